This design comes from an exercise in tuning for small area, a short achievable clock period and few clock cycles per item on the open sky130 flow, not from production work.
At most, simulation tests tie the RTL to the original design; equivalence was not proved.
Order is by start time. A run may have started before the one above it ended, and the first run may already hold edits.
The series may have gaps, and a smaller design here may also do less where the tests do not look.
Function not checked in run 8: the RTL went through the layout flow alone.
Power figures rest on the tool's default switching activity, not on a simulated workload.

==> flow/design.v <==
module RSA_IP #(parameter WIDTH = 3) (
    IN_P, IN_Q, IN_E,
    OUT_N, OUT_D
);
input  [WIDTH-1:0]   IN_P, IN_Q;
input  [WIDTH*2-1:0] IN_E;
output [WIDTH*2-1:0] OUT_N, OUT_D;
wire  [WIDTH*2-1:0] OUT_N;
wire  signed[WIDTH*2-1:0] OUT_D;
wire [WIDTH-1:0] P;
wire [WIDTH-1:0] Q;
wire [WIDTH*2-1:0] N;
wire signed[WIDTH*2-1:0] Phi;
assign OUT_N = IN_P*IN_Q;
assign Phi = (IN_P-1)*(IN_Q-1);
wire signed[WIDTH*2-1:0]remainder [1:WIDTH*2];
wire signed[WIDTH*2-1:0]quotient [1:WIDTH*2];
wire checkDone [1:WIDTH*2];
wire signed[WIDTH*2-1:0] A [1:WIDTH*2];
wire signed[WIDTH*2-1:0] B [1:WIDTH*2];
genvar level_idx,iter_idx;
genvar iter_idx2;
generate
	for(level_idx = 1; level_idx<=1; level_idx=level_idx+1)begin: level_l
		if(level_idx ==1)begin: if_lv_1
			for(iter_idx = 1 ; iter_idx<=6; iter_idx = iter_idx+1)begin : iter_l
				wire checkOne;
				if(iter_idx==1)begin
					assign remainder[1] = Phi % IN_E;
					assign quotient[1] = Phi / IN_E;
					assign checkOne = remainder[1]==1;
					assign checkDone[1] = 0;
					assign A[1] = (checkOne)?1:B[2];
					assign B[1] = (checkOne)?(-1*quotient[1]):(A[2] + B[2] * -1 *quotient[1]);
					assign OUT_D = (B[1][WIDTH*2-1]==1)? B[1]+Phi:B[1];
				end
				else if(iter_idx==2)begin
					assign remainder[2] = (IN_E) % (remainder[1]);
					assign quotient[2] = (IN_E) / (remainder[1]);
					assign checkOne = remainder[2]==1;
					assign checkDone[2] = (checkDone[1] || level_l[1].if_lv_1.iter_l[1].checkOne);
					assign A[2] = (checkOne)?1:((checkDone[2])?0:B[3]);
					assign B[2] = (checkOne)?(-1*quotient[2]):((checkDone[2])?0:(A[3] + B[3] * -1 *quotient[2]));
				end
				else begin
					assign remainder[iter_idx] = (remainder[iter_idx-2]) % (remainder[iter_idx-1]);
					assign quotient[iter_idx] = (remainder[iter_idx-2]) / (remainder[iter_idx-1]);
					assign checkOne = remainder[iter_idx]==1;
					assign checkDone[iter_idx] = (checkDone[iter_idx-1] || level_l[1].if_lv_1.iter_l[iter_idx-1].checkOne);
					assign A[iter_idx] = (checkOne)?1:((checkDone[iter_idx])?0:B[iter_idx+1]);
					assign B[iter_idx] = (checkOne)?(-1*quotient[iter_idx]):((checkDone[iter_idx])?0:(A[iter_idx+1] + B[iter_idx+1] * -1 *quotient[iter_idx]));
				end
			end
		end
	end
endgenerate
endmodule
module RSA_TOP (
    clk, rst_n, in_valid,
    in_p, in_q, in_e, in_c,
    out_valid, out_m
);
input clk, rst_n, in_valid;
input [3:0] in_p, in_q;
input [7:0] in_e, in_c;
output reg out_valid;
output reg [7:0] out_m;
parameter IDLE = 4'd0;
parameter RD = 4'd1;
parameter IDLE2 = 4'd4;
parameter Set_C = 4'd6;
parameter OP = 4'd2;
parameter IDLE3 = 4'd5;
parameter DONE = 4'd3;
integer i;
reg [3:0] state_cs,state_ns;
reg [7:0] counter;
reg [3:0] round_counter;
reg [3:0]in_p_reg;
reg [3:0]in_q_reg;
reg [7:0]in_e_reg;
reg [7:0]in_c_reg[0:7];
reg [7:0]OUT_N_reg;
reg [7:0]OUT_D_reg;
reg [7:0]tmp_mod1;
wire doneRD,doneOP,doneOUTPUT,doneDecrypt;
assign doneRD = counter==7;
assign doneOP = counter==OUT_D_reg;
assign doneOUTPUT = counter==8;
assign doneDecrypt = round_counter==8;
wire signed[7:0] OUT_N,OUT_D;
RSA_IP #(.WIDTH(4)) I_RSA_IP ( .IN_P(in_p_reg), .IN_Q(in_q_reg), .IN_E(in_e_reg), .OUT_N(OUT_N), .OUT_D(OUT_D) );
always@(posedge clk or negedge rst_n)begin
	if(!rst_n)
		state_cs<=IDLE;
	else 
		state_cs<=state_ns;
end
always@(*)begin
	case(state_cs)
		IDLE:state_ns = in_valid?RD:IDLE;
		RD : state_ns = doneRD?IDLE2:RD;
		IDLE2:state_ns = doneDecrypt?IDLE3:Set_C;
		Set_C:state_ns = OP;
		OP : state_ns = doneOP?IDLE2:OP;
		IDLE3: state_ns = DONE;
		DONE:state_ns = doneOUTPUT?IDLE:DONE;
		default:state_ns = state_cs;
	endcase
end
always@(posedge clk or negedge rst_n)begin
	if(!rst_n)
		counter<=0;
	else if(state_ns==IDLE || state_ns==IDLE2 || state_ns==IDLE3)
		counter<=0;
	else if(state_ns==RD || state_ns ==OP || state_ns==DONE)
		counter<=counter+1;
end
always@(posedge clk or negedge rst_n)begin
	if(!rst_n)
		round_counter<=0;
	else if(state_ns == IDLE)
		round_counter<=0;
	else if(state_ns==IDLE2 && state_cs==OP)
		round_counter<=round_counter+1;
end
always@(posedge clk or negedge rst_n)begin
	if(!rst_n)
		OUT_N_reg<=0;
	else if(state_cs==RD && counter==7)
		OUT_N_reg<=OUT_N;
end
always@(posedge clk or negedge rst_n)begin
	if(!rst_n)
		OUT_D_reg<=0;
	else if(state_cs==RD && counter==7)
		OUT_D_reg<=OUT_D;
end
always@(posedge clk or negedge rst_n)begin
	if(!rst_n)
		in_p_reg<=0;
	else if(state_ns==RD && state_cs==IDLE)
		in_p_reg<=in_p;
end
always@(posedge clk or negedge rst_n)begin
	if(!rst_n)
		in_q_reg<=0;
	else if(state_ns==RD && state_cs==IDLE)
		in_q_reg<=in_q;
end
always@(posedge clk or negedge rst_n)begin
	if(!rst_n)
		in_e_reg<=0;
	else if(state_ns==RD && state_cs==IDLE)
		in_e_reg<=in_e;
end
always@(posedge clk or negedge rst_n)begin
	if(!rst_n)
		for(i=0;i<8;i=i+1)
			in_c_reg[i]<=0;
	else if(state_ns==RD || state_cs==RD)
		in_c_reg[counter]<=in_c;
	else if(state_cs==OP && state_ns==IDLE2)
		in_c_reg[round_counter]<=tmp_mod1;
end
reg [7:0]choose_val;
reg [7:0]tmp_out1;
reg [7:0]tmp_out2;
reg [15:0]tmp_out3;
reg [7:0] round_c;
always@(posedge clk or negedge rst_n)begin
	if(!rst_n)
		round_c<=0;
	else if(state_ns==Set_C)
		round_c<=tmp_out1;
end
always@(*)begin
	if(state_ns== Set_C)
		choose_val = in_c_reg[round_counter];
	else if(state_ns==OP && counter==0)
		choose_val = 1;
	else if(state_ns==OP)
		choose_val = tmp_mod1;
	else
		choose_val = 0;
end
always@(posedge clk or negedge rst_n)begin
	if(!rst_n)
		tmp_mod1<=0;
	else if(state_ns==OP)
		tmp_mod1<=tmp_out3;
end
always@(*)begin
	tmp_out1 = choose_val % OUT_N_reg;
end
always@(*)begin
	tmp_out3 = (tmp_out1*round_c) % OUT_N_reg;
end
always@(posedge clk or negedge rst_n)begin
	if(!rst_n)
		out_m<=0;
	else if(state_ns==IDLE)
		out_m<=0;
	else if(state_ns==DONE)
		out_m<=in_c_reg[counter];
end
always@(posedge clk or negedge rst_n)begin
	if(!rst_n)
		out_valid<=0;
	else if(state_ns==IDLE)
		out_valid<=0;
	else if(state_ns==DONE)
		out_valid<=1;
end
endmodule
==> flow/run.sh <==
#!/bin/bash
# synth_recipe.tcl (not shown) runs the flow's synth.tcl, then flattens the netlist and writes it again
# the make line also repeats each setting of config.mk as NAME=value (left out here)
make -C /OpenROAD-flow-scripts/flow DESIGN_CONFIG=/design/flow/config.mk WORK_HOME=/design/flow/orfs CLKGATE_MAP_FILE= SYNTH_SCRIPT=/design/flow/synth_recipe.tcl finish
==> flow/config.mk <==
export PLATFORM = sky130hd
export DESIGN_NAME = RSA_TOP
export DESIGN_NICKNAME = RSA_TOP
export VERILOG_FILES = /design/flow/design.v
export SDC_FILE = /design/flow/constraint.sdc
export NUM_CORES = 4
export LEC_CHECK = 0
export CAP_MARGIN = 20
export CORE_MARGIN = 2
export CORE_UTILIZATION = 40
export SLEW_MARGIN = 20
==> flow/constraint.sdc <==
create_clock -name core_clock -period 110.0 [get_ports {clk}]
set_input_delay 22.0000 -clock core_clock [delete_from_list [all_inputs] [get_ports {clk}]]
set_output_delay 22.0000 -clock core_clock [all_outputs]
set_load 0.01 [all_outputs]
==> flow_summary.ini, run 1 <==
[yosys]
synthDistinctLibCells = 127
syn_avg_cell_area_um2 = 7.67
ys_async_sr_fraction_pct = 100
synth_nets = 5995
ys.flop_type = dfrtp_1
synthCells = 5256
seq_area_frac_synth_pct = 8.50
synth-seq-cells = 137
yosys_warnings = 19
synth_edf_count = 0
synth_area_mm2 = 0.0403

[cells_and_area]
final_common_cell = ha_1
layout-drive-gt1-share_pct = 14.3
nNetsFinal = 6192
area_delta_synth_final_pct = 12.9
multiInputGateArea_mm2 = 0.0358
seqCellArea_mm2 = 0.00343
layout_common_cells = ha_1 (557), nor2_1 (473), nand2_1 (471)
largest_register_ffs = 64
fillers = 9965
final_util_pct = 45.5

[global_routing]
grt_pass1_wl_um = 208000
grt_pass1_vias = 38249
globalRoute.totalOverflow = 0
antenna_found_initial = 1
track_usage_pct = 24.8
grt_max_degree = 73

[placement]
gp_congestion = 0.998
hpwl_um = 108000
numPortBuffers = 35

[detailed_routing]
remaining_drc_errors = 0
viasPerCell = 5.97
drt_iter0_drc = 3258
wirelength_um = 133000
wl_met2_um = 62200
wirelength_met1_um = 57700
top_layer_used = met4
routedWlPerCell_um = 19.6
vias = 40357
postRouteAntennaNets = 0
first_pass_iters = 6
route.met3.wl_um = 7380

[critical_path]
crit_path_start_kind = flip-flop
critical_path_class = reg2reg
regToRegStartpoint = in_q_reg[2]
endpoint_kind = flip-flop
slowest_stage = or4b_2
critPathMaxFanout = 20
r2r_slack_ns = 6.40
worstRegToRegCells = 518
critPathMaxStageDelay_ns = 0.67
cp.depth = 518
cp_data_required_time_ns = 110.28
crit_buf_inv = 52
crit_start = in_q_reg[2]
crit_top_cell = ha_1
critPathTopFamily = compound AO/OA/AOI/OAI gates
critPathArrivalTime_ns = 103.88
endpoint = OUT_D_reg[4]
r2r-end = OUT_D_reg[4]

[flow_run]
drv_cap = 0

[outcome]
outcome = finished clean

[floorplanning]
num_rows = 116
die_y_um = 322
chipWidth_um = 322
core_area_mm2 = 0.100
io-pin-count = 36
start_util_pct = 40.3
die-area_mm2 = 0.103

[timing]
final_hold_viol_count = 0
finalMaxSlewViolations = 0
final.min_clock_period_ns = 103.60
slew_headroom_pct = 19.7
min_period_over_period_pct = 94.2
worstMarginPinSlew_ns = 1.20
max_freq_mhz = 9.65
setup_viol = 0
fin_skew_ns = 0.0215

[hold_path]
hold_path.class = reg2reg
hold_depth = 1
min_from = out_m[3]
min_to = out_m[3]

[clocking]
holdBufCountCts = 0
cts_buffers = 17
insertion_delay_ns = 0.43
cts_max_path_buffers = 2
htree_num_levels = 4
cts_tree = yes
clkTransAtPathRegs_ns = 0.07
cts-root-buf = clkbuf_16
cts.sinks = 137
[final cells by class]
type | count | share of cell area, %
Clock inverter | 15 | 0.431
Timing Repair Buffer | 332 | 5.72
Tap cell | 1298 | 3.57
Inverter | 391 | 3.28
Sequential cell | 137 | 7.54
Multi-Input combinational cell | 4574 | 78.5
Clock buffer | 17 | 0.934
Antenna cell | 1 | 0.00550
[kinds of logic (layout without fill, tap and decap cells)]
group | after synthesis | after routing | share of synthesized area (%)
other | 0 | 1 | 0
adders and majority gates | 714 | 714 | 24.8
and+or+nand+nor | 1862 | 1863 | 22.6
AOI/OAI and AO/OA | 1388 | 1389 | 24.2
xor gates and xnor gates | 398 | 398 | 8.96
muxes | 210 | 210 | 5.69
buffers and inverters | 547 | 755 | 5.25
DFF | 137 | 137 | 8.50
[per-layer routing]
layer,track usage [%],vias to the layer above
li1,-,19496
met1,32.1,19350
met2,42.3,1222
met3,2.74,289
met4,9.09,0
met5,0,-
[synthesized netlist by cell type (all sizes together), types with 24 or more instances]
library cell | number | area share, %
nand4 | 60 | 0.93
a31oi | 68 | 1.2
mux2i | 56 | 1.4
nor2 | 493 | 4.6
a222oi | 24 | 0.60
o31ai | 92 | 1.8
inv | 388 | 3.6
clkbuf | 109 | 1.0
nor4 | 28 | 0.54
or4 | 24 | 0.47
fa | 145 | 7.2
o21a | 160 | 3.0
buf | 47 | 0.60
a21o | 116 | 2.2
ha | 567 | 18
nand2 | 482 | 4.5
o2111ai | 25 | 0.56
xnor2 | 285 | 6.2
nor2b | 90 | 1.4
a211oi | 29 | 0.58
or3 | 48 | 0.74
or2 | 36 | 0.56
and2 | 91 | 1.4
o211ai | 48 | 0.94
o21ai | 250 | 3.1
nor3 | 204 | 2.6
a21oi | 287 | 3.7
and3 | 52 | 0.81
nand2b | 82 | 1.3
mux2 | 154 | 4.3
nand3 | 119 | 1.5
xor2 | 106 | 2.3
dfrtp | 137 | 8.5
[what timing repair did]
action | 4_1_cts | 5_1_grt
resized for setup | 16 | 220
endpoints found under the hold margin | 0 | 0
pin swaps | 1 | 45
cloned | 0 | 2
setup endpoints to repair | 8 | 8
setup buffers | 1 | 78
[worst max path at each step]
| stage | startpoint | end | cells past startpoint |
|---|---|---|---|
| after global placement | in_q_reg[0] | OUT_D_reg[6] | 511 |
| after floorplan | in_q_reg[0] | OUT_D_reg[2] | 523 |
[per-stage QoR]
step           setup TNS (ns)  hold WS [ns]  cells  instance area (um^2)  worst slack (ns)
6_report                    0         0.505   6765                 45500              6.40
4_1_cts                     0         0.512   6684                 44000            0.0609
2_1_floorplan               0         0.469   5256                 40300              5.90
5_1_grt                 -5.14         0.526   6764                 45500            -0.702
3_5_place_dp           -12.16         0.493   6651                 43300             -1.58
3_3_place_gp                0         0.462   6650                 43300             0.741
Testbench counts, summed over its fixed seeds: cycles 60,096, items 320.
Power of run 1 is not shown: the default activity estimate is doubtful for this run.
==> run 2: changes to the inputs <==
==> flow/design.v (replaced) <==
module RSA_TOP (
    input clk, input rst_n, input in_valid,
    input [3:0] in_p, input [3:0] in_q, input [7:0] in_e, input [7:0] in_c,
    output reg out_valid, output reg [7:0] out_m
);
reg [3:0] cnt;
reg [7:0] s0, s1, s2, s3, s4, s5, s6, s7;
always @(posedge clk or negedge rst_n)
  if (!rst_n) begin cnt <= 4'd0; out_valid <= 1'b0; out_m <= 8'd0; end
  else begin
    if (in_valid | (|cnt)) cnt <= cnt + 4'd1;
    out_valid <= cnt[3];
    out_m <= cnt[3] ? s7 : 8'd0;
  end
reg [3:0] kp, kq;
reg [6:0] ke;
wire swap = in_p < in_q;
always @(posedge clk)
  if (in_valid && cnt == 4'd0) begin
    kp <= swap ? in_q : in_p;
    kq <= swap ? in_p : in_q;
    ke <= in_e[6:0];
  end
wire [7:0] f1, f2;
always @(posedge clk) begin
  s0 <= in_c; s1 <= f1; s2 <= f2; s3 <= s2; s4 <= s3; s5 <= s4; s6 <= s5; s7 <= s6;
end
wire e1 = ke[1];
wire [1:0] e3 = ke % 7'd3;
wire [2:0] e5 = ke % 7'd5;
wire [3:0] r3 = s0 % 8'd3;
wire [3:0] r5 = s0 % 8'd5;
wire [3:0] r7 = s0 % 8'd7;
wire [3:0] r11 = s0 % 8'd11;
wire [3:0] r13 = s0 % 8'd13;
wire [3:0] r2 = {3'd0, s0[0]};
wire [3:0] x2 = r2, x3 = r3;
reg [3:0] x5;
always @(*) begin
  case ({e1, r5})
    {1'd0, 4'd0}: x5 = 4'd0;
    {1'd0, 4'd1}: x5 = 4'd1;
    {1'd0, 4'd2}: x5 = 4'd2;
    {1'd0, 4'd3}: x5 = 4'd3;
    {1'd0, 4'd4}: x5 = 4'd4;
    {1'd1, 4'd0}: x5 = 4'd0;
    {1'd1, 4'd1}: x5 = 4'd1;
    {1'd1, 4'd2}: x5 = 4'd3;
    {1'd1, 4'd3}: x5 = 4'd2;
    {1'd1, 4'd4}: x5 = 4'd4;
    default: x5 = 4'bx;
  endcase
end
reg [3:0] x7;
always @(*) begin
  case ({e3, r7})
    {2'd1, 4'd0}: x7 = 4'd0;
    {2'd1, 4'd1}: x7 = 4'd1;
    {2'd1, 4'd2}: x7 = 4'd2;
    {2'd1, 4'd3}: x7 = 4'd3;
    {2'd1, 4'd4}: x7 = 4'd4;
    {2'd1, 4'd5}: x7 = 4'd5;
    {2'd1, 4'd6}: x7 = 4'd6;
    {2'd2, 4'd0}: x7 = 4'd0;
    {2'd2, 4'd1}: x7 = 4'd1;
    {2'd2, 4'd2}: x7 = 4'd4;
    {2'd2, 4'd3}: x7 = 4'd5;
    {2'd2, 4'd4}: x7 = 4'd2;
    {2'd2, 4'd5}: x7 = 4'd3;
    {2'd2, 4'd6}: x7 = 4'd6;
    default: x7 = 4'bx;
  endcase
end
reg [3:0] x11;
always @(*) begin
  case ({e5, r11})
    {3'd1, 4'd0}: x11 = 4'd0;
    {3'd1, 4'd1}: x11 = 4'd1;
    {3'd1, 4'd2}: x11 = 4'd2;
    {3'd1, 4'd3}: x11 = 4'd3;
    {3'd1, 4'd4}: x11 = 4'd4;
    {3'd1, 4'd5}: x11 = 4'd5;
    {3'd1, 4'd6}: x11 = 4'd6;
    {3'd1, 4'd7}: x11 = 4'd7;
    {3'd1, 4'd8}: x11 = 4'd8;
    {3'd1, 4'd9}: x11 = 4'd9;
    {3'd1, 4'd10}: x11 = 4'd10;
    {3'd2, 4'd0}: x11 = 4'd0;
    {3'd2, 4'd1}: x11 = 4'd1;
    {3'd2, 4'd2}: x11 = 4'd8;
    {3'd2, 4'd3}: x11 = 4'd5;
    {3'd2, 4'd4}: x11 = 4'd9;
    {3'd2, 4'd5}: x11 = 4'd4;
    {3'd2, 4'd6}: x11 = 4'd7;
    {3'd2, 4'd7}: x11 = 4'd2;
    {3'd2, 4'd8}: x11 = 4'd6;
    {3'd2, 4'd9}: x11 = 4'd3;
    {3'd2, 4'd10}: x11 = 4'd10;
    {3'd3, 4'd0}: x11 = 4'd0;
    {3'd3, 4'd1}: x11 = 4'd1;
    {3'd3, 4'd2}: x11 = 4'd7;
    {3'd3, 4'd3}: x11 = 4'd9;
    {3'd3, 4'd4}: x11 = 4'd5;
    {3'd3, 4'd5}: x11 = 4'd3;
    {3'd3, 4'd6}: x11 = 4'd8;
    {3'd3, 4'd7}: x11 = 4'd6;
    {3'd3, 4'd8}: x11 = 4'd2;
    {3'd3, 4'd9}: x11 = 4'd4;
    {3'd3, 4'd10}: x11 = 4'd10;
    {3'd4, 4'd0}: x11 = 4'd0;
    {3'd4, 4'd1}: x11 = 4'd1;
    {3'd4, 4'd2}: x11 = 4'd6;
    {3'd4, 4'd3}: x11 = 4'd4;
    {3'd4, 4'd4}: x11 = 4'd3;
    {3'd4, 4'd5}: x11 = 4'd9;
    {3'd4, 4'd6}: x11 = 4'd2;
    {3'd4, 4'd7}: x11 = 4'd8;
    {3'd4, 4'd8}: x11 = 4'd7;
    {3'd4, 4'd9}: x11 = 4'd5;
    {3'd4, 4'd10}: x11 = 4'd10;
    default: x11 = 4'bx;
  endcase
end
reg [3:0] x13;
always @(*) begin
  case ({{e1,e3}, r13})
    {3'd1, 4'd0}: x13 = 4'd0;
    {3'd1, 4'd1}: x13 = 4'd1;
    {3'd1, 4'd2}: x13 = 4'd2;
    {3'd1, 4'd3}: x13 = 4'd3;
    {3'd1, 4'd4}: x13 = 4'd4;
    {3'd1, 4'd5}: x13 = 4'd5;
    {3'd1, 4'd6}: x13 = 4'd6;
    {3'd1, 4'd7}: x13 = 4'd7;
    {3'd1, 4'd8}: x13 = 4'd8;
    {3'd1, 4'd9}: x13 = 4'd9;
    {3'd1, 4'd10}: x13 = 4'd10;
    {3'd1, 4'd11}: x13 = 4'd11;
    {3'd1, 4'd12}: x13 = 4'd12;
    {3'd2, 4'd0}: x13 = 4'd0;
    {3'd2, 4'd1}: x13 = 4'd1;
    {3'd2, 4'd2}: x13 = 4'd6;
    {3'd2, 4'd3}: x13 = 4'd9;
    {3'd2, 4'd4}: x13 = 4'd10;
    {3'd2, 4'd5}: x13 = 4'd5;
    {3'd2, 4'd6}: x13 = 4'd2;
    {3'd2, 4'd7}: x13 = 4'd11;
    {3'd2, 4'd8}: x13 = 4'd8;
    {3'd2, 4'd9}: x13 = 4'd3;
    {3'd2, 4'd10}: x13 = 4'd4;
    {3'd2, 4'd11}: x13 = 4'd7;
    {3'd2, 4'd12}: x13 = 4'd12;
    {3'd5, 4'd0}: x13 = 4'd0;
    {3'd5, 4'd1}: x13 = 4'd1;
    {3'd5, 4'd2}: x13 = 4'd11;
    {3'd5, 4'd3}: x13 = 4'd3;
    {3'd5, 4'd4}: x13 = 4'd4;
    {3'd5, 4'd5}: x13 = 4'd8;
    {3'd5, 4'd6}: x13 = 4'd7;
    {3'd5, 4'd7}: x13 = 4'd6;
    {3'd5, 4'd8}: x13 = 4'd5;
    {3'd5, 4'd9}: x13 = 4'd9;
    {3'd5, 4'd10}: x13 = 4'd10;
    {3'd5, 4'd11}: x13 = 4'd2;
    {3'd5, 4'd12}: x13 = 4'd12;
    {3'd6, 4'd0}: x13 = 4'd0;
    {3'd6, 4'd1}: x13 = 4'd1;
    {3'd6, 4'd2}: x13 = 4'd7;
    {3'd6, 4'd3}: x13 = 4'd9;
    {3'd6, 4'd4}: x13 = 4'd10;
    {3'd6, 4'd5}: x13 = 4'd8;
    {3'd6, 4'd6}: x13 = 4'd11;
    {3'd6, 4'd7}: x13 = 4'd2;
    {3'd6, 4'd8}: x13 = 4'd5;
    {3'd6, 4'd9}: x13 = 4'd3;
    {3'd6, 4'd10}: x13 = 4'd4;
    {3'd6, 4'd11}: x13 = 4'd6;
    {3'd6, 4'd12}: x13 = 4'd12;
    default: x13 = 4'bx;
  endcase
end
reg [3:0] mp, mq;
always @(*) begin
  case (kp)
    4'd5: mp = x5; 4'd7: mp = x7; 4'd11: mp = x11; 4'd13: mp = x13;
    default: mp = 4'bx;
  endcase
  case (kq)
    4'd2: mq = x2; 4'd3: mq = x3; 4'd5: mq = x5; 4'd7: mq = x7; 4'd11: mq = x11;
    default: mq = 4'bx;
  endcase
end
assign f1 = {mp, mq};
wire [3:0] ap = s1[7:4], aq = s1[3:0];
wire [4:0] t0 = {1'b0, ap} - {1'b0, aq};
wire [3:0] t = t0[4] ? t0[3:0] + kp : t0[3:0];
reg [3:0] h;
always @(*) begin
  case ({kp, kq, t})
    {4'd5, 4'd2, 4'd0}: h = 4'd0;
    {4'd5, 4'd2, 4'd1}: h = 4'd3;
    {4'd5, 4'd2, 4'd2}: h = 4'd1;
    {4'd5, 4'd2, 4'd3}: h = 4'd4;
    {4'd5, 4'd2, 4'd4}: h = 4'd2;
    {4'd5, 4'd3, 4'd0}: h = 4'd0;
    {4'd5, 4'd3, 4'd1}: h = 4'd2;
    {4'd5, 4'd3, 4'd2}: h = 4'd4;
    {4'd5, 4'd3, 4'd3}: h = 4'd1;
    {4'd5, 4'd3, 4'd4}: h = 4'd3;
    {4'd7, 4'd2, 4'd0}: h = 4'd0;
    {4'd7, 4'd2, 4'd1}: h = 4'd4;
    {4'd7, 4'd2, 4'd2}: h = 4'd1;
    {4'd7, 4'd2, 4'd3}: h = 4'd5;
    {4'd7, 4'd2, 4'd4}: h = 4'd2;
    {4'd7, 4'd2, 4'd5}: h = 4'd6;
    {4'd7, 4'd2, 4'd6}: h = 4'd3;
    {4'd7, 4'd3, 4'd0}: h = 4'd0;
    {4'd7, 4'd3, 4'd1}: h = 4'd5;
    {4'd7, 4'd3, 4'd2}: h = 4'd3;
    {4'd7, 4'd3, 4'd3}: h = 4'd1;
    {4'd7, 4'd3, 4'd4}: h = 4'd6;
    {4'd7, 4'd3, 4'd5}: h = 4'd4;
    {4'd7, 4'd3, 4'd6}: h = 4'd2;
    {4'd7, 4'd5, 4'd0}: h = 4'd0;
    {4'd7, 4'd5, 4'd1}: h = 4'd3;
    {4'd7, 4'd5, 4'd2}: h = 4'd6;
    {4'd7, 4'd5, 4'd3}: h = 4'd2;
    {4'd7, 4'd5, 4'd4}: h = 4'd5;
    {4'd7, 4'd5, 4'd5}: h = 4'd1;
    {4'd7, 4'd5, 4'd6}: h = 4'd4;
    {4'd11, 4'd2, 4'd0}: h = 4'd0;
    {4'd11, 4'd2, 4'd1}: h = 4'd6;
    {4'd11, 4'd2, 4'd2}: h = 4'd1;
    {4'd11, 4'd2, 4'd3}: h = 4'd7;
    {4'd11, 4'd2, 4'd4}: h = 4'd2;
    {4'd11, 4'd2, 4'd5}: h = 4'd8;
    {4'd11, 4'd2, 4'd6}: h = 4'd3;
    {4'd11, 4'd2, 4'd7}: h = 4'd9;
    {4'd11, 4'd2, 4'd8}: h = 4'd4;
    {4'd11, 4'd2, 4'd9}: h = 4'd10;
    {4'd11, 4'd2, 4'd10}: h = 4'd5;
    {4'd11, 4'd3, 4'd0}: h = 4'd0;
    {4'd11, 4'd3, 4'd1}: h = 4'd4;
    {4'd11, 4'd3, 4'd2}: h = 4'd8;
    {4'd11, 4'd3, 4'd3}: h = 4'd1;
    {4'd11, 4'd3, 4'd4}: h = 4'd5;
    {4'd11, 4'd3, 4'd5}: h = 4'd9;
    {4'd11, 4'd3, 4'd6}: h = 4'd2;
    {4'd11, 4'd3, 4'd7}: h = 4'd6;
    {4'd11, 4'd3, 4'd8}: h = 4'd10;
    {4'd11, 4'd3, 4'd9}: h = 4'd3;
    {4'd11, 4'd3, 4'd10}: h = 4'd7;
    {4'd11, 4'd5, 4'd0}: h = 4'd0;
    {4'd11, 4'd5, 4'd1}: h = 4'd9;
    {4'd11, 4'd5, 4'd2}: h = 4'd7;
    {4'd11, 4'd5, 4'd3}: h = 4'd5;
    {4'd11, 4'd5, 4'd4}: h = 4'd3;
    {4'd11, 4'd5, 4'd5}: h = 4'd1;
    {4'd11, 4'd5, 4'd6}: h = 4'd10;
    {4'd11, 4'd5, 4'd7}: h = 4'd8;
    {4'd11, 4'd5, 4'd8}: h = 4'd6;
    {4'd11, 4'd5, 4'd9}: h = 4'd4;
    {4'd11, 4'd5, 4'd10}: h = 4'd2;
    {4'd11, 4'd7, 4'd0}: h = 4'd0;
    {4'd11, 4'd7, 4'd1}: h = 4'd8;
    {4'd11, 4'd7, 4'd2}: h = 4'd5;
    {4'd11, 4'd7, 4'd3}: h = 4'd2;
    {4'd11, 4'd7, 4'd4}: h = 4'd10;
    {4'd11, 4'd7, 4'd5}: h = 4'd7;
    {4'd11, 4'd7, 4'd6}: h = 4'd4;
    {4'd11, 4'd7, 4'd7}: h = 4'd1;
    {4'd11, 4'd7, 4'd8}: h = 4'd9;
    {4'd11, 4'd7, 4'd9}: h = 4'd6;
    {4'd11, 4'd7, 4'd10}: h = 4'd3;
    {4'd13, 4'd2, 4'd0}: h = 4'd0;
    {4'd13, 4'd2, 4'd1}: h = 4'd7;
    {4'd13, 4'd2, 4'd2}: h = 4'd1;
    {4'd13, 4'd2, 4'd3}: h = 4'd8;
    {4'd13, 4'd2, 4'd4}: h = 4'd2;
    {4'd13, 4'd2, 4'd5}: h = 4'd9;
    {4'd13, 4'd2, 4'd6}: h = 4'd3;
    {4'd13, 4'd2, 4'd7}: h = 4'd10;
    {4'd13, 4'd2, 4'd8}: h = 4'd4;
    {4'd13, 4'd2, 4'd9}: h = 4'd11;
    {4'd13, 4'd2, 4'd10}: h = 4'd5;
    {4'd13, 4'd2, 4'd11}: h = 4'd12;
    {4'd13, 4'd2, 4'd12}: h = 4'd6;
    {4'd13, 4'd3, 4'd0}: h = 4'd0;
    {4'd13, 4'd3, 4'd1}: h = 4'd9;
    {4'd13, 4'd3, 4'd2}: h = 4'd5;
    {4'd13, 4'd3, 4'd3}: h = 4'd1;
    {4'd13, 4'd3, 4'd4}: h = 4'd10;
    {4'd13, 4'd3, 4'd5}: h = 4'd6;
    {4'd13, 4'd3, 4'd6}: h = 4'd2;
    {4'd13, 4'd3, 4'd7}: h = 4'd11;
    {4'd13, 4'd3, 4'd8}: h = 4'd7;
    {4'd13, 4'd3, 4'd9}: h = 4'd3;
    {4'd13, 4'd3, 4'd10}: h = 4'd12;
    {4'd13, 4'd3, 4'd11}: h = 4'd8;
    {4'd13, 4'd3, 4'd12}: h = 4'd4;
    {4'd13, 4'd5, 4'd0}: h = 4'd0;
    {4'd13, 4'd5, 4'd1}: h = 4'd8;
    {4'd13, 4'd5, 4'd2}: h = 4'd3;
    {4'd13, 4'd5, 4'd3}: h = 4'd11;
    {4'd13, 4'd5, 4'd4}: h = 4'd6;
    {4'd13, 4'd5, 4'd5}: h = 4'd1;
    {4'd13, 4'd5, 4'd6}: h = 4'd9;
    {4'd13, 4'd5, 4'd7}: h = 4'd4;
    {4'd13, 4'd5, 4'd8}: h = 4'd12;
    {4'd13, 4'd5, 4'd9}: h = 4'd7;
    {4'd13, 4'd5, 4'd10}: h = 4'd2;
    {4'd13, 4'd5, 4'd11}: h = 4'd10;
    {4'd13, 4'd5, 4'd12}: h = 4'd5;
    {4'd13, 4'd7, 4'd0}: h = 4'd0;
    {4'd13, 4'd7, 4'd1}: h = 4'd2;
    {4'd13, 4'd7, 4'd2}: h = 4'd4;
    {4'd13, 4'd7, 4'd3}: h = 4'd6;
    {4'd13, 4'd7, 4'd4}: h = 4'd8;
    {4'd13, 4'd7, 4'd5}: h = 4'd10;
    {4'd13, 4'd7, 4'd6}: h = 4'd12;
    {4'd13, 4'd7, 4'd7}: h = 4'd1;
    {4'd13, 4'd7, 4'd8}: h = 4'd3;
    {4'd13, 4'd7, 4'd9}: h = 4'd5;
    {4'd13, 4'd7, 4'd10}: h = 4'd7;
    {4'd13, 4'd7, 4'd11}: h = 4'd9;
    {4'd13, 4'd7, 4'd12}: h = 4'd11;
    {4'd13, 4'd11, 4'd0}: h = 4'd0;
    {4'd13, 4'd11, 4'd1}: h = 4'd6;
    {4'd13, 4'd11, 4'd2}: h = 4'd12;
    {4'd13, 4'd11, 4'd3}: h = 4'd5;
    {4'd13, 4'd11, 4'd4}: h = 4'd11;
    {4'd13, 4'd11, 4'd5}: h = 4'd4;
    {4'd13, 4'd11, 4'd6}: h = 4'd10;
    {4'd13, 4'd11, 4'd7}: h = 4'd3;
    {4'd13, 4'd11, 4'd8}: h = 4'd9;
    {4'd13, 4'd11, 4'd9}: h = 4'd2;
    {4'd13, 4'd11, 4'd10}: h = 4'd8;
    {4'd13, 4'd11, 4'd11}: h = 4'd1;
    {4'd13, 4'd11, 4'd12}: h = 4'd7;
    default: h = 4'bx;
  endcase
end
assign f2 = {4'd0, aq} + kq * h;
endmodule
--- a/flow/config.mk
+++ b/flow/config.mk
@@ -6,4 +6,5 @@
 export NUM_CORES = 4
 export LEC_CHECK = 0
+export ABC_AREA = 1
 export CAP_MARGIN = 20
 export CORE_MARGIN = 2
==> run 2 against run 1 <==
- wire length is 86% lower
- cell area decreased by 80%
- largest cell class unchanged
- sequential cell count down 45
==> flow_summary.ini, run 2 <==
[yosys]
yosysMostFrequentCell = nand2_1
ys.flop_type = dfxtp_1
synth_top_area_share_pct = 15.5
seq_area_frac_synth_pct = 25.0
yosysTopAreaCell = dfxtp_1
synthDistinctLibCells = 61
yosys-top-cells-count = nand2_1 (290), inv_1 (190), nor2_1 (125)
ys_async_sr_fraction_pct = 14.1
syn_avg_cell_area_um2 = 6.79
synth_area_mm2 = 0.00824
synth_edf_count = 15
synth_nets = 1312
yosys_warnings = 1
synth_area_leaders = dfxtp_1 (16%), nand2_1 (13%), ha_1 (9.4%)
synthCells = 1214
synth-seq-cells = 92

[critical_path]
worstRegToRegCells = 36
r2r_slack_ns = 102.77
critPathArrivalTime_ns = 23.70
critical_path_class = in2reg
crit_path_start_kind = input port
endpoint_kind = flip-flop
critPathMaxFanout = 12
endpoint = kq[0]
cp_data_required_time_ns = 110.07
r2r-end = s2[6]
crit_start = in_q[1]
regToRegStartpoint = s1[0]

[clocking]
cts.repair.resized = 0
insertion_delay_ns = 0.35
cts.sinks = 92
cts_buffers = 9
holdBufCountCts = 0
clkTransAtPathRegs_ns = 0.08
htree_num_levels = 3
post_cts_buffers = 0
cts_tree = yes
cts_max_path_buffers = 2
cts-root-buf = clkbuf_16

[power_and_ir_drop]
power_uw = 207
ir_worst_vdd_uv = 14.1
p_leak_nw = 4.62
p_int_uw = 101
seqPwrFrac_pct = 21.9
power_frac_comb_pct = 62.8
switching_share_pct = 51.4
power_density_mw_per_mm2 = 22.6
p_sw_uw = 107
p_clk_share_pct = 15.3

[floorplanning]
die-area_mm2 = 0.0218
start_util_pct = 40.7
die_y_um = 148
core_area_mm2 = 0.0202
chipWidth_um = 148
num_rows = 52
io-pin-count = 36

[placement]
place_area_mm2 = 0.00887
gp_congestion = 0.945
hpwl_um = 14100
post-place-ws_ns = 86.05
numPortBuffers = 34

[timing]
hold_slack_ns = 0.316
finalSetupTns_ns = 0
rsz0062_at_grt = false
worstMarginPinSlew_ns = 0.812
layout_setup_ws_ns = 86.37
fin_skew_ns = 0.0168
setup_viol = 0
finalMaxSlewViolations = 0
slew_headroom_pct = 45.7
final_hold_viol_count = 0
min_period_over_period_pct = 21.5
max_freq_mhz = 42.3
final.min_clock_period_ns = 23.63

[cells_and_area]
area_delta_synth_final_pct = 11.3
layout-drive-gt1-share_pct = 9.82
nNetsFinal = 1345
fin_area_mm2 = 0.00917
final_common_cell = nand2_1
fillers = 2059
diodes = 0
layout_common_cells = nand2_1 (290), inv_1 (190), nor2_1 (125)

[detailed_routing]
postRouteAntennaNets = 0
vias = 7418
drt_iter0_drc = 503
viasPerCell = 4.87
remaining_drc_errors = 0
wirelength_um = 18000
routedWlPerCell_um = 11.8
first_pass_iters = 7

[global_routing]
grt_pass1_vias = 6743
grt_pass1_wl_um = 30800
track_usage_pct = 16.8
globalRoute.totalOverflow = 0
antenna_found_initial = 0
grt_max_degree = 20

[hold_path]
hold_path.class = reg2reg

[flow_run]
drv_cap = 0

[outcome]
outcome = finished clean
## run 2: cell types whose count changed after synthesis, sizes merged, moves of 124 or more
cell   before  now
ha        567   62
nor2      493  133
xnor2     285    7
a21oi     287   46
inv       388  201
nor3      204   17
o21ai     250   63
o21a      160    4
mux2      154    0
nand2     482  332
fa        145    9
dfrtp     137   13
## run 2: area by class of cell
| class | count | area (um^2) | share of cell area, % |
|---|---|---|---|
| repair buffers | 39 | 378 | 4.12 |
| multi-input cells | 898 | 5320 | 58.0 |
| clock buffers | 9 | 225 | 2.46 |
| inverters | 207 | 781 | 8.52 |
| well taps | 270 | 338 | 3.69 |
| flip-flops and latches | 92 | 2060 | 22.4 |
| clock inverters | 7 | 73.8 | 0.805 |
## run 2: worst min-delay path by stage
| stage | start | endpoint | cells after the start |
|---|---|---|---|
| after global routing | s4[0] | s5[0] | 0 |
| after CTS | s4[0] | s5[0] | 0 |
| after global placement | s5[0] | s6[0] | 0 |
| final | s4[0] | s5[0] | 0 |
| after floorplan | s2[0] | s3[0] | 0 |
| after detailed placement | s2[4] | s3[4] | 0 |
## run 2: routing by layer
layer	vias up	GRT usage, %	part of all wire, %
li1	3988	-	-
met1	3250	23.3	50
met2	161	27.8	45
met3	19	2.38	4.4
met4	0	3.99	1.2
met5	-	0	0
## run 2: kinds of logic after synthesis
family	count (synthesis)	synth area share, %
fa+ha+maj	71	11.6
buf+inv	224	10.5
flops	92	25.0
compound gates	157	12.3
xor+xnor	37	4.71
simple gates	633	35.9
## run 2: critical path, stage by stage
cell             delay [ns]
clkdlybuf4s50_1        0.45
inv_1                  0.06
ha_1                   0.26
o21ai_0                0.07
nand2_1                0.06
a21oi_1                0.06
o21bai_1               0.58
a21oi_1                0.17
## run 2: through the flow
step | utilization (%) | cells
final | 45.3 | 1522
after global routing | 45.3 | 1522
after detailed placement | 43.8 | 1506
after global placement | 43.8 | 1506
after CTS | 45.3 | 1522
after floorplan | - | 1214
## run 2: power by group through the flow
stage               clock network, mW  logic [mW]  registers, mW
global placement                    0       0.129         0.0459
floorplan                           0       0.104         0.0447
CTS                            0.0328       0.130         0.0454
detailed placement                  0       0.129         0.0462
global route                   0.0341       0.149         0.0461
finish                         0.0317       0.130         0.0453
Testbench counts for the RTL of run 2, summed over its fixed seeds: cycles 5,120, items 320.
==> run 3: changes to the inputs <==
==> flow/flow/run.sh (new file) <==
#!/bin/bash
# Layout flow: the standard synthesis, then a stronger ABC re-mapping of the
# combinational logic only (every flip-flop instance, its name and its cell type are kept),
# then the standard layout from floorplan to finish.
set -euo pipefail
HERE=$(pwd)
LIB=$FLOW_HOME/platforms/sky130hd/lib/sky130_fd_sc_hd__tt_025C_1v80.lib
R=$HERE/orfs/results/sky130hd/RSA_TOP/base

bash standard.sh synth > log_1_standard_synth.txt 2>&1
cp $R/1_2_yosys.v $HERE/std_1_2_yosys.v

python3 flow/mkmodels.py $LIB $HERE/std_1_2_yosys.v $HERE/cell_models.v > log_2_models.txt 2>&1
DU=""
for c in $(grep -o 'cell *( *"\?sky130_fd_sc_hd__\(lpflow\|probe\)[a-z0-9_]*' $LIB | sed 's/.*(\s*"\?//'); do DU="$DU -dont_use $c"; done
cat > $HERE/resynth.ys <<EOY
read_liberty -lib $LIB
read_verilog -overwrite $HERE/cell_models.v
read_verilog $HERE/std_1_2_yosys.v
hierarchy -top RSA_TOP
flatten
proc
techmap
opt -fast -purge
abc -liberty $LIB $DU -script $HERE/flow/resynth.abc
read_liberty -lib -ignore_redef $LIB
opt_clean -purge
hilomap -singleton -hicell sky130_fd_sc_hd__conb_1 HI -locell sky130_fd_sc_hd__conb_1 LO
insbuf -buf sky130_fd_sc_hd__buf_4 A X
splitnets
opt_clean -purge
check -assert -mapped
tee -o $HERE/resynth_stat.txt stat -liberty $LIB
write_verilog -noattr -nohex -nodec $HERE/resynth_1_2_yosys.v
EOY
yosys -s $HERE/resynth.ys > log_3_resynth.txt 2>&1

grep -oE '^\s*sky130_fd_sc_hd__(df|edf|sdf|dl)[a-z0-9_]+ [^ ]+' $HERE/std_1_2_yosys.v | sed 's/^ *//' | sort > $HERE/ff_std.txt
grep -oE '^\s*sky130_fd_sc_hd__(df|edf|sdf|dl)[a-z0-9_]+ [^ ]+' $HERE/resynth_1_2_yosys.v | sed 's/^ *//' | sort > $HERE/ff_new.txt
if cmp -s $HERE/ff_std.txt $HERE/ff_new.txt && [ -s $HERE/ff_std.txt ]; then
  cp $HERE/resynth_1_2_yosys.v $R/1_2_yosys.v
  echo "resynthesised netlist used" > log_4_choice.txt
else
  echo "flip-flops differ; standard netlist kept" > log_4_choice.txt
fi
rm -f $R/1_synth.odb $R/1_synth.sdc
bash standard.sh finish > log_5_standard_finish.txt 2>&1
==> flow/flow/mkmodels.py (new file) <==
#!/usr/bin/env python3
# Writes Verilog models of the combinational cells of a liberty file that a netlist uses.
# usage: mkmodels.py LIB NETLIST OUT
import re, sys
lib, net, out = sys.argv[1:4]
used = set(re.findall(r'\b(sky130_fd_sc_hd__\w+)\s', open(net).read()))
txt = open(lib).read()
cells = {}
for m in re.finditer(r'\n\s*cell\s*\(\s*"?([\w]+)"?\s*\)\s*\{', txt):
    cells[m.group(1)] = m.end()
names = list(cells)
res = []
for i, name in enumerate(names):
    if name not in used: continue
    start = cells[name]
    end = cells[names[i+1]] if i+1 < len(names) else len(txt)
    body = txt[start:end]
    if re.search(r'\b(ff|latch|statetable)\s*\(', body): continue
    pins = []
    for pm in re.finditer(r'\n\s*pin\s*\(\s*"?(\w+)"?\s*\)\s*\{', body):
        pstart = pm.end()
        nxt = re.search(r'\n\s*pin\s*\(', body[pstart:])
        pbody = body[pstart: pstart + (nxt.start() if nxt else len(body)-pstart)]
        d = re.search(r'direction\s*:\s*"?(\w+)"?', pbody)
        f = re.search(r'\bfunction\s*:\s*"([^"]*)"', pbody)
        pins.append((pm.group(1), d.group(1) if d else None, f.group(1) if f else None))
    outs = [p for p in pins if p[1] == 'output']
    if not outs or any(p[2] is None for p in outs):
        continue
    ports = [p[0] for p in pins if p[1] in ('input', 'output')]
    s = [f"module {name}({', '.join(ports)});"]
    for p in pins:
        if p[1] == 'input': s.append(f"  input {p[0]};")
        if p[1] == 'output': s.append(f"  output {p[0]};")
    for p in outs:
        f = p[2].replace('!', '~').replace('+', '|').replace('*', '&')
        f = re.sub(r'(\w)\s+(?=[\w(~])', r'\1 & ', f)   # juxtaposition means AND
        f = re.sub(r'\)\s+(?=[\w(~])', r') & ', f)
        s.append(f"  assign {p[0]} = {f};")
    s.append("endmodule")
    res.append("\n".join(s))
open(out, 'w').write("\n".join(res) + "\n")
==> flow/flow/resynth.abc (new file) <==
strash
&get -n
&deepsyn -T 60
&put
dch -f
map -a
topo
==> flow/standard.sh (new file) <==
#!/bin/bash
# synth_recipe.tcl (not shown) runs the flow's synth.tcl, then flattens the netlist and writes it again
# the make line also repeats each setting of config.mk as NAME=value (left out here)
make -C /OpenROAD-flow-scripts/flow DESIGN_CONFIG=/design/flow/config.mk WORK_HOME=/design/flow/orfs CLKGATE_MAP_FILE= SYNTH_SCRIPT=/design/flow/synth_recipe.tcl "${@:-finish}"
removed: flow/run.sh
==> run 3 against run 2 <==
- still clean
- area after synthesis down 30%
- clock skew down 0.0023 ns
- first-iteration DRC count down 22%
- cell area down 27%
- synthesized cell count down 28%
- wire length down 26%
- utilization up 2.3 points
- power down 35%
- via count down 23%
- setup slack worse by 0.15 ns
- sequential share of layout area up 8.3 points
- critical path type unchanged
==> flow_summary.ini, run 3 <==
[outcome]
outcome = finished clean

[clocking]
cts-root-buf = clkbuf_16
cts_max_path_buffers = 2
cts.sinks = 92
cts_buffers = 9
cts_tree = yes
cts.repair.resized = 0
holdBufCountCts = 0
clkTransAtPathRegs_ns = 0.07
htree_num_levels = 3
post_cts_buffers = 0
insertion_delay_ns = 0.35

[cells_and_area]
final_util_pct = 47.6
diodes = 0
fillers = 1388
fin_area_mm2 = 0.00668
area_delta_synth_final_pct = 15.3
nNetsFinal = 955
multiInputGateArea_mm2 = 0.00321
layout-drive-gt1-share_pct = 3.32
seqCellArea_mm2 = 0.00206
layout_common_cells = nor2_1 (187), nand2_1 (151), clkinv_1 (142)
final_common_cell = nor2_1

[critical_path]
critPathMaxFanout = 12
slowest_stage = a21oi_1
endpoint = kq[2]
cp_data_required_time_ns = 110.05
r2r_slack_ns = 103.45
crit_top_cell = o21ai_0
critical_path_class = in2reg
crit_chain = clkdlybuf4s50_1 -> clkinv_1 -> o21ai_0 -> o221ai_1 -> o21ai_0 -> a21oi_1 -> a21oi_1 -> o21ai_0
regToRegStartpoint = s0[7]
critPathArrivalTime_ns = 23.82
critPathMaxStageDelay_ns = 0.54
crit_start = in_p[1]
r2r-end = s1[1]
worstRegToRegCells = 46
crit_path_start_kind = input port
endpoint_kind = flip-flop

[floorplanning]
die_y_um = 124
chipWidth_um = 124
start_util_pct = 41.3
die-area_mm2 = 0.0155
io-pin-count = 36
core_area_mm2 = 0.0140
num_rows = 43

[detailed_routing]
drt_iter0_drc = 392
remaining_drc_errors = 0
vias = 5701
postRouteAntennaNets = 0
routedWlPerCell_um = 12.0
first_pass_iters = 5
viasPerCell = 5.12
wirelength_um = 13300

[global_routing]
track_usage_pct = 17.5
globalRoute.totalOverflow = 0
grt_pass1_vias = 5029
grt_pass1_wl_um = 23000
antenna_found_initial = 0
grt_max_degree = 20

[timing]
min_period_over_period_pct = 21.6
rsz0062_at_grt = false
worstMarginPinSlew_ns = 0.681
final.min_clock_period_ns = 23.77
fin_skew_ns = 0.0145
max_freq_mhz = 42.1
setup_viol = 0
final_hold_viol_count = 0
finalSetupTns_ns = 0
finalMaxSlewViolations = 0
slew_headroom_pct = 54.3

[yosys]
syn_avg_cell_area_um2 = 6.59
synth_area_mm2 = 0.00580
yosys_warnings = 1
synthCells = 880
synth_nets = 907

[placement]
gp_congestion = 0.976
numPortBuffers = 34
place_area_mm2 = 0.00638
hpwl_um = 10400

[power_and_ir_drop]
power_uw = 136
power_density_mw_per_mm2 = 20.3
ir_worst_vdd_uv = 9.16
p_leak_nw = 2.51

[flow_run]
drv_cap = 0

[hold_path]
hold_path.class = reg2reg
run 3: where the power goes:
part	internal, mW	switching, mW	total (mW)	leakage [nW]
sequential	0.0424	0.00303	0.0455	0.830
clock	0.0161	0.0147	0.0308	0.147
combinational	0.0194	0.0400	0.0594	1.54
run 3: through the flow:
step	worst slack, ns	instances	hold WS (ns)
final	86.23	1113	0.320
after detailed placement	85.85	1097	0.312
after global placement	85.89	1097	0.310
after floorplan	86.76	880	0.310
after CTS	86.22	1113	0.323
after global routing	85.96	1113	0.320
run 3: worst min-delay path by stage:
stage	start	endpoint	slack, ns	cells after the start
finish	s5[4]	s6[4]	0.32	0
global route	s2[5]	s3[5]	0.32	0
CTS	s3[6]	s4[6]	0.32	0
detailed placement	s2[0]	s3[0]	0.31	0
global placement	s2[3]	s3[3]	0.31	0
floorplan	s2[0]	s3[0]	0.31	0
run 3: layout make-up:
class	count	area share (%)
multi-input combinational	646	48.0
clock buffer	9	3.37
tap	180	3.37
sequential	92	30.8
inverter	142	7.98
timing repair buffer	37	5.43
clock inverter	7	1.10
run 3: worst max-delay path, delay by kind of cell:
kind                   cells  cell delay, ns
AOI/OAI and AO/OA          6            1.22
buffers and inverters      2            0.60
run 3: metal layers:
| layer | part of all wire [%] | vias up | wire length, um | GRT usage (%) |
|---|---|---|---|---|
| met1 | 50 | 2404 | 6640 | 24.9 |
| met3 | 6.7 | 42 | 899 | 3.35 |
| met4 | 3.5 | 0 | 466 | 8.66 |
| li1 | - | 3047 | - | - |
| met5 | 0 | - | 0 | 0 |
| met2 | 40 | 208 | 5340 | 25.2 |
==> run 4: changes to the inputs <==
==> flow/design.v (replaced) <==
module RSA_TOP (
    input clk, input rst_n, input in_valid,
    input [3:0] in_p, input [3:0] in_q, input [7:0] in_e, input [7:0] in_c,
    output reg out_valid, output reg [7:0] out_m
);
reg [3:0] cnt;
reg [7:0] s0, s1, s2, s3, s4, s5, s6, s7;
always @(posedge clk or negedge rst_n)
  if (!rst_n) begin cnt <= 4'd0; out_valid <= 1'b0; out_m <= 8'd0; end
  else begin
    if (in_valid | (|cnt)) cnt <= cnt + 4'd1;
    out_valid <= cnt[3];
    out_m <= cnt[3] ? s7 : 8'd0;
  end
reg [2:0] kp, kq;
reg [6:0] ke;
always @(posedge clk)
  if (in_valid && cnt == 4'd0) begin
    kp <= {in_p[3], in_p[2], in_p[1] ^ in_p[0]};
    kq <= {in_q[3], in_q[2], in_q[1] ^ in_q[0]};
    ke <= in_e[6:0];
  end
wire [3:0] xp, xq;
wire [7:0] m;
core1 u1 (.c(s0), .cp(kp), .cq(kq), .e(ke), .xp(xp), .xq(xq));
core2 u2 (.xp(s1[7:4]), .xq(s1[3:0]), .cp(kp), .cq(kq), .m(m));
always @(posedge clk) begin
  s0 <= in_c; s1 <= {xp, xq}; s2 <= m; s3 <= s2; s4 <= s3; s5 <= s4; s6 <= s5; s7 <= s6;
end
endmodule
module core1(input [7:0] c, input [2:0] cp, input [2:0] cq, input [6:0] e, output reg [3:0] xp, output reg [3:0] xq);
wire i2 = (cp==3'd1)|(cq==3'd1);
wire i3 = (cp==3'd0)|(cq==3'd0);
wire i5 = (cp==3'd3)|(cq==3'd3);
wire i7 = (cp==3'd2)|(cq==3'd2);
wire i11 = (cp==3'd4)|(cq==3'd4);
wire i13 = (cp==3'd7)|(cq==3'd7);
wire [1:0] pi = i13 ? 2'd3 : i11 ? 2'd2 : i7 ? 2'd1 : 2'd0;
wire [2:0] qi = i2 ? 3'd0 : i3 ? 3'd1 : i5 ? 3'd2 : i7 ? 3'd3 : 3'd4;
wire [1:0] e3 = e % 7'd3;
wire [2:0] e5 = e % 7'd5;
wire [3:0] r3 = c % 8'd3, r5 = c % 8'd5, r7 = c % 8'd7, r11 = c % 8'd11, r13 = c % 8'd13;
reg [3:0] x5;
always @(*) case ({e[1], r5})
  {1'd0, 4'd0}: x5 = 4'd0;
  {1'd0, 4'd1}: x5 = 4'd1;
  {1'd0, 4'd2}: x5 = 4'd2;
  {1'd0, 4'd3}: x5 = 4'd3;
  {1'd0, 4'd4}: x5 = 4'd4;
  {1'd1, 4'd0}: x5 = 4'd0;
  {1'd1, 4'd1}: x5 = 4'd1;
  {1'd1, 4'd2}: x5 = 4'd3;
  {1'd1, 4'd3}: x5 = 4'd2;
  {1'd1, 4'd4}: x5 = 4'd4;
  default: x5 = 4'bx;
endcase
reg [3:0] x7;
always @(*) case ({e3, r7})
  {2'd1, 4'd0}: x7 = 4'd0;
  {2'd1, 4'd1}: x7 = 4'd1;
  {2'd1, 4'd2}: x7 = 4'd2;
  {2'd1, 4'd3}: x7 = 4'd3;
  {2'd1, 4'd4}: x7 = 4'd4;
  {2'd1, 4'd5}: x7 = 4'd5;
  {2'd1, 4'd6}: x7 = 4'd6;
  {2'd2, 4'd0}: x7 = 4'd0;
  {2'd2, 4'd1}: x7 = 4'd1;
  {2'd2, 4'd2}: x7 = 4'd4;
  {2'd2, 4'd3}: x7 = 4'd5;
  {2'd2, 4'd4}: x7 = 4'd2;
  {2'd2, 4'd5}: x7 = 4'd3;
  {2'd2, 4'd6}: x7 = 4'd6;
  default: x7 = 4'bx;
endcase
reg [3:0] x11;
always @(*) case ({e5, r11})
  {3'd1, 4'd0}: x11 = 4'd0;
  {3'd1, 4'd1}: x11 = 4'd1;
  {3'd1, 4'd2}: x11 = 4'd2;
  {3'd1, 4'd3}: x11 = 4'd3;
  {3'd1, 4'd4}: x11 = 4'd4;
  {3'd1, 4'd5}: x11 = 4'd5;
  {3'd1, 4'd6}: x11 = 4'd6;
  {3'd1, 4'd7}: x11 = 4'd7;
  {3'd1, 4'd8}: x11 = 4'd8;
  {3'd1, 4'd9}: x11 = 4'd9;
  {3'd1, 4'd10}: x11 = 4'd10;
  {3'd2, 4'd0}: x11 = 4'd0;
  {3'd2, 4'd1}: x11 = 4'd1;
  {3'd2, 4'd2}: x11 = 4'd8;
  {3'd2, 4'd3}: x11 = 4'd5;
  {3'd2, 4'd4}: x11 = 4'd9;
  {3'd2, 4'd5}: x11 = 4'd4;
  {3'd2, 4'd6}: x11 = 4'd7;
  {3'd2, 4'd7}: x11 = 4'd2;
  {3'd2, 4'd8}: x11 = 4'd6;
  {3'd2, 4'd9}: x11 = 4'd3;
  {3'd2, 4'd10}: x11 = 4'd10;
  {3'd3, 4'd0}: x11 = 4'd0;
  {3'd3, 4'd1}: x11 = 4'd1;
  {3'd3, 4'd2}: x11 = 4'd7;
  {3'd3, 4'd3}: x11 = 4'd9;
  {3'd3, 4'd4}: x11 = 4'd5;
  {3'd3, 4'd5}: x11 = 4'd3;
  {3'd3, 4'd6}: x11 = 4'd8;
  {3'd3, 4'd7}: x11 = 4'd6;
  {3'd3, 4'd8}: x11 = 4'd2;
  {3'd3, 4'd9}: x11 = 4'd4;
  {3'd3, 4'd10}: x11 = 4'd10;
  {3'd4, 4'd0}: x11 = 4'd0;
  {3'd4, 4'd1}: x11 = 4'd1;
  {3'd4, 4'd2}: x11 = 4'd6;
  {3'd4, 4'd3}: x11 = 4'd4;
  {3'd4, 4'd4}: x11 = 4'd3;
  {3'd4, 4'd5}: x11 = 4'd9;
  {3'd4, 4'd6}: x11 = 4'd2;
  {3'd4, 4'd7}: x11 = 4'd8;
  {3'd4, 4'd8}: x11 = 4'd7;
  {3'd4, 4'd9}: x11 = 4'd5;
  {3'd4, 4'd10}: x11 = 4'd10;
  default: x11 = 4'bx;
endcase
reg [3:0] x13;
always @(*) case ({{e[1],e3}, r13})
  {3'd1, 4'd0}: x13 = 4'd0;
  {3'd1, 4'd1}: x13 = 4'd1;
  {3'd1, 4'd2}: x13 = 4'd2;
  {3'd1, 4'd3}: x13 = 4'd3;
  {3'd1, 4'd4}: x13 = 4'd4;
  {3'd1, 4'd5}: x13 = 4'd5;
  {3'd1, 4'd6}: x13 = 4'd6;
  {3'd1, 4'd7}: x13 = 4'd7;
  {3'd1, 4'd8}: x13 = 4'd8;
  {3'd1, 4'd9}: x13 = 4'd9;
  {3'd1, 4'd10}: x13 = 4'd10;
  {3'd1, 4'd11}: x13 = 4'd11;
  {3'd1, 4'd12}: x13 = 4'd12;
  {3'd2, 4'd0}: x13 = 4'd0;
  {3'd2, 4'd1}: x13 = 4'd1;
  {3'd2, 4'd2}: x13 = 4'd6;
  {3'd2, 4'd3}: x13 = 4'd9;
  {3'd2, 4'd4}: x13 = 4'd10;
  {3'd2, 4'd5}: x13 = 4'd5;
  {3'd2, 4'd6}: x13 = 4'd2;
  {3'd2, 4'd7}: x13 = 4'd11;
  {3'd2, 4'd8}: x13 = 4'd8;
  {3'd2, 4'd9}: x13 = 4'd3;
  {3'd2, 4'd10}: x13 = 4'd4;
  {3'd2, 4'd11}: x13 = 4'd7;
  {3'd2, 4'd12}: x13 = 4'd12;
  {3'd5, 4'd0}: x13 = 4'd0;
  {3'd5, 4'd1}: x13 = 4'd1;
  {3'd5, 4'd2}: x13 = 4'd11;
  {3'd5, 4'd3}: x13 = 4'd3;
  {3'd5, 4'd4}: x13 = 4'd4;
  {3'd5, 4'd5}: x13 = 4'd8;
  {3'd5, 4'd6}: x13 = 4'd7;
  {3'd5, 4'd7}: x13 = 4'd6;
  {3'd5, 4'd8}: x13 = 4'd5;
  {3'd5, 4'd9}: x13 = 4'd9;
  {3'd5, 4'd10}: x13 = 4'd10;
  {3'd5, 4'd11}: x13 = 4'd2;
  {3'd5, 4'd12}: x13 = 4'd12;
  {3'd6, 4'd0}: x13 = 4'd0;
  {3'd6, 4'd1}: x13 = 4'd1;
  {3'd6, 4'd2}: x13 = 4'd7;
  {3'd6, 4'd3}: x13 = 4'd9;
  {3'd6, 4'd4}: x13 = 4'd10;
  {3'd6, 4'd5}: x13 = 4'd8;
  {3'd6, 4'd6}: x13 = 4'd11;
  {3'd6, 4'd7}: x13 = 4'd2;
  {3'd6, 4'd8}: x13 = 4'd5;
  {3'd6, 4'd9}: x13 = 4'd3;
  {3'd6, 4'd10}: x13 = 4'd4;
  {3'd6, 4'd11}: x13 = 4'd6;
  {3'd6, 4'd12}: x13 = 4'd12;
  default: x13 = 4'bx;
endcase
always @(*) begin
  case (pi) 2'd0: xp = x5; 2'd1: xp = x7; 2'd2: xp = x11; default: xp = x13; endcase
  case (qi) 3'd0: xq = {3'd0, c[0]}; 3'd1: xq = r3; 3'd2: xq = x5; 3'd3: xq = x7; 3'd4: xq = x11; default: xq = 4'bx; endcase
end
endmodule
module core2(input [3:0] xp, input [3:0] xq, input [2:0] cp, input [2:0] cq, output [7:0] m);
wire i2 = (cp==3'd1)|(cq==3'd1);
wire i3 = (cp==3'd0)|(cq==3'd0);
wire i5 = (cp==3'd3)|(cq==3'd3);
wire i7 = (cp==3'd2)|(cq==3'd2);
wire i11 = (cp==3'd4)|(cq==3'd4);
wire i13 = (cp==3'd7)|(cq==3'd7);
wire [1:0] pi = i13 ? 2'd3 : i11 ? 2'd2 : i7 ? 2'd1 : 2'd0;
wire [2:0] qi = i2 ? 3'd0 : i3 ? 3'd1 : i5 ? 3'd2 : i7 ? 3'd3 : 3'd4;
reg [3:0] pv, qv;
always @(*) begin
  case (pi) 2'd0: pv = 4'd5; 2'd1: pv = 4'd7; 2'd2: pv = 4'd11; default: pv = 4'd13; endcase
  case (qi) 3'd0: qv = 4'd2; 3'd1: qv = 4'd3; 3'd2: qv = 4'd5; 3'd3: qv = 4'd7; 3'd4: qv = 4'd11; default: qv = 4'bx; endcase
end
wire [4:0] t0 = {1'b0, xp} - {1'b0, xq};
wire [3:0] d = t0[4] ? t0[3:0] + pv : t0[3:0];
reg [3:0] h;
always @(*) case ({pi, qi, d})
  {2'd0, 3'd0, 4'd0}: h = 4'd0;
  {2'd0, 3'd0, 4'd1}: h = 4'd3;
  {2'd0, 3'd0, 4'd2}: h = 4'd1;
  {2'd0, 3'd0, 4'd3}: h = 4'd4;
  {2'd0, 3'd0, 4'd4}: h = 4'd2;
  {2'd0, 3'd1, 4'd0}: h = 4'd0;
  {2'd0, 3'd1, 4'd1}: h = 4'd2;
  {2'd0, 3'd1, 4'd2}: h = 4'd4;
  {2'd0, 3'd1, 4'd3}: h = 4'd1;
  {2'd0, 3'd1, 4'd4}: h = 4'd3;
  {2'd1, 3'd0, 4'd0}: h = 4'd0;
  {2'd1, 3'd0, 4'd1}: h = 4'd4;
  {2'd1, 3'd0, 4'd2}: h = 4'd1;
  {2'd1, 3'd0, 4'd3}: h = 4'd5;
  {2'd1, 3'd0, 4'd4}: h = 4'd2;
  {2'd1, 3'd0, 4'd5}: h = 4'd6;
  {2'd1, 3'd0, 4'd6}: h = 4'd3;
  {2'd1, 3'd1, 4'd0}: h = 4'd0;
  {2'd1, 3'd1, 4'd1}: h = 4'd5;
  {2'd1, 3'd1, 4'd2}: h = 4'd3;
  {2'd1, 3'd1, 4'd3}: h = 4'd1;
  {2'd1, 3'd1, 4'd4}: h = 4'd6;
  {2'd1, 3'd1, 4'd5}: h = 4'd4;
  {2'd1, 3'd1, 4'd6}: h = 4'd2;
  {2'd1, 3'd2, 4'd0}: h = 4'd0;
  {2'd1, 3'd2, 4'd1}: h = 4'd3;
  {2'd1, 3'd2, 4'd2}: h = 4'd6;
  {2'd1, 3'd2, 4'd3}: h = 4'd2;
  {2'd1, 3'd2, 4'd4}: h = 4'd5;
  {2'd1, 3'd2, 4'd5}: h = 4'd1;
  {2'd1, 3'd2, 4'd6}: h = 4'd4;
  {2'd2, 3'd0, 4'd0}: h = 4'd0;
  {2'd2, 3'd0, 4'd1}: h = 4'd6;
  {2'd2, 3'd0, 4'd2}: h = 4'd1;
  {2'd2, 3'd0, 4'd3}: h = 4'd7;
  {2'd2, 3'd0, 4'd4}: h = 4'd2;
  {2'd2, 3'd0, 4'd5}: h = 4'd8;
  {2'd2, 3'd0, 4'd6}: h = 4'd3;
  {2'd2, 3'd0, 4'd7}: h = 4'd9;
  {2'd2, 3'd0, 4'd8}: h = 4'd4;
  {2'd2, 3'd0, 4'd9}: h = 4'd10;
  {2'd2, 3'd0, 4'd10}: h = 4'd5;
  {2'd2, 3'd1, 4'd0}: h = 4'd0;
  {2'd2, 3'd1, 4'd1}: h = 4'd4;
  {2'd2, 3'd1, 4'd2}: h = 4'd8;
  {2'd2, 3'd1, 4'd3}: h = 4'd1;
  {2'd2, 3'd1, 4'd4}: h = 4'd5;
  {2'd2, 3'd1, 4'd5}: h = 4'd9;
  {2'd2, 3'd1, 4'd6}: h = 4'd2;
  {2'd2, 3'd1, 4'd7}: h = 4'd6;
  {2'd2, 3'd1, 4'd8}: h = 4'd10;
  {2'd2, 3'd1, 4'd9}: h = 4'd3;
  {2'd2, 3'd1, 4'd10}: h = 4'd7;
  {2'd2, 3'd2, 4'd0}: h = 4'd0;
  {2'd2, 3'd2, 4'd1}: h = 4'd9;
  {2'd2, 3'd2, 4'd2}: h = 4'd7;
  {2'd2, 3'd2, 4'd3}: h = 4'd5;
  {2'd2, 3'd2, 4'd4}: h = 4'd3;
  {2'd2, 3'd2, 4'd5}: h = 4'd1;
  {2'd2, 3'd2, 4'd6}: h = 4'd10;
  {2'd2, 3'd2, 4'd7}: h = 4'd8;
  {2'd2, 3'd2, 4'd8}: h = 4'd6;
  {2'd2, 3'd2, 4'd9}: h = 4'd4;
  {2'd2, 3'd2, 4'd10}: h = 4'd2;
  {2'd2, 3'd3, 4'd0}: h = 4'd0;
  {2'd2, 3'd3, 4'd1}: h = 4'd8;
  {2'd2, 3'd3, 4'd2}: h = 4'd5;
  {2'd2, 3'd3, 4'd3}: h = 4'd2;
  {2'd2, 3'd3, 4'd4}: h = 4'd10;
  {2'd2, 3'd3, 4'd5}: h = 4'd7;
  {2'd2, 3'd3, 4'd6}: h = 4'd4;
  {2'd2, 3'd3, 4'd7}: h = 4'd1;
  {2'd2, 3'd3, 4'd8}: h = 4'd9;
  {2'd2, 3'd3, 4'd9}: h = 4'd6;
  {2'd2, 3'd3, 4'd10}: h = 4'd3;
  {2'd3, 3'd0, 4'd0}: h = 4'd0;
  {2'd3, 3'd0, 4'd1}: h = 4'd7;
  {2'd3, 3'd0, 4'd2}: h = 4'd1;
  {2'd3, 3'd0, 4'd3}: h = 4'd8;
  {2'd3, 3'd0, 4'd4}: h = 4'd2;
  {2'd3, 3'd0, 4'd5}: h = 4'd9;
  {2'd3, 3'd0, 4'd6}: h = 4'd3;
  {2'd3, 3'd0, 4'd7}: h = 4'd10;
  {2'd3, 3'd0, 4'd8}: h = 4'd4;
  {2'd3, 3'd0, 4'd9}: h = 4'd11;
  {2'd3, 3'd0, 4'd10}: h = 4'd5;
  {2'd3, 3'd0, 4'd11}: h = 4'd12;
  {2'd3, 3'd0, 4'd12}: h = 4'd6;
  {2'd3, 3'd1, 4'd0}: h = 4'd0;
  {2'd3, 3'd1, 4'd1}: h = 4'd9;
  {2'd3, 3'd1, 4'd2}: h = 4'd5;
  {2'd3, 3'd1, 4'd3}: h = 4'd1;
  {2'd3, 3'd1, 4'd4}: h = 4'd10;
  {2'd3, 3'd1, 4'd5}: h = 4'd6;
  {2'd3, 3'd1, 4'd6}: h = 4'd2;
  {2'd3, 3'd1, 4'd7}: h = 4'd11;
  {2'd3, 3'd1, 4'd8}: h = 4'd7;
  {2'd3, 3'd1, 4'd9}: h = 4'd3;
  {2'd3, 3'd1, 4'd10}: h = 4'd12;
  {2'd3, 3'd1, 4'd11}: h = 4'd8;
  {2'd3, 3'd1, 4'd12}: h = 4'd4;
  {2'd3, 3'd2, 4'd0}: h = 4'd0;
  {2'd3, 3'd2, 4'd1}: h = 4'd8;
  {2'd3, 3'd2, 4'd2}: h = 4'd3;
  {2'd3, 3'd2, 4'd3}: h = 4'd11;
  {2'd3, 3'd2, 4'd4}: h = 4'd6;
  {2'd3, 3'd2, 4'd5}: h = 4'd1;
  {2'd3, 3'd2, 4'd6}: h = 4'd9;
  {2'd3, 3'd2, 4'd7}: h = 4'd4;
  {2'd3, 3'd2, 4'd8}: h = 4'd12;
  {2'd3, 3'd2, 4'd9}: h = 4'd7;
  {2'd3, 3'd2, 4'd10}: h = 4'd2;
  {2'd3, 3'd2, 4'd11}: h = 4'd10;
  {2'd3, 3'd2, 4'd12}: h = 4'd5;
  {2'd3, 3'd3, 4'd0}: h = 4'd0;
  {2'd3, 3'd3, 4'd1}: h = 4'd2;
  {2'd3, 3'd3, 4'd2}: h = 4'd4;
  {2'd3, 3'd3, 4'd3}: h = 4'd6;
  {2'd3, 3'd3, 4'd4}: h = 4'd8;
  {2'd3, 3'd3, 4'd5}: h = 4'd10;
  {2'd3, 3'd3, 4'd6}: h = 4'd12;
  {2'd3, 3'd3, 4'd7}: h = 4'd1;
  {2'd3, 3'd3, 4'd8}: h = 4'd3;
  {2'd3, 3'd3, 4'd9}: h = 4'd5;
  {2'd3, 3'd3, 4'd10}: h = 4'd7;
  {2'd3, 3'd3, 4'd11}: h = 4'd9;
  {2'd3, 3'd3, 4'd12}: h = 4'd11;
  {2'd3, 3'd4, 4'd0}: h = 4'd0;
  {2'd3, 3'd4, 4'd1}: h = 4'd6;
  {2'd3, 3'd4, 4'd2}: h = 4'd12;
  {2'd3, 3'd4, 4'd3}: h = 4'd5;
  {2'd3, 3'd4, 4'd4}: h = 4'd11;
  {2'd3, 3'd4, 4'd5}: h = 4'd4;
  {2'd3, 3'd4, 4'd6}: h = 4'd10;
  {2'd3, 3'd4, 4'd7}: h = 4'd3;
  {2'd3, 3'd4, 4'd8}: h = 4'd9;
  {2'd3, 3'd4, 4'd9}: h = 4'd2;
  {2'd3, 3'd4, 4'd10}: h = 4'd8;
  {2'd3, 3'd4, 4'd11}: h = 4'd1;
  {2'd3, 3'd4, 4'd12}: h = 4'd7;
  default: h = 4'bx;
endcase
assign m = {4'd0, xq} + qv * h;
endmodule
--- a/flow/flow/run.sh
+++ b/flow/flow/run.sh
@@ -45,3 +45,5 @@
 fi
 rm -f $R/1_synth.odb $R/1_synth.sdc
-bash standard.sh finish > log_5_standard_finish.txt 2>&1
+EXTRA=()
+if [ -f flow/extra_make_args.txt ]; then mapfile -t EXTRA < flow/extra_make_args.txt; fi
+bash standard.sh finish "${EXTRA[@]}" > log_5_standard_finish.txt 2>&1
==> flow/flow/extra_make_args.txt (new file) <==
BUFFER_PORTS_ARGS=-buffer_cell sky130_fd_sc_hd__buf_1
==> run 4 against run 3 <==
- register-to-register slack got worse by 0.83 ns
- cell area fell by 3.5%
- sequential cell count fell by 2
- first-iteration DRC count decreased by 19%
- count of clock-buffer cells in the layout stayed put
- global-route usage increased by 1.0 points
- non-clock buffer count grew 1
- critical endpoint is now out_valid
==> flow_summary.ini, run 4 <==
[global_routing]
track_usage_pct = 18.5
grt_pass1_vias = 5131
antenna_found_initial = 0
grt_max_degree = 19
globalRoute.totalOverflow = 0
grt_pass1_wl_um = 22900

[yosys]
synth_nets = 925
syn_avg_cell_area_um2 = 6.42
yosys_warnings = 3
synth_area_mm2 = 0.00577
synthCells = 898

[floorplanning]
die-area_mm2 = 0.0154
core_area_mm2 = 0.0140
die_y_um = 124
io-pin-count = 36
start_util_pct = 41.2
num_rows = 43
chipWidth_um = 124

[critical_path]
slowest_stage = dfrtp_1
crit_chain = buf_1
critPathTopFamily = flip-flops
critical_path_class = reg2out
critPathMaxFanout = 1
endpoint_kind = output port
critPathMaxStageDelay_ns = 0.37
crit_path_start_kind = flip-flop
cp_data_required_time_ns = 88.00
crit_buf_inv = 1
critPathArrivalTime_ns = 0.82

[clocking]
cts-root-buf = clkbuf_16
post_cts_buffers = 0
cts_max_path_buffers = 2
clkTransAtPathRegs_ns = 0.07
cts.repair.resized = 0
htree_num_levels = 3
cts_tree = yes
cts_buffers = 9
insertion_delay_ns = 0.34
cts.sinks = 90
holdBufCountCts = 0

[cells_and_area]
diodes = 0
layout_common_cells = nor2_1 (186), nand2_1 (166), clkinv_1 (146)
layout-drive-gt1-share_pct = 4.20
nNetsFinal = 974
area_delta_synth_final_pct = 11.8
final_common_cell = nor2_1

[timing]
final_hold_viol_count = 0
finalSetupTns_ns = 0
max_freq_mhz = 43.8
worstMarginPinSlew_ns = 0.732
finalMaxSlewViolations = 0
fin_skew_ns = 0.0141
rsz0062_at_grt = false
slew_headroom_pct = 51.0
final.min_clock_period_ns = 22.82
min_period_over_period_pct = 20.7
setup_viol = 0

[placement]
gp_congestion = 0.954
numPortBuffers = 34
hpwl_um = 10400

[detailed_routing]
first_pass_iters = 6
viasPerCell = 5.00
drt_iter0_drc = 318
remaining_drc_errors = 0
wirelength_um = 13500
routedWlPerCell_um = 11.9
vias = 5660
postRouteAntennaNets = 0

[flow_run]
drv_cap = 0

[hold_path]
hold_path.class = reg2reg

[outcome]
outcome = finished clean
run 4: changes by cell type in the layout (fill, tap and decap cells not counted), moves of 5 or more:
cell	delta
a21oi_1	+20
buf_1	+34
clkdlybuf4s50_1	-34
nand2_1	+15
nor3_1	-9
nor4_1	-6
o211ai_1	+5
o21a_1	-5
o22ai_1	-6
o311ai_0	+6
or2_2	+7
run 4: worst paths after layout:
check | depth (start not counted) | endpoint | start | slack, ns
worst max-delay path | 1 | out_valid | out_valid | 87.18
worst min-delay path | 0 | s5[1] | s4[1] | 0.32
worst max register to register | 32 | s2[6] | kp[2] | 102.62
worst min register to register | 0 | s5[1] | s4[1] | 0.32
max in group asynchronous | 1 | out_m[5] | rst_n | 87.91
min in group asynchronous | 1 | cnt[0] | rst_n | 21.66
run 4: layer usage:
metal	GRT usage (%)	part of all wire (%)	vias up
li1	-	-	3043
met1	25.0	49	2402
met2	29.7	43	193
met3	4.26	6.7	22
met4	4.92	1.7	0
met5	0	0	-
run 4: layout make-up:
class	count	area, um^2
fill	1495	7540
multi-input combinational	662	3220
sequential	90	2000
inverter	146	548
clock buffer	9	225
tap	180	225
timing repair buffer	38	158
clock inverter	7	71.3
run 4: through the flow:
step | std cells | setup slack [ns] | utilization [%] | hold WS (ns) | cell area [um^2]
6_report | 1132 | 87.18 | 46.1 | 0.319 | 6450
4_1_cts | 1132 | 86.95 | 46.1 | 0.321 | 6440
2_1_floorplan | 898 | 86.99 | - | 0.310 | 5770
3_5_place_dp | 1116 | 86.59 | 44.0 | 0.312 | 6150
5_1_grt | 1132 | 87.11 | 46.1 | 0.320 | 6450
3_3_place_gp | 1116 | 86.62 | 44.0 | 0.310 | 6150
Testbench counts for the RTL of run 4, summed over its fixed seeds: cycles 5,120, items 320.
Power of run 4 is not shown: the default activity estimate is doubtful for this run.
==> run 5: changes to the inputs <==
==> flow/flow/extra_make_args.txt (replaced) <==
BUFFER_PORTS_ARGS=-buffer_cell sky130_fd_sc_hd__buf_1
CTS_ARGS=-sink_clustering_enable -repair_clock_nets -buf_list sky130_fd_sc_hd__clkbuf_4 -root_buf sky130_fd_sc_hd__clkbuf_8 -dont_use_dummy_load
==> run 5 against run 4 <==
- sequential share of layout area rose by 0.85 points
- wire length fell by 0.72%
- critical path depth did not move
- largest cell class unchanged
- global-route usage fell by 0.24 points
- critical path type unchanged
- count of clock-buffer cells in the layout did not move
- cell area fell by 2.7%
- maximum frequency fell by 0.16%
- final cell count fell by 0.62%
- non-clock buffer count did not move
- utilization fell by 1.2 points
==> flow_summary.ini, run 5 <==
[outcome]
outcome = finished clean

[detailed_routing]
remaining_drc_errors = 0
first_pass_iters = 7
routedWlPerCell_um = 11.9
drt_iter0_drc = 346
viasPerCell = 4.99
vias = 5619
wirelength_um = 13400
postRouteAntennaNets = 0

[global_routing]
grt_pass1_wl_um = 22700
grt_max_degree = 19
antenna_found_initial = 0
globalRoute.totalOverflow = 0
track_usage_pct = 18.3
grt_pass1_vias = 5106

[placement]
numPortBuffers = 34
place_area_mm2 = 0.00615
hpwl_um = 10400
gp_congestion = 0.954

[critical_path]
crit_path_start_kind = flip-flop
cp_data_required_time_ns = 88.00
critPathArrivalTime_ns = 0.86
critPathTopFamily = flip-flops
critical_path_class = reg2out
critPathMaxStageDelay_ns = 0.38
crit_buf_inv = 1
critPathMaxFanout = 1
slowest_stage = dfrtp_1
endpoint_kind = output port
crit_chain = buf_1

[cells_and_area]
area_delta_synth_final_pct = 8.83
final_common_cell = nor2_1
diodes = 0
nNetsFinal = 974
layout-drive-gt1-share_pct = 3.49
fin_area_mm2 = 0.00627
layout_common_cells = nor2_1 (186), nand2_1 (166), clkinv_1 (146)

[floorplanning]
num_rows = 43
core_area_mm2 = 0.0140
start_util_pct = 41.2
io-pin-count = 36
chipWidth_um = 124
die_y_um = 124
die-area_mm2 = 0.0154

[timing]
max_freq_mhz = 43.7
fin_skew_ns = 0.0402
rsz0062_at_grt = false
slew_headroom_pct = 52.3
final_hold_viol_count = 0
final.min_clock_period_ns = 22.86
setup_viol = 0
min_period_over_period_pct = 20.8
finalMaxSlewViolations = 0
worstMarginPinSlew_ns = 0.713
finalSetupTns_ns = 0

[yosys]
synth_nets = 925
synthCells = 898
yosys_warnings = 3
synth_area_mm2 = 0.00577
syn_avg_cell_area_um2 = 6.42

[clocking]
post_cts_buffers = 0
cts_tree = yes
cts.repair.resized = 0
cts_buffers = 9
cts_max_path_buffers = 2
cts.sinks = 90
htree_num_levels = 3
cts-root-buf = clkbuf_8
holdBufCountCts = 0
clkTransAtPathRegs_ns = 0.10
insertion_delay_ns = 0.36

[flow_run]
drv_cap = 0

[hold_path]
hold_path.class = reg2reg
-- run 5: stage by stage --
stage / std cells / worst slack, ns / util (%) / hold slack (ns)
2_1_floorplan: 898 / 86.99 / - / 0.310
3_5_place_dp: 1116 / 86.59 / 44.0 / 0.312
3_3_place_gp: 1116 / 86.62 / 44.0 / 0.310
5_1_grt: 1125 / 87.07 / 44.9 / 0.281
6_report: 1125 / 87.14 / 44.9 / 0.278
4_1_cts: 1125 / 86.97 / 44.8 / 0.282
-- run 5: layout make-up --
type / instances / area [um^2]
inverters: 146 / 548
well taps: 180 / 225
repair buffers: 38 / 158
multi-input cells: 662 / 3220
flip-flops and latches: 90 / 2000
fillers: 1525 / 7710
clock buffers: 9 / 124
-- run 5: final timing paths --
| check | startpoint | end | slack, ns | depth (start not counted) |
|---|---|---|---|---|
| worst max register to register | kp[1] | s2[6] | 102.60 | 31 |
| worst min-delay path | s2[0] | s3[0] | 0.28 | 0 |
| worst min register to register | s2[0] | s3[0] | 0.28 | 0 |
| worst max-delay path | out_valid | out_valid | 87.14 | 1 |
| max in group asynchronous | rst_n | out_m[5] | 87.91 | 1 |
| min in group asynchronous | rst_n | cnt[0] | 21.63 | 1 |
-- run 5: routing by layer --
layer	global-route usage [%]	up-vias	part of all wire [%]
li1	-	3038	-
met1	24.7	2394	50
met2	29.5	163	43
met3	3.80	24	6.2
met4	4.99	0	1.7
met5	0	-	0
Power of run 5 is not shown: default switching activity piles up to over one toggle a cycle in this logic, so the estimate is an artifact.
==> run 6: changes to the inputs <==
==> flow/flow/resynth.abc (replaced) <==
strash
&get -n
&deepsyn -T 60 -I 4
&put
dch -f
amap
topo
==> run 6 against run 5 <==
- setup slack worse by 0.0077 ns
- global-route usage up 1.0 points
- final cell count down 9.2%
- worst hold slack better by 0.026 ns
- highest routed layer unchanged
- synthesized cell count down 11%
- clock skew down 0.0098 ns
- largest cell class unchanged
- count of clock-buffer cells in the layout unchanged
- area after synthesis down 5.4%
- wire length up 1.6%
- cell area down 5.0%
==> flow_summary.ini, run 6 <==
[critical_path]
crit_buf_inv = 1
worstRegToRegCells = 37
regToRegStartpoint = kq[0]
critPathMaxStageDelay_ns = 0.38
critPathMaxFanout = 1
r2r-end = s2[6]
r2r_slack_ns = 101.72
critPathTopFamily = flip-flops
critical_path_class = reg2out
endpoint_kind = output port
critPathArrivalTime_ns = 0.87
slowest_stage = dfrtp_1
crit_path_start_kind = flip-flop
crit_chain = buf_1
cp_data_required_time_ns = 88.00

[clocking]
holdBufCountCts = 0
post_cts_buffers = 0
htree_num_levels = 3
cts_buffers = 9
cts.repair.resized = 0
cts-root-buf = clkbuf_8
insertion_delay_ns = 0.37
cts_tree = yes
cts.sinks = 90
clkTransAtPathRegs_ns = 0.09
cts_max_path_buffers = 2

[floorplanning]
num_rows = 42
core_area_mm2 = 0.0133
die-area_mm2 = 0.0146
chipWidth_um = 121
die_y_um = 121
start_util_pct = 41.0
io-pin-count = 36

[hold_path]
min_from = s5[2]
min_to = s6[2]
hold_depth = 0
hold_path.class = reg2reg

[global_routing]
antenna_found_initial = 0
grt_pass1_wl_um = 23100
track_usage_pct = 19.3
grt_pass1_vias = 5151
grt_max_degree = 20
globalRoute.totalOverflow = 0

[timing]
max_freq_mhz = 43.7
slew_headroom_pct = 42.3
finalMaxSlewViolations = 0
finalSetupTns_ns = 0
min_period_over_period_pct = 20.8
final_hold_viol_count = 0
rsz0062_at_grt = false
worstMarginPinSlew_ns = 0.856
setup_viol = 0
final.min_clock_period_ns = 22.87
fin_skew_ns = 0.0304

[detailed_routing]
drt_iter0_drc = 515
vias = 5671
postRouteAntennaNets = 0
wirelength_um = 13600
first_pass_iters = 6
viasPerCell = 5.55
routedWlPerCell_um = 13.3
remaining_drc_errors = 0

[yosys]
synthCells = 798
syn_avg_cell_area_um2 = 6.83
synth_nets = 825
yosys_warnings = 3
synth_area_mm2 = 0.00545

[cells_and_area]
layout_common_cells = nor2_1 (192), clkinv_1 (95), o21ai_0 (80)
finalNonFillerCells = 1022
nNetsFinal = 875
fillers = 1358
final_common_cell = nor2_1
diodes = 0
layout-drive-gt1-share_pct = 1.65
area_delta_synth_final_pct = 9.34

[placement]
gp_congestion = 0.929
hpwl_um = 10700
place_inst = 1013
numPortBuffers = 34

[outcome]
outcome = finished clean

[flow_run]
drv_cap = 0
-- run 6: stage by stage --
step	setup slack, ns	hold WS, ns	instance area (um^2)	util (%)
finish	87.13	0.304	5960	44.9
global route	87.08	0.305	5960	44.9
CTS	87.10	0.301	5960	44.9
detailed placement	87.21	0.312	5840	43.9
global placement	87.20	0.310	5840	43.9
floorplan	86.98	0.310	5450	-
-- run 6: per-layer routing --
layer | share of wire [%] | global-route usage (%)
met5 | 0 | 0
met4 | 1.9 | 5.31
met3 | 5.0 | 3.96
met2 | 46 | 32.7
met1 | 47 | 24.9
-- run 6: cell type report --
cell class / count / area, um^2 / share of cell area, %
timing repair buffer: 39 / 165 / 2.77
sequential: 90 / 2000 / 33.5
clock buffer: 9 / 124 / 2.08
inverter: 95 / 357 / 5.98
multi-input combinational: 613 / 3100 / 52.0
tap: 176 / 220 / 3.69
-- run 6: worst max path at each step --
stage | slack [ns] | start | cells past startpoint | end
final | 87.13 | out_m[4] | 1 | out_m[4]
after floorplan | 86.98 | in_valid | 1 | ke[0]
after detailed placement | 87.21 | in_valid | 3 | ke[4]
after CTS | 87.10 | out_m[4] | 1 | out_m[4]
after global placement | 87.20 | in_valid | 3 | ke[0]
after global routing | 87.08 | out_m[4] | 1 | out_m[4]
Power of run 6 is not shown: the default activity estimate is doubtful for this run.
==> run 7: changes to the inputs <==
==> flow/flow/extra_make_args.txt (replaced) <==
BUFFER_PORTS_ARGS=-buffer_cell sky130_fd_sc_hd__buf_1
CTS_ARGS=-sink_clustering_enable -repair_clock_nets -buf_list sky130_fd_sc_hd__clkbuf_16 -root_buf sky130_fd_sc_hd__clkbuf_16 -sink_clustering_size 100 -sink_clustering_max_diameter 1000 -dont_use_dummy_load
==> run 7 against run 6 <==
- still clean on timing, DRC and antenna
- sequential share of layout area fell by 0.56 points
- final cell count did not move
- cell area up 1.7%
- wire length grew 0.59%
==> flow_summary.ini, run 7 <==
[clocking]
insertion_delay_ns = 0.34
holdBufCountCts = 0
cts.sinks = 90
cts_buffers = 9
cts-root-buf = clkbuf_16
cts_tree = yes
htree_num_levels = 3
cts_max_path_buffers = 2
cts.repair.resized = 0
post_cts_buffers = 0
clkTransAtPathRegs_ns = 0.07

[critical_path]
critPathTopFamily = flip-flops
cp_data_required_time_ns = 88.00
cp.depth = 1
critPathArrivalTime_ns = 0.83
regToRegStartpoint = kq[0]
r2r_slack_ns = 101.74
slowest_stage = dfrtp_1
r2r-end = s2[6]
crit_path_start_kind = flip-flop
endpoint_kind = output port
critPathMaxFanout = 1
crit_start = out_m[4]
critPathMaxStageDelay_ns = 0.37
crit_buf_inv = 1
crit_chain = buf_1
worstRegToRegCells = 37
critical_path_class = reg2out
endpoint = out_m[4]

[timing]
worstMarginPinSlew_ns = 0.890
finalSetupTns_ns = 0
setup_viol = 0
fin_skew_ns = 0.0223
slew_headroom_pct = 40.0
final.min_clock_period_ns = 22.83
final_hold_viol_count = 0
min_period_over_period_pct = 20.8
finalMaxSlewViolations = 0
max_freq_mhz = 43.8
rsz0062_at_grt = false

[cells_and_area]
diodes = 0
fin_area_mm2 = 0.00606
fillers = 1339
layout_common_cells = nor2_1 (192), clkinv_1 (95), o21ai_0 (80)
final_common_cell = nor2_1
area_delta_synth_final_pct = 11.2
layout-drive-gt1-share_pct = 1.65
finalNonFillerCells = 1022
nNetsFinal = 875
final_util_pct = 45.6

[placement]
numPortBuffers = 34
place_inst = 1013
hpwl_um = 10700
gp_congestion = 0.929
place_area_mm2 = 0.00584

[detailed_routing]
viasPerCell = 5.59
routedWlPerCell_um = 13.4
first_pass_iters = 5
vias = 5710
postRouteAntennaNets = 0
remaining_drc_errors = 0
wirelength_um = 13700
drt_iter0_drc = 485

[global_routing]
track_usage_pct = 19.4
grt_pass1_wl_um = 23200
grt_max_degree = 20
globalRoute.totalOverflow = 0
antenna_found_initial = 0
grt_pass1_vias = 5191

[yosys]
synth_area_mm2 = 0.00545
synth_nets = 825
synthCells = 798
syn_avg_cell_area_um2 = 6.83
yosys_warnings = 3

[floorplanning]
die_y_um = 121
chipWidth_um = 121
core_area_mm2 = 0.0133
start_util_pct = 41.0
die-area_mm2 = 0.0146
io-pin-count = 36
num_rows = 42

[hold_path]
hold_path.class = reg2reg

[flow_run]
drv_cap = 0

[outcome]
outcome = finished clean
[run 7: how the worst min path moves through the flow]
stage	start	end	cells past startpoint
6_report	s5[2]	s6[2]	0
4_1_cts	s6[3]	s7[3]	0
2_1_floorplan	s2[0]	s3[0]	0
3_3_place_gp	s3[7]	s4[7]	0
5_1_grt	s3[6]	s4[6]	0
3_5_place_dp	s4[2]	s5[2]	0
[run 7: routing by layer]
| layer | wire [um] | share of wire [%] | global-route usage, % | up-vias |
|---|---|---|---|---|
| met5 | 0 | 0 | 0 | - |
| met3 | 690 | 5.0 | 3.96 | 40 |
| met2 | 6280 | 46 | 33.1 | 187 |
| met1 | 6400 | 47 | 24.9 | 2571 |
| li1 | - | - | - | 2912 |
| met4 | 314 | 2.3 | 5.52 | 0 |
[run 7: cell type report]
| cell class | instances | area (um^2) | share of cell area [%] |
|---|---|---|---|
| Multi-Input combinational cell | 613 | 3100 | 51.1 |
| Tap cell | 176 | 220 | 3.63 |
| Clock buffer | 9 | 225 | 3.71 |
| Timing Repair Buffer | 39 | 165 | 2.72 |
| Inverter | 95 | 357 | 5.88 |
| Sequential cell | 90 | 2000 | 32.9 |
[run 7: through the flow]
step,worst slack [ns],hold slack (ns)
6_report,87.17,0.310
4_1_cts,87.15,0.308
5_1_grt,87.13,0.314
3_3_place_gp,87.20,0.310
3_5_place_dp,87.21,0.312
2_1_floorplan,86.98,0.310
Power of run 7 is not shown: the default activity estimate is doubtful for this run.
==> run 8: changes to the inputs <==
--- a/flow/design.v
+++ b/flow/design.v
@@ -13,182 +13,181 @@
     out_m <= cnt[3] ? s7 : 8'd0;
   end
-reg [2:0] kp, kq;
-reg [6:0] ke;
+wire j2 = (in_p == 4'd2) | (in_q == 4'd2);
+wire j3 = (in_p == 4'd3) | (in_q == 4'd3);
+wire j5 = (in_p == 4'd5) | (in_q == 4'd5);
+wire j7 = (in_p == 4'd7) | (in_q == 4'd7);
+wire j11 = (in_p == 4'd11) | (in_q == 4'd11);
+wire j13 = (in_p == 4'd13) | (in_q == 4'd13);
+wire [1:0] npi = j13 ? 2'd3 : j11 ? 2'd2 : j7 ? 2'd1 : 2'd0;
+wire [2:0] nqi = j2 ? 3'd0 : j3 ? 3'd1 : j5 ? 3'd2 : j7 ? 3'd3 : 3'd4;
+wire [1:0] e3 = in_e[6:0] % 7'd3;
+wire [2:0] e5 = in_e[6:0] % 7'd5;
+reg [1:0] kpi;
+reg [2:0] kqi;
+reg ka5, ka7, ka11, kb11;
 always @(posedge clk)
   if (in_valid && cnt == 4'd0) begin
-    kp <= {in_p[3], in_p[2], in_p[1] ^ in_p[0]};
-    kq <= {in_q[3], in_q[2], in_q[1] ^ in_q[0]};
-    ke <= in_e[6:0];
+    kpi <= npi; kqi <= nqi;
+    ka5 <= in_e[1];
+    ka7 <= e3[1];
+    ka11 <= e5[2] | (e5 == 3'd3);
+    kb11 <= (e5 == 3'd2) | (e5 == 3'd3);
   end
 wire [3:0] xp, xq;
 wire [7:0] m;
-core1 u1 (.c(s0), .cp(kp), .cq(kq), .e(ke), .xp(xp), .xq(xq));
-core2 u2 (.xp(s1[7:4]), .xq(s1[3:0]), .cp(kp), .cq(kq), .m(m));
+core1 u1 (.c(s0), .pi(kpi), .qi(kqi), .a5(ka5), .a7(ka7), .a11(ka11), .b11(kb11), .xp(xp), .xq(xq));
+core2 u2 (.xp(s1[7:4]), .xq(s1[3:0]), .pi(kpi), .qi(kqi), .m(m));
 always @(posedge clk) begin
   s0 <= in_c; s1 <= {xp, xq}; s2 <= m; s3 <= s2; s4 <= s3; s5 <= s4; s6 <= s5; s7 <= s6;
 end
 endmodule
-module core1(input [7:0] c, input [2:0] cp, input [2:0] cq, input [6:0] e, output reg [3:0] xp, output reg [3:0] xq);
-wire i2 = (cp==3'd1)|(cq==3'd1);
-wire i3 = (cp==3'd0)|(cq==3'd0);
-wire i5 = (cp==3'd3)|(cq==3'd3);
-wire i7 = (cp==3'd2)|(cq==3'd2);
-wire i11 = (cp==3'd4)|(cq==3'd4);
-wire i13 = (cp==3'd7)|(cq==3'd7);
-wire [1:0] pi = i13 ? 2'd3 : i11 ? 2'd2 : i7 ? 2'd1 : 2'd0;
-wire [2:0] qi = i2 ? 3'd0 : i3 ? 3'd1 : i5 ? 3'd2 : i7 ? 3'd3 : 3'd4;
-wire [1:0] e3 = e % 7'd3;
-wire [2:0] e5 = e % 7'd5;
-wire [3:0] r3 = c % 8'd3, r5 = c % 8'd5, r7 = c % 8'd7, r11 = c % 8'd11, r13 = c % 8'd13;
+module core1(input [7:0] c, input [1:0] pi, input [2:0] qi, input a5, input a7, input a11, input b11,
+             output reg [3:0] xp, output reg [3:0] xq);
+wire a13 = a5, b13 = a5 ^ a7;
+wire [1:0] r3 = c % 8'd3;
+wire [2:0] r5 = c % 8'd5, r7 = c % 8'd7;
+wire [3:0] r11 = c % 8'd11, r13 = c % 8'd13;
 reg [3:0] x5;
-always @(*) case ({e[1], r5})
-  {1'd0, 4'd0}: x5 = 4'd0;
-  {1'd0, 4'd1}: x5 = 4'd1;
-  {1'd0, 4'd2}: x5 = 4'd2;
-  {1'd0, 4'd3}: x5 = 4'd3;
-  {1'd0, 4'd4}: x5 = 4'd4;
-  {1'd1, 4'd0}: x5 = 4'd0;
-  {1'd1, 4'd1}: x5 = 4'd1;
-  {1'd1, 4'd2}: x5 = 4'd3;
-  {1'd1, 4'd3}: x5 = 4'd2;
-  {1'd1, 4'd4}: x5 = 4'd4;
+always @(*) case ({a5, r5})
+  {1'd0, 3'd0}: x5 = 4'd0;
+  {1'd0, 3'd1}: x5 = 4'd1;
+  {1'd0, 3'd2}: x5 = 4'd2;
+  {1'd0, 3'd3}: x5 = 4'd3;
+  {1'd0, 3'd4}: x5 = 4'd4;
+  {1'd1, 3'd0}: x5 = 4'd0;
+  {1'd1, 3'd1}: x5 = 4'd1;
+  {1'd1, 3'd2}: x5 = 4'd3;
+  {1'd1, 3'd3}: x5 = 4'd2;
+  {1'd1, 3'd4}: x5 = 4'd4;
   default: x5 = 4'bx;
 endcase
 reg [3:0] x7;
-always @(*) case ({e3, r7})
-  {2'd1, 4'd0}: x7 = 4'd0;
-  {2'd1, 4'd1}: x7 = 4'd1;
-  {2'd1, 4'd2}: x7 = 4'd2;
-  {2'd1, 4'd3}: x7 = 4'd3;
-  {2'd1, 4'd4}: x7 = 4'd4;
-  {2'd1, 4'd5}: x7 = 4'd5;
-  {2'd1, 4'd6}: x7 = 4'd6;
-  {2'd2, 4'd0}: x7 = 4'd0;
-  {2'd2, 4'd1}: x7 = 4'd1;
-  {2'd2, 4'd2}: x7 = 4'd4;
-  {2'd2, 4'd3}: x7 = 4'd5;
-  {2'd2, 4'd4}: x7 = 4'd2;
-  {2'd2, 4'd5}: x7 = 4'd3;
-  {2'd2, 4'd6}: x7 = 4'd6;
+always @(*) case ({a7, r7})
+  {1'd0, 3'd0}: x7 = 4'd0;
+  {1'd0, 3'd1}: x7 = 4'd1;
+  {1'd0, 3'd2}: x7 = 4'd2;
+  {1'd0, 3'd3}: x7 = 4'd3;
+  {1'd0, 3'd4}: x7 = 4'd4;
+  {1'd0, 3'd5}: x7 = 4'd5;
+  {1'd0, 3'd6}: x7 = 4'd6;
+  {1'd1, 3'd0}: x7 = 4'd0;
+  {1'd1, 3'd1}: x7 = 4'd1;
+  {1'd1, 3'd2}: x7 = 4'd4;
+  {1'd1, 3'd3}: x7 = 4'd5;
+  {1'd1, 3'd4}: x7 = 4'd2;
+  {1'd1, 3'd5}: x7 = 4'd3;
+  {1'd1, 3'd6}: x7 = 4'd6;
   default: x7 = 4'bx;
 endcase
 reg [3:0] x11;
-always @(*) case ({e5, r11})
-  {3'd1, 4'd0}: x11 = 4'd0;
-  {3'd1, 4'd1}: x11 = 4'd1;
-  {3'd1, 4'd2}: x11 = 4'd2;
-  {3'd1, 4'd3}: x11 = 4'd3;
-  {3'd1, 4'd4}: x11 = 4'd4;
-  {3'd1, 4'd5}: x11 = 4'd5;
-  {3'd1, 4'd6}: x11 = 4'd6;
-  {3'd1, 4'd7}: x11 = 4'd7;
-  {3'd1, 4'd8}: x11 = 4'd8;
-  {3'd1, 4'd9}: x11 = 4'd9;
-  {3'd1, 4'd10}: x11 = 4'd10;
-  {3'd2, 4'd0}: x11 = 4'd0;
-  {3'd2, 4'd1}: x11 = 4'd1;
-  {3'd2, 4'd2}: x11 = 4'd8;
-  {3'd2, 4'd3}: x11 = 4'd5;
-  {3'd2, 4'd4}: x11 = 4'd9;
-  {3'd2, 4'd5}: x11 = 4'd4;
-  {3'd2, 4'd6}: x11 = 4'd7;
-  {3'd2, 4'd7}: x11 = 4'd2;
-  {3'd2, 4'd8}: x11 = 4'd6;
-  {3'd2, 4'd9}: x11 = 4'd3;
-  {3'd2, 4'd10}: x11 = 4'd10;
-  {3'd3, 4'd0}: x11 = 4'd0;
-  {3'd3, 4'd1}: x11 = 4'd1;
-  {3'd3, 4'd2}: x11 = 4'd7;
-  {3'd3, 4'd3}: x11 = 4'd9;
-  {3'd3, 4'd4}: x11 = 4'd5;
-  {3'd3, 4'd5}: x11 = 4'd3;
-  {3'd3, 4'd6}: x11 = 4'd8;
-  {3'd3, 4'd7}: x11 = 4'd6;
-  {3'd3, 4'd8}: x11 = 4'd2;
-  {3'd3, 4'd9}: x11 = 4'd4;
-  {3'd3, 4'd10}: x11 = 4'd10;
-  {3'd4, 4'd0}: x11 = 4'd0;
-  {3'd4, 4'd1}: x11 = 4'd1;
-  {3'd4, 4'd2}: x11 = 4'd6;
-  {3'd4, 4'd3}: x11 = 4'd4;
-  {3'd4, 4'd4}: x11 = 4'd3;
-  {3'd4, 4'd5}: x11 = 4'd9;
-  {3'd4, 4'd6}: x11 = 4'd2;
-  {3'd4, 4'd7}: x11 = 4'd8;
-  {3'd4, 4'd8}: x11 = 4'd7;
-  {3'd4, 4'd9}: x11 = 4'd5;
-  {3'd4, 4'd10}: x11 = 4'd10;
+always @(*) case ({a11,b11, r11})
+  {2'd0, 4'd0}: x11 = 4'd0;
+  {2'd0, 4'd1}: x11 = 4'd1;
+  {2'd0, 4'd2}: x11 = 4'd2;
+  {2'd0, 4'd3}: x11 = 4'd3;
+  {2'd0, 4'd4}: x11 = 4'd4;
+  {2'd0, 4'd5}: x11 = 4'd5;
+  {2'd0, 4'd6}: x11 = 4'd6;
+  {2'd0, 4'd7}: x11 = 4'd7;
+  {2'd0, 4'd8}: x11 = 4'd8;
+  {2'd0, 4'd9}: x11 = 4'd9;
+  {2'd0, 4'd10}: x11 = 4'd10;
+  {2'd1, 4'd0}: x11 = 4'd0;
+  {2'd1, 4'd1}: x11 = 4'd1;
+  {2'd1, 4'd2}: x11 = 4'd8;
+  {2'd1, 4'd3}: x11 = 4'd5;
+  {2'd1, 4'd4}: x11 = 4'd9;
+  {2'd1, 4'd5}: x11 = 4'd4;
+  {2'd1, 4'd6}: x11 = 4'd7;
+  {2'd1, 4'd7}: x11 = 4'd2;
+  {2'd1, 4'd8}: x11 = 4'd6;
+  {2'd1, 4'd9}: x11 = 4'd3;
+  {2'd1, 4'd10}: x11 = 4'd10;
+  {2'd2, 4'd0}: x11 = 4'd0;
+  {2'd2, 4'd1}: x11 = 4'd1;
+  {2'd2, 4'd2}: x11 = 4'd6;
+  {2'd2, 4'd3}: x11 = 4'd4;
+  {2'd2, 4'd4}: x11 = 4'd3;
+  {2'd2, 4'd5}: x11 = 4'd9;
+  {2'd2, 4'd6}: x11 = 4'd2;
+  {2'd2, 4'd7}: x11 = 4'd8;
+  {2'd2, 4'd8}: x11 = 4'd7;
+  {2'd2, 4'd9}: x11 = 4'd5;
+  {2'd2, 4'd10}: x11 = 4'd10;
+  {2'd3, 4'd0}: x11 = 4'd0;
+  {2'd3, 4'd1}: x11 = 4'd1;
+  {2'd3, 4'd2}: x11 = 4'd7;
+  {2'd3, 4'd3}: x11 = 4'd9;
+  {2'd3, 4'd4}: x11 = 4'd5;
+  {2'd3, 4'd5}: x11 = 4'd3;
+  {2'd3, 4'd6}: x11 = 4'd8;
+  {2'd3, 4'd7}: x11 = 4'd6;
+  {2'd3, 4'd8}: x11 = 4'd2;
+  {2'd3, 4'd9}: x11 = 4'd4;
+  {2'd3, 4'd10}: x11 = 4'd10;
   default: x11 = 4'bx;
 endcase
 reg [3:0] x13;
-always @(*) case ({{e[1],e3}, r13})
-  {3'd1, 4'd0}: x13 = 4'd0;
-  {3'd1, 4'd1}: x13 = 4'd1;
-  {3'd1, 4'd2}: x13 = 4'd2;
-  {3'd1, 4'd3}: x13 = 4'd3;
-  {3'd1, 4'd4}: x13 = 4'd4;
-  {3'd1, 4'd5}: x13 = 4'd5;
-  {3'd1, 4'd6}: x13 = 4'd6;
-  {3'd1, 4'd7}: x13 = 4'd7;
-  {3'd1, 4'd8}: x13 = 4'd8;
-  {3'd1, 4'd9}: x13 = 4'd9;
-  {3'd1, 4'd10}: x13 = 4'd10;
-  {3'd1, 4'd11}: x13 = 4'd11;
-  {3'd1, 4'd12}: x13 = 4'd12;
-  {3'd2, 4'd0}: x13 = 4'd0;
-  {3'd2, 4'd1}: x13 = 4'd1;
-  {3'd2, 4'd2}: x13 = 4'd6;
-  {3'd2, 4'd3}: x13 = 4'd9;
-  {3'd2, 4'd4}: x13 = 4'd10;
-  {3'd2, 4'd5}: x13 = 4'd5;
-  {3'd2, 4'd6}: x13 = 4'd2;
-  {3'd2, 4'd7}: x13 = 4'd11;
-  {3'd2, 4'd8}: x13 = 4'd8;
-  {3'd2, 4'd9}: x13 = 4'd3;
-  {3'd2, 4'd10}: x13 = 4'd4;
-  {3'd2, 4'd11}: x13 = 4'd7;
-  {3'd2, 4'd12}: x13 = 4'd12;
-  {3'd5, 4'd0}: x13 = 4'd0;
-  {3'd5, 4'd1}: x13 = 4'd1;
-  {3'd5, 4'd2}: x13 = 4'd11;
-  {3'd5, 4'd3}: x13 = 4'd3;
-  {3'd5, 4'd4}: x13 = 4'd4;
-  {3'd5, 4'd5}: x13 = 4'd8;
-  {3'd5, 4'd6}: x13 = 4'd7;
-  {3'd5, 4'd7}: x13 = 4'd6;
-  {3'd5, 4'd8}: x13 = 4'd5;
-  {3'd5, 4'd9}: x13 = 4'd9;
-  {3'd5, 4'd10}: x13 = 4'd10;
-  {3'd5, 4'd11}: x13 = 4'd2;
-  {3'd5, 4'd12}: x13 = 4'd12;
-  {3'd6, 4'd0}: x13 = 4'd0;
-  {3'd6, 4'd1}: x13 = 4'd1;
-  {3'd6, 4'd2}: x13 = 4'd7;
-  {3'd6, 4'd3}: x13 = 4'd9;
-  {3'd6, 4'd4}: x13 = 4'd10;
-  {3'd6, 4'd5}: x13 = 4'd8;
-  {3'd6, 4'd6}: x13 = 4'd11;
-  {3'd6, 4'd7}: x13 = 4'd2;
-  {3'd6, 4'd8}: x13 = 4'd5;
-  {3'd6, 4'd9}: x13 = 4'd3;
-  {3'd6, 4'd10}: x13 = 4'd4;
-  {3'd6, 4'd11}: x13 = 4'd6;
-  {3'd6, 4'd12}: x13 = 4'd12;
+always @(*) case ({a13,b13, r13})
+  {2'd0, 4'd0}: x13 = 4'd0;
+  {2'd0, 4'd1}: x13 = 4'd1;
+  {2'd0, 4'd2}: x13 = 4'd2;
+  {2'd0, 4'd3}: x13 = 4'd3;
+  {2'd0, 4'd4}: x13 = 4'd4;
+  {2'd0, 4'd5}: x13 = 4'd5;
+  {2'd0, 4'd6}: x13 = 4'd6;
+  {2'd0, 4'd7}: x13 = 4'd7;
+  {2'd0, 4'd8}: x13 = 4'd8;
+  {2'd0, 4'd9}: x13 = 4'd9;
+  {2'd0, 4'd10}: x13 = 4'd10;
+  {2'd0, 4'd11}: x13 = 4'd11;
+  {2'd0, 4'd12}: x13 = 4'd12;
+  {2'd1, 4'd0}: x13 = 4'd0;
+  {2'd1, 4'd1}: x13 = 4'd1;
+  {2'd1, 4'd2}: x13 = 4'd6;
+  {2'd1, 4'd3}: x13 = 4'd9;
+  {2'd1, 4'd4}: x13 = 4'd10;
+  {2'd1, 4'd5}: x13 = 4'd5;
+  {2'd1, 4'd6}: x13 = 4'd2;
+  {2'd1, 4'd7}: x13 = 4'd11;
+  {2'd1, 4'd8}: x13 = 4'd8;
+  {2'd1, 4'd9}: x13 = 4'd3;
+  {2'd1, 4'd10}: x13 = 4'd4;
+  {2'd1, 4'd11}: x13 = 4'd7;
+  {2'd1, 4'd12}: x13 = 4'd12;
+  {2'd2, 4'd0}: x13 = 4'd0;
+  {2'd2, 4'd1}: x13 = 4'd1;
+  {2'd2, 4'd2}: x13 = 4'd7;
+  {2'd2, 4'd3}: x13 = 4'd9;
+  {2'd2, 4'd4}: x13 = 4'd10;
+  {2'd2, 4'd5}: x13 = 4'd8;
+  {2'd2, 4'd6}: x13 = 4'd11;
+  {2'd2, 4'd7}: x13 = 4'd2;
+  {2'd2, 4'd8}: x13 = 4'd5;
+  {2'd2, 4'd9}: x13 = 4'd3;
+  {2'd2, 4'd10}: x13 = 4'd4;
+  {2'd2, 4'd11}: x13 = 4'd6;
+  {2'd2, 4'd12}: x13 = 4'd12;
+  {2'd3, 4'd0}: x13 = 4'd0;
+  {2'd3, 4'd1}: x13 = 4'd1;
+  {2'd3, 4'd2}: x13 = 4'd11;
+  {2'd3, 4'd3}: x13 = 4'd3;
+  {2'd3, 4'd4}: x13 = 4'd4;
+  {2'd3, 4'd5}: x13 = 4'd8;
+  {2'd3, 4'd6}: x13 = 4'd7;
+  {2'd3, 4'd7}: x13 = 4'd6;
+  {2'd3, 4'd8}: x13 = 4'd5;
+  {2'd3, 4'd9}: x13 = 4'd9;
+  {2'd3, 4'd10}: x13 = 4'd10;
+  {2'd3, 4'd11}: x13 = 4'd2;
+  {2'd3, 4'd12}: x13 = 4'd12;
   default: x13 = 4'bx;
 endcase
 always @(*) begin
   case (pi) 2'd0: xp = x5; 2'd1: xp = x7; 2'd2: xp = x11; default: xp = x13; endcase
-  case (qi) 3'd0: xq = {3'd0, c[0]}; 3'd1: xq = r3; 3'd2: xq = x5; 3'd3: xq = x7; 3'd4: xq = x11; default: xq = 4'bx; endcase
+  case (qi) 3'd0: xq = {3'd0, c[0]}; 3'd1: xq = {2'd0, r3}; 3'd2: xq = x5; 3'd3: xq = x7; 3'd4: xq = x11; default: xq = 4'bx; endcase
 end
 endmodule
-module core2(input [3:0] xp, input [3:0] xq, input [2:0] cp, input [2:0] cq, output [7:0] m);
-wire i2 = (cp==3'd1)|(cq==3'd1);
-wire i3 = (cp==3'd0)|(cq==3'd0);
-wire i5 = (cp==3'd3)|(cq==3'd3);
-wire i7 = (cp==3'd2)|(cq==3'd2);
-wire i11 = (cp==3'd4)|(cq==3'd4);
-wire i13 = (cp==3'd7)|(cq==3'd7);
-wire [1:0] pi = i13 ? 2'd3 : i11 ? 2'd2 : i7 ? 2'd1 : 2'd0;
-wire [2:0] qi = i2 ? 3'd0 : i3 ? 3'd1 : i5 ? 3'd2 : i7 ? 3'd3 : 3'd4;
+module core2(input [3:0] xp, input [3:0] xq, input [1:0] pi, input [2:0] qi, output [7:0] m);
 reg [3:0] pv, qv;
 always @(*) begin
==> flow/flow/extra_make_args.txt (replaced) <==
BUFFER_PORTS_ARGS=-buffer_cell sky130_fd_sc_hd__buf_1
CTS_ARGS=-sink_clustering_enable -repair_clock_nets -buf_list sky130_fd_sc_hd__clkbuf_4 -root_buf sky130_fd_sc_hd__clkbuf_8 -dont_use_dummy_load
==> flow/flow/resynth.abc (replaced) <==
strash
&get -n
&deepsyn -T 60 -I 4
&put
dch -f
amap -m
topo
==> run 8 against run 7 <==
- still clean on timing, DRC and antenna
- utilization is 1.3 points lower
- worst hold slack gained 0.0085 ns
- wire length decreased by 9.2%
- synthesized cell count unchanged
- via count shrank 7.2%
- area after synthesis down 2.9%
==> flow_summary.ini, run 8 <==
[cells_and_area]
finalNonFillerCells = 1021
final_common_cell = nor2_1
final_util_pct = 44.3
fin_area_mm2 = 0.00580
layout-drive-gt1-share_pct = 1.54
fillers = 1346
nNetsFinal = 874
diodes = 0
area_delta_synth_final_pct = 9.48
layout_common_cells = nor2_1 (213), o21ai_0 (92), nand2_1 (89)

[clocking]
cts_tree = yes
cts_max_path_buffers = 2
clkTransAtPathRegs_ns = 0.08
cts-root-buf = clkbuf_8
holdBufCountCts = 0
cts.sinks = 86
htree_num_levels = 3
cts_buffers = 9
cts.repair.resized = 0
post_cts_buffers = 0
insertion_delay_ns = 0.36

[outcome]
outcome = finished clean

[power_and_ir_drop]
ir_worst_vdd_uv = 15.3
p_leak_nw = 2.14
power_uw = 138
power_density_mw_per_mm2 = 23.8

[critical_path]
endpoint_kind = flip-flop
worstRegToRegCells = 33
slowest_stage = or3_1
r2r_slack_ns = 103.04
crit_chain = buf_1 -> clkinv_1 -> nor2_1 -> clkinv_1 -> o21ai_0 -> nor2_1 -> nor2_1 -> nor3_1 -> or3_1 -> a22oi_1 -> clkinv_1 -> or2_0 -> o21ai_0 -> nor2_1 -> a21oi_1 -> nor2_1 -> nor2_1 -> o21ai_0
critPathTopFamily = simple AND/OR/NAND/NOR gates
critPathMaxFanout = 3
crit_top_cell = nor2_1
critical_path_class = in2reg
regToRegStartpoint = kpi[0]
crit_buf_inv = 4
critPathMaxStageDelay_ns = 0.34
r2r-end = s2[6]
cp_data_required_time_ns = 110.08
crit_path_start_kind = input port
critPathArrivalTime_ns = 24.44

[timing]
max_freq_mhz = 41.0
rsz0062_at_grt = false
hold_slack_ns = 0.318
final.min_clock_period_ns = 24.36
min_period_over_period_pct = 22.1
setup_viol = 0
finalMaxSlewViolations = 0
finalSetupTns_ns = 0
worstMarginPinSlew_ns = 0.679
layout_setup_ws_ns = 85.64
slew_headroom_pct = 54.2
fin_skew_ns = 0.0224
final_hold_viol_count = 0

[hold_path]
min_from = s4[4]
min_to = s5[4]
hold_depth = 0
hold_path.class = reg2reg

[floorplanning]
num_rows = 42
chipWidth_um = 119
die_y_um = 119
die-area_mm2 = 0.0142
start_util_pct = 40.5
io-pin-count = 36
core_area_mm2 = 0.0131

[placement]
hpwl_um = 9590
post-place-ws_ns = 85.27
numPortBuffers = 34
gp_congestion = 0.974
place_area_mm2 = 0.00567
place_inst = 1012

[yosys]
syn_avg_cell_area_um2 = 6.63
synthCells = 798
synth_nets = 825
synth_area_mm2 = 0.00529
yosys_warnings = 3

[flow_run]
drv_cap = 0

[detailed_routing]
routedWlPerCell_um = 12.2
remaining_drc_errors = 0
first_pass_iters = 5
vias = 5299
postRouteAntennaNets = 0
wirelength_um = 12400
drt_iter0_drc = 367
viasPerCell = 5.19

[global_routing]
globalRoute.totalOverflow = 0
grt_pass1_wl_um = 21000
track_usage_pct = 18.0
grt_max_degree = 16
grt_pass1_vias = 4694
antenna_found_initial = 0
run 8: how the worst max path moves through the flow:
stage          startpoint  endpoint  slack (ns)  cells past startpoint
4_1_cts           in_e[6]      ka11       85.65                     18
6_report          in_e[6]      ka11       85.64                     18
2_1_floorplan     in_e[6]      ka11       85.62                     17
3_5_place_dp      in_e[6]      ka11       85.27                     18
3_3_place_gp      in_e[6]      ka11       85.27                     18
5_1_grt           in_e[6]      ka11       85.22                     18
run 8: area by class of cell:
type / instances / area (um^2) / share of cell area (%)
timing repair buffer: 38 / 158 / 2.72
sequential: 86 / 1880 / 32.4
inverter: 88 / 330 / 5.70
clock buffer: 9 / 124 / 2.14
multi-input combinational: 624 / 3090 / 53.3
tap: 176 / 220 / 3.80
run 8: per-layer routing:
| layer | track usage [%] | wire, um |
|---|---|---|
| met5 | 0 | 0 |
| met3 | 4.31 | 719 |
| met1 | 23.9 | 6150 |
| met2 | 28.0 | 5310 |
| met4 | 7.66 | 257 |
run 8: where the power goes:
part / internal, mW / total, mW / switching, mW
Clock: 0.00733 / 0.0171 / 0.00974
Combinational: 0.0252 / 0.0754 / 0.0502
Sequential: 0.0424 / 0.0456 / 0.00321
Total: 0.0749 / 0.138 / 0.0632
run 8: worst register-to-register path, delay by kind of cell, from the launching register on:
kind	cells	cell delay, ns
buf+inv	4	0.74
simple gates	16	3.02
compound gates	13	2.61
flops	1	0.48
==> run 9: changes to the inputs <==
--- a/flow/design.v
+++ b/flow/design.v
@@ -13,25 +13,26 @@
     out_m <= cnt[3] ? s7 : 8'd0;
   end
-wire j2 = (in_p == 4'd2) | (in_q == 4'd2);
-wire j3 = (in_p == 4'd3) | (in_q == 4'd3);
-wire j5 = (in_p == 4'd5) | (in_q == 4'd5);
-wire j7 = (in_p == 4'd7) | (in_q == 4'd7);
-wire j11 = (in_p == 4'd11) | (in_q == 4'd11);
-wire j13 = (in_p == 4'd13) | (in_q == 4'd13);
-wire [1:0] npi = j13 ? 2'd3 : j11 ? 2'd2 : j7 ? 2'd1 : 2'd0;
-wire [2:0] nqi = j2 ? 3'd0 : j3 ? 3'd1 : j5 ? 3'd2 : j7 ? 3'd3 : 3'd4;
-wire [1:0] e3 = in_e[6:0] % 7'd3;
-wire [2:0] e5 = in_e[6:0] % 7'd5;
-reg [1:0] kpi;
-reg [2:0] kqi;
-reg ka5, ka7, ka11, kb11;
+reg [2:0] kp, kq;
+reg [6:0] ke;
 always @(posedge clk)
   if (in_valid && cnt == 4'd0) begin
-    kpi <= npi; kqi <= nqi;
-    ka5 <= in_e[1];
-    ka7 <= e3[1];
-    ka11 <= e5[2] | (e5 == 3'd3);
-    kb11 <= (e5 == 3'd2) | (e5 == 3'd3);
+    kp <= {in_p[3], in_p[2], in_p[1] ^ in_p[0]};
+    kq <= {in_q[3], in_q[2], in_q[1] ^ in_q[0]};
+    ke <= in_e[6:0];
   end
+wire j2 = (kp == 3'd1) | (kq == 3'd1);
+wire j3 = (kp == 3'd0) | (kq == 3'd0);
+wire j5 = (kp == 3'd3) | (kq == 3'd3);
+wire j7 = (kp == 3'd2) | (kq == 3'd2);
+wire j11 = (kp == 3'd4) | (kq == 3'd4);
+wire j13 = (kp == 3'd7) | (kq == 3'd7);
+wire [1:0] kpi = j13 ? 2'd3 : j11 ? 2'd2 : j7 ? 2'd1 : 2'd0;
+wire [2:0] kqi = j2 ? 3'd0 : j3 ? 3'd1 : j5 ? 3'd2 : j7 ? 3'd3 : 3'd4;
+wire [1:0] e3 = ke % 7'd3;
+wire [2:0] e5 = ke % 7'd5;
+wire ka5 = ke[1];
+wire ka7 = e3[1];
+wire ka11 = e5[2] | (e5 == 3'd3);
+wire kb11 = (e5 == 3'd2) | (e5 == 3'd3);
 wire [3:0] xp, xq;
 wire [7:0] m;
@@ -195,150 +196,139 @@
   case (qi) 3'd0: qv = 4'd2; 3'd1: qv = 4'd3; 3'd2: qv = 4'd5; 3'd3: qv = 4'd7; 3'd4: qv = 4'd11; default: qv = 4'bx; endcase
 end
-wire [4:0] t0 = {1'b0, xp} - {1'b0, xq};
-wire [3:0] d = t0[4] ? t0[3:0] + pv : t0[3:0];
+reg [3:0] xr;
+always @(*) case ({qi, xp})
+  {3'd0, 4'd0}: xr = 4'd0;
+  {3'd0, 4'd1}: xr = 4'd1;
+  {3'd0, 4'd2}: xr = 4'd0;
+  {3'd0, 4'd3}: xr = 4'd1;
+  {3'd0, 4'd4}: xr = 4'd0;
+  {3'd0, 4'd5}: xr = 4'd1;
+  {3'd0, 4'd6}: xr = 4'd0;
+  {3'd0, 4'd7}: xr = 4'd1;
+  {3'd0, 4'd8}: xr = 4'd0;
+  {3'd0, 4'd9}: xr = 4'd1;
+  {3'd0, 4'd10}: xr = 4'd0;
+  {3'd0, 4'd11}: xr = 4'd1;
+  {3'd0, 4'd12}: xr = 4'd0;
+  {3'd1, 4'd0}: xr = 4'd0;
+  {3'd1, 4'd1}: xr = 4'd1;
+  {3'd1, 4'd2}: xr = 4'd2;
+  {3'd1, 4'd3}: xr = 4'd0;
+  {3'd1, 4'd4}: xr = 4'd1;
+  {3'd1, 4'd5}: xr = 4'd2;
+  {3'd1, 4'd6}: xr = 4'd0;
+  {3'd1, 4'd7}: xr = 4'd1;
+  {3'd1, 4'd8}: xr = 4'd2;
+  {3'd1, 4'd9}: xr = 4'd0;
+  {3'd1, 4'd10}: xr = 4'd1;
+  {3'd1, 4'd11}: xr = 4'd2;
+  {3'd1, 4'd12}: xr = 4'd0;
+  {3'd2, 4'd0}: xr = 4'd0;
+  {3'd2, 4'd1}: xr = 4'd1;
+  {3'd2, 4'd2}: xr = 4'd2;
+  {3'd2, 4'd3}: xr = 4'd3;
+  {3'd2, 4'd4}: xr = 4'd4;
+  {3'd2, 4'd5}: xr = 4'd0;
+  {3'd2, 4'd6}: xr = 4'd1;
+  {3'd2, 4'd7}: xr = 4'd2;
+  {3'd2, 4'd8}: xr = 4'd3;
+  {3'd2, 4'd9}: xr = 4'd4;
+  {3'd2, 4'd10}: xr = 4'd0;
+  {3'd2, 4'd11}: xr = 4'd1;
+  {3'd2, 4'd12}: xr = 4'd2;
+  {3'd3, 4'd0}: xr = 4'd0;
+  {3'd3, 4'd1}: xr = 4'd1;
+  {3'd3, 4'd2}: xr = 4'd2;
+  {3'd3, 4'd3}: xr = 4'd3;
+  {3'd3, 4'd4}: xr = 4'd4;
+  {3'd3, 4'd5}: xr = 4'd5;
+  {3'd3, 4'd6}: xr = 4'd6;
+  {3'd3, 4'd7}: xr = 4'd0;
+  {3'd3, 4'd8}: xr = 4'd1;
+  {3'd3, 4'd9}: xr = 4'd2;
+  {3'd3, 4'd10}: xr = 4'd3;
+  {3'd3, 4'd11}: xr = 4'd4;
+  {3'd3, 4'd12}: xr = 4'd5;
+  {3'd4, 4'd0}: xr = 4'd0;
+  {3'd4, 4'd1}: xr = 4'd1;
+  {3'd4, 4'd2}: xr = 4'd2;
+  {3'd4, 4'd3}: xr = 4'd3;
+  {3'd4, 4'd4}: xr = 4'd4;
+  {3'd4, 4'd5}: xr = 4'd5;
+  {3'd4, 4'd6}: xr = 4'd6;
+  {3'd4, 4'd7}: xr = 4'd7;
+  {3'd4, 4'd8}: xr = 4'd8;
+  {3'd4, 4'd9}: xr = 4'd9;
+  {3'd4, 4'd10}: xr = 4'd10;
+  {3'd4, 4'd11}: xr = 4'd0;
+  {3'd4, 4'd12}: xr = 4'd1;
+  default: xr = 4'bx;
+endcase
+wire [4:0] t0 = {1'b0, xq} - {1'b0, xr};
+wire [3:0] d = t0[4] ? t0[3:0] + qv : t0[3:0];
 reg [3:0] h;
 always @(*) case ({pi, qi, d})
   {2'd0, 3'd0, 4'd0}: h = 4'd0;
-  {2'd0, 3'd0, 4'd1}: h = 4'd3;
-  {2'd0, 3'd0, 4'd2}: h = 4'd1;
-  {2'd0, 3'd0, 4'd3}: h = 4'd4;
-  {2'd0, 3'd0, 4'd4}: h = 4'd2;
+  {2'd0, 3'd0, 4'd1}: h = 4'd1;
   {2'd0, 3'd1, 4'd0}: h = 4'd0;
   {2'd0, 3'd1, 4'd1}: h = 4'd2;
-  {2'd0, 3'd1, 4'd2}: h = 4'd4;
-  {2'd0, 3'd1, 4'd3}: h = 4'd1;
-  {2'd0, 3'd1, 4'd4}: h = 4'd3;
+  {2'd0, 3'd1, 4'd2}: h = 4'd1;
   {2'd1, 3'd0, 4'd0}: h = 4'd0;
-  {2'd1, 3'd0, 4'd1}: h = 4'd4;
-  {2'd1, 3'd0, 4'd2}: h = 4'd1;
-  {2'd1, 3'd0, 4'd3}: h = 4'd5;
-  {2'd1, 3'd0, 4'd4}: h = 4'd2;
-  {2'd1, 3'd0, 4'd5}: h = 4'd6;
-  {2'd1, 3'd0, 4'd6}: h = 4'd3;
+  {2'd1, 3'd0, 4'd1}: h = 4'd1;
   {2'd1, 3'd1, 4'd0}: h = 4'd0;
-  {2'd1, 3'd1, 4'd1}: h = 4'd5;
-  {2'd1, 3'd1, 4'd2}: h = 4'd3;
-  {2'd1, 3'd1, 4'd3}: h = 4'd1;
-  {2'd1, 3'd1, 4'd4}: h = 4'd6;
-  {2'd1, 3'd1, 4'd5}: h = 4'd4;
-  {2'd1, 3'd1, 4'd6}: h = 4'd2;
+  {2'd1, 3'd1, 4'd1}: h = 4'd1;
+  {2'd1, 3'd1, 4'd2}: h = 4'd2;
   {2'd1, 3'd2, 4'd0}: h = 4'd0;
   {2'd1, 3'd2, 4'd1}: h = 4'd3;
-  {2'd1, 3'd2, 4'd2}: h = 4'd6;
-  {2'd1, 3'd2, 4'd3}: h = 4'd2;
-  {2'd1, 3'd2, 4'd4}: h = 4'd5;
-  {2'd1, 3'd2, 4'd5}: h = 4'd1;
-  {2'd1, 3'd2, 4'd6}: h = 4'd4;
+  {2'd1, 3'd2, 4'd2}: h = 4'd1;
+  {2'd1, 3'd2, 4'd3}: h = 4'd4;
+  {2'd1, 3'd2, 4'd4}: h = 4'd2;
   {2'd2, 3'd0, 4'd0}: h = 4'd0;
-  {2'd2, 3'd0, 4'd1}: h = 4'd6;
-  {2'd2, 3'd0, 4'd2}: h = 4'd1;
-  {2'd2, 3'd0, 4'd3}: h = 4'd7;
-  {2'd2, 3'd0, 4'd4}: h = 4'd2;
-  {2'd2, 3'd0, 4'd5}: h = 4'd8;
-  {2'd2, 3'd0, 4'd6}: h = 4'd3;
-  {2'd2, 3'd0, 4'd7}: h = 4'd9;
-  {2'd2, 3'd0, 4'd8}: h = 4'd4;
-  {2'd2, 3'd0, 4'd9}: h = 4'd10;
-  {2'd2, 3'd0, 4'd10}: h = 4'd5;
+  {2'd2, 3'd0, 4'd1}: h = 4'd1;
   {2'd2, 3'd1, 4'd0}: h = 4'd0;
-  {2'd2, 3'd1, 4'd1}: h = 4'd4;
-  {2'd2, 3'd1, 4'd2}: h = 4'd8;
-  {2'd2, 3'd1, 4'd3}: h = 4'd1;
-  {2'd2, 3'd1, 4'd4}: h = 4'd5;
-  {2'd2, 3'd1, 4'd5}: h = 4'd9;
-  {2'd2, 3'd1, 4'd6}: h = 4'd2;
-  {2'd2, 3'd1, 4'd7}: h = 4'd6;
-  {2'd2, 3'd1, 4'd8}: h = 4'd10;
-  {2'd2, 3'd1, 4'd9}: h = 4'd3;
-  {2'd2, 3'd1, 4'd10}: h = 4'd7;
+  {2'd2, 3'd1, 4'd1}: h = 4'd2;
+  {2'd2, 3'd1, 4'd2}: h = 4'd1;
   {2'd2, 3'd2, 4'd0}: h = 4'd0;
-  {2'd2, 3'd2, 4'd1}: h = 4'd9;
-  {2'd2, 3'd2, 4'd2}: h = 4'd7;
-  {2'd2, 3'd2, 4'd3}: h = 4'd5;
-  {2'd2, 3'd2, 4'd4}: h = 4'd3;
-  {2'd2, 3'd2, 4'd5}: h = 4'd1;
-  {2'd2, 3'd2, 4'd6}: h = 4'd10;
-  {2'd2, 3'd2, 4'd7}: h = 4'd8;
-  {2'd2, 3'd2, 4'd8}: h = 4'd6;
-  {2'd2, 3'd2, 4'd9}: h = 4'd4;
-  {2'd2, 3'd2, 4'd10}: h = 4'd2;
+  {2'd2, 3'd2, 4'd1}: h = 4'd1;
+  {2'd2, 3'd2, 4'd2}: h = 4'd2;
+  {2'd2, 3'd2, 4'd3}: h = 4'd3;
+  {2'd2, 3'd2, 4'd4}: h = 4'd4;
   {2'd2, 3'd3, 4'd0}: h = 4'd0;
-  {2'd2, 3'd3, 4'd1}: h = 4'd8;
-  {2'd2, 3'd3, 4'd2}: h = 4'd5;
-  {2'd2, 3'd3, 4'd3}: h = 4'd2;
-  {2'd2, 3'd3, 4'd4}: h = 4'd10;
-  {2'd2, 3'd3, 4'd5}: h = 4'd7;
-  {2'd2, 3'd3, 4'd6}: h = 4'd4;
-  {2'd2, 3'd3, 4'd7}: h = 4'd1;
-  {2'd2, 3'd3, 4'd8}: h = 4'd9;
-  {2'd2, 3'd3, 4'd9}: h = 4'd6;
-  {2'd2, 3'd3, 4'd10}: h = 4'd3;
+  {2'd2, 3'd3, 4'd1}: h = 4'd2;
+  {2'd2, 3'd3, 4'd2}: h = 4'd4;
+  {2'd2, 3'd3, 4'd3}: h = 4'd6;
+  {2'd2, 3'd3, 4'd4}: h = 4'd1;
+  {2'd2, 3'd3, 4'd5}: h = 4'd3;
+  {2'd2, 3'd3, 4'd6}: h = 4'd5;
   {2'd3, 3'd0, 4'd0}: h = 4'd0;
-  {2'd3, 3'd0, 4'd1}: h = 4'd7;
-  {2'd3, 3'd0, 4'd2}: h = 4'd1;
-  {2'd3, 3'd0, 4'd3}: h = 4'd8;
-  {2'd3, 3'd0, 4'd4}: h = 4'd2;
-  {2'd3, 3'd0, 4'd5}: h = 4'd9;
-  {2'd3, 3'd0, 4'd6}: h = 4'd3;
-  {2'd3, 3'd0, 4'd7}: h = 4'd10;
-  {2'd3, 3'd0, 4'd8}: h = 4'd4;
-  {2'd3, 3'd0, 4'd9}: h = 4'd11;
-  {2'd3, 3'd0, 4'd10}: h = 4'd5;
-  {2'd3, 3'd0, 4'd11}: h = 4'd12;
-  {2'd3, 3'd0, 4'd12}: h = 4'd6;
+  {2'd3, 3'd0, 4'd1}: h = 4'd1;
   {2'd3, 3'd1, 4'd0}: h = 4'd0;
-  {2'd3, 3'd1, 4'd1}: h = 4'd9;
-  {2'd3, 3'd1, 4'd2}: h = 4'd5;
-  {2'd3, 3'd1, 4'd3}: h = 4'd1;
-  {2'd3, 3'd1, 4'd4}: h = 4'd10;
-  {2'd3, 3'd1, 4'd5}: h = 4'd6;
-  {2'd3, 3'd1, 4'd6}: h = 4'd2;
-  {2'd3, 3'd1, 4'd7}: h = 4'd11;
-  {2'd3, 3'd1, 4'd8}: h = 4'd7;
-  {2'd3, 3'd1, 4'd9}: h = 4'd3;
-  {2'd3, 3'd1, 4'd10}: h = 4'd12;
-  {2'd3, 3'd1, 4'd11}: h = 4'd8;
-  {2'd3, 3'd1, 4'd12}: h = 4'd4;
+  {2'd3, 3'd1, 4'd1}: h = 4'd1;
+  {2'd3, 3'd1, 4'd2}: h = 4'd2;
   {2'd3, 3'd2, 4'd0}: h = 4'd0;
-  {2'd3, 3'd2, 4'd1}: h = 4'd8;
-  {2'd3, 3'd2, 4'd2}: h = 4'd3;
-  {2'd3, 3'd2, 4'd3}: h = 4'd11;
-  {2'd3, 3'd2, 4'd4}: h = 4'd6;
-  {2'd3, 3'd2, 4'd5}: h = 4'd1;
-  {2'd3, 3'd2, 4'd6}: h = 4'd9;
-  {2'd3, 3'd2, 4'd7}: h = 4'd4;
-  {2'd3, 3'd2, 4'd8}: h = 4'd12;
-  {2'd3, 3'd2, 4'd9}: h = 4'd7;
-  {2'd3, 3'd2, 4'd10}: h = 4'd2;
-  {2'd3, 3'd2, 4'd11}: h = 4'd10;
-  {2'd3, 3'd2, 4'd12}: h = 4'd5;
+  {2'd3, 3'd2, 4'd1}: h = 4'd2;
+  {2'd3, 3'd2, 4'd2}: h = 4'd4;
+  {2'd3, 3'd2, 4'd3}: h = 4'd1;
+  {2'd3, 3'd2, 4'd4}: h = 4'd3;
   {2'd3, 3'd3, 4'd0}: h = 4'd0;
-  {2'd3, 3'd3, 4'd1}: h = 4'd2;
-  {2'd3, 3'd3, 4'd2}: h = 4'd4;
-  {2'd3, 3'd3, 4'd3}: h = 4'd6;
-  {2'd3, 3'd3, 4'd4}: h = 4'd8;
-  {2'd3, 3'd3, 4'd5}: h = 4'd10;
-  {2'd3, 3'd3, 4'd6}: h = 4'd12;
-  {2'd3, 3'd3, 4'd7}: h = 4'd1;
-  {2'd3, 3'd3, 4'd8}: h = 4'd3;
-  {2'd3, 3'd3, 4'd9}: h = 4'd5;
-  {2'd3, 3'd3, 4'd10}: h = 4'd7;
-  {2'd3, 3'd3, 4'd11}: h = 4'd9;
-  {2'd3, 3'd3, 4'd12}: h = 4'd11;
+  {2'd3, 3'd3, 4'd1}: h = 4'd6;
+  {2'd3, 3'd3, 4'd2}: h = 4'd5;
+  {2'd3, 3'd3, 4'd3}: h = 4'd4;
+  {2'd3, 3'd3, 4'd4}: h = 4'd3;
+  {2'd3, 3'd3, 4'd5}: h = 4'd2;
+  {2'd3, 3'd3, 4'd6}: h = 4'd1;
   {2'd3, 3'd4, 4'd0}: h = 4'd0;
   {2'd3, 3'd4, 4'd1}: h = 4'd6;
-  {2'd3, 3'd4, 4'd2}: h = 4'd12;
-  {2'd3, 3'd4, 4'd3}: h = 4'd5;
-  {2'd3, 3'd4, 4'd4}: h = 4'd11;
-  {2'd3, 3'd4, 4'd5}: h = 4'd4;
-  {2'd3, 3'd4, 4'd6}: h = 4'd10;
-  {2'd3, 3'd4, 4'd7}: h = 4'd3;
-  {2'd3, 3'd4, 4'd8}: h = 4'd9;
-  {2'd3, 3'd4, 4'd9}: h = 4'd2;
-  {2'd3, 3'd4, 4'd10}: h = 4'd8;
-  {2'd3, 3'd4, 4'd11}: h = 4'd1;
-  {2'd3, 3'd4, 4'd12}: h = 4'd7;
+  {2'd3, 3'd4, 4'd2}: h = 4'd1;
+  {2'd3, 3'd4, 4'd3}: h = 4'd7;
+  {2'd3, 3'd4, 4'd4}: h = 4'd2;
+  {2'd3, 3'd4, 4'd5}: h = 4'd8;
+  {2'd3, 3'd4, 4'd6}: h = 4'd3;
+  {2'd3, 3'd4, 4'd7}: h = 4'd9;
+  {2'd3, 3'd4, 4'd8}: h = 4'd4;
+  {2'd3, 3'd4, 4'd9}: h = 4'd10;
+  {2'd3, 3'd4, 4'd10}: h = 4'd5;
   default: h = 4'bx;
 endcase
-assign m = {4'd0, xq} + qv * h;
+assign m = {4'd0, xp} + pv * h;
 endmodule
==> run 9 against run 8 <==
- wire length up 0.54%
- setup slack better by 1.5 ns
- sequential share of layout area up 2.6 points
- maximum frequency up 6.6%
- highest routed layer unchanged
- sequential power up 6.1%
- still clean
==> flow_summary.ini, run 9 <==
[critical_path]
crit_buf_inv = 1
crit_chain = buf_1
critPathArrivalTime_ns = 0.86
slowest_stage = dfrtp_1
critPathMaxFanout = 1
critical_path_class = reg2out
critPathTopFamily = flip-flops
crit_path_start_kind = flip-flop
critPathMaxStageDelay_ns = 0.37
cp_data_required_time_ns = 88.00
endpoint_kind = output port

[global_routing]
track_usage_pct = 18.3
grt_pass1_wl_um = 21500
globalRoute.totalOverflow = 0
grt_max_degree = 20
grt_pass1_vias = 4727
antenna_found_initial = 0

[clocking]
cts.sinks = 90
cts.repair.resized = 0
cts-root-buf = clkbuf_8
post_cts_buffers = 0
cts_max_path_buffers = 2
insertion_delay_ns = 0.36
htree_num_levels = 3
holdBufCountCts = 0
cts_buffers = 9
cts_tree = yes
clkTransAtPathRegs_ns = 0.10

[cells_and_area]
final_common_cell = nor2_1
multiInputGateArea_mm2 = 0.00289
layout_common_cells = nor2_1 (188), clkinv_1 (93), nand2_1 (80), o21ai_0 (80)
seqCellArea_mm2 = 0.00200
nNetsFinal = 838
layout-drive-gt1-share_pct = 1.11
fillers = 1322
diodes = 0
area_delta_synth_final_pct = 8.91
fin_area_mm2 = 0.00570

[yosys]
syn_avg_cell_area_um2 = 6.84
synth_nets = 793
synth_area_mm2 = 0.00524
synthCells = 766
yosys_warnings = 3

[timing]
final_hold_viol_count = 0
finalSetupTns_ns = 0
worstMarginPinSlew_ns = 0.868
finalMaxSlewViolations = 0
rsz0062_at_grt = false
setup_viol = 0
fin_skew_ns = 0.0313
min_period_over_period_pct = 20.8
slew_headroom_pct = 41.6
final.min_clock_period_ns = 22.86
max_freq_mhz = 43.7

[floorplanning]
num_rows = 41
die_y_um = 118
io-pin-count = 36
core_area_mm2 = 0.0127
die-area_mm2 = 0.0140
start_util_pct = 41.2
chipWidth_um = 118

[power_and_ir_drop]
power_density_mw_per_mm2 = 23.7
p_leak_nw = 2.07
ir_worst_vdd_uv = 7.99

[placement]
hpwl_um = 9860
gp_congestion = 0.921
numPortBuffers = 34
place_area_mm2 = 0.00558

[detailed_routing]
viasPerCell = 5.33
drt_iter0_drc = 285
vias = 5227
wirelength_um = 12500
routedWlPerCell_um = 12.7
remaining_drc_errors = 0
first_pass_iters = 5
postRouteAntennaNets = 0

[hold_path]
hold_path.class = reg2reg

[outcome]
outcome = finished clean

[flow_run]
drv_cap = 0
run 9: metrics by stage:
stage	hold slack (ns)	power (mW)	setup WS, ns	std cells	util, %
finish	0.293	0.135	87.14	981	44.8
global route	0.297	0.150	87.08	981	44.8
CTS	0.297	0.136	87.10	981	44.8
detailed placement	0.312	0.119	86.91	972	43.9
global placement	0.310	0.118	86.95	972	43.9
floorplan	0.310	0.103	87.23	766	-
run 9: cell type report:
class	count	share of cell area [%]
multi-input cells	583	50.7
flip-flops and latches	90	35.0
inverters	93	6.12
well taps	172	3.77
repair buffers	34	2.24
clock buffers	9	2.17
run 9: routing by layer:
| layer | track usage [%] | wire length, um |
|---|---|---|
| met4 | 4.24 | 116 |
| met3 | 4.01 | 540 |
| met1 | 24.3 | 6230 |
| met5 | 0 | 0 |
| met2 | 30.3 | 5610 |
run 9: final timing paths:
kind | depth (start not counted) | end | slack, ns | startpoint
max | 1 | out_m[2] | 87.14 | out_m[2]
min | 0 | s4[1] | 0.29 | s3[1]
max reg2reg | 37 | s2[6] | 101.92 | kp[0]
min reg2reg | 0 | s4[1] | 0.29 | s3[1]
max in group asynchronous | 1 | cnt[2] | 87.93 | rst_n
min in group asynchronous | 1 | out_m[1] | 21.62 | rst_n
run 9: where the power goes:
part	switching [mW]	internal, mW	total, mW
registers	0.00409	0.0443	0.0484
logic	0.0471	0.0231	0.0702
clock network	0.00950	0.00732	0.0168
total	0.0607	0.0747	0.135
Testbench counts for the RTL of run 9, summed over its fixed seeds: cycles 5,120, items 320.
==> run 10: changes to the inputs <==
--- a/flow/design.v
+++ b/flow/design.v
@@ -46,7 +46,8 @@
              output reg [3:0] xp, output reg [3:0] xq);
 wire a13 = a5, b13 = a5 ^ a7;
-wire [1:0] r3 = c % 8'd3;
-wire [2:0] r5 = c % 8'd5, r7 = c % 8'd7;
-wire [3:0] r11 = c % 8'd11, r13 = c % 8'd13;
+wire [7:0] cc = c[7] ? {4'b1000, c[3:0]} : c;
+wire [1:0] r3 = cc % 8'd3;
+wire [2:0] r5 = cc % 8'd5, r7 = cc % 8'd7;
+wire [3:0] r11 = cc % 8'd11, r13 = cc % 8'd13;
 reg [3:0] x5;
 always @(*) case ({a5, r5})
==> run 10 against run 9 <==
- critical path depth unchanged
- wire length fell by 9.0%
- count of clock-buffer cells in the layout unchanged
- highest routed layer unchanged
- largest cell class unchanged
- die area shrank 4.9%
- combinational power is 3.7% lower
- final cell count fell by 7.1%
- synthesized cell count is 8.9% lower
- worst hold slack improved by 0.019 ns
- first-iteration DRC count rose by 28%
- sequential power is 1% higher
- via count fell by 7.0%
==> flow_summary.ini, run 10 <==
[outcome]
outcome = finished clean

[global_routing]
antenna_found_initial = 0
use_met3_pct = 3.45
globalRoute.totalOverflow = 0
track_usage_pct = 17.7
grt_pass1_vias = 4386
top_usage_layer = met2
met2_usage_pct = 29.2
grt_pass1_wl_um = 19200
use_met1_pct = 23.3
grt_max_degree = 18

[clocking]
cts-root-buf = clkbuf_8
insertion_delay_ns = 0.35
cts_buffers = 9
cts_tree = yes
cts.repair.resized = 0
cts.sinks = 90
holdBufCountCts = 0
clkTransAtPathRegs_ns = 0.09
htree_num_levels = 3
post_cts_buffers = 0
cts_max_path_buffers = 2

[hold_path]
min_from = s3[2]
min_to = s4[2]
hold_path.class = reg2reg
hold_depth = 0

[detailed_routing]
wirelength_um = 11400
remaining_drc_errors = 0
viasPerCell = 5.34
routedWlPerCell_um = 12.5
vias = 4863
postRouteAntennaNets = 0
first_pass_iters = 5
drt_iter0_drc = 365

[placement]
hpwl_um = 8970
gp_congestion = 0.890
numPortBuffers = 34

[power_and_ir_drop]
p_clk_share_pct = 12.6
p_leak_nw = 1.98
ir_worst_vdd_uv = 8.39
switching_share_pct = 43.1
seqPwrFrac_pct = 36.7
power_density_mw_per_mm2 = 24.5
power_frac_comb_pct = 50.7
p_int_uw = 75.8
p_sw_uw = 57.5

[critical_path]
r2r_slack_ns = 102.17
crit_path_start_kind = flip-flop
slowest_stage = dfrtp_1
critPathMaxStageDelay_ns = 0.37
critPathTopFamily = flip-flops
regToRegStartpoint = kp[1]
cp_data_required_time_ns = 88.00
worstRegToRegCells = 44
endpoint_kind = output port
critPathMaxFanout = 1
crit_buf_inv = 1
critical_path_class = reg2out
crit_chain = buf_1
r2r-end = s2[6]
critPathArrivalTime_ns = 0.85

[timing]
setup_viol = 0
final.min_clock_period_ns = 22.85
max_freq_mhz = 43.8
final_hold_viol_count = 0
min_period_over_period_pct = 20.8
worstMarginPinSlew_ns = 0.857
rsz0062_at_grt = false
slew_headroom_pct = 42.3
fin_skew_ns = 0.0175
finalSetupTns_ns = 0
finalMaxSlewViolations = 0
hold_slack_ns = 0.312

[cells_and_area]
layout-drive-gt1-share_pct = 1.48
diodes = 0
layout_common_cells = nor2_1 (157), clkinv_1 (86), o21ai_0 (75)
nNetsFinal = 772
area_delta_synth_final_pct = 9.59
final_common_cell = nor2_1

[floorplanning]
num_rows = 40
start_util_pct = 41.2
core_area_mm2 = 0.0121
chipWidth_um = 115
die-area_mm2 = 0.0133
die_y_um = 115
io-pin-count = 36

[yosys]
synthCells = 698
syn_avg_cell_area_um2 = 7.12
synth_nets = 725
yosys_warnings = 3
synth_area_mm2 = 0.00497

[flow_run]
drv_cap = 0
[run 10: cell types whose count changed in the layout (fill, tap and decap cells not counted), sizes merged, moves of 3 or more]
cell / previous run / this run
a211oi: 10 / 3
a21boi: 0 / 3
a21oi: 64 / 49
a22oi: 2 / 6
and2: 2 / 5
clkinv: 93 / 86
nand2: 80 / 74
nand3: 9 / 5
nor2: 188 / 157
nor2b: 16 / 13
nor3: 27 / 23
o211ai: 6 / 2
o21ai: 80 / 75
o32a: 3 / 0
[run 10: worst max path at each step]
stage	from	end	slack [ns]	depth (start not counted)
2_1_floorplan	in_valid	ke[0]	87.23	1
3_3_place_gp	in_valid	ke[0]	86.96	2
3_5_place_dp	in_valid	ke[0]	86.95	2
4_1_cts	out_m[3]	out_m[3]	87.13	1
5_1_grt	out_m[3]	out_m[3]	87.09	1
6_report	out_m[3]	out_m[3]	87.15	1
[run 10: per-stage QoR]
stage / cells / power [mW] / util, % / instance area, um^2 / setup slack, ns
2_1_floorplan: 698 / 0.102 / - / 4970 / 87.23
3_3_place_gp: 902 / 0.115 / 44.1 / 5320 / 86.96
3_5_place_dp: 902 / 0.116 / 44.1 / 5320 / 86.95
4_1_cts: 911 / 0.133 / 45.1 / 5450 / 87.13
5_1_grt: 911 / 0.147 / 45.1 / 5450 / 87.09
6_report: 911 / 0.133 / 45.1 / 5450 / 87.15
[run 10: layout make-up]
cell class,instances,area (um^2)
Clock buffer,9,124
Timing Repair Buffer,36,143
Fill cell,1227,6620
Sequential cell,90,2000
Multi-Input combinational cell,522,2650
Inverter,86,323
Tap cell,168,210
[run 10: worst reg2reg max path: cells and delay by family (launching register included)]
kind            cells  cell delay [ns]
simple gates       23             3.63
compound gates     15             2.66
buf+inv             6             0.99
flops               1             0.41
[run 10: power by group through the flow]
stage | logic, mW | clock network [mW] | registers (mW)
3_3_place_gp | 0.0656 | 0 | 0.0496
2_1_floorplan | 0.0527 | 0 | 0.0491
5_1_grt | 0.0780 | 0.0187 | 0.0502
6_report | 0.0676 | 0.0167 | 0.0490
4_1_cts | 0.0666 | 0.0178 | 0.0491
3_5_place_dp | 0.0662 | 0 | 0.0498
[run 10: metal layers]
layer	part of all wire, %	up-vias	routed length (um)
li1	-	2549	-
met1	50	2154	5670
met4	1.4	0	160
met5	0	-	0
met3	5.0	13	574
met2	44	147	4970
Testbench counts for the RTL of run 10, summed over its fixed seeds: cycles 5,120, items 320.
==> run 11: changes to the inputs <==
--- a/flow/design.v
+++ b/flow/design.v
@@ -14,10 +14,10 @@
   end
 reg [2:0] kp, kq;
-reg [6:0] ke;
+reg [6:1] ke;
 always @(posedge clk)
   if (in_valid && cnt == 4'd0) begin
     kp <= {in_p[3], in_p[2], in_p[1] ^ in_p[0]};
     kq <= {in_q[3], in_q[2], in_q[1] ^ in_q[0]};
-    ke <= in_e[6:0];
+    ke <= in_e[6:1];
   end
 wire j2 = (kp == 3'd1) | (kq == 3'd1);
@@ -29,6 +29,7 @@
 wire [1:0] kpi = j13 ? 2'd3 : j11 ? 2'd2 : j7 ? 2'd1 : 2'd0;
 wire [2:0] kqi = j2 ? 3'd0 : j3 ? 3'd1 : j5 ? 3'd2 : j7 ? 3'd3 : 3'd4;
-wire [1:0] e3 = ke % 7'd3;
-wire [2:0] e5 = ke % 7'd5;
+wire [6:0] ef = {ke, 1'b1};    
+wire [1:0] e3 = ef % 7'd3;
+wire [2:0] e5 = ef % 7'd5;
 wire ka5 = ke[1];
 wire ka7 = e3[1];
==> run 11 against run 10 <==
- highest routed layer unchanged
- sequential cell count fell by 1
- wire length rose by 3.3%
- synthesized cell count fell by 1.0%
- via count barely moved
- first-iteration DRC count rose by 44%
- critical endpoint is now ke[1]
- global-route usage rose by 0.71 points
- non-clock buffer count fell by 1
- final cell count fell by 3.2%
- cell area fell by 2.3%
- power fell by 8.0%
==> flow_summary.ini, run 11 <==
[cells_and_area]
layout-drive-gt1-share_pct = 1.50
area_delta_synth_final_pct = 9.16
finalNonFillerCells = 882
fin_area_mm2 = 0.00532
multiInputGateArea_mm2 = 0.00262
seqCellArea_mm2 = 0.00197
final_util_pct = 44.5
layout_common_cells = nor2_1 (155), nand2_1 (80), clkinv_1 (77)
nNetsFinal = 764
fillers = 1240
diodes = 0
final_common_cell = nor2_1

[critical_path]
critical_path_class = in2reg
endpoint_kind = flip-flop
critPathMaxStageDelay_ns = 0.83
r2r_slack_ns = 102.23
critPathMaxFanout = 12
crit_buf_inv = 1
cp_data_required_time_ns = 109.97
regToRegStartpoint = kq[2]
worstRegToRegCells = 42
r2r-end = s2[6]
crit_chain = buf_1 -> nor2b_1
critPathArrivalTime_ns = 22.91
critPathTopFamily = simple AND/OR/NAND/NOR gates
crit_path_start_kind = input port
slowest_stage = nor2b_1

[clocking]
cts_max_path_buffers = 2
cts.sinks = 89
cts-root-buf = clkbuf_8
htree_num_levels = 3
post_cts_buffers = 0
cts_tree = yes
cts_buffers = 9
clkTransAtPathRegs_ns = 0.09
insertion_delay_ns = 0.36
cts.repair.resized = 0
holdBufCountCts = 0

[power_and_ir_drop]
p_int_uw = 70.4
power_frac_comb_pct = 48.0
p_leak_nw = 1.94
switching_share_pct = 42.6
ir_worst_vdd_uv = 5.63
power_uw = 123
power_density_mw_per_mm2 = 23.0
p_clk_share_pct = 13.9
seqPwrFrac_pct = 38.2
p_sw_uw = 52.3

[detailed_routing]
route.met3.wl_um = 626
remaining_drc_errors = 0
postRouteAntennaNets = 0
drt_iter0_drc = 524
wirelength_um = 11800
routedWlPerCell_um = 13.3
vias = 4859
top_layer_used = met4
first_pass_iters = 5
wirelength_met1_um = 5670
viasPerCell = 5.51
wl_met2_um = 5320

[hold_path]
min_to = s3[3]
hold_depth = 0
hold_path.class = reg2reg
min_from = s2[3]

[floorplanning]
io-pin-count = 36
num_rows = 40
start_util_pct = 40.8
core_area_mm2 = 0.0120
chipWidth_um = 114
die-area_mm2 = 0.0131
die_y_um = 114

[timing]
min_period_over_period_pct = 20.9
rsz0062_at_grt = false
final.min_clock_period_ns = 22.95
max_freq_mhz = 43.6
finalMaxSlewViolations = 0
finalSetupTns_ns = 0
hold_slack_ns = 0.309
worstMarginPinSlew_ns = 1.05
final_hold_viol_count = 0
slew_headroom_pct = 29.9
fin_skew_ns = 0.0289
layout_setup_ws_ns = 87.05
setup_viol = 0

[placement]
place_inst = 873
place_area_mm2 = 0.00520
numPortBuffers = 33
hpwl_um = 9010
post-place-ws_ns = 86.65
gp_congestion = 0.928

[global_routing]
globalRoute.totalOverflow = 0
track_usage_pct = 18.4
antenna_found_initial = 0
grt_pass1_vias = 4113
grt_max_degree = 17
grt_pass1_wl_um = 19300

[yosys]
syn_avg_cell_area_um2 = 7.06
synthCells = 691
synth_area_mm2 = 0.00488
yosys_warnings = 3
synth_nets = 718

[outcome]
outcome = finished clean

[flow_run]
drv_cap = 0
## run 11: layout make-up
class	instances	area share [%]
Multi-Input combinational cell	525	49.2
Sequential cell	89	37.0
Inverter	77	5.43
Tap cell	147	3.46
Timing Repair Buffer	35	2.61
Clock buffer	9	2.33
## run 11: how the worst max path moves through the flow
stage	slack [ns]	cells past startpoint	to	start
4_1_cts	87.04	2	ke[1]	in_valid
3_3_place_gp	86.69	2	ke[1]	in_valid
2_1_floorplan	87.02	1	ke[1]	in_valid
5_1_grt	86.97	2	kp[2]	in_valid
3_5_place_dp	86.65	2	ke[1]	in_valid
6_report	87.05	2	ke[1]	in_valid
## run 11: power by group through the flow
stage | clock (mW) | combinational (mW) | sequential (mW)
5_1_grt | 0.0194 | 0.0669 | 0.0480
4_1_cts | 0.0181 | 0.0583 | 0.0470
6_report | 0.0170 | 0.0588 | 0.0468
3_3_place_gp | 0 | 0.0572 | 0.0473
3_5_place_dp | 0 | 0.0579 | 0.0477
2_1_floorplan | 0 | 0.0453 | 0.0471
## run 11: routing by layer
metal | track usage [%] | up-vias
li1 | - | 2522
met3 | 4.45 | 15
met2 | 29.8 | 139
met4 | 4.88 | 0
met5 | 0 | -
met1 | 24.6 | 2183
## run 11: worst reg2reg max path: cells and delay by family, from the launching register on
family,cells,cell delay [ns]
AOI/OAI and AO/OA,18,3.92
and+or+nand+nor,19,2.35
buffers and inverters,5,0.95
DFF,1,0.45
Testbench counts for the RTL of run 11, summed over its fixed seeds: cycles 5,120, items 320.
==> run 12: changes to the inputs <==
--- a/flow/design.v
+++ b/flow/design.v
@@ -47,8 +47,26 @@
              output reg [3:0] xp, output reg [3:0] xq);
 wire a13 = a5, b13 = a5 ^ a7;
-wire [7:0] cc = c[7] ? {4'b1000, c[3:0]} : c;
-wire [1:0] r3 = cc % 8'd3;
-wire [2:0] r5 = cc % 8'd5, r7 = cc % 8'd7;
-wire [3:0] r11 = cc % 8'd11, r13 = cc % 8'd13;
+wire [3:0] h = c[7] ? 4'd8 : {1'b0, c[6:4]}, l = c[3:0];
+wire [4:0] s15 = h + l;
+wire [1:0] r3 = s15 % 5'd3;
+wire [2:0] r5 = s15 % 5'd5;
+wire [4:0] s7 = {h, 1'b0} % 5'd7 + l;
+wire [2:0] r7 = s7 % 5'd7;
+reg [3:0] t11, t13;
+always @(*) begin
+  case (h)
+    4'd0: begin t11 = 4'd0; t13 = 4'd0; end
+    4'd1: begin t11 = 4'd5; t13 = 4'd3; end
+    4'd2: begin t11 = 4'd10; t13 = 4'd6; end
+    4'd3: begin t11 = 4'd4; t13 = 4'd9; end
+    4'd4: begin t11 = 4'd9; t13 = 4'd12; end
+    4'd5: begin t11 = 4'd3; t13 = 4'd2; end
+    4'd6: begin t11 = 4'd8; t13 = 4'd5; end
+    4'd7: begin t11 = 4'd2; t13 = 4'd8; end
+    default: begin t11 = 4'd7; t13 = 4'd11; end
+  endcase
+end
+wire [4:0] s11 = t11 + l, s13 = t13 + l;
+wire [3:0] r11 = s11 % 5'd11, r13 = s13 % 5'd13;
 reg [3:0] x5;
 always @(*) case ({a5, r5})
==> run 12 against run 11 <==
- first-iteration DRC count fell by 21%
- count of clock-buffer cells in the layout did not move
- global-route usage fell by 0.52 points
- worst hold slack got worse by 0.020 ns
- setup slack improved by 0.082 ns
- combinational power fell by 1%
- cell area fell by 1.6%
- via count fell by 2.7%
- final cell count fell by 2.0%
- critical path depth fell by 1
- sequential cell count did not move
- highest routed layer unchanged
- still clean
==> flow_summary.ini, run 12 <==
[timing]
slew_headroom_pct = 43.1
min_period_over_period_pct = 20.8
max_freq_mhz = 43.7
final_hold_viol_count = 0
setup_viol = 0
worstMarginPinSlew_ns = 0.845
rsz0062_at_grt = false
hold_slack_ns = 0.290
finalSetupTns_ns = 0
final.min_clock_period_ns = 22.86
fin_skew_ns = 0.0315
finalMaxSlewViolations = 0

[clocking]
cts_tree = yes
cts.repair.resized = 0
cts-root-buf = clkbuf_8
cts_buffers = 9
cts_max_path_buffers = 2
post_cts_buffers = 0
cts.sinks = 89
htree_num_levels = 3
holdBufCountCts = 0
insertion_delay_ns = 0.37
clkTransAtPathRegs_ns = 0.10

[detailed_routing]
postRouteAntennaNets = 0
vias = 4730
routedWlPerCell_um = 12.6
viasPerCell = 5.47
first_pass_iters = 5
drt_iter0_drc = 414
wirelength_um = 10900
remaining_drc_errors = 0

[critical_path]
critPathTopFamily = flip-flops
crit_start = out_m[3]
endpoint_kind = output port
slowest_stage = dfrtp_1
crit_path_start_kind = flip-flop
critPathMaxFanout = 1
worstRegToRegCells = 40
regToRegStartpoint = kp[1]
cp_data_required_time_ns = 88.00
crit_buf_inv = 1
critical_path_class = reg2out
critPathMaxStageDelay_ns = 0.38
cp.depth = 1
critPathArrivalTime_ns = 0.86
crit_chain = buf_1

[outcome]
outcome = finished clean

[global_routing]
antenna_found_initial = 0
track_usage_pct = 17.9
grt_max_degree = 20
grt_pass1_wl_um = 19000
grt_pass1_vias = 4307
globalRoute.totalOverflow = 0

[cells_and_area]
fin_area_mm2 = 0.00524
area_delta_synth_final_pct = 9.04
nNetsFinal = 746
diodes = 0
layout_common_cells = nor2_1 (152), clkinv_1 (85), o21ai_0 (75)
finalNonFillerCells = 864
layout-drive-gt1-share_pct = 1.39
final_common_cell = nor2_1

[yosys]
synthCells = 675
syn_avg_cell_area_um2 = 7.12
synth_area_mm2 = 0.00480
synth_nets = 702
yosys_warnings = 3

[power_and_ir_drop]
ir_worst_vdd_uv = 6.85
power_density_mw_per_mm2 = 23.2
power_uw = 122
p_leak_nw = 1.90

[floorplanning]
chipWidth_um = 114
io-pin-count = 36
die_y_um = 114
core_area_mm2 = 0.0119
start_util_pct = 40.5
num_rows = 40
die-area_mm2 = 0.0129

[placement]
place_inst = 855
place_area_mm2 = 0.00511
hpwl_um = 8510
numPortBuffers = 33
gp_congestion = 0.893

[hold_path]
min_from = s3[3]
hold_path.class = reg2reg
hold_depth = 0

[flow_run]
drv_cap = 0
## run 12: cell type report
type,instances,area [um^2]
Tap cell,147,184
Sequential cell,89,1970
Timing Repair Buffer,33,124
Inverter,85,319
Clock buffer,9,124
Fill cell,1174,6620
Multi-Input combinational cell,501,2520
## run 12: metrics by stage
stage          util [%]  worst slack (ns)
2_1_floorplan         -             87.02
3_3_place_gp       43.1             86.70
3_5_place_dp       43.1             86.63
4_1_cts            44.1             87.05
5_1_grt            44.2             87.08
6_report           44.2             87.14
## run 12: worst paths after layout
kind,end,slack [ns]
min in group asynchronous,out_m[3],21.63
max in group asynchronous,out_m[1],87.91
setup reg to reg,s2[6],102.29
hold / removal,s4[3],0.29
setup / recovery,out_m[3],87.14
hold reg to reg,s4[3],0.29
## run 12: routing by layer
metal	track usage [%]	wire length, um	up-vias	share of wire (%)
met2	30.0	4990	165	46
met5	0	0	-	0
met4	5.53	153	0	1.4
met1	22.9	5080	2094	47
met3	4.30	659	21	6.1
li1	-	-	2450	-
## run 12: report_power, final
part           leakage (nW)  switching (mW)  internal [mW]
Clock                0.0647         0.00949        0.00732
Combinational          1.02          0.0384         0.0196
Sequential            0.808         0.00352         0.0432
Total                  1.90          0.0514         0.0701
## run 12: worst reg2reg max path, delay by kind of cell (launching register included)
family / cells / cell delay [ns]
AOI/OAI and AO/OA: 16 / 3.21
and+or+nand+nor: 18 / 3.15
buffers and inverters: 6 / 0.78
DFF: 1 / 0.45
Testbench counts for the RTL of run 12, summed over its fixed seeds: cycles 5,120, items 320.
==> run 13: changes to the inputs <==
--- a/flow/design.v
+++ b/flow/design.v
@@ -16,17 +16,13 @@
 reg [6:1] ke;
 always @(posedge clk)
-  if (in_valid && cnt == 4'd0) begin
-    kp <= {in_p[3], in_p[2], in_p[1] ^ in_p[0]};
-    kq <= {in_q[3], in_q[2], in_q[1] ^ in_q[0]};
+  if (cnt == 4'd0) begin
+    kp <= {in_p[3], in_p[2] & ~in_p[3], (in_p[1] & in_p[0] & ~in_p[3]) | (in_p[3] & in_p[2])};
+    kq <= {in_q[3], in_q[2] & ~in_q[3], (in_q[1] & in_q[0] & ~in_q[3]) | (in_q[3] & in_q[2])};
     ke <= in_e[6:1];
   end
-wire j2 = (kp == 3'd1) | (kq == 3'd1);
-wire j3 = (kp == 3'd0) | (kq == 3'd0);
-wire j5 = (kp == 3'd3) | (kq == 3'd3);
-wire j7 = (kp == 3'd2) | (kq == 3'd2);
-wire j11 = (kp == 3'd4) | (kq == 3'd4);
-wire j13 = (kp == 3'd7) | (kq == 3'd7);
-wire [1:0] kpi = j13 ? 2'd3 : j11 ? 2'd2 : j7 ? 2'd1 : 2'd0;
-wire [2:0] kqi = j2 ? 3'd0 : j3 ? 3'd1 : j5 ? 3'd2 : j7 ? 3'd3 : 3'd4;
+wire pgt = kp > kq;
+wire [2:0] kmax = pgt ? kp : kq;
+wire [2:0] kqi = pgt ? kq : kp;
+wire [1:0] kpi = {kmax[2], kmax[0]};
 wire [6:0] ef = {ke, 1'b1};    
 wire [1:0] e3 = ef % 7'd3;
==> flow/flow/extra_make_args.txt (replaced) <==
BUFFER_PORTS_ARGS=-buffer_cell sky130_fd_sc_hd__buf_1
CTS_ARGS=-sink_clustering_enable -repair_clock_nets -buf_list sky130_fd_sc_hd__clkbuf_16 -root_buf sky130_fd_sc_hd__clkbuf_16 -sink_clustering_size 100 -sink_clustering_max_diameter 500 -sink_clustering_levels 1 -dont_use_dummy_load
==> run 13 against run 12 <==
- still clean on timing, DRC and antenna
- count of clock-buffer cells in the layout is the same
- clock skew shrank 0.020 ns
- combinational power grew 31%
- sequential share of layout area shrank 0.85 points
- global-route usage grew 1.1 points
- critical path type unchanged
- highest routed layer unchanged
==> flow_summary.ini, run 13 <==
[detailed_routing]
wirelength_um = 11800
drt_iter0_drc = 316
postRouteAntennaNets = 0
viasPerCell = 5.38
first_pass_iters = 5
vias = 4649
remaining_drc_errors = 0
routedWlPerCell_um = 13.6

[timing]
final_hold_viol_count = 0
min_period_over_period_pct = 20.7
final.min_clock_period_ns = 22.82
worstMarginPinSlew_ns = 0.751
fin_skew_ns = 0.0116
finalMaxSlewViolations = 0
max_freq_mhz = 43.8
setup_viol = 0
finalSetupTns_ns = 0
slew_headroom_pct = 49.1
layout_setup_ws_ns = 87.18
rsz0062_at_grt = false

[critical_path]
regToRegStartpoint = kq[2]
r2r_slack_ns = 101.77
critPathTopFamily = flip-flops
cp.depth = 1
endpoint_kind = output port
crit_start = out_m[1]
crit_buf_inv = 1
slowest_stage = dfrtp_1
crit_chain = buf_1
worstRegToRegCells = 39
critical_path_class = reg2out
crit_path_start_kind = flip-flop
critPathArrivalTime_ns = 0.82
critPathMaxStageDelay_ns = 0.36
critPathMaxFanout = 1
endpoint = out_m[1]
r2r-end = s2[6]
cp_data_required_time_ns = 88.00

[clocking]
post_cts_buffers = 0
cts.repair.resized = 0
htree_num_levels = 3
cts-root-buf = clkbuf_16
cts_buffers = 9
cts_max_path_buffers = 2
cts_tree = yes
insertion_delay_ns = 0.34
clkTransAtPathRegs_ns = 0.06
cts.sinks = 89
holdBufCountCts = 0

[global_routing]
track_usage_pct = 19.0
grt_pass1_wl_um = 20000
grt_max_degree = 17
grt_pass1_vias = 4215
globalRoute.totalOverflow = 0
antenna_found_initial = 0

[power_and_ir_drop]
p_leak_nw = 1.94
power_uw = 150
power_density_mw_per_mm2 = 27.9
ir_worst_vdd_uv = 13.6

[cells_and_area]
layout_common_cells = nor2_1 (161), clkinv_1 (85), nand2_1 (71)
nNetsFinal = 746
final_common_cell = nor2_1
diodes = 0
area_delta_synth_final_pct = 11.5
layout-drive-gt1-share_pct = 1.67

[floorplanning]
core_area_mm2 = 0.0119
die_y_um = 114
io-pin-count = 36
die-area_mm2 = 0.0129
chipWidth_um = 114
start_util_pct = 40.5
num_rows = 40

[hold_path]
hold_path.class = reg2reg

[flow_run]
drv_cap = 0

[yosys]
synth_area_mm2 = 0.00480
synth_nets = 700
yosys_warnings = 3
synthCells = 673
syn_avg_cell_area_um2 = 7.14

[placement]
post-place-ws_ns = 87.43
numPortBuffers = 33
hpwl_um = 9370
gp_congestion = 0.952

[outcome]
outcome = finished clean
## run 13: power by group
group	switching, mW	internal (mW)	total (mW)
sequential	0.00463	0.0442	0.0488
combinational	0.0496	0.0264	0.0760
clock	0.0105	0.0144	0.0249
total	0.0648	0.0849	0.150
## run 13: worst min path at each step
| stage | from | end | depth (start not counted) |
|---|---|---|---|
| after floorplan | s2[0] | s3[0] | 0 |
| after global placement | s4[5] | s5[5] | 0 |
| after detailed placement | s5[5] | s6[5] | 0 |
| after CTS | s5[0] | s6[0] | 0 |
| after global routing | s4[1] | s5[1] | 0 |
| final | s3[7] | s4[7] | 0 |
## run 13: through the flow
stage               hold WS (ns)  area [um^2]  utilization [%]  std cells
floorplan                  0.310         4800                -        673
detailed placement         0.312         5130             43.3        855
global route               0.323         5360             45.2        864
global placement           0.310         5130             43.3        855
CTS                        0.320         5360             45.2        864
finish                     0.316         5360             45.2        864
## run 13: per-layer routing
| metal | routed length [um] | vias up | part of all wire, % | track usage (%) |
|---|---|---|---|---|
| li1 | - | 2430 | - | - |
| met3 | 567 | 19 | 4.8 | 3.67 |
| met4 | 172 | 0 | 1.5 | 5.77 |
| met5 | 0 | - | 0 | 0 |
| met1 | 6010 | 2069 | 51 | 27.5 |
| met2 | 5040 | 131 | 43 | 28.8 |
## run 13: layout make-up
class | count | area [um^2]
Tap cell | 147 | 184
Timing Repair Buffer | 35 | 139
Clock buffer | 9 | 225
Inverter | 85 | 319
Sequential cell | 89 | 1970
Fill cell | 1194 | 6500
Multi-Input combinational cell | 499 | 2520
Testbench counts for the RTL of run 13, summed over its fixed seeds: cycles 5,120, items 320.

port drivers added, routing unchanged:
How much do the figures lean on ideal ports? The routed layouts below were timed once more, with nothing changed but the port constraints.
Step 1 (the two cells are an assumption about what drives the block):
set clk [get_ports {clk}]
set_driving_cell -lib_cell sky130_fd_sc_hd__clkbuf_16 $clk
set_driving_cell -lib_cell sky130_fd_sc_hd__buf_2 [delete_from_list [all_inputs] $clk]
Step 2, shift: input delay + t, output delay - t, t = (earliest + latest rising clock arrival at the registers) / 2. This alone moves slack from input paths to output paths.
Slacks: ideal ports / drivers / drivers and shift; pairs: ideal ports / drivers.
run | t, ns | setup WS [ns] | hold WS [ns] | latest minus earliest clock arrival (ns) | worst slew at a driven data input, ns
run 1 | 0.474 | 6.400 / 6.400 / 6.400 | 0.505 / 0.505 / 0.505 | 0.022 / 0.021 | 0.07
run 2 | 0.386 | 86.375 / 86.396 / 86.010 | 0.316 / 0.316 / 0.316 | 0.019 / 0.019 | 0.05
run 3 | 0.383 | 86.226 / 86.243 / 85.860 | 0.320 / 0.320 / 0.320 | 0.015 / 0.015 | 0.05
run 4 | 0.374 | 87.178 / 87.141 / 86.876 | 0.319 / 0.319 / 0.319 | 0.016 / 0.016 | 0.05
run 5 | 0.373 | 87.142 / 87.109 / 86.888 | 0.278 / 0.278 / 0.278 | 0.040 / 0.040 | 0.05
run 6 | 0.384 | 87.134 / 87.100 / 87.165 | 0.304 / 0.304 / 0.304 | 0.036 / 0.036 | 0.03
run 7 | 0.367 | 87.174 / 87.136 / 87.170 | 0.310 / 0.310 / 0.310 | 0.022 / 0.022 | 0.03
run 8 | 0.384 | 85.639 / 85.655 / 85.271 | 0.318 / 0.318 / 0.318 | 0.024 / 0.024 | 0.03
run 9 | 0.379 | 87.140 / 87.105 / 86.937 | 0.293 / 0.293 / 0.293 | 0.042 / 0.042 | 0.05
run 10 | 0.377 | 87.149 / 87.118 / 86.951 | 0.312 / 0.312 / 0.312 | 0.024 / 0.024 | 0.04
run 11 | 0.382 | 87.053 / 87.063 / 86.681 | 0.309 / 0.309 / 0.309 | 0.029 / 0.029 | 0.04
run 12 | 0.383 | 87.135 / 87.105 / 86.987 | 0.290 / 0.290 / 0.290 | 0.032 / 0.032 | 0.03
run 13 | 0.364 | 87.181 / 87.146 / 87.449 | 0.316 / 0.316 / 0.316 | 0.015 / 0.015 | 0.03
After both steps every run listed still meets setup and hold. The setup slack of run 11, which loses most, moves by +0.010 ns with the drivers and by -0.372 ns with both steps.
